What follows belongs to an exercise in optimizing a design on an open flow for small area; a production flow would make more cautious choices.
Function was checked by simulation only, so behaviour that the tests miss may differ from the original.
Order is by start time. A run may have started before the one above it ended, and the first run may already hold edits.
Some runs may be left out. An edit can pass the tests and still lose a function that they never use.
Power figures rest on the tool's default switching activity, not on a simulated workload.

==> design.v <==
module tv80_alu ( 
  Q, F_Out, 
  Arith16, Z16, ALU_Op, IR, ISet, BusA, BusB, F_In
  );
  parameter		Mode   = 0;
  parameter		Flag_C = 0;
  parameter		Flag_N = 1;
  parameter		Flag_P = 2;
  parameter		Flag_X = 3;
  parameter		Flag_H = 4;
  parameter		Flag_Y = 5;
  parameter		Flag_Z = 6;
  parameter		Flag_S = 7;
  input 		Arith16;
  input 		Z16;
  input [3:0]           ALU_Op ;
  input [5:0]           IR;
  input [1:0]           ISet;
  input [7:0]           BusA;
  input [7:0]           BusB;
  input [7:0]           F_In;
  output [7:0]          Q;
  output [7:0]          F_Out;
  reg [7:0]             Q;
  reg [7:0]             F_Out;
  function [4:0] AddSub4;
    input [3:0] A;
    input [3:0] B;
    input Sub;
    input Carry_In;
    begin
      AddSub4 = { 1'b0, A } + { 1'b0, (Sub)?~B:B } + Carry_In;
    end
  endfunction  
  function [3:0] AddSub3;
    input [2:0] A;
    input [2:0] B;
    input Sub;
    input Carry_In;
    begin
      AddSub3 = { 1'b0, A } + { 1'b0, (Sub)?~B:B } + Carry_In;
    end
  endfunction  
  function [1:0] AddSub1;
    input A;
    input B;
    input Sub;
    input Carry_In;
    begin
      AddSub1 = { 1'b0, A } + { 1'b0, (Sub)?~B:B } + Carry_In;
    end
  endfunction  
  reg UseCarry;
  reg Carry7_v;
  reg OverFlow_v;
  reg HalfCarry_v;
  reg Carry_v;
  reg [7:0] Q_v;
  reg [7:0] BitMask;
  always @( ALU_Op or BusA or BusB or F_In or IR)
    begin
      case (IR[5:3])
        3'b000 : BitMask = 8'b00000001;
        3'b001 : BitMask = 8'b00000010;
        3'b010 : BitMask = 8'b00000100; 
        3'b011 : BitMask = 8'b00001000; 
        3'b100 : BitMask = 8'b00010000; 
        3'b101 : BitMask = 8'b00100000; 
        3'b110 : BitMask = 8'b01000000; 
        default: BitMask = 8'b10000000; 
      endcase  
      UseCarry = ~ ALU_Op[2] && ALU_Op[0];
      { HalfCarry_v, Q_v[3:0] } = AddSub4(BusA[3:0], BusB[3:0], ALU_Op[1], ALU_Op[1] ^ (UseCarry && F_In[Flag_C]) );
      { Carry7_v, Q_v[6:4]  } = AddSub3(BusA[6:4], BusB[6:4], ALU_Op[1], HalfCarry_v);
      { Carry_v, Q_v[7] } = AddSub1(BusA[7], BusB[7], ALU_Op[1], Carry7_v);
      OverFlow_v = Carry_v ^ Carry7_v;
    end  
  reg [7:0] Q_t;
  reg [8:0] DAA_Q;
  always @ ( ALU_Op or Arith16 or BitMask or BusA or BusB
	    or Carry_v or F_In or HalfCarry_v or IR or ISet
	    or OverFlow_v or Q_v or Z16)
    begin
      Q_t = 8'h00;
      DAA_Q = 9'h000;
      F_Out = F_In;
      case (ALU_Op)
	4'b0000, 4'b0001,  4'b0010, 4'b0011, 4'b0100, 4'b0101, 4'b0110, 4'b0111 :
          begin
	    F_Out[Flag_N] = 1'b0;
	    F_Out[Flag_C] = 1'b0;
	    case (ALU_Op[2:0])
	      3'b000, 3'b001 :  
                begin
		  Q_t = Q_v;
		  F_Out[Flag_C] = Carry_v;
		  F_Out[Flag_H] = HalfCarry_v;
		  F_Out[Flag_P] = OverFlow_v;
                end
	      3'b010, 3'b011, 3'b111 :  
                begin
		  Q_t = Q_v;
		  F_Out[Flag_N] = 1'b1;
		  F_Out[Flag_C] = ~ Carry_v;
		  F_Out[Flag_H] = ~ HalfCarry_v;
		  F_Out[Flag_P] = OverFlow_v;
                end
	      3'b100 :  
                begin
		  Q_t[7:0] = BusA & BusB;
		  F_Out[Flag_H] = 1'b1;
                end
	      3'b101 :  
                begin
		  Q_t[7:0] = BusA ^ BusB;
		  F_Out[Flag_H] = 1'b0;
                end
	      default :  
                begin
		  Q_t[7:0] = BusA | BusB;
		  F_Out[Flag_H] = 1'b0;
                end
	    endcase  
	    if (ALU_Op[2:0] == 3'b111 ) 
              begin  
		F_Out[Flag_X] = BusB[3];
		F_Out[Flag_Y] = BusB[5];
	      end 
            else 
              begin
		F_Out[Flag_X] = Q_t[3];
		F_Out[Flag_Y] = Q_t[5];
	      end
	    if (Q_t[7:0] == 8'b00000000 ) 
              begin
		F_Out[Flag_Z] = 1'b1;
		if (Z16 == 1'b1 ) 
                  begin
		    F_Out[Flag_Z] = F_In[Flag_Z];	 
		  end
	      end 
            else 
              begin
		F_Out[Flag_Z] = 1'b0;
	      end  
	    F_Out[Flag_S] = Q_t[7];
	    case (ALU_Op[2:0])
	      3'b000, 3'b001, 3'b010, 3'b011, 3'b111 :  
                ;
	      default :
	        F_Out[Flag_P] = ~(^Q_t);                    
	    endcase  
	    if (Arith16 == 1'b1 ) 
              begin
		F_Out[Flag_S] = F_In[Flag_S];
		F_Out[Flag_Z] = F_In[Flag_Z];
		F_Out[Flag_P] = F_In[Flag_P];
	      end
          end  
	4'b1100 :
          begin
	    F_Out[Flag_H] = F_In[Flag_H];
	    F_Out[Flag_C] = F_In[Flag_C];
	    DAA_Q[7:0] = BusA;
	    DAA_Q[8] = 1'b0;
	    if (F_In[Flag_N] == 1'b0 ) 
              begin
		if (DAA_Q[3:0] > 9 || F_In[Flag_H] == 1'b1 ) 
                  begin
		    if ((DAA_Q[3:0] > 9) ) 
                      begin
			F_Out[Flag_H] = 1'b1;
		      end 
                    else 
                      begin
			F_Out[Flag_H] = 1'b0;
		      end
		    DAA_Q = DAA_Q + 6;
		  end  
		if (DAA_Q[8:4] > 9 || F_In[Flag_C] == 1'b1 ) 
                  begin
		    DAA_Q = DAA_Q + 96;  
		  end
	      end 
            else 
              begin
		if (DAA_Q[3:0] > 9 || F_In[Flag_H] == 1'b1 ) 
                  begin
		    if (DAA_Q[3:0] > 5 ) 
                      begin
			F_Out[Flag_H] = 1'b0;
		      end
		    DAA_Q[7:0] = DAA_Q[7:0] - 6;
		  end
		if (BusA > 153 || F_In[Flag_C] == 1'b1 ) 
                  begin
		    DAA_Q = DAA_Q - 352;  
		  end
	      end  
	    F_Out[Flag_X] = DAA_Q[3];
	    F_Out[Flag_Y] = DAA_Q[5];
	    F_Out[Flag_C] = F_In[Flag_C] || DAA_Q[8];
	    Q_t = DAA_Q[7:0];
	    if (DAA_Q[7:0] == 8'b00000000 ) 
              begin
		F_Out[Flag_Z] = 1'b1;
	      end 
            else 
              begin
		F_Out[Flag_Z] = 1'b0;
	      end
	    F_Out[Flag_S] = DAA_Q[7];
	    F_Out[Flag_P] = ~ (^DAA_Q);
          end  
	4'b1101, 4'b1110 :
          begin
	    Q_t[7:4] = BusA[7:4];
	    if (ALU_Op[0] == 1'b1 ) 
              begin
		Q_t[3:0] = BusB[7:4];
	      end 
            else 
              begin
		Q_t[3:0] = BusB[3:0];
	      end
	    F_Out[Flag_H] = 1'b0;
	    F_Out[Flag_N] = 1'b0;
	    F_Out[Flag_X] = Q_t[3];
	    F_Out[Flag_Y] = Q_t[5];
	    if (Q_t[7:0] == 8'b00000000 ) 
              begin
		F_Out[Flag_Z] = 1'b1;
	      end 
            else 
              begin
		F_Out[Flag_Z] = 1'b0;
	      end
	    F_Out[Flag_S] = Q_t[7];
            F_Out[Flag_P] = ~(^Q_t);
          end  
	4'b1001 :
          begin
	    Q_t[7:0] = BusB & BitMask;
	    F_Out[Flag_S] = Q_t[7];
	    if (Q_t[7:0] == 8'b00000000 ) 
              begin
		F_Out[Flag_Z] = 1'b1;
		F_Out[Flag_P] = 1'b1;
	      end 
            else 
              begin
		F_Out[Flag_Z] = 1'b0;
		F_Out[Flag_P] = 1'b0;
	      end
	    F_Out[Flag_H] = 1'b1;
	    F_Out[Flag_N] = 1'b0;
	    F_Out[Flag_X] = 1'b0;
	    F_Out[Flag_Y] = 1'b0;
	    if (IR[2:0] != 3'b110 ) 
              begin
		F_Out[Flag_X] = BusB[3];
		F_Out[Flag_Y] = BusB[5];
	      end
          end  
	4'b1010 :
	  Q_t[7:0] = BusB | BitMask;
	4'b1011 :
	  Q_t[7:0] = BusB & ~ BitMask;
	4'b1000 :
          begin
	    case (IR[5:3])
	      3'b000 :  
                begin
		  Q_t[7:1] = BusA[6:0];
		  Q_t[0] = BusA[7];
		  F_Out[Flag_C] = BusA[7];
                end
	      3'b010 :  
                begin
		  Q_t[7:1] = BusA[6:0];
		  Q_t[0] = F_In[Flag_C];
		  F_Out[Flag_C] = BusA[7];
                end
	      3'b001 :  
                begin
		  Q_t[6:0] = BusA[7:1];
		  Q_t[7] = BusA[0];
		  F_Out[Flag_C] = BusA[0];
                end
	      3'b011 :  
                begin                        
		  Q_t[6:0] = BusA[7:1];
		  Q_t[7] = F_In[Flag_C];
		  F_Out[Flag_C] = BusA[0];
                end
	      3'b100 :  
                begin
		  Q_t[7:1] = BusA[6:0];
		  Q_t[0] = 1'b0;
		  F_Out[Flag_C] = BusA[7];
                end
	      3'b110 :  
                begin
		  if (Mode == 3 ) 
                    begin
		      Q_t[7:4] = BusA[3:0];
		      Q_t[3:0] = BusA[7:4];
		      F_Out[Flag_C] = 1'b0;                            
		    end 
                  else 
                    begin
		      Q_t[7:1] = BusA[6:0];
		      Q_t[0] = 1'b1;
		      F_Out[Flag_C] = BusA[7];
		    end  
                end  
	      3'b101 :  
                begin
		  Q_t[6:0] = BusA[7:1];
		  Q_t[7] = BusA[7];
		  F_Out[Flag_C] = BusA[0];
                end
	      default :  
                begin
		  Q_t[6:0] = BusA[7:1];
		  Q_t[7] = 1'b0;
		  F_Out[Flag_C] = BusA[0];
                end
	    endcase  
	    F_Out[Flag_H] = 1'b0;
	    F_Out[Flag_N] = 1'b0;
	    F_Out[Flag_X] = Q_t[3];
	    F_Out[Flag_Y] = Q_t[5];
	    F_Out[Flag_S] = Q_t[7];
	    if (Q_t[7:0] == 8'b00000000 ) 
              begin
		F_Out[Flag_Z] = 1'b1;
	      end 
            else 
              begin
		F_Out[Flag_Z] = 1'b0;
	      end
            F_Out[Flag_P] = ~(^Q_t);
	    if (ISet == 2'b00 ) 
              begin
		F_Out[Flag_P] = F_In[Flag_P];
		F_Out[Flag_S] = F_In[Flag_S];
		F_Out[Flag_Z] = F_In[Flag_Z];
	      end
          end  
	default :
	  ;
      endcase  
      Q = Q_t;
    end  
endmodule  
module tv80_mcode 
  ( 
  MCycles, TStates, Prefix, Inc_PC, Inc_WZ, IncDec_16, Read_To_Reg, 
  Read_To_Acc, Set_BusA_To, Set_BusB_To, ALU_Op, Save_ALU, PreserveC, 
  Arith16, Set_Addr_To, IORQ, Jump, JumpE, JumpXY, Call, RstP, LDZ, 
  LDW, LDSPHL, Special_LD, ExchangeDH, ExchangeRp, ExchangeAF, 
  ExchangeRS, I_DJNZ, I_CPL, I_CCF, I_SCF, I_RETN, I_BT, I_BC, I_BTR, 
  I_RLD, I_RRD, I_INRC, SetDI, SetEI, IMode, Halt, NoRead, Write, 
  IR, ISet, MCycle, F, NMICycle, IntCycle
  );
  parameter             Mode   = 0;
  parameter             Flag_C = 0;
  parameter             Flag_N = 1;
  parameter             Flag_P = 2;
  parameter             Flag_X = 3;
  parameter             Flag_H = 4;
  parameter             Flag_Y = 5;
  parameter             Flag_Z = 6;
  parameter             Flag_S = 7;
  input [7:0]           IR;
  input [1:0]           ISet                    ;
  input [6:0]           MCycle                  ;
  input [7:0]           F                       ;
  input                 NMICycle                ;
  input                 IntCycle                ;
  output [2:0]          MCycles                 ;
  output [2:0]          TStates                 ;
  output [1:0]          Prefix                  ;  
  output                Inc_PC                  ;
  output                Inc_WZ                  ;
  output [3:0]          IncDec_16               ;  
  output                Read_To_Reg             ;
  output                Read_To_Acc             ;
  output [3:0]          Set_BusA_To     ;  
  output [3:0]          Set_BusB_To     ;  
  output [3:0]          ALU_Op                  ;
  output                Save_ALU                ;
  output                PreserveC               ;
  output                Arith16                 ;
  output [2:0]          Set_Addr_To             ;  
  output                IORQ                    ;
  output                Jump                    ;
  output                JumpE                   ;
  output                JumpXY                  ;
  output                Call                    ;
  output                RstP                    ;
  output                LDZ                     ;
  output                LDW                     ;
  output                LDSPHL                  ;
  output [2:0]          Special_LD              ;  
  output                ExchangeDH              ;
  output                ExchangeRp              ;
  output                ExchangeAF              ;
  output                ExchangeRS              ;
  output                I_DJNZ                  ;
  output                I_CPL                   ;
  output                I_CCF                   ;
  output                I_SCF                   ;
  output                I_RETN                  ;
  output                I_BT                    ;
  output                I_BC                    ;
  output                I_BTR                   ;
  output                I_RLD                   ;
  output                I_RRD                   ;
  output                I_INRC                  ;
  output                SetDI                   ;
  output                SetEI                   ;
  output [1:0]          IMode                   ;
  output                Halt                    ;
  output                NoRead                  ;
  output                Write   ;                
  reg [2:0]             MCycles                 ;
  reg [2:0]             TStates                 ;
  reg [1:0]             Prefix                  ;  
  reg                   Inc_PC                  ;
  reg                   Inc_WZ                  ;
  reg [3:0]             IncDec_16               ;  
  reg                   Read_To_Reg             ;
  reg                   Read_To_Acc             ;
  reg [3:0]             Set_BusA_To     ;  
  reg [3:0]             Set_BusB_To     ;  
  reg [3:0]             ALU_Op                  ;
  reg                   Save_ALU                ;
  reg                   PreserveC               ;
  reg                   Arith16                 ;
  reg [2:0]             Set_Addr_To             ;  
  reg                   IORQ                    ;
  reg                   Jump                    ;
  reg                   JumpE                   ;
  reg                   JumpXY                  ;
  reg                   Call                    ;
  reg                   RstP                    ;
  reg                   LDZ                     ;
  reg                   LDW                     ;
  reg                   LDSPHL                  ;
  reg [2:0]             Special_LD              ;  
  reg                   ExchangeDH              ;
  reg                   ExchangeRp              ;
  reg                   ExchangeAF              ;
  reg                   ExchangeRS              ;
  reg                   I_DJNZ                  ;
  reg                   I_CPL                   ;
  reg                   I_CCF                   ;
  reg                   I_SCF                   ;
  reg                   I_RETN                  ;
  reg                   I_BT                    ;
  reg                   I_BC                    ;
  reg                   I_BTR                   ;
  reg                   I_RLD                   ;
  reg                   I_RRD                   ;
  reg                   I_INRC                  ;
  reg                   SetDI                   ;
  reg                   SetEI                   ;
  reg [1:0]             IMode                   ;
  reg                   Halt                    ;
  reg                   NoRead                  ;
  reg                   Write   ;                
  parameter             aNone   = 3'b111;
  parameter             aBC     = 3'b000;
  parameter             aDE     = 3'b001;
  parameter             aXY     = 3'b010;
  parameter             aIOA    = 3'b100;
  parameter             aSP     = 3'b101;
  parameter             aZI     = 3'b110;
  function is_cc_true;
    input [7:0] F;
    input [2:0] cc;
    begin
      if (Mode == 3 ) 
        begin
          case (cc)
            3'b000  : is_cc_true = F[7] == 1'b0;  
            3'b001  : is_cc_true = F[7] == 1'b1;  
            3'b010  : is_cc_true = F[4] == 1'b0;  
            3'b011  : is_cc_true = F[4] == 1'b1;  
            3'b100  : is_cc_true = 0;
            3'b101  : is_cc_true = 0;
            3'b110  : is_cc_true = 0;
            3'b111  : is_cc_true = 0;
          endcase
        end 
      else 
        begin
          case (cc)
            3'b000  : is_cc_true = F[6] == 1'b0;  
            3'b001  : is_cc_true = F[6] == 1'b1;  
            3'b010  : is_cc_true = F[0] == 1'b0;  
            3'b011  : is_cc_true = F[0] == 1'b1;  
            3'b100  : is_cc_true = F[2] == 1'b0;  
            3'b101  : is_cc_true = F[2] == 1'b1;  
            3'b110  : is_cc_true = F[7] == 1'b0;  
            3'b111  : is_cc_true = F[7] == 1'b1;  
          endcase
        end
    end
  endfunction  
  reg [2:0] DDD;
  reg [2:0] SSS;
  reg [1:0] DPAIR;
  always @ ( F or IR or ISet or IntCycle or MCycle
            or NMICycle)
    begin
      DDD = IR[5:3];
      SSS = IR[2:0];
      DPAIR = IR[5:4];
      MCycles = 3'b001;
      if (MCycle[0] ) 
        begin
          TStates = 3'b100;
        end 
      else 
        begin
          TStates = 3'b011;
        end
      Prefix = 2'b00;
      Inc_PC = 1'b0;
      Inc_WZ = 1'b0;
      IncDec_16 = 4'b0000;
      Read_To_Acc = 1'b0;
      Read_To_Reg = 1'b0;
      Set_BusB_To = 4'b0000;
      Set_BusA_To = 4'b0000;
      ALU_Op = { 1'b0, IR[5:3] };
      Save_ALU = 1'b0;
      PreserveC = 1'b0;
      Arith16 = 1'b0;
      IORQ = 1'b0;
      Set_Addr_To = aNone;
      Jump = 1'b0;
      JumpE = 1'b0;
      JumpXY = 1'b0;
      Call = 1'b0;
      RstP = 1'b0;
      LDZ = 1'b0;
      LDW = 1'b0;
      LDSPHL = 1'b0;
      Special_LD = 3'b000;
      ExchangeDH = 1'b0;
      ExchangeRp = 1'b0;
      ExchangeAF = 1'b0;
      ExchangeRS = 1'b0;
      I_DJNZ = 1'b0;
      I_CPL = 1'b0;
      I_CCF = 1'b0;
      I_SCF = 1'b0;
      I_RETN = 1'b0;
      I_BT = 1'b0;
      I_BC = 1'b0;
      I_BTR = 1'b0;
      I_RLD = 1'b0;
      I_RRD = 1'b0;
      I_INRC = 1'b0;
      SetDI = 1'b0;
      SetEI = 1'b0;
      IMode = 2'b11;
      Halt = 1'b0;
      NoRead = 1'b0;
      Write = 1'b0;
      case (ISet)
        2'b00  :
          begin
            casex (IR)
              8'b01xxxxxx :
                begin
                  if (IR[5:0] == 6'b110110)
                    Halt = 1'b1;
                  else if (IR[2:0] == 3'b110)
                    begin
                      MCycles = 3'b010;
                      if (MCycle[0])
                        Set_Addr_To = aXY;
                      if (MCycle[1])
                        begin
                          Set_BusA_To[2:0] = DDD;
                          Read_To_Reg = 1'b1;
                        end
                    end  
                  else if (IR[5:3] == 3'b110)
                    begin
                      MCycles = 3'b010;
                      if (MCycle[0])
                        begin
                          Set_Addr_To = aXY;
                          Set_BusB_To[2:0] = SSS;
                          Set_BusB_To[3] = 1'b0;
                        end
                      if (MCycle[1])
                        Write = 1'b1;
                    end  
                  else
                    begin
                      Set_BusB_To[2:0] = SSS;
                      ExchangeRp = 1'b1;
                      Set_BusA_To[2:0] = DDD;
                      Read_To_Reg = 1'b1;
                    end  
                end  
              8'b00xxx110 :
                begin
                  if (IR[5:3] == 3'b110)
                    begin
                      MCycles = 3'b011;
                      if (MCycle[1])
                        begin
                          Inc_PC = 1'b1;
                          Set_Addr_To = aXY;
                          Set_BusB_To[2:0] = SSS;
                          Set_BusB_To[3] = 1'b0;
                        end
                      if (MCycle[2])
                        Write = 1'b1;
                    end  
                  else
                    begin
                      MCycles = 3'b010;
                      if (MCycle[1])
                        begin
                          Inc_PC = 1'b1;
                          Set_BusA_To[2:0] = DDD;
                          Read_To_Reg = 1'b1;
                        end
                    end
                end
              8'b00001010  :
                begin
                  MCycles = 3'b010;
                  if (MCycle[0])
                    Set_Addr_To = aBC;
                  if (MCycle[1])
                    Read_To_Acc = 1'b1;
                end  
              8'b00011010  :
                begin
                  MCycles = 3'b010;
                  if (MCycle[0])
                    Set_Addr_To = aDE;
                  if (MCycle[1])
                    Read_To_Acc = 1'b1;
                end  
              8'b00111010  :
                begin
                  if (Mode == 3 ) 
                    begin
                      MCycles = 3'b010;
                      if (MCycle[0])
                        Set_Addr_To = aXY;
                      if (MCycle[1])
                        begin
                          Read_To_Acc = 1'b1;
                          IncDec_16 = 4'b1110;
                        end
                    end 
                  else 
                    begin
                      MCycles = 3'b100;
                      if (MCycle[1])
                        begin
                          Inc_PC = 1'b1;
                          LDZ = 1'b1;
                        end
                      if (MCycle[2])
                        begin
                          Set_Addr_To = aZI;
                          Inc_PC = 1'b1;
                        end
                      if (MCycle[3])
                        begin
                          Read_To_Acc = 1'b1;
                        end
                    end  
                end  
              8'b00000010  :
                begin
                  MCycles = 3'b010;
                  if (MCycle[0])
                    begin
                      Set_Addr_To = aBC;
                      Set_BusB_To = 4'b0111;
                    end
                  if (MCycle[1])
                    begin
                      Write = 1'b1;
                    end
                end  
              8'b00010010  :
                begin
                  MCycles = 3'b010;
                  case (1'b1)  
                    MCycle[0] :
                      begin
                        Set_Addr_To = aDE;
                        Set_BusB_To = 4'b0111;
                      end
                    MCycle[1] :
                      Write = 1'b1;
                    default :;
                  endcase  
                end  
              8'b00110010  :
                begin
                  if (Mode == 3 ) 
                    begin
                      MCycles = 3'b010;
                      case (1'b1)  
                        MCycle[0] :
                          begin
                            Set_Addr_To = aXY;
                            Set_BusB_To = 4'b0111;
                          end
                        MCycle[1] :
                          begin
                            Write = 1'b1;
                            IncDec_16 = 4'b1110;
                          end
                        default :;
                      endcase  
                    end 
                  else 
                    begin
                      MCycles = 3'b100;
                      case (1'b1)  
                        MCycle[1] :
                          begin
                            Inc_PC = 1'b1;
                            LDZ = 1'b1;
                          end
                        MCycle[2] :
                          begin
                            Set_Addr_To = aZI;
                            Inc_PC = 1'b1;
                            Set_BusB_To = 4'b0111;
                          end
                        MCycle[3] :
                          begin
                            Write = 1'b1;
                          end
                        default :;
                      endcase
                    end  
                end  
              8'b00000001,8'b00010001,8'b00100001,8'b00110001  :
                begin
                  MCycles = 3'b011;
                  case (1'b1)  
                    MCycle[1] :
                      begin
                        Inc_PC = 1'b1;
                        Read_To_Reg = 1'b1;
                        if (DPAIR == 2'b11 ) 
                          begin
                            Set_BusA_To[3:0] = 4'b1000;
                          end 
                        else 
                          begin
                            Set_BusA_To[2:1] = DPAIR;
                            Set_BusA_To[0] = 1'b1;
                          end
                      end  
                    MCycle[2] :
                      begin
                        Inc_PC = 1'b1;
                        Read_To_Reg = 1'b1;
                        if (DPAIR == 2'b11 ) 
                          begin
                            Set_BusA_To[3:0] = 4'b1001;
                          end 
                        else 
                          begin
                            Set_BusA_To[2:1] = DPAIR;
                            Set_BusA_To[0] = 1'b0;
                          end
                      end  
                    default :;
                  endcase  
                end  
              8'b00101010  :
                begin
                  if (Mode == 3 ) 
                    begin
                      MCycles = 3'b010;
                      case (1'b1)  
                        MCycle[0] :
                          Set_Addr_To = aXY;
                        MCycle[1] :
                          begin
                            Read_To_Acc = 1'b1;
                            IncDec_16 = 4'b0110;
                          end
                        default :;
                      endcase
                    end 
                  else 
                    begin
                      MCycles = 3'b101;
                      case (1'b1)  
                        MCycle[1] :
                          begin
                            Inc_PC = 1'b1;
                            LDZ = 1'b1;
                          end
                        MCycle[2] :
                          begin
                            Set_Addr_To = aZI;
                            Inc_PC = 1'b1;
                            LDW = 1'b1;
                          end
                        MCycle[3] :
                          begin
                            Set_BusA_To[2:0] = 3'b101;  
                            Read_To_Reg = 1'b1;
                            Inc_WZ = 1'b1;
                            Set_Addr_To = aZI;
                          end
                        MCycle[4] :
                          begin
                            Set_BusA_To[2:0] = 3'b100;  
                            Read_To_Reg = 1'b1;
                          end
                        default :;
                      endcase
                    end  
                end  
              8'b00100010  :
                begin
                  if (Mode == 3 ) 
                    begin
                      MCycles = 3'b010;
                      case (1'b1)  
                        MCycle[0] :
                          begin
                            Set_Addr_To = aXY;
                            Set_BusB_To = 4'b0111;
                          end
                        MCycle[1] :
                          begin
                            Write = 1'b1;
                            IncDec_16 = 4'b0110;
                          end
                        default :;
                      endcase
                    end 
                  else 
                    begin
                      MCycles = 3'b101;
                      case (1'b1)  
                        MCycle[1] :
                          begin
                            Inc_PC = 1'b1;
                            LDZ = 1'b1;
                          end
                        MCycle[2] :
                          begin
                            Set_Addr_To = aZI;
                            Inc_PC = 1'b1;
                            LDW = 1'b1;
                            Set_BusB_To = 4'b0101;  
                          end
                        MCycle[3] :
                          begin
                            Inc_WZ = 1'b1;
                            Set_Addr_To = aZI;
                            Write = 1'b1;
                            Set_BusB_To = 4'b0100;  
                          end
                        MCycle[4] :                          
                          Write = 1'b1;
                        default :;
                      endcase
                    end  
                end  
              8'b11111001  :
                begin
                  TStates = 3'b110;
                  LDSPHL = 1'b1;
                end
              8'b11xx0101 :
                begin
                  MCycles = 3'b011;
                  case (1'b1)  
                    MCycle[0] :
                      begin
                        TStates = 3'b101;
                        IncDec_16 = 4'b1111;
                        Set_Addr_To = aSP;
                        if (DPAIR == 2'b11 ) 
                          begin
                            Set_BusB_To = 4'b0111;
                          end 
                        else
                          begin
                            Set_BusB_To[2:1] = DPAIR;
                            Set_BusB_To[0] = 1'b0;
                            Set_BusB_To[3] = 1'b0;
                          end
                      end  
                    MCycle[1] :
                      begin
                        IncDec_16 = 4'b1111;
                        Set_Addr_To = aSP;
                        if (DPAIR == 2'b11 ) 
                          begin
                            Set_BusB_To = 4'b1011;
                          end 
                        else 
                          begin
                            Set_BusB_To[2:1] = DPAIR;
                            Set_BusB_To[0] = 1'b1;
                            Set_BusB_To[3] = 1'b0;
                          end
                        Write = 1'b1;
                      end  
                    MCycle[2] :
                      Write = 1'b1;
                    default :;
                  endcase  
                end  
              8'b11xx0001 :
                begin
                  MCycles = 3'b011;
                  case (1'b1)  
                    MCycle[0] :
                      Set_Addr_To = aSP;
                    MCycle[1] :
                      begin
                        IncDec_16 = 4'b0111;
                        Set_Addr_To = aSP;
                        Read_To_Reg = 1'b1;
                        if (DPAIR == 2'b11 ) 
                          begin
                            Set_BusA_To[3:0] = 4'b1011;
                          end 
                        else 
                          begin
                            Set_BusA_To[2:1] = DPAIR;
                            Set_BusA_To[0] = 1'b1;
                          end
                      end  
                    MCycle[2] :
                      begin
                        IncDec_16 = 4'b0111;
                        Read_To_Reg = 1'b1;
                        if (DPAIR == 2'b11 ) 
                          begin
                            Set_BusA_To[3:0] = 4'b0111;
                          end 
                        else 
                          begin
                            Set_BusA_To[2:1] = DPAIR;
                            Set_BusA_To[0] = 1'b0;
                          end
                      end  
                    default :;
                  endcase  
                end  
              8'b11101011  :
                begin
                  if (Mode != 3 ) 
                    begin
                      ExchangeDH = 1'b1;
                    end
                end
              8'b00001000  :
                begin
                  if (Mode == 3 ) 
                    begin
                      MCycles = 3'b101;
                      case (1'b1)  
                        MCycle[1] :
                          begin
                            Inc_PC = 1'b1;
                            LDZ = 1'b1;
                          end
                        MCycle[2] :
                          begin
                            Set_Addr_To = aZI;
                            Inc_PC = 1'b1;
                            LDW = 1'b1;
                            Set_BusB_To = 4'b1000;
                          end
                        MCycle[3] :
                          begin
                            Inc_WZ = 1'b1;
                            Set_Addr_To = aZI;
                            Write = 1'b1;
                            Set_BusB_To = 4'b1001;
                          end
                        MCycle[4] :
                          Write = 1'b1;
                        default :;
                      endcase
                    end 
                  else if (Mode < 2 ) 
                    begin
                      ExchangeAF = 1'b1;
                    end
                end  
              8'b11011001  :
                begin
                  if (Mode == 3 ) 
                    begin
                      MCycles = 3'b011;
                      case (1'b1)  
                        MCycle[0] :
                          Set_Addr_To = aSP;
                        MCycle[1] :
                          begin
                            IncDec_16 = 4'b0111;
                            Set_Addr_To = aSP;
                            LDZ = 1'b1;
                          end
                        MCycle[2] :
                          begin
                            Jump = 1'b1;
                            IncDec_16 = 4'b0111;
                            I_RETN = 1'b1;
                            SetEI = 1'b1;
                          end
                        default :;
                      endcase
                    end 
                  else if (Mode < 2 ) 
                    begin
                      ExchangeRS = 1'b1;
                    end
                end  
              8'b11100011  :
                begin
                  if (Mode != 3 ) 
                    begin
                      MCycles = 3'b101;
                      case (1'b1)  
                        MCycle[0] :
                          Set_Addr_To = aSP;
                        MCycle[1] :
                          begin
                            Read_To_Reg = 1'b1;
                            Set_BusA_To = 4'b0101;
                            Set_BusB_To = 4'b0101;
                            Set_Addr_To = aSP;
                          end
                        MCycle[2] :
                          begin
                            IncDec_16 = 4'b0111;
                            Set_Addr_To = aSP;
                            TStates = 3'b100;
                            Write = 1'b1;
                          end
                        MCycle[3] :
                          begin
                            Read_To_Reg = 1'b1;
                            Set_BusA_To = 4'b0100;
                            Set_BusB_To = 4'b0100;
                            Set_Addr_To = aSP;
                          end
                        MCycle[4] :
                          begin
                            IncDec_16 = 4'b1111;
                            TStates = 3'b101;
                            Write = 1'b1;
                          end
                        default :;
                      endcase
                    end  
                end  
              8'b10xxxxxx :
                begin
                  if (IR[2:0] == 3'b110)
                    begin
                      MCycles = 3'b010;
                      case (1'b1)  
                        MCycle[0] :
                          Set_Addr_To = aXY;
                        MCycle[1] :
                          begin
                            Read_To_Reg = 1'b1;
                            Save_ALU = 1'b1;
                            Set_BusB_To[2:0] = SSS;
                            Set_BusA_To[2:0] = 3'b111;
                          end
                        default :;
                      endcase  
                    end  
                  else
                    begin
                      Set_BusB_To[2:0] = SSS;
                      Set_BusA_To[2:0] = 3'b111;
                      Read_To_Reg = 1'b1;
                      Save_ALU = 1'b1;
                    end  
                end  
              8'b11xxx110 :
                begin
                  MCycles = 3'b010;
                  if (MCycle[1] ) 
                    begin
                      Inc_PC = 1'b1;
                      Read_To_Reg = 1'b1;
                      Save_ALU = 1'b1;
                      Set_BusB_To[2:0] = SSS;
                      Set_BusA_To[2:0] = 3'b111;
                    end
                end
              8'b00xxx100 :
                begin
                  if (IR[5:3] == 3'b110)
                    begin
                      MCycles = 3'b011;
                      case (1'b1)  
                        MCycle[0] :
                          Set_Addr_To = aXY;
                        MCycle[1] :
                          begin
                            TStates = 3'b100;
                            Set_Addr_To = aXY;
                            Read_To_Reg = 1'b1;
                            Save_ALU = 1'b1;
                            PreserveC = 1'b1;
                            ALU_Op = 4'b0000;
                            Set_BusB_To = 4'b1010;
                            Set_BusA_To[2:0] = DDD;
                          end  
                        MCycle[2] :
                          Write = 1'b1;
                        default :;
                      endcase  
                    end  
                  else
                    begin
                      Set_BusB_To = 4'b1010;
                      Set_BusA_To[2:0] = DDD;
                      Read_To_Reg = 1'b1;
                      Save_ALU = 1'b1;
                      PreserveC = 1'b1;
                      ALU_Op = 4'b0000;
                    end
                end
              8'b00xxx101 :
                begin               
                  if (IR[5:3] == 3'b110)
                    begin
                      MCycles = 3'b011;
                      case (1'b1)  
                        MCycle[0] :
                          Set_Addr_To = aXY;
                        MCycle[1] :
                          begin
                            TStates = 3'b100;
                            Set_Addr_To = aXY;
                            ALU_Op = 4'b0010;
                            Read_To_Reg = 1'b1;
                            Save_ALU = 1'b1;
                            PreserveC = 1'b1;
                            Set_BusB_To = 4'b1010;
                            Set_BusA_To[2:0] = DDD;
                          end  
                        MCycle[2] :
                          Write = 1'b1;
                        default :;
                      endcase  
                    end
                  else
                    begin
                      Set_BusB_To = 4'b1010;
                      Set_BusA_To[2:0] = DDD;
                      Read_To_Reg = 1'b1;
                      Save_ALU = 1'b1;
                      PreserveC = 1'b1;
                      ALU_Op = 4'b0010;
                    end
                end
              8'b00100111  :
                begin
                  Set_BusA_To[2:0] = 3'b111;
                  Read_To_Reg = 1'b1;
                  ALU_Op = 4'b1100;
                  Save_ALU = 1'b1;
                end
              8'b00101111  :
                I_CPL = 1'b1;
              8'b00111111  :
                I_CCF = 1'b1;
              8'b00110111  :
                I_SCF = 1'b1;
              8'b00000000  :
                begin
                  if (NMICycle == 1'b1 ) 
                    begin
                      MCycles = 3'b011;
                      case (1'b1)  
                        MCycle[0] :
                          begin
                            TStates = 3'b101;
                            IncDec_16 = 4'b1111;
                            Set_Addr_To = aSP;
                            Set_BusB_To = 4'b1101;
                          end
                        MCycle[1] :
                          begin
                            TStates = 3'b100;
                            Write = 1'b1;
                            IncDec_16 = 4'b1111;
                            Set_Addr_To = aSP;
                            Set_BusB_To = 4'b1100;
                          end
                        MCycle[2] :
                          begin
                            TStates = 3'b100;
                            Write = 1'b1;
                          end
                        default :;
                      endcase  
                    end 
                  else if (IntCycle == 1'b1 ) 
                    begin
                      MCycles = 3'b101;
                      case (1'b1)  
                        MCycle[0] :
                          begin
                            LDZ = 1'b1;
                            TStates = 3'b101;
                            IncDec_16 = 4'b1111;
                            Set_Addr_To = aSP;
                            Set_BusB_To = 4'b1101;
                          end
                        MCycle[1] :
                          begin
                            TStates = 3'b100;
                            Write = 1'b1;
                            IncDec_16 = 4'b1111;
                            Set_Addr_To = aSP;
                            Set_BusB_To = 4'b1100;
                          end
                        MCycle[2] :
                          begin
                            TStates = 3'b100;
                            Write = 1'b1;
                          end
                        MCycle[3] :
                          begin
                            Inc_PC = 1'b1;
                            LDZ = 1'b1;
                          end
                        MCycle[4] :
                          Jump = 1'b1;
                        default :;
                      endcase
                    end
                end  
              8'b11110011  :
                SetDI = 1'b1;
              8'b11111011  :
                SetEI = 1'b1;
              8'b00xx1001  :
                begin
                  MCycles = 3'b011;
                  case (1'b1)  
                    MCycle[1] :
                      begin
                        NoRead = 1'b1;
                        ALU_Op = 4'b0000;
                        Read_To_Reg = 1'b1;
                        Save_ALU = 1'b1;
                        Set_BusA_To[2:0] = 3'b101;
                        case (IR[5:4])
                          0,1,2  :
                            begin
                              Set_BusB_To[2:1] = IR[5:4];
                              Set_BusB_To[0] = 1'b1;
                            end
                          default :
                            Set_BusB_To = 4'b1000;
                        endcase  
                        TStates = 3'b100;
                        Arith16 = 1'b1;
                      end  
                    MCycle[2] :
                      begin
                        NoRead = 1'b1;
                        Read_To_Reg = 1'b1;
                        Save_ALU = 1'b1;
                        ALU_Op = 4'b0001;
                        Set_BusA_To[2:0] = 3'b100;
                        case (IR[5:4])
                          0,1,2  :
                            Set_BusB_To[2:1] = IR[5:4];
                          default :
                            Set_BusB_To = 4'b1001;
                        endcase
                        Arith16 = 1'b1;
                      end  
                    default :;
                  endcase  
                end  
              8'b00xx0011 :
                begin
                  TStates = 3'b110;
                  IncDec_16[3:2] = 2'b01;
                  IncDec_16[1:0] = DPAIR;
                end
              8'b00xx1011 :
                begin
                  TStates = 3'b110;
                  IncDec_16[3:2] = 2'b11;
                  IncDec_16[1:0] = DPAIR;
                end
              8'b00000111,
                  8'b00010111,
                  8'b00001111,
                  8'b00011111 :
                    begin
                      Set_BusA_To[2:0] = 3'b111;
                      ALU_Op = 4'b1000;
                      Read_To_Reg = 1'b1;
                      Save_ALU = 1'b1;
                    end  
              8'b11000011  :
                begin
                  MCycles = 3'b011;
                  if (MCycle[1])
                    begin
                      Inc_PC = 1'b1;
                      LDZ = 1'b1;
                    end
                  if (MCycle[2])
                    begin
                      Inc_PC = 1'b1;
                      Jump = 1'b1;
                    end
                end  
              8'b11xxx010  :
                begin
                  if (IR[5] == 1'b1 && Mode == 3 ) 
                    begin
                      case (IR[4:3])
                        2'b00  :
                          begin
                            MCycles = 3'b010;
                            case (1'b1)  
                              MCycle[0] :
                                begin
                                  Set_Addr_To = aBC;
                                  Set_BusB_To   = 4'b0111;
                                end
                              MCycle[1] :
                                begin
                                  Write = 1'b1;
                                  IORQ = 1'b1;
                                end
                              default :;
                            endcase  
                          end  
                        2'b01  :
                          begin
                            MCycles = 3'b100;
                            case (1'b1)  
                              MCycle[1] :
                                begin
                                  Inc_PC = 1'b1;
                                  LDZ = 1'b1;
                                end
                              MCycle[2] :
                                begin
                                  Set_Addr_To = aZI;
                                  Inc_PC = 1'b1;
                                  Set_BusB_To = 4'b0111;
                                end
                              MCycle[3] :
                                Write = 1'b1;
                              default :;
                            endcase  
                          end  
                        2'b10  :
                          begin
                            MCycles = 3'b010;
                            case (1'b1)  
                              MCycle[0] :
                                Set_Addr_To = aBC;
                              MCycle[1] :
                                begin
                                  Read_To_Acc = 1'b1;
                                  IORQ = 1'b1;
                                end
                              default :;
                            endcase  
                          end  
                        2'b11  :
                          begin
                            MCycles = 3'b100;
                            case (1'b1)  
                              MCycle[1] :
                                begin
                                  Inc_PC = 1'b1;
                                  LDZ = 1'b1;
                                end
                              MCycle[2] :
                                begin
                                  Set_Addr_To = aZI;
                                  Inc_PC = 1'b1;
                                end
                              MCycle[3] :
                                Read_To_Acc = 1'b1;
                              default :;
                            endcase  
                          end
                      endcase
                    end 
                  else 
                    begin
                      MCycles = 3'b011;
                      case (1'b1)  
                        MCycle[1] :
                          begin
                            Inc_PC = 1'b1;
                            LDZ = 1'b1;
                          end
                        MCycle[2] :
                          begin
                            Inc_PC = 1'b1;
                            if (is_cc_true(F, IR[5:3]) ) 
                              begin
                                Jump = 1'b1;
                              end
                          end
                        default :;
                      endcase
                    end  
                end  
              8'b00011000  :
                begin
                  if (Mode != 2 ) 
                    begin
                      MCycles = 3'b011;
                      case (1'b1)  
                        MCycle[1] :
                          Inc_PC = 1'b1;
                        MCycle[2] :
                          begin
                            NoRead = 1'b1;
                            JumpE = 1'b1;
                            TStates = 3'b101;
                          end
                        default :;
                      endcase
                    end  
                end  
              8'b001xx000  :
                begin
                  if (Mode != 2 ) 
                    begin
                      MCycles = 3'd3;
                      case (1'b1)  
                        MCycle[1] :
                          begin
                            Inc_PC = 1'b1;
                            case (IR[4:3])
                              0 : MCycles = (F[Flag_Z]) ? 3'd2 : 3'd3;
                              1 : MCycles = (!F[Flag_Z]) ? 3'd2 : 3'd3;
                              2 : MCycles = (F[Flag_C]) ? 3'd2 : 3'd3;
                              3 : MCycles = (!F[Flag_C]) ? 3'd2 : 3'd3;
                            endcase
                          end
                        MCycle[2] :
                          begin
                            NoRead = 1'b1;
                            JumpE = 1'b1;
                            TStates = 3'd5;
                          end
                        default :;
                      endcase
                    end  
                end  
              8'b11101001  :
                JumpXY = 1'b1;
              8'b00010000  :
                begin
                  if (Mode == 3 ) 
                    begin
                      I_DJNZ = 1'b1;
                    end 
                  else if (Mode < 2 ) 
                    begin
                      MCycles = 3'b011;
                      case (1'b1)  
                        MCycle[0] :
                          begin
                            TStates = 3'b101;
                            I_DJNZ = 1'b1;
                            Set_BusB_To = 4'b1010;
                            Set_BusA_To[2:0] = 3'b000;
                            Read_To_Reg = 1'b1;
                            Save_ALU = 1'b1;
                            ALU_Op = 4'b0010;
                          end
                        MCycle[1] :
                          begin
                            I_DJNZ = 1'b1;
                            Inc_PC = 1'b1;
                          end
                        MCycle[2] :
                          begin
                            NoRead = 1'b1;
                            JumpE = 1'b1;
                            TStates = 3'b101;
                          end
                        default :;
                      endcase
                    end  
                end  
              8'b11001101  :
                begin
                  MCycles = 3'b101;
                  case (1'b1)  
                    MCycle[1] :
                      begin
                        Inc_PC = 1'b1;
                        LDZ = 1'b1;
                      end
                    MCycle[2] :
                      begin
                        IncDec_16 = 4'b1111;
                        Inc_PC = 1'b1;
                        TStates = 3'b100;
                        Set_Addr_To = aSP;
                        LDW = 1'b1;
                        Set_BusB_To = 4'b1101;
                      end
                    MCycle[3] :
                      begin
                        Write = 1'b1;
                        IncDec_16 = 4'b1111;
                        Set_Addr_To = aSP;
                        Set_BusB_To = 4'b1100;
                      end
                    MCycle[4] :
                      begin
                        Write = 1'b1;
                        Call = 1'b1;
                      end
                    default :;
                  endcase  
                end  
              8'b11xxx100  :
                begin
                  if (IR[5] == 1'b0 || Mode != 3 ) 
                    begin
                      MCycles = 3'b101;
                      case (1'b1)  
                        MCycle[1] :
                          begin
                            Inc_PC = 1'b1;
                            LDZ = 1'b1;
                          end
                        MCycle[2] :
                          begin
                            Inc_PC = 1'b1;
                            LDW = 1'b1;
                            if (is_cc_true(F, IR[5:3]) ) 
                              begin
                                IncDec_16 = 4'b1111;
                                Set_Addr_To = aSP;
                                TStates = 3'b100;
                                Set_BusB_To = 4'b1101;
                              end 
                            else 
                              begin
                                MCycles = 3'b011;
                              end  
                          end  
                        MCycle[3] :
                          begin
                            Write = 1'b1;
                            IncDec_16 = 4'b1111;
                            Set_Addr_To = aSP;
                            Set_BusB_To = 4'b1100;
                          end
                        MCycle[4] :
                          begin
                            Write = 1'b1;
                            Call = 1'b1;
                          end
                        default :;
                      endcase
                    end  
                end  
              8'b11001001  :
                begin
                  MCycles = 3'b011;
                  case (1'b1)  
                    MCycle[0] :
                      begin
                        TStates = 3'b101;
                        Set_Addr_To = aSP;
                      end
                    MCycle[1] :
                      begin
                        IncDec_16 = 4'b0111;
                        Set_Addr_To = aSP;
                        LDZ = 1'b1;
                      end
                    MCycle[2] :
                      begin
                        Jump = 1'b1;
                        IncDec_16 = 4'b0111;
                      end
                    default :;
                  endcase  
                end  
              8'b11000000,8'b11001000,8'b11010000,8'b11011000,8'b11100000,8'b11101000,8'b11110000,8'b11111000  :
                begin                  
                  if (IR[5] == 1'b1 && Mode == 3 ) 
                    begin
                      case (IR[4:3])
                        2'b00  :
                          begin
                            MCycles = 3'b011;
                            case (1'b1)  
                              MCycle[1] :
                                begin
                                  Inc_PC = 1'b1;
                                  Set_Addr_To = aIOA;
                                  Set_BusB_To   = 4'b0111;
                                end
                              MCycle[2] :
                                Write = 1'b1;
                              default :;
                            endcase  
                          end  
                        2'b01  :
                          begin
                            MCycles = 3'b011;
                            case (1'b1)  
                              MCycle[1] :
                                begin
                                  ALU_Op = 4'b0000;
                                  Inc_PC = 1'b1;
                                  Read_To_Reg = 1'b1;
                                  Save_ALU = 1'b1;
                                  Set_BusA_To = 4'b1000;
                                  Set_BusB_To = 4'b0110;
                                end
                              MCycle[2] :
                                begin
                                  NoRead = 1'b1;
                                  Read_To_Reg = 1'b1;
                                  Save_ALU = 1'b1;
                                  ALU_Op = 4'b0001;
                                  Set_BusA_To = 4'b1001;
                                  Set_BusB_To = 4'b1110;         
                                end
                              default :;
                            endcase  
                          end  
                        2'b10  :
                          begin
                            MCycles = 3'b011;
                            case (1'b1)  
                              MCycle[1] :
                                begin
                                  Inc_PC = 1'b1;
                                  Set_Addr_To = aIOA;
                                end
                              MCycle[2] :
                                Read_To_Acc = 1'b1;
                              default :;
                            endcase  
                          end  
                        2'b11  :
                          begin
                            MCycles = 3'b101;
                            case (1'b1)  
                              MCycle[1] :
                                begin
                                  Inc_PC = 1'b1;
                                  LDZ = 1'b1;
                                end
                              MCycle[2] :
                                begin
                                  Set_Addr_To = aZI;
                                  Inc_PC = 1'b1;
                                  LDW = 1'b1;
                                end
                              MCycle[3] :
                                begin
                                  Set_BusA_To[2:0] = 3'b101;  
                                  Read_To_Reg = 1'b1;
                                  Inc_WZ = 1'b1;
                                  Set_Addr_To = aZI;
                                end
                              MCycle[4] :
                                begin
                                  Set_BusA_To[2:0] = 3'b100;  
                                  Read_To_Reg = 1'b1;
                                end
                              default :;
                            endcase  
                          end  
                      endcase  
                    end 
                  else 
                    begin
                      MCycles = 3'b011;
                      case (1'b1)  
                        MCycle[0] :
                          begin
                            if (is_cc_true(F, IR[5:3]) )                              
                              begin
                                Set_Addr_To = aSP;
                              end 
                            else 
                              begin
                                MCycles = 3'b001;
                              end
                            TStates = 3'b101;
                          end  
                        MCycle[1] :
                          begin
                            IncDec_16 = 4'b0111;
                            Set_Addr_To = aSP;
                            LDZ = 1'b1;
                          end
                        MCycle[2] :
                          begin
                            Jump = 1'b1;
                            IncDec_16 = 4'b0111;
                          end
                        default :;
                      endcase
                    end  
                end  
              8'b11000111,8'b11001111,8'b11010111,8'b11011111,8'b11100111,8'b11101111,8'b11110111,8'b11111111  :
                begin
                  MCycles = 3'b011;
                  case (1'b1)  
                    MCycle[0] :
                      begin
                        TStates = 3'b101;
                        IncDec_16 = 4'b1111;
                        Set_Addr_To = aSP;
                        Set_BusB_To = 4'b1101;
                      end
                    MCycle[1] :
                      begin
                        Write = 1'b1;
                        IncDec_16 = 4'b1111;
                        Set_Addr_To = aSP;
                        Set_BusB_To = 4'b1100;
                      end
                    MCycle[2] :
                      begin
                        Write = 1'b1;
                        RstP = 1'b1;
                      end
                    default :;
                  endcase  
                end  
              8'b11011011  :
                begin
                  if (Mode != 3 ) 
                    begin
                      MCycles = 3'b011;
                      case (1'b1)  
                        MCycle[1] :
                          begin
                            Inc_PC = 1'b1;
                            Set_Addr_To = aIOA;
                          end
                        MCycle[2] :
                          begin
                            Read_To_Acc = 1'b1;
                            IORQ = 1'b1;
                          end
                        default :;
                      endcase
                    end  
                end  
              8'b11010011  :
                begin
                  if (Mode != 3 ) 
                    begin
                      MCycles = 3'b011;
                      case (1'b1)  
                        MCycle[1] :
                          begin
                            Inc_PC = 1'b1;
                            Set_Addr_To = aIOA;
                            Set_BusB_To = 4'b0111;
                          end
                        MCycle[2] :
                          begin
                            Write = 1'b1;
                            IORQ = 1'b1;
                          end
                        default :;
                      endcase
                    end  
                end  
              8'b11001011  :
                begin
                  if (Mode != 2 ) 
                    begin
                      Prefix = 2'b01;
                    end
                end              
              8'b11101101  :
                begin
                  if (Mode < 2 ) 
                    begin
                      Prefix = 2'b10;
                    end
                end
              8'b11011101,8'b11111101  :
                begin
                  if (Mode < 2 ) 
                    begin
                      Prefix = 2'b11;
                    end
                end
            endcase  
          end  
        2'b01  :
          begin
            Set_BusA_To[2:0] = IR[2:0];
            Set_BusB_To[2:0] = IR[2:0];
            casex (IR)
              8'b00000000,8'b00000001,8'b00000010,8'b00000011,8'b00000100,8'b00000101,8'b00000111,
              8'b00010000,8'b00010001,8'b00010010,8'b00010011,8'b00010100,8'b00010101,8'b00010111,
              8'b00001000,8'b00001001,8'b00001010,8'b00001011,8'b00001100,8'b00001101,8'b00001111,
              8'b00011000,8'b00011001,8'b00011010,8'b00011011,8'b00011100,8'b00011101,8'b00011111,
              8'b00100000,8'b00100001,8'b00100010,8'b00100011,8'b00100100,8'b00100101,8'b00100111,
              8'b00101000,8'b00101001,8'b00101010,8'b00101011,8'b00101100,8'b00101101,8'b00101111,
              8'b00110000,8'b00110001,8'b00110010,8'b00110011,8'b00110100,8'b00110101,8'b00110111,
              8'b00111000,8'b00111001,8'b00111010,8'b00111011,8'b00111100,8'b00111101,8'b00111111 :
                begin
                  if (MCycle[0] ) begin
                    ALU_Op = 4'b1000;
                    Read_To_Reg = 1'b1;
                    Save_ALU = 1'b1;
                  end
                end  
              8'b00xxx110  :
                begin
                  MCycles = 3'b011;
                  case (1'b1)  
                    MCycle[0], MCycle[6] :
                      Set_Addr_To = aXY;
                    MCycle[1] :
                      begin
                        ALU_Op = 4'b1000;
                        Read_To_Reg = 1'b1;
                        Save_ALU = 1'b1;
                        Set_Addr_To = aXY;
                        TStates = 3'b100;
                      end
                    MCycle[2] :
                      Write = 1'b1;
                    default :;
                  endcase  
                end  
              8'b01000000,8'b01000001,8'b01000010,8'b01000011,8'b01000100,8'b01000101,8'b01000111,
                  8'b01001000,8'b01001001,8'b01001010,8'b01001011,8'b01001100,8'b01001101,8'b01001111,
                  8'b01010000,8'b01010001,8'b01010010,8'b01010011,8'b01010100,8'b01010101,8'b01010111,
                  8'b01011000,8'b01011001,8'b01011010,8'b01011011,8'b01011100,8'b01011101,8'b01011111,
                  8'b01100000,8'b01100001,8'b01100010,8'b01100011,8'b01100100,8'b01100101,8'b01100111,
                  8'b01101000,8'b01101001,8'b01101010,8'b01101011,8'b01101100,8'b01101101,8'b01101111,
                  8'b01110000,8'b01110001,8'b01110010,8'b01110011,8'b01110100,8'b01110101,8'b01110111,
                  8'b01111000,8'b01111001,8'b01111010,8'b01111011,8'b01111100,8'b01111101,8'b01111111 :
                    begin
                      if (MCycle[0] )
                        begin
                          Set_BusB_To[2:0] = IR[2:0];
                          ALU_Op = 4'b1001;
                        end
                    end  
              8'b01000110,8'b01001110,8'b01010110,8'b01011110,8'b01100110,8'b01101110,8'b01110110,8'b01111110  :
                begin
                  MCycles = 3'b010;
                  case (1'b1)  
                    MCycle[0], MCycle[6] :
                      Set_Addr_To = aXY;
                    MCycle[1] :
                      begin
                        ALU_Op = 4'b1001;
                        TStates = 3'b100;
                      end
                    default :;
                  endcase  
                end  
              8'b11000000,8'b11000001,8'b11000010,8'b11000011,8'b11000100,8'b11000101,8'b11000111,
                  8'b11001000,8'b11001001,8'b11001010,8'b11001011,8'b11001100,8'b11001101,8'b11001111,
                  8'b11010000,8'b11010001,8'b11010010,8'b11010011,8'b11010100,8'b11010101,8'b11010111,
                  8'b11011000,8'b11011001,8'b11011010,8'b11011011,8'b11011100,8'b11011101,8'b11011111,
                  8'b11100000,8'b11100001,8'b11100010,8'b11100011,8'b11100100,8'b11100101,8'b11100111,
                  8'b11101000,8'b11101001,8'b11101010,8'b11101011,8'b11101100,8'b11101101,8'b11101111,
                  8'b11110000,8'b11110001,8'b11110010,8'b11110011,8'b11110100,8'b11110101,8'b11110111,
                  8'b11111000,8'b11111001,8'b11111010,8'b11111011,8'b11111100,8'b11111101,8'b11111111 :
                    begin
                      if (MCycle[0] ) 
                        begin
                          ALU_Op = 4'b1010;
                          Read_To_Reg = 1'b1;
                          Save_ALU = 1'b1;
                        end
                    end  
              8'b11000110,8'b11001110,8'b11010110,8'b11011110,8'b11100110,8'b11101110,8'b11110110,8'b11111110  :
                begin
                  MCycles = 3'b011;
                  case (1'b1)  
                    MCycle[0], MCycle[6] :
                      Set_Addr_To = aXY;
                    MCycle[1] :
                      begin
                        ALU_Op = 4'b1010;
                        Read_To_Reg = 1'b1;
                        Save_ALU = 1'b1;
                        Set_Addr_To = aXY;
                        TStates = 3'b100;
                      end
                    MCycle[2] :
                      Write = 1'b1;
                    default :;
                  endcase  
                end  
              8'b10000000,8'b10000001,8'b10000010,8'b10000011,8'b10000100,8'b10000101,8'b10000111,
                  8'b10001000,8'b10001001,8'b10001010,8'b10001011,8'b10001100,8'b10001101,8'b10001111,
                  8'b10010000,8'b10010001,8'b10010010,8'b10010011,8'b10010100,8'b10010101,8'b10010111,
                  8'b10011000,8'b10011001,8'b10011010,8'b10011011,8'b10011100,8'b10011101,8'b10011111,
                  8'b10100000,8'b10100001,8'b10100010,8'b10100011,8'b10100100,8'b10100101,8'b10100111,
                  8'b10101000,8'b10101001,8'b10101010,8'b10101011,8'b10101100,8'b10101101,8'b10101111,
                  8'b10110000,8'b10110001,8'b10110010,8'b10110011,8'b10110100,8'b10110101,8'b10110111,
                  8'b10111000,8'b10111001,8'b10111010,8'b10111011,8'b10111100,8'b10111101,8'b10111111 :
                    begin
                      if (MCycle[0] ) 
                        begin
                          ALU_Op = 4'b1011;
                          Read_To_Reg = 1'b1;
                          Save_ALU = 1'b1;
                        end
                    end  
              8'b10000110,8'b10001110,8'b10010110,8'b10011110,8'b10100110,8'b10101110,8'b10110110,8'b10111110  :
                begin
                  MCycles = 3'b011;
                  case (1'b1)  
                    MCycle[0], MCycle[6] :
                      Set_Addr_To = aXY;
                    MCycle[1] :
                      begin
                        ALU_Op = 4'b1011;
                        Read_To_Reg = 1'b1;
                        Save_ALU = 1'b1;
                        Set_Addr_To = aXY;
                        TStates = 3'b100;
                      end
                    MCycle[2] :
                      Write = 1'b1;
                    default :;
                  endcase  
                end  
            endcase  
          end  
        default :
          begin : default_ed_block
            casex (IR)
              8'b01010111  :
                begin
                  Special_LD = 3'b100;
                  TStates = 3'b101;
                end
              8'b01011111  :
                begin
                  Special_LD = 3'b101;
                  TStates = 3'b101;
                end
              8'b01000111  :
                begin
                  Special_LD = 3'b110;
                  TStates = 3'b101;
                end
              8'b01001111  :
                begin
                  Special_LD = 3'b111;
                  TStates = 3'b101;
                end
              8'b01001011,8'b01011011,8'b01101011,8'b01111011  :
                begin
                  MCycles = 3'b101;
                  case (1'b1)  
                    MCycle[1] :
                      begin
                        Inc_PC = 1'b1;
                        LDZ = 1'b1;
                      end
                    MCycle[2] :
                      begin
                        Set_Addr_To = aZI;
                        Inc_PC = 1'b1;
                        LDW = 1'b1;
                      end
                    MCycle[3] :
                      begin
                        Read_To_Reg = 1'b1;
                        if (IR[5:4] == 2'b11 ) 
                          begin
                            Set_BusA_To = 4'b1000;
                          end 
                        else 
                          begin
                            Set_BusA_To[2:1] = IR[5:4];
                            Set_BusA_To[0] = 1'b1;
                          end
                        Inc_WZ = 1'b1;
                        Set_Addr_To = aZI;
                      end  
                    MCycle[4] :
                      begin
                        Read_To_Reg = 1'b1;
                        if (IR[5:4] == 2'b11 ) 
                          begin
                            Set_BusA_To = 4'b1001;
                          end 
                        else 
                          begin
                            Set_BusA_To[2:1] = IR[5:4];
                            Set_BusA_To[0] = 1'b0;
                          end
                      end  
                    default :;
                  endcase  
                end  
              8'b01000011,8'b01010011,8'b01100011,8'b01110011  :
                begin
                  MCycles = 3'b101;
                  case (1'b1)  
                    MCycle[1] :
                      begin
                        Inc_PC = 1'b1;
                        LDZ = 1'b1;
                      end
                    MCycle[2] :
                      begin
                        Set_Addr_To = aZI;
                        Inc_PC = 1'b1;
                        LDW = 1'b1;
                        if (IR[5:4] == 2'b11 ) 
                          begin
                            Set_BusB_To = 4'b1000;
                          end 
                        else 
                          begin
                            Set_BusB_To[2:1] = IR[5:4];
                            Set_BusB_To[0] = 1'b1;
                            Set_BusB_To[3] = 1'b0;
                          end
                      end  
                    MCycle[3] :
                      begin
                        Inc_WZ = 1'b1;
                        Set_Addr_To = aZI;
                        Write = 1'b1;
                        if (IR[5:4] == 2'b11 ) 
                          begin
                            Set_BusB_To = 4'b1001;
                          end 
                        else 
                          begin
                            Set_BusB_To[2:1] = IR[5:4];
                            Set_BusB_To[0] = 1'b0;
                            Set_BusB_To[3] = 1'b0;
                          end
                      end  
                    MCycle[4] :
                      begin
                        Write = 1'b1;
                      end
                    default :;
                  endcase  
                end  
              8'b10100000 , 8'b10101000 , 8'b10110000 , 8'b10111000  :
                begin
                  MCycles = 3'b100;
                  case (1'b1)  
                    MCycle[0] :
                      begin
                        Set_Addr_To = aXY;
                        IncDec_16 = 4'b1100;  
                      end
                    MCycle[1] :
                      begin
                        Set_BusB_To = 4'b0110;
                        Set_BusA_To[2:0] = 3'b111;
                        ALU_Op = 4'b0000;
                        Set_Addr_To = aDE;
                        if (IR[3] == 1'b0 ) 
                          begin
                            IncDec_16 = 4'b0110;  
                          end 
                        else 
                          begin
                            IncDec_16 = 4'b1110;
                          end
                      end  
                    MCycle[2] :
                      begin
                        I_BT = 1'b1;
                        TStates = 3'b101;
                        Write = 1'b1;
                        if (IR[3] == 1'b0 ) 
                          begin
                            IncDec_16 = 4'b0101;  
                          end 
                        else 
                          begin
                            IncDec_16 = 4'b1101;
                          end
                      end  
                    MCycle[3] :
                      begin
                        NoRead = 1'b1;
                        TStates = 3'b101;
                      end
                    default :;
                  endcase  
                end  
              8'b10100001 , 8'b10101001 , 8'b10110001 , 8'b10111001  :
                begin
                  MCycles = 3'b100;
                  case (1'b1)  
                    MCycle[0] :
                      begin
                        Set_Addr_To = aXY;
                        IncDec_16 = 4'b1100;  
                      end
                    MCycle[1] :
                      begin
                        Set_BusB_To = 4'b0110;
                        Set_BusA_To[2:0] = 3'b111;
                        ALU_Op = 4'b0111;
                        Save_ALU = 1'b1;
                        PreserveC = 1'b1;
                        if (IR[3] == 1'b0 ) 
                          begin
                            IncDec_16 = 4'b0110;
                          end 
                        else 
                          begin
                            IncDec_16 = 4'b1110;
                          end
                      end  
                    MCycle[2] :
                      begin
                        NoRead = 1'b1;
                        I_BC = 1'b1;
                        TStates = 3'b101;
                      end
                    MCycle[3] :
                      begin
                        NoRead = 1'b1;
                        TStates = 3'b101;
                      end
                    default :;
                  endcase  
                end  
              8'b01000100,8'b01001100,8'b01010100,8'b01011100,8'b01100100,8'b01101100,8'b01110100,8'b01111100  :
                begin
                  ALU_Op = 4'b0010;
                  Set_BusB_To = 4'b0111;
                  Set_BusA_To = 4'b1010;
                  Read_To_Acc = 1'b1;
                  Save_ALU = 1'b1;
                end
              8'b01000110,8'b01001110,8'b01100110,8'b01101110  :
                begin
                  IMode = 2'b00;
                end
              8'b01010110,8'b01110110  :
                IMode = 2'b01;
              8'b01011110,8'b01110111  :
                IMode = 2'b10;
              8'b01001010,8'b01011010,8'b01101010,8'b01111010  :
                begin
                  MCycles = 3'b011;
                  case (1'b1)  
                    MCycle[1] :
                      begin
                        NoRead = 1'b1;
                        ALU_Op = 4'b0001;
                        Read_To_Reg = 1'b1;
                        Save_ALU = 1'b1;
                        Set_BusA_To[2:0] = 3'b101;
                        case (IR[5:4])
                          0,1,2  :
                            begin
                              Set_BusB_To[2:1] = IR[5:4];
                              Set_BusB_To[0] = 1'b1;
                            end
                          default :
                            Set_BusB_To = 4'b1000;
                        endcase
                        TStates = 3'b100;
                      end  
                    MCycle[2] :
                      begin
                        NoRead = 1'b1;
                        Read_To_Reg = 1'b1;
                        Save_ALU = 1'b1;
                        ALU_Op = 4'b0001;
                        Set_BusA_To[2:0] = 3'b100;
                        case (IR[5:4])
                          0,1,2  :
                            begin
                              Set_BusB_To[2:1] = IR[5:4];
                              Set_BusB_To[0] = 1'b0;
                            end
                          default :
                            Set_BusB_To = 4'b1001;
                        endcase  
                      end  
                    default :;
                  endcase  
                end  
              8'b01000010,8'b01010010,8'b01100010,8'b01110010  :
                begin
                  MCycles = 3'b011;
                  case (1'b1)  
                    MCycle[1] :
                      begin
                        NoRead = 1'b1;
                        ALU_Op = 4'b0011;
                        Read_To_Reg = 1'b1;
                        Save_ALU = 1'b1;
                        Set_BusA_To[2:0] = 3'b101;
                        case (IR[5:4])
                          0,1,2  :
                            begin
                              Set_BusB_To[2:1] = IR[5:4];
                              Set_BusB_To[0] = 1'b1;
                            end
                          default :
                            Set_BusB_To = 4'b1000;
                        endcase
                        TStates = 3'b100;
                      end  
                    MCycle[2] :
                      begin
                        NoRead = 1'b1;
                        ALU_Op = 4'b0011;
                        Read_To_Reg = 1'b1;
                        Save_ALU = 1'b1;
                        Set_BusA_To[2:0] = 3'b100;
                        case (IR[5:4])
                          0,1,2  :
                            Set_BusB_To[2:1] = IR[5:4];
                          default :
                            Set_BusB_To = 4'b1001;
                        endcase
                      end  
                    default :;
                  endcase  
                end  
              8'b01101111  :
                begin
                  MCycles = 3'b100;
                  case (1'b1)  
                    MCycle[1] :
                      begin
                        NoRead = 1'b1;
                        Set_Addr_To = aXY;
                      end
                    MCycle[2] :
                      begin
                        Read_To_Reg = 1'b1;
                        Set_BusB_To[2:0] = 3'b110;
                        Set_BusA_To[2:0] = 3'b111;
                        ALU_Op = 4'b1101;
                        TStates = 3'b100;
                        Set_Addr_To = aXY;
                        Save_ALU = 1'b1;
                      end
                    MCycle[3] :
                      begin
                        I_RLD = 1'b1;
                        Write = 1'b1;
                      end
                    default :;
                  endcase  
                end  
              8'b01100111  :
                begin
                  MCycles = 3'b100;
                  case (1'b1)  
                    MCycle[1] :
                      Set_Addr_To = aXY;
                    MCycle[2] :
                      begin
                        Read_To_Reg = 1'b1;
                        Set_BusB_To[2:0] = 3'b110;
                        Set_BusA_To[2:0] = 3'b111;
                        ALU_Op = 4'b1110;
                        TStates = 3'b100;
                        Set_Addr_To = aXY;
                        Save_ALU = 1'b1;
                      end
                    MCycle[3] :
                      begin
                        I_RRD = 1'b1;
                        Write = 1'b1;
                      end
                    default :;
                  endcase  
                end  
              8'b01000101,8'b01001101,8'b01010101,8'b01011101,8'b01100101,8'b01101101,8'b01110101,8'b01111101  :
                begin
                  MCycles = 3'b011;
                  case (1'b1)  
                    MCycle[0] :
                      Set_Addr_To = aSP;
                    MCycle[1] :
                      begin
                        IncDec_16 = 4'b0111;
                        Set_Addr_To = aSP;
                        LDZ = 1'b1;
                      end
                    MCycle[2] :
                      begin
                        Jump = 1'b1;
                        IncDec_16 = 4'b0111;
                        I_RETN = 1'b1;
                      end
                    default :;
                  endcase  
                end  
              8'b01000000,8'b01001000,8'b01010000,8'b01011000,8'b01100000,8'b01101000,8'b01110000,8'b01111000  :
                begin
                  MCycles = 3'b010;
                  case (1'b1)  
                    MCycle[0] :
                      Set_Addr_To = aBC;
                    MCycle[1] :
                      begin
                        IORQ = 1'b1;
                        if (IR[5:3] != 3'b110 ) 
                          begin
                            Read_To_Reg = 1'b1;
                            Set_BusA_To[2:0] = IR[5:3];
                          end
                        I_INRC = 1'b1;
                      end
                    default :;
                  endcase  
                end  
              8'b01000001,8'b01001001,8'b01010001,8'b01011001,8'b01100001,8'b01101001,8'b01110001,8'b01111001  :
                begin
                  MCycles = 3'b010;
                  case (1'b1)  
                    MCycle[0] :
                      begin
                        Set_Addr_To = aBC;
                        Set_BusB_To[2:0]        = IR[5:3];
                        if (IR[5:3] == 3'b110 ) 
                          begin
                            Set_BusB_To[3] = 1'b1;
                          end
                      end
                    MCycle[1] :
                      begin
                        Write = 1'b1;
                        IORQ = 1'b1;
                      end
                    default :;
                  endcase  
                end  
              8'b10100010 , 8'b10101010 , 8'b10110010 , 8'b10111010  :
                begin
                  MCycles = 3'b100;
                  case (1'b1)  
                    MCycle[0] :
                      begin
                        Set_Addr_To = aBC;
                        Set_BusB_To = 4'b1010;
                        Set_BusA_To = 4'b0000;
                        Read_To_Reg = 1'b1;
                        Save_ALU = 1'b1;
                        ALU_Op = 4'b0010;
                      end
                    MCycle[1] :
                      begin
                        IORQ = 1'b1;
                        Set_BusB_To = 4'b0110;
                        Set_Addr_To = aXY;
                      end
                    MCycle[2] :
                      begin
                        if (IR[3] == 1'b0 ) 
                          begin
			    IncDec_16 = 4'b0110;
                          end 
                        else 
                          begin
			    IncDec_16 = 4'b1110;
                          end
                        TStates = 3'b100;
                        Write = 1'b1;
                        I_BTR = 1'b1;
                      end  
                    MCycle[3] :
                      begin
                        NoRead = 1'b1;
                        TStates = 3'b101;
                      end
                    default :;
                  endcase  
                end  
              8'b10100011 , 8'b10101011 , 8'b10110011 , 8'b10111011  :
                begin
                  MCycles = 3'b100;
                  case (1'b1)  
                    MCycle[0] :
                      begin
                        TStates = 3'b101;
                        Set_Addr_To = aXY;
                        Set_BusB_To = 4'b1010;
                        Set_BusA_To = 4'b0000;
                        Read_To_Reg = 1'b1;
                        Save_ALU = 1'b1;
                        ALU_Op = 4'b0010;
                      end
                    MCycle[1] :
                      begin
                        Set_BusB_To = 4'b0110;
                        Set_Addr_To = aBC;
                        if (IR[3] == 1'b0 ) 
                          begin
                            IncDec_16 = 4'b0110;
                          end 
                        else 
                          begin
                            IncDec_16 = 4'b1110;
                          end
                      end
                    MCycle[2] :
                      begin
                        if (IR[3] == 1'b0 ) 
                          begin
                            IncDec_16 = 4'b0010;
                          end 
                        else 
                          begin
                            IncDec_16 = 4'b1010;
                          end
                        IORQ = 1'b1;
                        Write = 1'b1;
                        I_BTR = 1'b1;
                      end  
                    MCycle[3] :
                      begin
                        NoRead = 1'b1;
                        TStates = 3'b101;
                      end
                    default :;
                  endcase  
                end  
            endcase  
          end  
      endcase  
      if (Mode == 1 ) 
        begin
          if (MCycle[0] ) 
            begin
            end 
          else 
            begin
              TStates = 3'b011;
            end
        end
      if (Mode == 3 ) 
        begin
          if (MCycle[0] ) 
            begin
            end 
          else 
            begin
              TStates = 3'b100;
            end
        end
      if (Mode < 2 ) 
        begin
          if (MCycle[5] ) 
            begin
              Inc_PC = 1'b1;
              if (Mode == 1 ) 
                begin
                  Set_Addr_To = aXY;
                  TStates = 3'b100;
                  Set_BusB_To[2:0] = SSS;
                  Set_BusB_To[3] = 1'b0;
                end
              if (IR == 8'b00110110 || IR == 8'b11001011 ) 
                begin
                  Set_Addr_To = aNone;
                end
            end
          if (MCycle[6] ) 
            begin
              if (Mode == 0 ) 
                begin
                  TStates = 3'b101;
                end
              if (ISet != 2'b01 ) 
                begin
                  Set_Addr_To = aXY;
                end
              Set_BusB_To[2:0] = SSS;
              Set_BusB_To[3] = 1'b0;
              if (IR == 8'b00110110 || ISet == 2'b01 ) 
                begin
                  Inc_PC = 1'b1;
                end 
              else 
                begin
                  NoRead = 1'b1;
                end
            end
        end  
    end  
endmodule  
module tv80_reg ( 
  DOBH, DOAL, DOCL, DOBL, DOCH, DOAH, 
  AddrC, AddrA, AddrB, DIH, DIL, clk, CEN, WEH, WEL
  );
    input  [2:0] AddrC;
    output [7:0] DOBH;
    input  [2:0] AddrA;
    input  [2:0] AddrB;
    input  [7:0] DIH;
    output [7:0] DOAL;
    output [7:0] DOCL;
    input  [7:0] DIL;
    output [7:0] DOBL;
    output [7:0] DOCH;
    output [7:0] DOAH;
    input  clk, CEN, WEH, WEL;
  reg [7:0] RegsH [0:7];
  reg [7:0] RegsL [0:7];
  always @(posedge clk)
    begin
      if (CEN)
        begin
          if (WEH) RegsH[AddrA] <= DIH;
          if (WEL) RegsL[AddrA] <= DIL;
        end
    end
  assign DOAH = RegsH[AddrA];
  assign DOAL = RegsL[AddrA];
  assign DOBH = RegsH[AddrB];
  assign DOBL = RegsL[AddrB];
  assign DOCH = RegsH[AddrC];
  assign DOCL = RegsL[AddrC];
  wire [7:0] H = RegsH[2];
  wire [7:0] L = RegsL[2];
endmodule
module tv80_core ( 
  m1_n, iorq, no_read, write, rfsh_n, halt_n, busak_n, A, dout, mc, ts, 
  intcycle_n, IntE, stop, 
  reset_n, clk, cen, wait_n, int_n, nmi_n, busrq_n, dinst, di
  );
  parameter Mode = 1;    
  parameter IOWait = 1;  
  parameter Flag_C = 0;
  parameter Flag_N = 1;
  parameter Flag_P = 2;
  parameter Flag_X = 3;
  parameter Flag_H = 4;
  parameter Flag_Y = 5;
  parameter Flag_Z = 6;
  parameter Flag_S = 7;
  input     reset_n;            
  input     clk;                
  input     cen;                
  input     wait_n;             
  input     int_n;              
  input     nmi_n;              
  input     busrq_n;            
  output    m1_n;               
  output    iorq;               
  output    no_read;            
  output    write;              
  output    rfsh_n;             
  output    halt_n;             
  output    busak_n;            
  output [15:0] A; 
  input [7:0]   dinst;  
  input [7:0]   di;     
  output [7:0]  dout;     
  output [6:0]  mc;     
  output [6:0]  ts;     
  output        intcycle_n;     
  output        IntE;           
  output        stop;           
  reg    m1_n;          
  reg    iorq;          
  reg    rfsh_n;                
  reg    halt_n;                
  reg    busak_n;               
  reg [15:0] A; 
  reg [7:0]  dout;        
  reg [6:0]  mc;        
  reg [6:0]  ts;        
  reg   intcycle_n;     
  reg   IntE;           
  reg   stop;           
  parameter     aNone    = 3'b111;
  parameter     aBC      = 3'b000;
  parameter     aDE      = 3'b001;
  parameter     aXY      = 3'b010;
  parameter     aIOA     = 3'b100;
  parameter     aSP      = 3'b101;
  parameter     aZI      = 3'b110;
  reg [7:0]     ACC, F;
  reg [7:0]     Ap, Fp;
  reg [7:0]     I;
  reg [7:0]     R;
  reg [15:0]    SP, PC;
  reg [7:0]     RegDIH;
  reg [7:0]     RegDIL;
  wire [15:0]   RegBusA;
  wire [15:0]   RegBusB;
  wire [15:0]   RegBusC;
  reg [2:0]     RegAddrA_r;
  reg [2:0]     RegAddrA;
  reg [2:0]     RegAddrB_r;
  reg [2:0]     RegAddrB;
  reg [2:0]     RegAddrC;
  reg           RegWEH;
  reg           RegWEL;
  reg           Alternate;
  reg [15:0]    TmpAddr;         
  reg [7:0]     IR;              
  reg [1:0]     ISet;            
  reg [15:0]    RegBusA_r;
  reg [15:0]    ID16;
  reg [7:0]     Save_Mux;
  reg [6:0]     tstate;
  reg [6:0]     mcycle;
  reg           last_mcycle, last_tstate;
  reg           IntE_FF1;
  reg           IntE_FF2;
  reg           Halt_FF;
  reg           BusReq_s;
  reg           BusAck;
  reg           ClkEn;
  reg           NMI_s;
  reg           INT_s;
  reg [1:0]     IStatus;
  reg [7:0]     DI_Reg;
  reg           T_Res;
  reg [1:0]     XY_State;
  reg [2:0]     Pre_XY_F_M;
  reg           NextIs_XY_Fetch;
  reg           XY_Ind;
  reg           No_BTR;
  reg           BTR_r;
  reg           Auto_Wait;
  reg           Auto_Wait_t1;
  reg           Auto_Wait_t2;
  reg           IncDecZ;
  reg [7:0]     BusB;
  reg [7:0]     BusA;
  wire [7:0]    ALU_Q;
  wire [7:0]    F_Out;
  reg [4:0]     Read_To_Reg_r;
  reg           Arith16_r;
  reg           Z16_r;
  reg [3:0]     ALU_Op_r;
  reg           Save_ALU_r;
  reg           PreserveC_r;
  reg [2:0]     mcycles;
  wire [2:0]    mcycles_d;
  wire [2:0]    tstates;
  reg           IntCycle;
  reg           NMICycle;
  wire          Inc_PC;
  wire          Inc_WZ;
  wire [3:0]    IncDec_16;
  wire [1:0]    Prefix;
  wire          Read_To_Acc;
  wire          Read_To_Reg;
  wire [3:0]     Set_BusB_To;
  wire [3:0]     Set_BusA_To;
  wire [3:0]     ALU_Op;
  wire           Save_ALU;
  wire           PreserveC;
  wire           Arith16;
  wire [2:0]     Set_Addr_To;
  wire           Jump;
  wire           JumpE;
  wire           JumpXY;
  wire           Call;
  wire           RstP;
  wire           LDZ;
  wire           LDW;
  wire           LDSPHL;
  wire           iorq_i;
  wire [2:0]     Special_LD;
  wire           ExchangeDH;
  wire           ExchangeRp;
  wire           ExchangeAF;
  wire           ExchangeRS;
  wire           I_DJNZ;
  wire           I_CPL;
  wire           I_CCF;
  wire           I_SCF;
  wire           I_RETN;
  wire           I_BT;
  wire           I_BC;
  wire           I_BTR;
  wire           I_RLD;
  wire           I_RRD;
  wire           I_INRC;
  wire           SetDI;
  wire           SetEI;
  wire [1:0]     IMode;
  wire           Halt;
  reg [15:0]     PC16;
  reg [15:0]     PC16_B;
  reg [15:0]     SP16, SP16_A, SP16_B;
  reg [15:0]     ID16_B;
  reg            Oldnmi_n;
  tv80_mcode #(Mode, Flag_C, Flag_N, Flag_P, Flag_X, Flag_H, Flag_Y, Flag_Z, Flag_S) i_mcode
    (
     .IR                   (IR),
     .ISet                 (ISet),
     .MCycle               (mcycle),
     .F                    (F),
     .NMICycle             (NMICycle),
     .IntCycle             (IntCycle),
     .MCycles              (mcycles_d),
     .TStates              (tstates),
     .Prefix               (Prefix),
     .Inc_PC               (Inc_PC),
     .Inc_WZ               (Inc_WZ),
     .IncDec_16            (IncDec_16),
     .Read_To_Acc          (Read_To_Acc),
     .Read_To_Reg          (Read_To_Reg),
     .Set_BusB_To          (Set_BusB_To),
     .Set_BusA_To          (Set_BusA_To),
     .ALU_Op               (ALU_Op),
     .Save_ALU             (Save_ALU),
     .PreserveC            (PreserveC),
     .Arith16              (Arith16),
     .Set_Addr_To          (Set_Addr_To),
     .IORQ                 (iorq_i),
     .Jump                 (Jump),
     .JumpE                (JumpE),
     .JumpXY               (JumpXY),
     .Call                 (Call),
     .RstP                 (RstP),
     .LDZ                  (LDZ),
     .LDW                  (LDW),
     .LDSPHL               (LDSPHL),
     .Special_LD           (Special_LD),
     .ExchangeDH           (ExchangeDH),
     .ExchangeRp           (ExchangeRp),
     .ExchangeAF           (ExchangeAF),
     .ExchangeRS           (ExchangeRS),
     .I_DJNZ               (I_DJNZ),
     .I_CPL                (I_CPL),
     .I_CCF                (I_CCF),
     .I_SCF                (I_SCF),
     .I_RETN               (I_RETN),
     .I_BT                 (I_BT),
     .I_BC                 (I_BC),
     .I_BTR                (I_BTR),
     .I_RLD                (I_RLD),
     .I_RRD                (I_RRD),
     .I_INRC               (I_INRC),
     .SetDI                (SetDI),
     .SetEI                (SetEI),
     .IMode                (IMode),
     .Halt                 (Halt),
     .NoRead               (no_read),
     .Write                (write)
     );
  tv80_alu #(Mode, Flag_C, Flag_N, Flag_P, Flag_X, Flag_H, Flag_Y, Flag_Z, Flag_S) i_alu
    (
     .Arith16              (Arith16_r),
     .Z16                  (Z16_r),
     .ALU_Op               (ALU_Op_r),
     .IR                   (IR[5:0]),
     .ISet                 (ISet),
     .BusA                 (BusA),
     .BusB                 (BusB),
     .F_In                 (F),
     .Q                    (ALU_Q),
     .F_Out                (F_Out)
     );
  function [6:0] number_to_bitvec;
    input [2:0] num;
    begin
      case (num)
        1 : number_to_bitvec = 7'b0000001;
        2 : number_to_bitvec = 7'b0000010;
        3 : number_to_bitvec = 7'b0000100;
        4 : number_to_bitvec = 7'b0001000;
        5 : number_to_bitvec = 7'b0010000;
        6 : number_to_bitvec = 7'b0100000;
        7 : number_to_bitvec = 7'b1000000;
        default : number_to_bitvec = 7'b0000000;
      endcase  
    end
  endfunction  
  always @( mcycle or mcycles or tstate or tstates)
    begin
      case (mcycles)
        1 : last_mcycle = mcycle[0];
        2 : last_mcycle = mcycle[1];
        3 : last_mcycle = mcycle[2];
        4 : last_mcycle = mcycle[3];
        5 : last_mcycle = mcycle[4];
        6 : last_mcycle = mcycle[5];
        7 : last_mcycle = mcycle[6];
        default : last_mcycle = 1'b0;
      endcase  
      case (tstates)
        0 : last_tstate = tstate[0];
        1 : last_tstate = tstate[1];
        2 : last_tstate = tstate[2];
        3 : last_tstate = tstate[3];
        4 : last_tstate = tstate[4];
        5 : last_tstate = tstate[5];
        6 : last_tstate = tstate[6];
        default : last_tstate = 1'b0;
      endcase
    end  
  always @( ALU_Q or BusAck or BusB or DI_Reg
           or ExchangeRp or IR or Save_ALU_r or Set_Addr_To or XY_Ind
           or XY_State or cen or last_tstate or mcycle)
    begin
      ClkEn = cen && ~ BusAck;
      if (last_tstate)
        T_Res = 1'b1;
      else T_Res = 1'b0;
      if (XY_State != 2'b00 && XY_Ind == 1'b0 &&
          ((Set_Addr_To == aXY) ||
           (mcycle[0] && IR == 8'b11001011) ||
           (mcycle[0] && IR == 8'b00110110)))
        NextIs_XY_Fetch = 1'b1;
      else 
        NextIs_XY_Fetch = 1'b0;
      if (ExchangeRp)
        Save_Mux = BusB;
      else if (!Save_ALU_r)
        Save_Mux = DI_Reg;
      else
        Save_Mux = ALU_Q;
    end  
  always @ (posedge clk)
    begin
      if (reset_n == 1'b0 ) 
        begin
          PC <= 0;   
          A <= 0;
          TmpAddr <= 0;
          IR <= 8'b00000000;
          ISet <= 2'b00;
          XY_State <= 2'b00;
          IStatus <= 2'b00;
          mcycles <= 3'b000;
          dout <= 8'b00000000;
          ACC <= 8'hFF;
          F <= 8'hFF;
          Ap <= 8'hFF;
          Fp <= 8'hFF;
          I <= 0;
          R <= 0;
          SP <= 16'hFFFF;
          Alternate <= 1'b0;
          Read_To_Reg_r <= 5'b00000;
          Arith16_r <= 1'b0;
          BTR_r <= 1'b0;
          Z16_r <= 1'b0;
          ALU_Op_r <= 4'b0000;
          Save_ALU_r <= 1'b0;
          PreserveC_r <= 1'b0;
          XY_Ind <= 1'b0;
        end 
      else 
        begin
          if (ClkEn == 1'b1 ) 
            begin
              ALU_Op_r <= 4'b0000;
              Save_ALU_r <= 1'b0;
              Read_To_Reg_r <= 5'b00000;
              mcycles <= mcycles_d;
              if (IMode != 2'b11 ) 
                begin
                  IStatus <= IMode;
                end
              Arith16_r <= Arith16;
              PreserveC_r <= PreserveC;
              if (ISet == 2'b10 && ALU_Op[2] == 1'b0 && ALU_Op[0] == 1'b1 && mcycle[2] ) 
                begin
                  Z16_r <= 1'b1;
                end 
              else 
                begin
                  Z16_r <= 1'b0;
                end
              if (mcycle[0] && (tstate[1] | tstate[2] | tstate[3] )) 
                begin
                  if (tstate[2] && wait_n == 1'b1 ) 
                    begin
                      if (Mode < 2 ) 
                        begin
                          A[7:0] <= R;
                          A[15:8] <= I;
                          R[6:0] <= R[6:0] + 1;
                        end
                      if (Jump == 1'b0 && Call == 1'b0 && NMICycle == 1'b0 && IntCycle == 1'b0 && ~ (Halt_FF == 1'b1 || Halt == 1'b1) ) 
                        begin
                          PC <= PC16;
                        end
                      if (IntCycle == 1'b1 && IStatus == 2'b01 ) 
                        begin
                          IR <= 8'b11111111;
                        end 
                      else if (Halt_FF == 1'b1 || (IntCycle == 1'b1 && IStatus == 2'b10) || NMICycle == 1'b1 ) 
                        begin
                          IR <= 8'b00000000;
                        end 
                      else 
                        begin
                          IR <= dinst;
                        end
                      ISet <= 2'b00;
                      if (Prefix != 2'b00 ) 
                        begin
                          if (Prefix == 2'b11 ) 
                            begin
                              if (IR[5] == 1'b1 ) 
                                begin
                                  XY_State <= 2'b10;
                                end 
                              else 
                                begin
                                  XY_State <= 2'b01;
                                end
                            end 
                          else 
                            begin
                              if (Prefix == 2'b10 ) 
                                begin
                                  XY_State <= 2'b00;
                                  XY_Ind <= 1'b0;
                                end
                              ISet <= Prefix;
                            end
                        end 
                      else 
                        begin
                          XY_State <= 2'b00;
                          XY_Ind <= 1'b0;
                        end
                    end  
                end 
              else 
                begin
                  if (mcycle[5] ) 
                    begin
                      XY_Ind <= 1'b1;
                      if (Prefix == 2'b01 ) 
                        begin
                          ISet <= 2'b01;
                        end
                    end
                  if (T_Res == 1'b1 ) 
                    begin
                      BTR_r <= (I_BT || I_BC || I_BTR) && ~ No_BTR;
                      if (Jump == 1'b1 ) 
                        begin
                          A[15:8] <= DI_Reg;
                          A[7:0] <= TmpAddr[7:0];
                          PC[15:8] <= DI_Reg;
                          PC[7:0] <= TmpAddr[7:0];
                        end 
                      else if (JumpXY == 1'b1 ) 
                        begin
                          A <= RegBusC;
                          PC <= RegBusC;
                        end else if (Call == 1'b1 || RstP == 1'b1 ) 
                          begin
                            A <= TmpAddr;
                            PC <= TmpAddr;
                          end 
                        else if (last_mcycle && NMICycle == 1'b1 ) 
                          begin
                            A <= 16'b0000000001100110;
                            PC <= 16'b0000000001100110;
                          end 
                        else if (mcycle[2] && IntCycle == 1'b1 && IStatus == 2'b10 ) 
                          begin
                            A[15:8] <= I;
                            A[7:0] <= TmpAddr[7:0];
                            PC[15:8] <= I;
                            PC[7:0] <= TmpAddr[7:0];
                          end 
                        else 
                          begin
                            case (Set_Addr_To)
                              aXY :
                                begin
                                  if (XY_State == 2'b00 ) 
                                    begin
                                      A <= RegBusC;
                                    end 
                                  else 
                                    begin
                                      if (NextIs_XY_Fetch == 1'b1 )
                                        begin
                                          A <= PC;
                                        end 
                                      else 
                                        begin
                                          A <= TmpAddr;
                                        end
                                    end  
                                end  
                              aIOA :
                                begin
                                  if (Mode == 3 ) 
                                    begin
                                      A[15:8] <= 8'hFF;
                                    end 
                                  else if (Mode == 2 ) 
                                    begin
                                      A[15:8] <= DI_Reg;
                                    end 
                                  else 
                                    begin
                                      A[15:8] <= ACC;
                                    end
                                  A[7:0] <= DI_Reg;
                                end  
                              aSP :
                                begin
                                  A <= SP;
                                end
                              aBC :
                                begin
                                  if (Mode == 3 && iorq_i == 1'b1 ) 
                                    begin
                                      A[15:8] <= 8'hFF;
                                      A[7:0] <= RegBusC[7:0];
                                    end 
                                  else 
                                    begin
                                      A <= RegBusC;
                                    end
                                end  
                              aDE :
                                begin
                                  A <= RegBusC;
                                end
                              aZI :
                                begin                                  
                                  if (Inc_WZ == 1'b1 ) 
                                    begin
                                      A <= TmpAddr + 1;
                                    end 
                                  else 
                                    begin
                                      A[15:8] <= DI_Reg;
                                      A[7:0] <= TmpAddr[7:0];
                                    end
                                end  
                              default   :
                                begin                                    
                                  A <= PC;
                                end
                            endcase  
                          end  
                      Save_ALU_r <= Save_ALU;
                      ALU_Op_r <= ALU_Op;
                      if (I_CPL == 1'b1 ) 
                        begin
                          ACC <= ~ ACC;
                          F[Flag_Y] <= ~ ACC[5];
                          F[Flag_H] <= 1'b1;
                          F[Flag_X] <= ~ ACC[3];
                          F[Flag_N] <= 1'b1;
                        end
                      if (I_CCF == 1'b1 ) 
                        begin
                          F[Flag_C] <= ~ F[Flag_C];
                          F[Flag_Y] <= ACC[5];
                          F[Flag_H] <= F[Flag_C];
                          F[Flag_X] <= ACC[3];
                          F[Flag_N] <= 1'b0;
                        end
                      if (I_SCF == 1'b1 ) 
                        begin
                          F[Flag_C] <= 1'b1;
                          F[Flag_Y] <= ACC[5];
                          F[Flag_H] <= 1'b0;
                          F[Flag_X] <= ACC[3];
                          F[Flag_N] <= 1'b0;
                        end
                    end  
                  if (tstate[2] && wait_n == 1'b1 ) 
                    begin
                      if (ISet == 2'b01 && mcycle[6] ) 
                        begin
                          IR <= dinst;
                        end
                      if (JumpE == 1'b1 ) 
                        begin
                          PC <= PC16;
                        end 
                      else if (Inc_PC == 1'b1 ) 
                        begin
                          PC <= PC16;
                        end
                      if (BTR_r == 1'b1 ) 
                        begin
                          PC <= PC16;
                        end
                      if (RstP == 1'b1 ) 
                        begin
                          TmpAddr <= { 10'h0, IR[5:3], 3'h0 };
                        end
                    end
                  if (tstate[3] && mcycle[5] ) 
                    begin
                      TmpAddr <= SP16;
                    end
                  if ((tstate[2] && wait_n == 1'b1) || (tstate[4] && mcycle[0]) ) 
                    begin
                      if (IncDec_16[2:0] == 3'b111 ) 
                        begin
                          SP <= SP16;
                        end
                    end
                  if (LDSPHL == 1'b1 ) 
                    begin
                      SP <= RegBusC;
                    end
                  if (ExchangeAF == 1'b1 ) 
                    begin
                      Ap <= ACC;
                      ACC <= Ap;
                      Fp <= F;
                      F <= Fp;
                    end
                  if (ExchangeRS == 1'b1 ) 
                    begin
                      Alternate <= ~ Alternate;
                    end
                end  
              if (tstate[3] ) 
                begin
                  if (LDZ == 1'b1 ) 
                    begin
                      TmpAddr[7:0] <= DI_Reg;
                    end
                  if (LDW == 1'b1 ) 
                    begin
                      TmpAddr[15:8] <= DI_Reg;
                    end
                  if (Special_LD[2] == 1'b1 ) 
                    begin
                      case (Special_LD[1:0])
                        2'b00 :
                          begin
                            ACC <= I;
                            F[Flag_P] <= IntE_FF2;
                          end
                        2'b01 :
                          begin
                            ACC <= R;
                            F[Flag_P] <= IntE_FF2;
                          end
                        2'b10 :
                          I <= ACC;
                        default :
                          R <= ACC;
                      endcase
                    end
                end  
              if ((I_DJNZ == 1'b0 && Save_ALU_r == 1'b1) || ALU_Op_r == 4'b1001 ) 
                begin
                  if (Mode == 3 ) 
                    begin
                      F[6] <= F_Out[6];
                      F[5] <= F_Out[5];
                      F[7] <= F_Out[7];
                      if (PreserveC_r == 1'b0 ) 
                        begin
                          F[4] <= F_Out[4];
                        end
                    end 
                  else 
                    begin
                      F[7:1] <= F_Out[7:1];
                      if (PreserveC_r == 1'b0 ) 
                        begin
                          F[Flag_C] <= F_Out[0];
                        end
                    end
                end  
              if (T_Res == 1'b1 && I_INRC == 1'b1 ) 
                begin
                  F[Flag_H] <= 1'b0;
                  F[Flag_N] <= 1'b0;
                  if (DI_Reg[7:0] == 8'b00000000 ) 
                    begin
                      F[Flag_Z] <= 1'b1;
                    end 
                  else 
                    begin
                      F[Flag_Z] <= 1'b0;
                    end
                  F[Flag_S] <= DI_Reg[7];
                  F[Flag_P] <= ~ (^DI_Reg[7:0]);
                end  
              if (tstate[1] && Auto_Wait_t1 == 1'b0 ) 
                begin
                  dout <= BusB;
                  if (I_RLD == 1'b1 ) 
                    begin
                      dout[3:0] <= BusA[3:0];
                      dout[7:4] <= BusB[3:0];
                    end
                  if (I_RRD == 1'b1 ) 
                    begin
                      dout[3:0] <= BusB[7:4];
                      dout[7:4] <= BusA[3:0];
                    end
                end
              if (T_Res == 1'b1 ) 
                begin
                  Read_To_Reg_r[3:0] <= Set_BusA_To;
                  Read_To_Reg_r[4] <= Read_To_Reg;
                  if (Read_To_Acc == 1'b1 ) 
                    begin
                      Read_To_Reg_r[3:0] <= 4'b0111;
                      Read_To_Reg_r[4] <= 1'b1;
                    end
                end
              if (tstate[1] && I_BT == 1'b1 ) 
                begin
                  F[Flag_X] <= ALU_Q[3];
                  F[Flag_Y] <= ALU_Q[1];
                  F[Flag_H] <= 1'b0;
                  F[Flag_N] <= 1'b0;
                end
              if (I_BC == 1'b1 || I_BT == 1'b1 ) 
                begin
                  F[Flag_P] <= IncDecZ;
                end
              if ((tstate[1] && Save_ALU_r == 1'b0 && Auto_Wait_t1 == 1'b0) ||
                  (Save_ALU_r == 1'b1 && ALU_Op_r != 4'b0111) ) 
                begin
                  case (Read_To_Reg_r)
                    5'b10111 :
                      ACC <= Save_Mux;
                    5'b10110 :
                      dout <= Save_Mux;
                    5'b11000 :
                      SP[7:0] <= Save_Mux;
                    5'b11001 :
                      SP[15:8] <= Save_Mux;
                    5'b11011 :
                      F <= Save_Mux;
                  endcase
                end  
            end  
        end  
    end
  always @ (posedge clk)
    begin
      if (ClkEn == 1'b1 ) 
        begin
          RegAddrA_r <=  { Alternate, Set_BusA_To[2:1] };
          if (XY_Ind == 1'b0 && XY_State != 2'b00 && Set_BusA_To[2:1] == 2'b10 ) 
            begin
              RegAddrA_r <= { XY_State[1],  2'b11 };
            end
          RegAddrB_r <= { Alternate, Set_BusB_To[2:1] };
          if (XY_Ind == 1'b0 && XY_State != 2'b00 && Set_BusB_To[2:1] == 2'b10 ) 
            begin
              RegAddrB_r <= { XY_State[1],  2'b11 };
            end
          RegAddrC <= { Alternate,  Set_Addr_To[1:0] };
          if ((JumpXY == 1'b1 || LDSPHL == 1'b1) ) 
            begin
              RegAddrC <= { Alternate, 2'b10 };
            end
          if (((JumpXY == 1'b1 || LDSPHL == 1'b1) && XY_State != 2'b00) || (mcycle[5]) ) 
            begin
              RegAddrC <= { XY_State[1],  2'b11 };
            end
          if (I_DJNZ == 1'b1 && Save_ALU_r == 1'b1 && Mode < 2 ) 
            begin
              IncDecZ <= F_Out[Flag_Z];
            end
          if ((tstate[2] || (tstate[3] && mcycle[0])) && IncDec_16[2:0] == 3'b100 ) 
            begin
              if (ID16 == 0 ) 
                begin
                  IncDecZ <= 1'b0;
                end 
              else 
                begin
                  IncDecZ <= 1'b1;
                end
            end
          RegBusA_r <= RegBusA;
        end
    end  
  always @( Alternate or ExchangeDH or IncDec_16
           or RegAddrA_r or RegAddrB_r or XY_State or mcycle or tstate)
    begin
      if ((tstate[2] || (tstate[3] && mcycle[0] && IncDec_16[2] == 1'b1)) && XY_State == 2'b00)
        RegAddrA = { Alternate, IncDec_16[1:0] };
      else if ((tstate[2] || (tstate[3] && mcycle[0] && IncDec_16[2] == 1'b1)) && IncDec_16[1:0] == 2'b10)
        RegAddrA = { XY_State[1], 2'b11 };
      else if (ExchangeDH == 1'b1 && tstate[3])
        RegAddrA = { Alternate, 2'b10 };
      else if (ExchangeDH == 1'b1 && tstate[4])
        RegAddrA = { Alternate, 2'b01 };
      else
        RegAddrA = RegAddrA_r;
      if (ExchangeDH == 1'b1 && tstate[3])
        RegAddrB = { Alternate, 2'b01 };
      else
        RegAddrB = RegAddrB_r;
    end  
  always @( ALU_Op_r or Auto_Wait_t1 or ExchangeDH
           or IncDec_16 or Read_To_Reg_r or Save_ALU_r or mcycle
           or tstate or wait_n)
    begin
      RegWEH = 1'b0;
      RegWEL = 1'b0;
      if ((tstate[1] && Save_ALU_r == 1'b0 && Auto_Wait_t1 == 1'b0) ||
          (Save_ALU_r == 1'b1 && ALU_Op_r != 4'b0111) ) 
        begin
          case (Read_To_Reg_r)
            5'b10000 , 5'b10001 , 5'b10010 , 5'b10011 , 5'b10100 , 5'b10101 :
              begin
                RegWEH = ~ Read_To_Reg_r[0];
                RegWEL = Read_To_Reg_r[0];
              end
          endcase  
        end  
      if (ExchangeDH == 1'b1 && (tstate[3] || tstate[4]) ) 
        begin
          RegWEH = 1'b1;
          RegWEL = 1'b1;
        end
      if (IncDec_16[2] == 1'b1 && ((tstate[2] && wait_n == 1'b1 && mcycle != 3'b001) || (tstate[3] && mcycle[0])) ) 
        begin
          case (IncDec_16[1:0])
            2'b00 , 2'b01 , 2'b10 :
              begin
                RegWEH = 1'b1;
                RegWEL = 1'b1;
              end
          endcase
        end
    end  
  always @( ExchangeDH or ID16 or IncDec_16 or RegBusA_r
           or RegBusB or Save_Mux or mcycle or tstate)
    begin
      RegDIH = Save_Mux;
      RegDIL = Save_Mux;
      if (ExchangeDH == 1'b1 && tstate[3] ) 
        begin
          RegDIH = RegBusB[15:8];
          RegDIL = RegBusB[7:0];
        end
      else if (ExchangeDH == 1'b1 && tstate[4] ) 
        begin
          RegDIH = RegBusA_r[15:8];
          RegDIL = RegBusA_r[7:0];
        end
      else if (IncDec_16[2] == 1'b1 && ((tstate[2] && mcycle != 3'b001) || (tstate[3] && mcycle[0])) ) 
        begin
          RegDIH = ID16[15:8];
          RegDIL = ID16[7:0];
        end
    end
  tv80_reg i_reg
    (
     .clk                  (clk),
     .CEN                  (ClkEn),
     .WEH                  (RegWEH),
     .WEL                  (RegWEL),
     .AddrA                (RegAddrA),
     .AddrB                (RegAddrB),
     .AddrC                (RegAddrC),
     .DIH                  (RegDIH),
     .DIL                  (RegDIL),
     .DOAH                 (RegBusA[15:8]),
     .DOAL                 (RegBusA[7:0]),
     .DOBH                 (RegBusB[15:8]),
     .DOBL                 (RegBusB[7:0]),
     .DOCH                 (RegBusC[15:8]),
     .DOCL                 (RegBusC[7:0])
     );
  always @ (posedge clk)
    begin
      if (ClkEn == 1'b1 ) 
        begin
          case (Set_BusB_To)
            4'b0111 :
              BusB <= ACC;
            4'b0000 , 4'b0001 , 4'b0010 , 4'b0011 , 4'b0100 , 4'b0101 :
              begin
                if (Set_BusB_To[0] == 1'b1 ) 
                  begin
                    BusB <= RegBusB[7:0];
                  end 
                else 
                  begin
                    BusB <= RegBusB[15:8];
                  end
              end
            4'b0110 :
              BusB <= DI_Reg;
            4'b1000 :
              BusB <= SP[7:0];
            4'b1001 :
              BusB <= SP[15:8];
            4'b1010 :
              BusB <= 8'b00000001;
            4'b1011 :
              BusB <= F;
            4'b1100 :
              BusB <= PC[7:0];
            4'b1101 :
              BusB <= PC[15:8];
            4'b1110 :
              BusB <= 8'b00000000;
            default :
              BusB <= 8'h00;
          endcase
          case (Set_BusA_To)
            4'b0111 :
              BusA <= ACC;
            4'b0000 , 4'b0001 , 4'b0010 , 4'b0011 , 4'b0100 , 4'b0101 :
              begin
                if (Set_BusA_To[0] == 1'b1 )
                  begin
                    BusA <= RegBusA[7:0];
                  end 
                else 
                  begin
                    BusA <= RegBusA[15:8];
                  end
              end
            4'b0110 :
              BusA <= DI_Reg;
            4'b1000 :
              BusA <= SP[7:0];
            4'b1001 :
              BusA <= SP[15:8];
            4'b1010 :
              BusA <= 8'b00000000;
            default :
              ;
          endcase
        end
    end
  always @ (posedge clk)
    begin
      if (reset_n == 1'b0 ) 
        begin
          rfsh_n <= 1'b1;
        end 
      else
        begin
          if (cen == 1'b1 ) 
            begin
              if (mcycle[0] && ((tstate[2]  && wait_n == 1'b1) || tstate[3]) ) 
                begin
                  rfsh_n <= 1'b0;
                end 
              else 
                begin
                  rfsh_n <= 1'b1;
                end
            end
        end
    end
  always @( BusAck or Halt_FF or I_DJNZ or IntCycle
           or IntE_FF1 or di or iorq_i or mcycle or tstate)
    begin
      mc = mcycle;
      ts = tstate;
      DI_Reg = di;
      halt_n = ~ Halt_FF;
      busak_n = ~ BusAck;
      intcycle_n = ~ IntCycle;
      IntE = IntE_FF1;
      iorq = iorq_i;
      stop = I_DJNZ;
    end
  always @ (posedge clk)
    begin : sync_inputs
      if (reset_n == 1'b0 ) 
        begin
          BusReq_s <= 1'b0;
          INT_s <= 1'b0;
          NMI_s <= 1'b0;
          Oldnmi_n <= 1'b0;
        end 
      else
        begin
          if (cen == 1'b1 ) 
            begin
              BusReq_s <= ~ busrq_n;
              INT_s <= ~ int_n;
              if (NMICycle == 1'b1 ) 
                begin
                  NMI_s <= 1'b0;
                end 
              else if (nmi_n == 1'b0 && Oldnmi_n == 1'b1 ) 
                begin
                  NMI_s <= 1'b1;
                end
              Oldnmi_n <= nmi_n;
            end
        end
    end
  always @ (posedge clk)
    begin
      if (reset_n == 1'b0 ) 
        begin
          mcycle <= 7'b0000001;
          tstate <= 7'b0000001;
          Pre_XY_F_M <= 3'b000;
          Halt_FF <= 1'b0;
          BusAck <= 1'b0;
          NMICycle <= 1'b0;
          IntCycle <= 1'b0;
          IntE_FF1 <= 1'b0;
          IntE_FF2 <= 1'b0;
          No_BTR <= 1'b0;
          Auto_Wait_t1 <= 1'b0;
          Auto_Wait_t2 <= 1'b0;
          m1_n <= 1'b1;
        end 
      else
        begin
          if (cen == 1'b1 ) 
            begin
              if (T_Res == 1'b1 ) 
                begin
                  Auto_Wait_t1 <= 1'b0;
                end 
              else 
                begin
                  Auto_Wait_t1 <= Auto_Wait || iorq_i;
                end
              Auto_Wait_t2 <= Auto_Wait_t1;
              No_BTR <= (I_BT && (~ IR[4] || ~ F[Flag_P])) ||
                        (I_BC && (~ IR[4] || F[Flag_Z] || ~ F[Flag_P])) ||
                        (I_BTR && (~ IR[4] || F[Flag_Z]));
              if (tstate[2] ) 
                begin
                  if (SetEI == 1'b1 ) 
                    begin
                      IntE_FF1 <= 1'b1;
                      IntE_FF2 <= 1'b1;
                    end
                  if (I_RETN == 1'b1 ) 
                    begin
                      IntE_FF1 <= IntE_FF2;
                    end
                end
              if (tstate[3] ) 
                begin
                  if (SetDI == 1'b1 ) 
                    begin
                      IntE_FF1 <= 1'b0;
                      IntE_FF2 <= 1'b0;
                    end
                end
              if (IntCycle == 1'b1 || NMICycle == 1'b1 ) 
                begin
                  Halt_FF <= 1'b0;
                end
              if (mcycle[0] && tstate[2] && wait_n == 1'b1 ) 
                begin
                  m1_n <= 1'b1;
                end
              if (BusReq_s == 1'b1 && BusAck == 1'b1 ) 
                begin
                end 
              else 
                begin
                  BusAck <= 1'b0;
                  if (tstate[2] && wait_n == 1'b0 ) 
                    begin
                    end 
                  else if (T_Res == 1'b1 ) 
                    begin
                      if (Halt == 1'b1 ) 
                        begin
                          Halt_FF <= 1'b1;
                        end
                      if (BusReq_s == 1'b1 ) 
                        begin
                          BusAck <= 1'b1;
                        end 
                      else 
                        begin
                          tstate <= 7'b0000010;
                          if (NextIs_XY_Fetch == 1'b1 ) 
                            begin
                              mcycle <= 7'b0100000;
                              Pre_XY_F_M <= mcycle;
                              if (IR == 8'b00110110 && Mode == 0 ) 
                                begin
                                  Pre_XY_F_M <= 3'b010;
                                end
                            end 
                          else if ((mcycle[6]) || (mcycle[5] && Mode == 1 && ISet != 2'b01) ) 
                            begin
                              mcycle <= number_to_bitvec(Pre_XY_F_M + 1);
                            end 
                          else if ((last_mcycle) ||
                                   No_BTR == 1'b1 ||
                                   (mcycle[1] && I_DJNZ == 1'b1 && IncDecZ == 1'b1) ) 
                            begin
                              m1_n <= 1'b0;
                              mcycle <= 7'b0000001;
                              IntCycle <= 1'b0;
                              NMICycle <= 1'b0;
                              if (NMI_s == 1'b1 && Prefix == 2'b00 ) 
                                begin
                                  NMICycle <= 1'b1;
                                  IntE_FF1 <= 1'b0;
                                end 
                              else if ((IntE_FF1 == 1'b1 && INT_s == 1'b1) && Prefix == 2'b00 && SetEI == 1'b0 ) 
                                begin
                                  IntCycle <= 1'b1;
                                  IntE_FF1 <= 1'b0;
                                  IntE_FF2 <= 1'b0;
                                end
                            end 
                          else 
                            begin
                              mcycle <= { mcycle[5:0], mcycle[6] };
                            end
                        end
                    end 
                  else 
                    begin    
                      if ( ~(Auto_Wait == 1'b1 && Auto_Wait_t2 == 1'b0) &&
                           ~(IOWait == 1 && iorq_i == 1'b1 && Auto_Wait_t1 == 1'b0) ) 
                        begin
                          tstate <= { tstate[5:0], tstate[6] };
                        end
                    end
                end
              if (tstate[0]) 
                begin
                  m1_n <= 1'b0;
                end
            end
        end
    end
  always @( BTR_r or DI_Reg or IncDec_16 or JumpE or PC
           or RegBusA or RegBusC or SP or tstate)
    begin
      if (JumpE == 1'b1 ) 
        begin
          PC16_B = { {8{DI_Reg[7]}}, DI_Reg };
        end 
      else if (BTR_r == 1'b1 ) 
        begin
          PC16_B = -2;
        end
      else
        begin
          PC16_B = 1;
        end
      if (tstate[3])
        begin
          SP16_A = RegBusC;
          SP16_B = { {8{DI_Reg[7]}}, DI_Reg };
        end
      else
        begin
          SP16_A = SP;
          if (IncDec_16[3] == 1'b1)
            SP16_B = -1;
          else
            SP16_B = 1;
        end
      if (IncDec_16[3])  
        ID16_B = -1;
      else
        ID16_B = 1;
      ID16 = RegBusA + ID16_B;
      PC16 = PC + PC16_B;
      SP16 = SP16_A + SP16_B;
    end  
  always @( IntCycle or NMICycle or mcycle)
    begin
      Auto_Wait = 1'b0;
      if (IntCycle == 1'b1 || NMICycle == 1'b1 ) 
        begin
          if (mcycle[0] ) 
            begin
              Auto_Wait = 1'b1;
            end
        end
    end  
endmodule  
module tv80s ( 
  m1_n, mreq_n, iorq_n, rd_n, wr_n, rfsh_n, halt_n, busak_n, A, dout, 
  reset_n, clk, wait_n, int_n, nmi_n, busrq_n, di
  );
  parameter Mode = 0;     
  parameter T2Write = 1;  
  parameter IOWait  = 1;  
  input         reset_n; 
  input         clk; 
  input         wait_n; 
  input         int_n; 
  input         nmi_n; 
  input         busrq_n; 
  output        m1_n; 
  output        mreq_n; 
  output        iorq_n; 
  output        rd_n; 
  output        wr_n; 
  output        rfsh_n; 
  output        halt_n; 
  output        busak_n; 
  output [15:0] A;
  input [7:0]   di;
  output [7:0]  dout;
  reg           mreq_n; 
  reg           iorq_n; 
  reg           rd_n; 
  reg           wr_n; 
  wire          cen;
  wire          intcycle_n;
  wire          no_read;
  wire          write;
  wire          iorq;
  reg [7:0]     di_reg;
  wire [6:0]    mcycle;
  wire [6:0]    tstate;
  assign    cen = 1;
  tv80_core #(Mode, IOWait) i_tv80_core
    (
     .cen (cen),
     .m1_n (m1_n),
     .iorq (iorq),
     .no_read (no_read),
     .write (write),
     .rfsh_n (rfsh_n),
     .halt_n (halt_n),
     .wait_n (wait_n),
     .int_n (int_n),
     .nmi_n (nmi_n),
     .reset_n (reset_n),
     .busrq_n (busrq_n),
     .busak_n (busak_n),
     .clk (clk),
     .IntE (),
     .stop (),
     .A (A),
     .dinst (di),
     .di (di_reg),
     .dout (dout),
     .mc (mcycle),
     .ts (tstate),
     .intcycle_n (intcycle_n)
     );  
  always @(posedge clk)
    begin
      if (!reset_n)
        begin
          rd_n   <= 1'b1;
          wr_n   <= 1'b1;
          iorq_n <= 1'b1;
          mreq_n <= 1'b1;
          di_reg <= 0;
        end
      else
        begin
          rd_n <= 1'b1;
          wr_n <= 1'b1;
          iorq_n <= 1'b1;
          mreq_n <= 1'b1;
          if (mcycle[0])
            begin
              if (tstate[1] || (tstate[2] && wait_n == 1'b0))
                begin
                  rd_n <= ~ intcycle_n;
                  mreq_n <= ~ intcycle_n;
                  iorq_n <= intcycle_n;
                end
              if (tstate[3])
            mreq_n <= 1'b0;
            end  
          else
            begin
              if ((tstate[1] || (tstate[2] && wait_n == 1'b0)) && no_read == 1'b0 && write == 1'b0)
                begin
                  rd_n <= 1'b0;
                  iorq_n <= ~ iorq;
                  mreq_n <= iorq;
                end
              if (T2Write == 0)
                begin                          
                  if (tstate[2] && write == 1'b1)
                    begin
                      wr_n <= 1'b0;
                      iorq_n <= ~ iorq;
                      mreq_n <= iorq;
                    end
                end
              else
                begin
                  if ((tstate[1] || (tstate[2] && wait_n == 1'b0)) && write == 1'b1)
                    begin
                      wr_n <= 1'b0;
                      iorq_n <= ~ iorq;
                      mreq_n <= iorq;
                  end
                end  
            end  
          if (tstate[2] && wait_n == 1'b1)
            di_reg <= di;
        end  
    end  
endmodule  
==> run.sh <==
#!/bin/bash
# synth_recipe.tcl (not shown) runs the flow's synth.tcl, then flattens the netlist and writes it again
# the make line also repeats each setting of config.mk as NAME=value (left out here)
make -C /OpenROAD-flow-scripts/flow DESIGN_CONFIG=/design/flow/config.mk WORK_HOME=/design/flow/orfs CLKGATE_MAP_FILE= SYNTH_SCRIPT=/design/flow/synth_recipe.tcl finish
==> config.mk <==
export PLATFORM = sky130hd
export DESIGN_NAME = tv80s
export DESIGN_NICKNAME = tv80s
export VERILOG_FILES = /design/flow/design.v
export SDC_FILE = /design/flow/constraint.sdc
export NUM_CORES = 4
export LEC_CHECK = 0
export CAP_MARGIN = 20
export CORE_MARGIN = 2
export CORE_UTILIZATION = 40
export SLEW_MARGIN = 20
==> constraint.sdc <==
create_clock -name core_clock -period 14.0 [get_ports {clk}]
set_input_delay 2.8000 -clock core_clock [delete_from_list [all_inputs] [get_ports {clk}]]
set_output_delay 2.8000 -clock core_clock [all_outputs]
set_load 0.01 [all_outputs]
==> summary.txt, run 1 <==
Worst setup path
  • Reg2Reg Launch Point: i_tv80_core.IR[3]
  • Critical path required time: 14.48 ns
  • R2R setup slack: 5.07 ns
  • Kind of end point of the critical path: flip-flop
  • Critical path peak fanout: 51
  • Critical R2R Capture: i_tv80_core.SP[14]
  • CP startpoint kind: flip-flop
  • Path depth of the worst reg2reg path: 31
  • Crit-path slowest cell: dfxtp_4
  • Slowest stage delay, CP: 0.77 ns
  • Crit path kind: flip-flop to flip-flop
  • CP arrival: 9.40 ns
  • Worst path most repeated cell: o21ai_0

Synthesis
  • Largest cells by area after synthesis: edfxtp_1 15%, dfxtp_1 12%, nand2_1 6.5%
  • Post-synth EDFFs: 170
  • Avg Synthesized Cell Area: 7.48 sq um
  • Ys Warns: 5
  • Post-synthesis cell area: 34,200 sq um
  • Sequential area share after synthesis: 26.5%
  • Biggest area consumer among synthesized cells: edfxtp_1
  • Synth async-reset ratio: 0%
  • Cell variety after synth: 115
  • Syn Inst Count: 4,566
  • Ys flop type: dfxtp_1
  • Yosys reg bits: 367
  • Post-synth top area share: 14.9%
  • Syn Nets: 4,691

STA
  • Fin crit share: 63.8%
  • Final hold vios: 0
  • Fmax: 112 MHz
  • Fin crit period: 8.93 ns
  • Final setup fails: 0
  • Max-slew violations: 0
  • Clock skew: 0.0270 ns
  • Max-Slew Margin vs Limit: 16.7%
  • Worst slew pin tran: 1.21 ns
  • Setup_tns: 0 ns
  • RSZ-0062 raised after global routing: no

CTS
  • Reg clk slew, reported paths: 0.06 ns
  • Worst-Skew Late Latency: 0.62 ns
  • Cts hold-fix bufs: 0
  • Root Buffer Master: clkbuf_16
  • H-Tree Depth: 2
  • Max Buffers Root-to-Sink: 3
  • Num Clock Sinks: 367
  • CTS tree: yes
  • Setup repair bufs after CTS: 0
  • PostCTS Resize Cnt: 0
  • CTS buffer count: 45

Route
  • Highest Signal Layer: met5
  • Pre-antenna DRT Iters: 9
  • Met1 Wirelength: 75.9 mm
  • Drt via density: 7.12
  • Drt total wl: 201 mm
  • Via count: 40,200
  • Routed len/inst: 35.6 um
  • Met3 wire len: 26.8 mm
  • Length of routed met2 wiring: 83.3 mm
  • Initial drt markers: 6,547
  • DRC errors left: 0
  • Number of routed nets with antenna violations: 0

Place
  • Post-DP HPWL: 150 mm
  • I/O Buffers: 45
  • GPL Wtd Cong: 1.09
  • Placed insts: 5,551

Global routing
  • Largest net degree at the start of global routing: 63
  • All-layer global routing usage: 44.5%
  • Vias in the first global route: 36,400
  • First-pass GRT wire length: 281 mm
  • Grt ovf: 0
  • Initial antenna violation count: 19

Pwr
  • Pwr/cell area: 244 nW/um^2
  • Pleak: 13.6 nW
  • Peak VDD IR: 0.227 mV

Flow run
  • Maximum Capacitance Violations: 0

Min path
  • Hold path start: i_tv80_core.Pre_XY_F_M[2]
  • Hold path cells: 2
  • Hold Path End: i_tv80_core.Pre_XY_F_M[2]
  • Tightest Hold Check Type: flip-flop to flip-flop

Cells and area
  • Area Growth Syn to Fin: 9.74%
  • Number of fill cells: 8,937
  • Final #Nets: 4,579
  • Share of layout cells above drive strength 1: 9.04%
  • Finished Layout Cells: 5,640
  • Top flop regs: i_tv80_core.i_reg.RegsH x64, i_tv80_core.i_reg.RegsL x64

Die
  • Starting Density: 40.2%
  • FP Rows: 107
  • Die width: 296 um
  • Top-level I/O count: 46
  • Core area: 84,900 sq um
  • Die H: 296 um
  • Full die area: 87,700 sq um

Outcome
  • Status: complete, no violations
==> cells by family (layout without fill, tap and decap cells) <==
family	after synthesis	count (layout)	synth area share, %
buffers and inverters	515	440	5.98
other	0	5	0
and+or+nand+nor	1738	1738	23.9
muxes	188	188	6.91
AOI/OAI and AO/OA	1543	1543	29.8
adders and majority gates	111	111	4.24
DFF	367	367	26.5
xor gates and xnor gates	104	104	2.67
==> synth_stat cells (43+ instances only) <==
master      n
a211oi_1   72
a21oi_1   429
a221oi_1   57
a22oi_1    43
a31oi_1    61
and3_1     46
clkbuf_1  315
dfxtp_1   197
edfxtp_1  170
ha_1      103
inv_1     123
mux2i_1   130
nand2_1   592
nand2b_1   43
nand3_1   144
nor2_1    485
nor2b_1    45
nor3_1    128
o211ai_1   83
o21ai_0   299
o22ai_1    94
xnor2_1    76
==> cell usage in the layout (no fill, tap or decap), types with 37 or more instances in the layout <==
| cell type | count |
|---|---|
| a211oi_1 | 71 |
| a21oi_1 | 423 |
| a221oi_1 | 57 |
| a22oi_1 | 43 |
| a31oi_1 | 61 |
| and3_1 | 46 |
| buf_4 | 180 |
| clkbuf_16 | 45 |
| clkdlybuf4s50_1 | 44 |
| dfxtp_1 | 187 |
| edfxtp_1 | 170 |
| ha_1 | 103 |
| inv_1 | 121 |
| mux2i_1 | 129 |
| nand2_1 | 592 |
| nand2b_1 | 42 |
| nand3_1 | 144 |
| nor2_1 | 481 |
| nor2b_1 | 45 |
| nor3_1 | 124 |
| o211ai_1 | 83 |
| o21ai_0 | 298 |
| o221ai_1 | 37 |
| o22ai_1 | 94 |
| xnor2_1 | 76 |
==> layer usage <==
layer | up-vias | GRT usage (%)
met5 | - | 0
met4 | 20 | 26.5
met3 | 741 | 14.4
met2 | 3146 | 65.2
met1 | 19400 | 57.0
li1 | 16900 | -
==> worst max path at each step <==
stage	slack, ns	endpoint	cells after the start	from
3_3_place_gp	5.37	i_tv80_core.i_reg.RegsH[2][7]	26	i_tv80_core.IR[3]
5_1_grt	4.61	i_tv80_core.i_reg.RegsH[3][7]	25	i_tv80_core.IR[1]
2_1_floorplan	6.88	i_tv80_core.i_reg.RegsH[0][7]	30	i_tv80_core.IR[7]
3_5_place_dp	5.34	i_tv80_core.i_reg.RegsH[2][7]	26	i_tv80_core.IR[3]
6_report	5.07	i_tv80_core.SP[14]	31	i_tv80_core.IR[3]
4_1_cts	5.30	i_tv80_core.i_reg.RegsH[3][7]	26	i_tv80_core.IR[3]
==> critical path: cells and delay by family, from the launching register on <==
family / cells / cell delay [ns]
AO/OA/AOI/OAI: 17 / 3.48
AND/OR/NAND/NOR: 9 / 2.63
buffers and inverters: 3 / 1.33
flip-flops: 1 / 0.77
adder cells (fa/ha/maj): 1 / 0.37
XOR/XNOR: 1 / 0.12
==> through the flow <==
stage / total power, mW / area [sq um] / hold slack (ns) / util, % / setup slack, ns
finish: 9.13 / 37500 / 0.455 / 44.2 / 5.07
CTS: 8.83 / 37400 / 0.459 / 44.1 / 5.30
detailed placement: 7.60 / 36000 / 0.449 / 42.4 / 5.34
floorplan: 5.37 / 34200 / 0.432 / - / 6.88
global placement: 7.61 / 36000 / 0.440 / 42.4 / 5.37
global route: 9.47 / 37500 / 0.476 / 44.1 / 4.61
==> area by class of cell <==
type / count / area (sq um) / area share (%)
Antenna cell: 5 / 12.5 / 0.0334
Multi-Input combinational cell: 3684 / 23200 / 61.9
Clock inverter: 27 / 300 / 0.801
Inverter: 132 / 499 / 1.33
Tap cell: 1144 / 1430 / 3.82
Timing Repair Buffer: 224 / 1790 / 4.78
Clock buffer: 57 / 1180 / 3.15
Sequential cell: 367 / 9070 / 24.2
==> where the power goes <==
group	leakage (nW)	internal (mW)	total, mW	switching, mW
Combinational	9.70	2.04	6.10	4.06
Sequential	3.23	1.43	1.81	0.379
Clock	0.702	0.680	1.22	0.541
Total	13.6	4.15	9.13	4.98
==> run 2, diff against run 1 <==
--- a/design.v
+++ b/design.v
@@ -2566,8 +2566,20 @@
     end
-  assign DOAH = RegsH[AddrA];
-  assign DOAL = RegsL[AddrA];
-  assign DOBH = RegsH[AddrB];
-  assign DOBL = RegsL[AddrB];
-  assign DOCH = RegsH[AddrC];
-  assign DOCL = RegsL[AddrC];
+  function [7:0] rd8;
+    input [2:0] a;
+    input [63:0] r;
+    integer k;
+    begin
+      rd8 = 8'h00;
+      for (k = 0; k < 8; k = k + 1)
+        rd8 = rd8 | (r[k*8 +: 8] & {8{a == k}});
+    end
+  endfunction
+  wire [63:0] allH = {RegsH[7], RegsH[6], RegsH[5], RegsH[4], RegsH[3], RegsH[2], RegsH[1], RegsH[0]};
+  wire [63:0] allL = {RegsL[7], RegsL[6], RegsL[5], RegsL[4], RegsL[3], RegsL[2], RegsL[1], RegsL[0]};
+  assign DOAH = rd8(AddrA, allH);
+  assign DOAL = rd8(AddrA, allL);
+  assign DOBH = rd8(AddrB, allH);
+  assign DOBL = rd8(AddrB, allL);
+  assign DOCH = rd8(AddrC, allH);
+  assign DOCL = rd8(AddrC, allL);
   wire [7:0] H = RegsH[2];
@@ -2656,4 +2668,6 @@
   reg [7:0]     Save_Mux;
-  reg [6:0]     tstate;
-  reg [6:0]     mcycle;
+  reg [2:0]     tstate_b;
+  reg [2:0]     mcycle_b;
+  wire [6:0]    tstate = 7'b0000001 << tstate_b;
+  wire [6:0]    mcycle = 7'b0000001 << mcycle_b;
   reg           last_mcycle, last_tstate;
@@ -2827,22 +2841,4 @@
     begin
-      case (mcycles)
-        1 : last_mcycle = mcycle[0];
-        2 : last_mcycle = mcycle[1];
-        3 : last_mcycle = mcycle[2];
-        4 : last_mcycle = mcycle[3];
-        5 : last_mcycle = mcycle[4];
-        6 : last_mcycle = mcycle[5];
-        7 : last_mcycle = mcycle[6];
-        default : last_mcycle = 1'b0;
-      endcase  
-      case (tstates)
-        0 : last_tstate = tstate[0];
-        1 : last_tstate = tstate[1];
-        2 : last_tstate = tstate[2];
-        3 : last_tstate = tstate[3];
-        4 : last_tstate = tstate[4];
-        5 : last_tstate = tstate[5];
-        6 : last_tstate = tstate[6];
-        default : last_tstate = 1'b0;
-      endcase
+      last_mcycle = (mcycle_b + 3'd1 == mcycles);
+      last_tstate = (tstate_b == tstates);
     end  
@@ -2872,31 +2868,2 @@
     begin
-      if (reset_n == 1'b0 ) 
-        begin
-          PC <= 0;   
-          A <= 0;
-          TmpAddr <= 0;
-          IR <= 8'b00000000;
-          ISet <= 2'b00;
-          XY_State <= 2'b00;
-          IStatus <= 2'b00;
-          mcycles <= 3'b000;
-          dout <= 8'b00000000;
-          ACC <= 8'hFF;
-          F <= 8'hFF;
-          Ap <= 8'hFF;
-          Fp <= 8'hFF;
-          I <= 0;
-          R <= 0;
-          SP <= 16'hFFFF;
-          Alternate <= 1'b0;
-          Read_To_Reg_r <= 5'b00000;
-          Arith16_r <= 1'b0;
-          BTR_r <= 1'b0;
-          Z16_r <= 1'b0;
-          ALU_Op_r <= 4'b0000;
-          Save_ALU_r <= 1'b0;
-          PreserveC_r <= 1'b0;
-          XY_Ind <= 1'b0;
-        end 
-      else 
         begin
@@ -3291,2 +3258,24 @@
         end  
+      if (reset_n == 1'b0 )
+        begin
+          PC <= 0;   
+          A <= 0;
+          TmpAddr <= 0;
+          IR <= 8'b00000000;
+          ISet <= 2'b00;
+          XY_State <= 2'b00;
+          IStatus <= 2'b00;
+          mcycles <= 3'b000;
+          I <= 0;
+          R <= 0;
+          Alternate <= 1'b0;
+          Read_To_Reg_r <= 5'b00000;
+          Arith16_r <= 1'b0;
+          BTR_r <= 1'b0;
+          Z16_r <= 1'b0;
+          ALU_Op_r <= 4'b0000;
+          Save_ALU_r <= 1'b0;
+          PreserveC_r <= 1'b0;
+          XY_Ind <= 1'b0;
+        end 
     end
@@ -3330,5 +3319,6 @@
             end
-          RegBusA_r <= RegBusA;
         end
     end  
+  always @ (posedge clk)
+    RegBusA_r <= RegBusA;
   always @( Alternate or ExchangeDH or IncDec_16
@@ -3552,4 +3542,4 @@
         begin
-          mcycle <= 7'b0000001;
-          tstate <= 7'b0000001;
+          mcycle_b <= 3'd0;
+          tstate_b <= 3'd0;
           Pre_XY_F_M <= 3'b000;
@@ -3631,6 +3621,6 @@
                         begin
-                          tstate <= 7'b0000010;
+                          tstate_b <= 3'd1;
                           if (NextIs_XY_Fetch == 1'b1 ) 
                             begin
-                              mcycle <= 7'b0100000;
+                              mcycle_b <= 3'd5;
                               Pre_XY_F_M <= mcycle;
@@ -3643,3 +3633,3 @@
                             begin
-                              mcycle <= number_to_bitvec(Pre_XY_F_M + 1);
+                              mcycle_b <= Pre_XY_F_M;
                             end 
@@ -3650,3 +3640,3 @@
                               m1_n <= 1'b0;
-                              mcycle <= 7'b0000001;
+                              mcycle_b <= 3'd0;
                               IntCycle <= 1'b0;
@@ -3667,3 +3657,3 @@
                             begin
-                              mcycle <= { mcycle[5:0], mcycle[6] };
+                              mcycle_b <= (mcycle_b == 3'd6) ? 3'd0 : mcycle_b + 3'd1;
                             end
@@ -3676,3 +3666,3 @@
                         begin
-                          tstate <= { tstate[5:0], tstate[6] };
+                          tstate_b <= (tstate_b == 3'd6) ? 3'd0 : tstate_b + 3'd1;
                         end
@@ -3800,11 +3790,2 @@
     begin
-      if (!reset_n)
-        begin
-          rd_n   <= 1'b1;
-          wr_n   <= 1'b1;
-          iorq_n <= 1'b1;
-          mreq_n <= 1'b1;
-          di_reg <= 0;
-        end
-      else
         begin
@@ -3854,3 +3835,10 @@
             di_reg <= di;
-        end  
+        end
+      if (!reset_n)
+        begin
+          rd_n   <= 1'b1;
+          wr_n   <= 1'b1;
+          iorq_n <= 1'b1;
+          mreq_n <= 1'b1;
+        end
     end  
==> flow/run.sh (new file) <==
#!/bin/bash
# Layout flow: the standard ORFS flow (standard.sh) with an area-oriented synthesis:
#  - ABC maps the combinational logic with flow/abc_area.script instead of ORFS's
#    delay-oriented script (no buffering or upsizing at synthesis),
#  - adders use a ripple-carry $lcu (flow/lcu_ripple.v) instead of Kogge-Stone,
#    and are left to ABC rather than mapped to full/half-adder cells.
# Flip-flop mapping, register names and every step after synthesis are the standard flow's own.
set -euo pipefail
W=$PWD
ABC_SCRIPT=$W/flow/abc_area.script

# ORFS synth.tcl with only the abc call's script replaced
sed 's#log_cmd abc {\*}$abc_args#log_cmd abc -script '"$ABC_SCRIPT"' {*}[lrange $abc_args 2 end]#' \
  "$FLOW_HOME/scripts/synth.tcl" > "$W/synth_area.tcl"
grep -q "abc -script $ABC_SCRIPT" "$W/synth_area.tcl"

# synth_recipe.tcl, sourcing the patched synth.tcl
sed 's#^source \$::env(SCRIPTS_DIR)/synth.tcl$#source '"$W"'/synth_area.tcl#' \
  "$W/synth_recipe.tcl" > "$W/synth_recipe_area.tcl"
grep -q "synth_area.tcl" "$W/synth_recipe_area.tcl"

# standard.sh, using the patched synthesis script and no adder-cell mapping
sed -e 's#SYNTH_SCRIPT=[^ ]*#SYNTH_SCRIPT='"$W"'/synth_recipe_area.tcl#' \
    -e 's#CLKGATE_MAP_FILE= #CLKGATE_MAP_FILE= ADDER_MAP_FILE= #' \
  "$W/standard.sh" > "$W/standard_area.sh"
grep -q "synth_recipe_area.tcl" "$W/standard_area.sh"
grep -q "ADDER_MAP_FILE= " "$W/standard_area.sh"

export SYNTH_OPERATIONS_ARGS="-extra-map $W/flow/lcu_ripple.v"
if [[ -f $W/flow/cts_args ]]; then
  export CTS_ARGS="$(cat $W/flow/cts_args)"
fi

bash "$W/standard_area.sh" ${ORFS_TARGETS:-finish} > "$W/flow_make.log" 2>&1
==> flow/abc_area.script (new file) <==
&get -n
&st
&deepsyn -T 60 -I 4
&dch -f
&nf -a -F 8 -A 4 -R 1000
&put
==> flow/cts_args (new file) <==
-sink_clustering_enable -repair_clock_nets -buf_list "sky130_fd_sc_hd__clkbuf_8" -sink_clustering_size 12 -sink_clustering_max_diameter 80 -dont_use_dummy_load
==> flow/lcu_ripple.v (new file) <==
(* techmap_celltype = "$lcu" *)
module _80_lcu_ripple (P, G, CI, CO);
	parameter WIDTH = 2;

	(* force_downto *)
	input [WIDTH-1:0] P, G;
	input CI;

	(* force_downto *)
	output [WIDTH-1:0] CO;

	integer i;
	(* force_downto *)
	reg [WIDTH-1:0] g;

	wire [1023:0] _TECHMAP_DO_ = "proc; opt -fast";

	always @* begin
		g = G;
		g[0] = g[0] | (P[0] & CI);
		for (i = 1; i < WIDTH; i = i + 1)
			g[i] = g[i] | P[i] & g[i - 1];
	end

	assign CO = g;
endmodule
==> standard.sh (new file) <==
#!/bin/bash
# synth_recipe.tcl (not shown) runs the flow's synth.tcl, then flattens the netlist and writes it again
# the make line also repeats each setting of config.mk as NAME=value (left out here)
make -C /OpenROAD-flow-scripts/flow DESIGN_CONFIG=/design/flow/config.mk WORK_HOME=/design/flow/orfs CLKGATE_MAP_FILE= SYNTH_SCRIPT=/design/flow/synth_recipe.tcl "${@:-finish}"
--- a/config.mk
+++ b/config.mk
@@ -10,2 +10,3 @@
 export CORE_UTILIZATION = 40
-export SLEW_MARGIN = 20
+export GPL_TIMING_DRIVEN = 0
+export SLEW_MARGIN = 10
removed: run.sh
==> run 2 against run 1 <==
Against the previous run:
- global-route usage shrank 2.4 points
- worst setup slack worse by 3.9 ns
- still clean
- utilization increased by 1.7 points
==> summary.txt, run 2 <==
Synthesis
  • Ys flop type: edfxtp_1
  • Syn Nets: 2,951 (-37%)
  • Post-synth top area share: 27.0% (+12 points)
  • Top-count cell post-synth: nand2_1
  • Avg Synthesized Cell Area: 8.26 sq um (+10%)
  • Post-synth top cells: 376 x nand2_1, 346 x nor2_1, 260 x a21oi_1
  • Post-synth EDFFs: 218 (+28%)
  • Syn Inst Count: 2,937 (-36%)
  • Biggest area consumer among synthesized cells: edfxtp_1
  • Ys Warns: 5 (unchanged)
  • Sequential area share after synthesis: 38.6% (+12 points)
  • Post-synthesis cell area: 24,300 sq um (-29%)
  • Cell variety after synth: 68 (-41%)
  • Synth async-reset ratio: 0% (unchanged)
  • Yosys reg bits: 359 (-2.2%)
  • Largest cells by area after synthesis: edfxtp_1 27%, dfxtp_1 12%, nand2_1 5.8%

CTS
  • Num Clock Sinks: 359 (-2.2%)
  • Max Buffers Root-to-Sink: 3 (unchanged)
  • Worst-Skew Late Latency: 0.70 ns (+0.08 ns)
  • CTS tree: yes
  • Setup repair bufs after CTS: 0 (unchanged)
  • Cts hold-fix bufs: 0 (unchanged)
  • Root Buffer Master: clkbuf_8
  • H-Tree Depth: 2 (unchanged)
  • Reg clk slew, reported paths: 0.08 ns (+0.02 ns)
  • CTS buffer count: 41 (-8.9%)
  • PostCTS Resize Cnt: 0 (unchanged)

Place
  • GPL Wtd Cong: 1.03 (-5.6%)
  • Post-DP HPWL: 102 mm (-32%)
  • I/O Buffers: 45 (unchanged)

Die
  • Die width: 250 um (-16%)
  • Full die area: 62,600 sq um (-29%)
  • Top-level I/O count: 46 (unchanged)
  • Starting Density: 40.3% (+0.093 points)
  • Die H: 250 um (-16%)
  • Core area: 60,100 sq um (-29%)
  • FP Rows: 90 (-16%)

STA
  • Final setup fails: 0 (unchanged)
  • Max-slew violations: 0 (unchanged)
  • Worst slew pin tran: 1.29 ns (+0.0790 ns)
  • Final hold vios: 0 (unchanged)
  • RSZ-0062 raised after global routing: no
  • Fmax: 78.1 MHz (-30%)
  • Clock skew: 0.0994 ns (+0.0724 ns)
  • Setup_tns: 0 ns (unchanged)
  • Max-Slew Margin vs Limit: 13.8% (-2.9 points)
  • Fin crit share: 91.4% (+28 points)
  • Fin crit period: 12.80 ns (+3.87 ns)

Worst setup path
  • Crit-path leading delay family: simple AND/OR/NAND/NOR gates
  • Crit path kind: flip-flop to flip-flop
  • Critical path peak fanout: 23 (-55%)
  • Worst path most repeated cell: nor2_1
  • Crit-path slowest cell: nor2_1
  • CP startpoint kind: flip-flop
  • Slowest stage delay, CP: 0.90 ns (+0.13 ns)
  • Kind of end point of the critical path: flip-flop
  • Critical path required time: 14.36 ns (-0.12 ns)
  • Crit path buf inv count: 2 (-1)
  • CP arrival: 13.16 ns (+3.76 ns)
  • R2R setup slack: 1.20 ns (-3.87 ns)

Cells and area
  • Most common cell after layout, fill and taps aside: nand2_1
  • Register area: 9380 sq um (+3.4%)
  • Share of layout cells above drive strength 1: 6.40% (-2.6 points)
  • Finished Core Util: 45.8% (+1.7 points)
  • Top flop regs: i_tv80_core.i_reg.RegsH x64, i_tv80_core.i_reg.RegsL x64
  • Final #Nets: 3,125 (-32%)
  • Number of fill cells: 5,949 (-33%)
  • Area Growth Syn to Fin: 13.7%
  • Area occupied by multi-input gates: 14,900 sq um (-36%)
  • Most frequent cells in the layout: 376 x nand2_1, 329 x nor2_1, 256 x a21oi_1

Route
  • Via count: 29,000 (-28%)
  • Pre-antenna DRT Iters: 13 (+4)
  • Routed len/inst: 35.1 um (-1.4%)
  • Drt via density: 7.44 (+4.4%)
  • Initial drt markers: 5,433 (-17%)
  • DRC errors left: 0 (unchanged)
  • Number of routed nets with antenna violations: 0 (unchanged)
  • Drt total wl: 137 mm (-32%)

Global routing
  • Vias in the first global route: 26,500 (-27%)
  • Largest net degree at the start of global routing: 70 (+11%)
  • First-pass GRT wire length: 194 mm (-31%)
  • All-layer global routing usage: 42.1% (-2.4 points)
  • Grt ovf: 0 (unchanged)
  • Initial antenna violation count: 4 (-15)

Flow run
  • Maximum Capacitance Violations: 0 (unchanged)

Pwr
  • Peak VDD IR: 0.0813 mV (-64%)
  • Pleak: 9.15 nW (-33%)
  • Pwr/cell area: 143 nW/um^2 (-41%)

Outcome
  • Status: complete, no violations

Min path
  • Tightest Hold Check Type: flip-flop to flip-flop
==> run 2: cell count changes after synthesis, moves of 69 or more <==
cell / change
clkbuf_1: -315
a222oi_1: +69
nand2_1: -216
ha_1: -103
mux2i_1: -118
a21oi_1: -169
inv_1: -123
clkinv_1: +71
nor2_1: -139
==> run 2: worst paths after layout <==
check                             from                             to  cells past startpoint
max                  i_tv80_core.IR[5]  i_tv80_core.i_reg.RegsH[4][7]                     45
min          i_tv80_core.Pre_XY_F_M[0]      i_tv80_core.Pre_XY_F_M[0]                      2
max reg2reg          i_tv80_core.IR[5]  i_tv80_core.i_reg.RegsH[4][7]                     45
min reg2reg  i_tv80_core.Pre_XY_F_M[0]      i_tv80_core.Pre_XY_F_M[0]                      2
==> run 2: area by class of cell <==
cell class	count	area share, %
Multi-Input combinational cell	2504	54.1
Sequential cell	359	34.0
Timing Repair Buffer	131	5.24
Tap cell	782	3.55
Clock buffer	41	2.05
Inverter	74	1.03
Antenna cell	6	0.0545
==> run 2: logic make-up after synthesis <==
family,count (synthesis),share of synthesized area [%]
flops,359,38.6
mux,13,0.542
simple gates,1214,23.0
buf+inv,74,1.15
xor+xnor,117,4.23
compound gates,1153,32.2
fa+ha+maj,7,0.289
==> run 2: per-layer routing <==
layer,global-route usage [%],up-vias,wire [um]
met2,62.3,2533,57000
met3,12.0,469,19200
met1,56.4,13900,52600
li1,-,12000,-
met4,20.6,6,7950
met5,0,-,42
==> run 2: worst register-to-register path, delay by kind of cell (launching register included) <==
| kind | cells | cell delay, ns |
|---|---|---|
| and+or+nand+nor | 23 | 5.25 |
| muxes | 1 | 0.17 |
| buffers and inverters | 2 | 0.89 |
| adders and majority gates | 1 | 0.40 |
| AOI/OAI and AO/OA | 16 | 3.92 |
| DFF | 1 | 0.87 |
| xor gates and xnor gates | 2 | 1.02 |
==> run 2: per-stage QoR <==
| step | hold slack, ns | instance area (sq um) | power (mW) | instances | worst slack, ns |
|---|---|---|---|---|---|
| after CTS | 0.463 | 27400 | 3.84 | 3876 | 1.97 |
| after floorplan | 0.421 | 24300 | 2.48 | 2937 | 4.98 |
| final | 0.465 | 27600 | 3.95 | 3897 | 1.20 |
| after detailed placement | 0.447 | 26800 | 3.20 | 3835 | 1.93 |
| after global placement | 0.444 | 25700 | 3.12 | 3764 | 0.483 |
| after global routing | 0.482 | 27600 | 4.06 | 3892 | 0.734 |
==> run 2: where the power goes <==
| part | total [mW] | internal [mW] | switching, mW | leakage [nW] |
|---|---|---|---|---|
| clock | 0.659 | 0.260 | 0.400 | 0.295 |
| sequential | 1.60 | 1.27 | 0.332 | 3.25 |
| combinational | 1.69 | 0.617 | 1.07 | 5.60 |
| total | 3.95 | 2.14 | 1.81 | 9.15 |
==> run 3, diff against run 2 <==
--- a/design.v
+++ b/design.v
@@ -2895,4 +2895,4 @@
                         begin
-                          A[7:0] <= R;
-                          A[15:8] <= I;
+                          ;  
+                          ;  
                           R[6:0] <= R[6:0] + 1;
@@ -2901,3 +2901,3 @@
                         begin
-                          PC <= PC16;
+                          ;  
                         end
@@ -2961,6 +2961,6 @@
                         begin
-                          A[15:8] <= DI_Reg;
-                          A[7:0] <= TmpAddr[7:0];
-                          PC[15:8] <= DI_Reg;
-                          PC[7:0] <= TmpAddr[7:0];
+                          ;  
+                          ;  
+                          ;  
+                          ;  
                         end 
@@ -2968,8 +2968,8 @@
                         begin
-                          A <= RegBusC;
-                          PC <= RegBusC;
+                          ;  
+                          ;  
                         end else if (Call == 1'b1 || RstP == 1'b1 ) 
                           begin
-                            A <= TmpAddr;
-                            PC <= TmpAddr;
+                            ;  
+                            ;  
                           end 
@@ -2977,4 +2977,4 @@
                           begin
-                            A <= 16'b0000000001100110;
-                            PC <= 16'b0000000001100110;
+                            ;  
+                            ;  
                           end 
@@ -2982,6 +2982,6 @@
                           begin
-                            A[15:8] <= I;
-                            A[7:0] <= TmpAddr[7:0];
-                            PC[15:8] <= I;
-                            PC[7:0] <= TmpAddr[7:0];
+                            ;  
+                            ;  
+                            ;  
+                            ;  
                           end 
@@ -2994,3 +2994,3 @@
                                     begin
-                                      A <= RegBusC;
+                                      ;  
                                     end 
@@ -3000,3 +3000,3 @@
                                         begin
-                                          A <= PC;
+                                          ;  
                                         end 
@@ -3004,3 +3004,3 @@
                                         begin
-                                          A <= TmpAddr;
+                                          ;  
                                         end
@@ -3012,3 +3012,3 @@
                                     begin
-                                      A[15:8] <= 8'hFF;
+                                      ;  
                                     end 
@@ -3016,3 +3016,3 @@
                                     begin
-                                      A[15:8] <= DI_Reg;
+                                      ;  
                                     end 
@@ -3020,5 +3020,5 @@
                                     begin
-                                      A[15:8] <= ACC;
+                                      ;  
                                     end
-                                  A[7:0] <= DI_Reg;
+                                  ;  
                                 end  
@@ -3026,3 +3026,3 @@
                                 begin
-                                  A <= SP;
+                                  ;  
                                 end
@@ -3032,4 +3032,4 @@
                                     begin
-                                      A[15:8] <= 8'hFF;
-                                      A[7:0] <= RegBusC[7:0];
+                                      ;  
+                                      ;  
                                     end 
@@ -3037,3 +3037,3 @@
                                     begin
-                                      A <= RegBusC;
+                                      ;  
                                     end
@@ -3042,3 +3042,3 @@
                                 begin
-                                  A <= RegBusC;
+                                  ;  
                                 end
@@ -3048,3 +3048,3 @@
                                     begin
-                                      A <= TmpAddr + 1;
+                                      ;  
                                     end 
@@ -3052,4 +3052,4 @@
                                     begin
-                                      A[15:8] <= DI_Reg;
-                                      A[7:0] <= TmpAddr[7:0];
+                                      ;  
+                                      ;  
                                     end
@@ -3058,3 +3058,3 @@
                                 begin                                    
-                                  A <= PC;
+                                  ;  
                                 end
@@ -3097,3 +3097,3 @@
                         begin
-                          PC <= PC16;
+                          ;  
                         end 
@@ -3101,3 +3101,3 @@
                         begin
-                          PC <= PC16;
+                          ;  
                         end
@@ -3105,3 +3105,3 @@
                         begin
-                          PC <= PC16;
+                          ;  
                         end
@@ -3260,4 +3260,4 @@
         begin
-          PC <= 0;   
-          A <= 0;
+          ;  
+          ;  
           TmpAddr <= 0;
@@ -3281,2 +3281,75 @@
     end
+  reg [15:0] JumpTarget;
+  reg        JumpTarget_v;
+  reg [15:0] AddrSel;
+  always @*
+    begin
+      JumpTarget_v = 1'b1;
+      if (Jump == 1'b1)
+        JumpTarget = { DI_Reg, TmpAddr[7:0] };
+      else if (JumpXY == 1'b1)
+        JumpTarget = RegBusC;
+      else if (Call == 1'b1 || RstP == 1'b1)
+        JumpTarget = TmpAddr;
+      else if (last_mcycle && NMICycle == 1'b1)
+        JumpTarget = 16'b0000000001100110;
+      else
+        begin
+          JumpTarget = { I, TmpAddr[7:0] };
+          JumpTarget_v = mcycle[2] && IntCycle == 1'b1 && IStatus == 2'b10;
+        end
+      case (Set_Addr_To)
+        aXY :
+          if (XY_State == 2'b00)
+            AddrSel = RegBusC;
+          else if (NextIs_XY_Fetch == 1'b1)
+            AddrSel = PC;
+          else
+            AddrSel = TmpAddr;
+        aIOA :
+          AddrSel = { ACC, DI_Reg };
+        aSP :
+          AddrSel = SP;
+        aBC, aDE :
+          AddrSel = RegBusC;
+        aZI :
+          if (Inc_WZ == 1'b1)
+            AddrSel = TmpAddr + 1;
+          else
+            AddrSel = { DI_Reg, TmpAddr[7:0] };
+        default :
+          AddrSel = PC;
+      endcase
+    end
+  always @ (posedge clk)
+    begin
+      if (ClkEn == 1'b1)
+        begin
+          if (mcycle[0] && (tstate[1] | tstate[2] | tstate[3]))
+            begin
+              if (tstate[2] && wait_n == 1'b1)
+                begin
+                  A <= { I, R };
+                  if (Jump == 1'b0 && Call == 1'b0 && NMICycle == 1'b0 && IntCycle == 1'b0 && ~ (Halt_FF == 1'b1 || Halt == 1'b1) )
+                    PC <= PC16;
+                end
+            end
+          else
+            begin
+              if (T_Res == 1'b1)
+                begin
+                  A <= JumpTarget_v ? JumpTarget : AddrSel;
+                  if (JumpTarget_v)
+                    PC <= JumpTarget;
+                end
+              if (tstate[2] && wait_n == 1'b1 && (JumpE == 1'b1 || Inc_PC == 1'b1 || BTR_r == 1'b1))
+                PC <= PC16;
+            end
+        end
+      if (reset_n == 1'b0)
+        begin
+          PC <= 0;
+          A <= 0;
+        end
+    end
   always @ (posedge clk)
--- a/flow/run.sh
+++ b/flow/run.sh
@@ -6,3 +6,5 @@
 #    and are left to ABC rather than mapped to full/half-adder cells.
-# Flip-flop mapping, register names and every step after synthesis are the standard flow's own.
+# After synthesis: the standard flow's own steps, except port buffers of the smallest buffer cell,
+# and clock-tree options from flow/cts_args (smaller clock buffers, no dummy loads).
+# Flip-flop mapping and register names are the standard flow's own.
 set -euo pipefail
@@ -29,2 +31,4 @@
 export SYNTH_OPERATIONS_ARGS="-extra-map $W/flow/lcu_ripple.v"
+# input and output port buffers: the smallest buffer cell
+export BUFFER_PORTS_ARGS="-buffer_cell sky130_fd_sc_hd__buf_1"
 if [[ -f $W/flow/cts_args ]]; then
==> run 3 against run 2 <==
Against the previous run:
- highest routed layer unchanged
- largest cell class unchanged
- cell count fell by 2.7%
- design area fell by 2.3%
- routed wire length fell by 4.6%
- via count fell by 3.0%
- first-iteration DRC count fell by 6.1%
- register-to-register slack got worse by 0.14 ns
- still clean
- sequential share of layout area rose by 0.83 points
- largest power group unchanged
==> summary.txt, run 3 <==
Synthesis
  • Syn Inst Count: 2,847 (-3.1%)
  • Post-synthesis cell area: 24,000 sq um (-1.1%)
  • Sequential area share after synthesis: 39.1% (+0.44 points)
  • Ys Warns: 5 (unchanged)
  • Synth async-reset ratio: 0% (unchanged)
  • Post-synth top area share: 27.3% (+0.31 points)
  • Ys flop type: edfxtp_1
  • Biggest area consumer among synthesized cells: edfxtp_1
  • Post-synth EDFFs: 218 (unchanged)
  • Yosys reg bits: 359 (unchanged)
  • Top-count cell post-synth: nand2_1
  • Largest cells by area after synthesis: edfxtp_1 27%, dfxtp_1 12%, nand2_1 5.9%
  • Post-synth top cells: 379 x nand2_1, 307 x nor2_1, 244 x o21ai_0
  • Syn Nets: 2,861 (-3.0%)
  • Avg Synthesized Cell Area: 8.42 sq um (+2.0%)
  • Cell variety after synth: 66 (-2.9%)

Pwr
  • Pwr/cell area: 214 nW/um^2 (+50%)
  • Pleak: 8.69 nW (-5.1%)
  • Total chip power: 5.77 mW (+46%)
  • Peak VDD IR: 0.0927 mV (+14%)

Global routing
  • Initial antenna violation count: 4 (unchanged)
  • First-pass GRT wire length: 186 mm (-3.9%)
  • Largest net degree at the start of global routing: 58 (-17%)
  • Vias in the first global route: 26,000 (-2.0%)
  • Grt ovf: 0 (unchanged)
  • All-layer global routing usage: 40.6% (-1.6 points)

Route
  • Number of routed nets with antenna violations: 0 (unchanged)
  • Met1 Wirelength: 49.6 mm (-5.7%)
  • Routed len/inst: 34.4 um (-2.0%)
  • Highest Signal Layer: met5
  • Drt via density: 7.42 (-0.30%)
  • Pre-antenna DRT Iters: 14 (+1)
  • Initial drt markers: 5,099 (-6.1%)
  • Length of routed met2 wiring: 53.4 mm (-6.3%)
  • Drt total wl: 131 mm (-4.6%)
  • Via count: 28,100 (-3.0%)
  • Met3 wire len: 18.6 mm (-3.0%)
  • DRC errors left: 0 (unchanged)

Die
  • Die width: 249 um (-0.56%)
  • Core area: 59,100 sq um (-1.7%)
  • Die H: 249 um (-0.56%)
  • FP Rows: 89 (-1.1%)
  • Starting Density: 40.5% (+0.22 points)
  • Top-level I/O count: 46 (unchanged)
  • Full die area: 61,900 sq um (-1.1%)

STA
  • Max-Slew Margin vs Limit: 10.9% (-2.9 points)
  • Max-slew violations: 0 (unchanged)
  • Fin crit share: 92.4% (+0.99 points)
  • Setup_tns: 0 ns (unchanged)
  • Fmax: 77.3 MHz (-1.1%)
  • Final hold vios: 0 (unchanged)
  • Clock skew: 0.122 ns (+0.0226 ns)
  • Worst slew pin tran: 1.34 ns (+0.0438 ns)
  • Final setup fails: 0 (unchanged)
  • PnR worst setup slack: 1.06 ns (-0.139 ns)
  • Fin Hold WS: 0.446 ns (-0.0194 ns)
  • RSZ-0062 raised after global routing: no
  • Fin crit period: 12.94 ns (+0.139 ns)

Cells and area
  • Finished Cell Area: 26,900 sq um (-2.3%)
  • Area Growth Syn to Fin: 12.3%
  • Finished Core Util: 45.5% (-0.31 points)
  • Finished Layout Cells: 3,793 (-2.7%)
  • Top flop regs: i_tv80_core.i_reg.RegsH x64, i_tv80_core.i_reg.RegsL x64
  • Number of fill cells: 5,818 (-2.2%)
  • Most frequent cells in the layout: 379 x nand2_1, 290 x nor2_1, 240 x o21ai_0
  • Final #Nets: 3,035 (-2.9%)
  • Most common cell after layout, fill and taps aside: nand2_1
  • Share of layout cells above drive strength 1: 6.66% (+0.26 points)

Worst setup path
  • Path depth of the worst reg2reg path: 51 (+13%)
  • Crit-path slowest cell: nor2b_1
  • Reg2Reg Launch Point: i_tv80_core.IR[5]
  • Crit path kind: flip-flop to flip-flop
  • Worst path most repeated cell: o21ai_0
  • Critical R2R Capture: i_tv80_core.SP[15]
  • Critical path peak fanout: 25 (+8.7%)
  • Kind of end point of the critical path: flip-flop
  • CP arrival: 13.30 ns (+0.14 ns)
  • CP startpoint kind: flip-flop
  • Critical path required time: 14.36 ns (about the same)
  • Slowest stage delay, CP: 0.91 ns (about the same)
  • R2R setup slack: 1.06 ns (-0.14 ns)

CTS
  • Root Buffer Master: clkbuf_8
  • H-Tree Depth: 2 (unchanged)
  • Num Clock Sinks: 359 (unchanged)
  • Setup repair bufs after CTS: 0 (unchanged)
  • Cts hold-fix bufs: 0 (unchanged)
  • Reg clk slew, reported paths: 0.09 ns (about the same)
  • PostCTS Resize Cnt: 0 (unchanged)
  • CTS tree: yes
  • CTS buffer count: 37 (-9.8%)
  • Worst-Skew Late Latency: 0.68 ns (-0.02 ns)
  • Max Buffers Root-to-Sink: 3 (unchanged)

Place
  • I/O Buffers: 45 (unchanged)
  • DP Area: 26,300 sq um (-2.0%)
  • GPL Wtd Cong: 1.04 (+0.82%)
  • Pre-CTS setup slack: 0.965 ns (-0.968 ns)
  • Post-DP HPWL: 96.8 mm (-5.5%)
  • Placed insts: 3,736 (-2.6%)

Min path
  • Hold Path End: i_tv80_core.A[3]
  • Tightest Hold Check Type: flip-flop to flip-flop
  • Hold path start: i_tv80_core.A[3]
  • Hold path cells: 2 (unchanged)

Flow run
  • Maximum Capacitance Violations: 0 (unchanged)

Outcome
  • Status: complete, no violations
## run 3: cell type report
class,instances,area [sq um],area share [%]
Multi-Input combinational cell,2411,14600,54.4
Sequential cell,359,9380,34.8
Timing Repair Buffer,135,1130,4.21
Tap cell,773,967,3.59
Clock buffer,37,509,1.89
Inverter,77,294,1.09
Antenna cell,1,2.50,0.00929
## run 3: where the power goes
| part | switching [mW] | internal (mW) |
|---|---|---|
| clock network | 0.383 | 0.236 |
| registers | 0.431 | 1.35 |
| logic | 2.23 | 1.13 |
| total | 3.05 | 2.72 |
## run 3: critical path, delay by kind of cell (launching register included)
kind,cells,cell delay [ns]
compound gates,22,5.01
xor+xnor,6,1.18
fa+ha+maj,2,0.71
buf+inv,3,0.77
flops,1,0.86
mux,3,0.65
simple gates,15,3.39
## run 3: how the worst max path moves through the flow
stage | start | endpoint | slack, ns | cells after the start
after floorplan | i_tv80_core.IR[3] | i_tv80_core.i_reg.RegsH[0][7] | 3.44 | 45
after global placement | i_tv80_core.IR[3] | i_tv80_core.i_reg.RegsH[1][7] | -2.44 | 46
after detailed placement | i_tv80_core.IR[5] | i_tv80_core.SP[14] | 0.96 | 50
after CTS | i_tv80_core.IR[5] | i_tv80_core.SP[14] | 0.94 | 50
after global routing | i_tv80_core.IR[5] | i_tv80_core.TmpAddr[15] | 0.38 | 50
final | i_tv80_core.IR[5] | i_tv80_core.SP[15] | 1.06 | 51
## run 3: kinds of logic after synthesis
group | after synthesis | synth area share [%]
buffers and inverters | 77 | 1.21
AND/OR/NAND/NOR | 1184 | 22.9
AO/OA/AOI/OAI | 1068 | 30.9
multiplexers | 21 | 0.908
flip-flops | 359 | 39.1
adder cells (fa/ha/maj) | 6 | 0.250
XOR/XNOR | 132 | 4.82
## run 3: routing by layer
layer	vias to the layer above	global-route usage, %
met5	-	0
li1	11700	-
met1	13500	53.3
met2	2419	59.0
met3	554	13.0
met4	6	22.1
==> run 4, diff against run 3 <==
--- a/design.v
+++ b/design.v
@@ -79,5 +79,5 @@
   reg [8:0] DAA_Q;
-  always @ ( ALU_Op or Arith16 or BitMask or BusA or BusB
-	    or Carry_v or F_In or HalfCarry_v or IR or ISet
-	    or OverFlow_v or Q_v or Z16)
+  reg       DAA_H;
+  always @ ( ALU_Op or BitMask or BusA or BusB
+	    or F_In or IR or Q_v)
     begin
@@ -85,2 +85,80 @@
       DAA_Q = 9'h000;
+      DAA_H = F_In[Flag_H];
+      case (ALU_Op)
+	4'b0000, 4'b0001,  4'b0010, 4'b0011, 4'b0100, 4'b0101, 4'b0110, 4'b0111 :
+	  case (ALU_Op[2:0])
+	    3'b100 : Q_t = BusA & BusB;    
+	    3'b101 : Q_t = BusA ^ BusB;    
+	    3'b110 : Q_t = BusA | BusB;    
+	    default : Q_t = Q_v;           
+	  endcase
+	4'b1100 :
+          begin
+	    DAA_Q[7:0] = BusA;
+	    DAA_Q[8] = 1'b0;
+	    if (F_In[Flag_N] == 1'b0 )
+              begin
+		if (DAA_Q[3:0] > 9 || F_In[Flag_H] == 1'b1 )
+                  begin
+		    DAA_H = (DAA_Q[3:0] > 9);
+		    DAA_Q = DAA_Q + 6;
+		  end
+		if (DAA_Q[8:4] > 9 || F_In[Flag_C] == 1'b1 )
+                  begin
+		    DAA_Q = DAA_Q + 96;  
+		  end
+	      end
+            else
+              begin
+		if (DAA_Q[3:0] > 9 || F_In[Flag_H] == 1'b1 )
+                  begin
+		    if (DAA_Q[3:0] > 5 )
+                      begin
+			DAA_H = 1'b0;
+		      end
+		    DAA_Q[7:0] = DAA_Q[7:0] - 6;
+		  end
+		if (BusA > 153 || F_In[Flag_C] == 1'b1 )
+                  begin
+		    DAA_Q = DAA_Q - 352;  
+		  end
+	      end
+	    Q_t = DAA_Q[7:0];
+          end
+	4'b1101, 4'b1110 :
+          begin
+	    Q_t[7:4] = BusA[7:4];
+	    if (ALU_Op[0] == 1'b1 )
+	      Q_t[3:0] = BusB[7:4];
+	    else
+	      Q_t[3:0] = BusB[3:0];
+          end
+	4'b1001 :
+	  Q_t[7:0] = BusB & BitMask;
+	4'b1010 :
+	  Q_t[7:0] = BusB | BitMask;
+	4'b1011 :
+	  Q_t[7:0] = BusB & ~ BitMask;
+	4'b1000 :
+	  case (IR[5:3])
+	    3'b000 : Q_t = { BusA[6:0], BusA[7] };       
+	    3'b010 : Q_t = { BusA[6:0], F_In[Flag_C] };  
+	    3'b001 : Q_t = { BusA[0], BusA[7:1] };       
+	    3'b011 : Q_t = { F_In[Flag_C], BusA[7:1] };  
+	    3'b100 : Q_t = { BusA[6:0], 1'b0 };          
+	    3'b110 : Q_t = { BusA[6:0], 1'b1 };          
+	    3'b101 : Q_t = { BusA[7], BusA[7:1] };       
+	    default : Q_t = { 1'b0, BusA[7:1] };         
+	  endcase
+	default :
+	  ;
+      endcase
+      Q = Q_t;
+    end
+  wire Q_zero = (Q == 8'b00000000);
+  wire Q_par  = ~(^Q);
+  always @ ( ALU_Op or Arith16 or BusA or BusB or Carry_v
+	    or DAA_H or DAA_Q or F_In or HalfCarry_v or IR or ISet
+	    or OverFlow_v or Q or Q_par or Q_zero or Z16)
+    begin
       F_Out = F_In;
@@ -94,3 +172,2 @@
                 begin
-		  Q_t = Q_v;
 		  F_Out[Flag_C] = Carry_v;
@@ -101,3 +178,2 @@
                 begin
-		  Q_t = Q_v;
 		  F_Out[Flag_N] = 1'b1;
@@ -109,9 +185,4 @@
                 begin
-		  Q_t[7:0] = BusA & BusB;
 		  F_Out[Flag_H] = 1'b1;
-                end
-	      3'b101 :  
-                begin
-		  Q_t[7:0] = BusA ^ BusB;
-		  F_Out[Flag_H] = 1'b0;
+		  F_Out[Flag_P] = Q_par;
                 end
@@ -119,7 +190,7 @@
                 begin
-		  Q_t[7:0] = BusA | BusB;
 		  F_Out[Flag_H] = 1'b0;
+		  F_Out[Flag_P] = Q_par;
                 end
-	    endcase  
-	    if (ALU_Op[2:0] == 3'b111 ) 
+	    endcase
+	    if (ALU_Op[2:0] == 3'b111 )
               begin  
@@ -127,28 +198,18 @@
 		F_Out[Flag_Y] = BusB[5];
-	      end 
-            else 
+	      end
+            else
               begin
-		F_Out[Flag_X] = Q_t[3];
-		F_Out[Flag_Y] = Q_t[5];
+		F_Out[Flag_X] = Q[3];
+		F_Out[Flag_Y] = Q[5];
 	      end
-	    if (Q_t[7:0] == 8'b00000000 ) 
+	    if (Q_zero)
               begin
 		F_Out[Flag_Z] = 1'b1;
-		if (Z16 == 1'b1 ) 
-                  begin
-		    F_Out[Flag_Z] = F_In[Flag_Z];	 
-		  end
-	      end 
-            else 
-              begin
-		F_Out[Flag_Z] = 1'b0;
-	      end  
-	    F_Out[Flag_S] = Q_t[7];
-	    case (ALU_Op[2:0])
-	      3'b000, 3'b001, 3'b010, 3'b011, 3'b111 :  
-                ;
-	      default :
-	        F_Out[Flag_P] = ~(^Q_t);                    
-	    endcase  
-	    if (Arith16 == 1'b1 ) 
+		if (Z16 == 1'b1 )
+		  F_Out[Flag_Z] = F_In[Flag_Z];	 
+	      end
+            else
+	      F_Out[Flag_Z] = 1'b0;
+	    F_Out[Flag_S] = Q[7];
+	    if (Arith16 == 1'b1 )
               begin
@@ -158,98 +219,28 @@
 	      end
-          end  
+          end
 	4'b1100 :
           begin
-	    F_Out[Flag_H] = F_In[Flag_H];
-	    F_Out[Flag_C] = F_In[Flag_C];
-	    DAA_Q[7:0] = BusA;
-	    DAA_Q[8] = 1'b0;
-	    if (F_In[Flag_N] == 1'b0 ) 
-              begin
-		if (DAA_Q[3:0] > 9 || F_In[Flag_H] == 1'b1 ) 
-                  begin
-		    if ((DAA_Q[3:0] > 9) ) 
-                      begin
-			F_Out[Flag_H] = 1'b1;
-		      end 
-                    else 
-                      begin
-			F_Out[Flag_H] = 1'b0;
-		      end
-		    DAA_Q = DAA_Q + 6;
-		  end  
-		if (DAA_Q[8:4] > 9 || F_In[Flag_C] == 1'b1 ) 
-                  begin
-		    DAA_Q = DAA_Q + 96;  
-		  end
-	      end 
-            else 
-              begin
-		if (DAA_Q[3:0] > 9 || F_In[Flag_H] == 1'b1 ) 
-                  begin
-		    if (DAA_Q[3:0] > 5 ) 
-                      begin
-			F_Out[Flag_H] = 1'b0;
-		      end
-		    DAA_Q[7:0] = DAA_Q[7:0] - 6;
-		  end
-		if (BusA > 153 || F_In[Flag_C] == 1'b1 ) 
-                  begin
-		    DAA_Q = DAA_Q - 352;  
-		  end
-	      end  
-	    F_Out[Flag_X] = DAA_Q[3];
-	    F_Out[Flag_Y] = DAA_Q[5];
+	    F_Out[Flag_H] = DAA_H;
+	    F_Out[Flag_X] = Q[3];
+	    F_Out[Flag_Y] = Q[5];
 	    F_Out[Flag_C] = F_In[Flag_C] || DAA_Q[8];
-	    Q_t = DAA_Q[7:0];
-	    if (DAA_Q[7:0] == 8'b00000000 ) 
-              begin
-		F_Out[Flag_Z] = 1'b1;
-	      end 
-            else 
-              begin
-		F_Out[Flag_Z] = 1'b0;
-	      end
-	    F_Out[Flag_S] = DAA_Q[7];
-	    F_Out[Flag_P] = ~ (^DAA_Q);
-          end  
+	    F_Out[Flag_Z] = Q_zero;
+	    F_Out[Flag_S] = Q[7];
+	    F_Out[Flag_P] = Q_par ^ DAA_Q[8];    
+          end
 	4'b1101, 4'b1110 :
           begin
-	    Q_t[7:4] = BusA[7:4];
-	    if (ALU_Op[0] == 1'b1 ) 
-              begin
-		Q_t[3:0] = BusB[7:4];
-	      end 
-            else 
-              begin
-		Q_t[3:0] = BusB[3:0];
-	      end
 	    F_Out[Flag_H] = 1'b0;
 	    F_Out[Flag_N] = 1'b0;
-	    F_Out[Flag_X] = Q_t[3];
-	    F_Out[Flag_Y] = Q_t[5];
-	    if (Q_t[7:0] == 8'b00000000 ) 
-              begin
-		F_Out[Flag_Z] = 1'b1;
-	      end 
-            else 
-              begin
-		F_Out[Flag_Z] = 1'b0;
-	      end
-	    F_Out[Flag_S] = Q_t[7];
-            F_Out[Flag_P] = ~(^Q_t);
-          end  
+	    F_Out[Flag_X] = Q[3];
+	    F_Out[Flag_Y] = Q[5];
+	    F_Out[Flag_Z] = Q_zero;
+	    F_Out[Flag_S] = Q[7];
+            F_Out[Flag_P] = Q_par;
+          end
 	4'b1001 :
           begin
-	    Q_t[7:0] = BusB & BitMask;
-	    F_Out[Flag_S] = Q_t[7];
-	    if (Q_t[7:0] == 8'b00000000 ) 
-              begin
-		F_Out[Flag_Z] = 1'b1;
-		F_Out[Flag_P] = 1'b1;
-	      end 
-            else 
-              begin
-		F_Out[Flag_Z] = 1'b0;
-		F_Out[Flag_P] = 1'b0;
-	      end
+	    F_Out[Flag_S] = Q[7];
+	    F_Out[Flag_Z] = Q_zero;
+	    F_Out[Flag_P] = Q_zero;
 	    F_Out[Flag_H] = 1'b1;
@@ -258,3 +249,3 @@
 	    F_Out[Flag_Y] = 1'b0;
-	    if (IR[2:0] != 3'b110 ) 
+	    if (IR[2:0] != 3'b110 )
               begin
@@ -263,7 +254,3 @@
 	      end
-          end  
-	4'b1010 :
-	  Q_t[7:0] = BusB | BitMask;
-	4'b1011 :
-	  Q_t[7:0] = BusB & ~ BitMask;
+          end
 	4'b1000 :
@@ -271,75 +258,15 @@
 	    case (IR[5:3])
-	      3'b000 :  
-                begin
-		  Q_t[7:1] = BusA[6:0];
-		  Q_t[0] = BusA[7];
-		  F_Out[Flag_C] = BusA[7];
-                end
-	      3'b010 :  
-                begin
-		  Q_t[7:1] = BusA[6:0];
-		  Q_t[0] = F_In[Flag_C];
-		  F_Out[Flag_C] = BusA[7];
-                end
-	      3'b001 :  
-                begin
-		  Q_t[6:0] = BusA[7:1];
-		  Q_t[7] = BusA[0];
-		  F_Out[Flag_C] = BusA[0];
-                end
-	      3'b011 :  
-                begin                        
-		  Q_t[6:0] = BusA[7:1];
-		  Q_t[7] = F_In[Flag_C];
-		  F_Out[Flag_C] = BusA[0];
-                end
-	      3'b100 :  
-                begin
-		  Q_t[7:1] = BusA[6:0];
-		  Q_t[0] = 1'b0;
-		  F_Out[Flag_C] = BusA[7];
-                end
-	      3'b110 :  
-                begin
-		  if (Mode == 3 ) 
-                    begin
-		      Q_t[7:4] = BusA[3:0];
-		      Q_t[3:0] = BusA[7:4];
-		      F_Out[Flag_C] = 1'b0;                            
-		    end 
-                  else 
-                    begin
-		      Q_t[7:1] = BusA[6:0];
-		      Q_t[0] = 1'b1;
-		      F_Out[Flag_C] = BusA[7];
-		    end  
-                end  
-	      3'b101 :  
-                begin
-		  Q_t[6:0] = BusA[7:1];
-		  Q_t[7] = BusA[7];
-		  F_Out[Flag_C] = BusA[0];
-                end
-	      default :  
-                begin
-		  Q_t[6:0] = BusA[7:1];
-		  Q_t[7] = 1'b0;
-		  F_Out[Flag_C] = BusA[0];
-                end
-	    endcase  
+	      3'b000, 3'b010, 3'b100, 3'b110 :  
+		F_Out[Flag_C] = BusA[7];
+	      default :                         
+		F_Out[Flag_C] = BusA[0];
+	    endcase
 	    F_Out[Flag_H] = 1'b0;
 	    F_Out[Flag_N] = 1'b0;
-	    F_Out[Flag_X] = Q_t[3];
-	    F_Out[Flag_Y] = Q_t[5];
-	    F_Out[Flag_S] = Q_t[7];
-	    if (Q_t[7:0] == 8'b00000000 ) 
-              begin
-		F_Out[Flag_Z] = 1'b1;
-	      end 
-            else 
-              begin
-		F_Out[Flag_Z] = 1'b0;
-	      end
-            F_Out[Flag_P] = ~(^Q_t);
-	    if (ISet == 2'b00 ) 
+	    F_Out[Flag_X] = Q[3];
+	    F_Out[Flag_Y] = Q[5];
+	    F_Out[Flag_S] = Q[7];
+	    F_Out[Flag_Z] = Q_zero;
+            F_Out[Flag_P] = Q_par;
+	    if (ISet == 2'b00 )
               begin
@@ -349,8 +276,7 @@
 	      end
-          end  
+          end
 	default :
 	  ;
-      endcase  
-      Q = Q_t;
-    end  
+      endcase
+    end
 endmodule  
@@ -3066,7 +2992,7 @@
                         begin
-                          ACC <= ~ ACC;
-                          F[Flag_Y] <= ~ ACC[5];
-                          F[Flag_H] <= 1'b1;
-                          F[Flag_X] <= ~ ACC[3];
-                          F[Flag_N] <= 1'b1;
+                          ;  
+                          ;  
+                          ;  
+                          ;  
+                          ;  
                         end
@@ -3074,7 +3000,7 @@
                         begin
-                          F[Flag_C] <= ~ F[Flag_C];
-                          F[Flag_Y] <= ACC[5];
-                          F[Flag_H] <= F[Flag_C];
-                          F[Flag_X] <= ACC[3];
-                          F[Flag_N] <= 1'b0;
+                          ;  
+                          ;  
+                          ;  
+                          ;  
+                          ;  
                         end
@@ -3082,7 +3008,7 @@
                         begin
-                          F[Flag_C] <= 1'b1;
-                          F[Flag_Y] <= ACC[5];
-                          F[Flag_H] <= 1'b0;
-                          F[Flag_X] <= ACC[3];
-                          F[Flag_N] <= 1'b0;
+                          ;  
+                          ;  
+                          ;  
+                          ;  
+                          ;  
                         end
@@ -3109,3 +3035,3 @@
                         begin
-                          TmpAddr <= { 10'h0, IR[5:3], 3'h0 };
+                          ;  
                         end
@@ -3114,3 +3040,3 @@
                     begin
-                      TmpAddr <= SP16;
+                      ;  
                     end
@@ -3120,3 +3046,3 @@
                         begin
-                          SP <= SP16;
+                          ;  
                         end
@@ -3125,3 +3051,3 @@
                     begin
-                      SP <= RegBusC;
+                      ;  
                     end
@@ -3130,5 +3056,5 @@
                       Ap <= ACC;
-                      ACC <= Ap;
+                      ;  
                       Fp <= F;
-                      F <= Fp;
+                      ;  
                     end
@@ -3143,3 +3069,3 @@
                     begin
-                      TmpAddr[7:0] <= DI_Reg;
+                      ;  
                     end
@@ -3147,3 +3073,3 @@
                     begin
-                      TmpAddr[15:8] <= DI_Reg;
+                      ;  
                     end
@@ -3154,4 +3080,4 @@
                           begin
-                            ACC <= I;
-                            F[Flag_P] <= IntE_FF2;
+                            ;  
+                            ;  
                           end
@@ -3159,4 +3085,4 @@
                           begin
-                            ACC <= R;
-                            F[Flag_P] <= IntE_FF2;
+                            ;  
+                            ;  
                           end
@@ -3173,8 +3099,8 @@
                     begin
-                      F[6] <= F_Out[6];
-                      F[5] <= F_Out[5];
-                      F[7] <= F_Out[7];
+                      ;  
+                      ;  
+                      ;  
                       if (PreserveC_r == 1'b0 ) 
                         begin
-                          F[4] <= F_Out[4];
+                          ;  
                         end
@@ -3183,6 +3109,6 @@
                     begin
-                      F[7:1] <= F_Out[7:1];
+                      ;  
                       if (PreserveC_r == 1'b0 ) 
                         begin
-                          F[Flag_C] <= F_Out[0];
+                          ;  
                         end
@@ -3192,7 +3118,7 @@
                 begin
-                  F[Flag_H] <= 1'b0;
-                  F[Flag_N] <= 1'b0;
+                  ;  
+                  ;  
                   if (DI_Reg[7:0] == 8'b00000000 ) 
                     begin
-                      F[Flag_Z] <= 1'b1;
+                      ;  
                     end 
@@ -3200,6 +3126,6 @@
                     begin
-                      F[Flag_Z] <= 1'b0;
+                      ;  
                     end
-                  F[Flag_S] <= DI_Reg[7];
-                  F[Flag_P] <= ~ (^DI_Reg[7:0]);
+                  ;  
+                  ;  
                 end  
@@ -3207,7 +3133,7 @@
                 begin
-                  dout <= BusB;
+                  ;  
                   if (I_RLD == 1'b1 ) 
                     begin
-                      dout[3:0] <= BusA[3:0];
-                      dout[7:4] <= BusB[3:0];
+                      ;  
+                      ;  
                     end
@@ -3215,4 +3141,4 @@
                     begin
-                      dout[3:0] <= BusB[7:4];
-                      dout[7:4] <= BusA[3:0];
+                      ;  
+                      ;  
                     end
@@ -3231,6 +3157,6 @@
                 begin
-                  F[Flag_X] <= ALU_Q[3];
-                  F[Flag_Y] <= ALU_Q[1];
-                  F[Flag_H] <= 1'b0;
-                  F[Flag_N] <= 1'b0;
+                  ;  
+                  ;  
+                  ;  
+                  ;  
                 end
@@ -3238,3 +3164,3 @@
                 begin
-                  F[Flag_P] <= IncDecZ;
+                  ;  
                 end
@@ -3245,11 +3171,11 @@
                     5'b10111 :
-                      ACC <= Save_Mux;
+                      ;  
                     5'b10110 :
-                      dout <= Save_Mux;
+                      ;  
                     5'b11000 :
-                      SP[7:0] <= Save_Mux;
+                      ;  
                     5'b11001 :
-                      SP[15:8] <= Save_Mux;
+                      ;  
                     5'b11011 :
-                      F <= Save_Mux;
+                      ;  
                   endcase
@@ -3262,3 +3188,3 @@
           ;  
-          TmpAddr <= 0;
+          ;  
           IR <= 8'b00000000;
@@ -3281,44 +3207,92 @@
     end
-  reg [15:0] JumpTarget;
-  reg        JumpTarget_v;
-  reg [15:0] AddrSel;
-  always @*
+  wire       M1_Early = mcycle[0] && (tstate[1] | tstate[2] | tstate[3]);
+  wire       T2_Go    = tstate[2] && wait_n == 1'b1;
+  wire       A_Rfsh   = ClkEn && M1_Early && T2_Go;              
+  wire       A_TRes   = ClkEn && !M1_Early && T_Res == 1'b1;     
+  wire       J_Jump = Jump == 1'b1;
+  wire       J_XY   = !J_Jump && JumpXY == 1'b1;
+  wire       J_Call = !J_Jump && !JumpXY && (Call == 1'b1 || RstP == 1'b1);
+  wire       J_NMI  = !J_Jump && !JumpXY && !(Call || RstP) && last_mcycle && NMICycle == 1'b1;
+  wire       J_IM2  = !J_Jump && !JumpXY && !(Call || RstP) && !(last_mcycle && NMICycle) &&
+                      mcycle[2] && IntCycle == 1'b1 && IStatus == 2'b10;
+  wire       J_Any  = J_Jump | J_XY | J_Call | J_NMI | J_IM2;
+  wire       S_Def  = !J_Any;
+  wire       S_RBC  = S_Def && (Set_Addr_To == aBC || Set_Addr_To == aDE ||
+                                (Set_Addr_To == aXY && XY_State == 2'b00));
+  wire       S_PC   = S_Def && (Set_Addr_To == 3'b011 || Set_Addr_To == aNone ||
+                                (Set_Addr_To == aXY && XY_State != 2'b00 && NextIs_XY_Fetch == 1'b1));
+  wire       S_Tmp  = S_Def && Set_Addr_To == aXY && XY_State != 2'b00 && NextIs_XY_Fetch == 1'b0;
+  wire       S_IOA  = S_Def && Set_Addr_To == aIOA;
+  wire       S_SP   = S_Def && Set_Addr_To == aSP;
+  wire       S_ZI1  = S_Def && Set_Addr_To == aZI && Inc_WZ == 1'b1;
+  wire       S_ZI0  = S_Def && Set_Addr_To == aZI && Inc_WZ == 1'b0;
+  wire [15:0] TmpAddr_1 = TmpAddr + 1;
+  wire [7:0] JT_H = ({8{J_Jump}} & DI_Reg) | ({8{J_XY}} & RegBusC[15:8]) |
+                    ({8{J_Call}} & TmpAddr[15:8]) | ({8{J_IM2}} & I);
+  wire [7:0] JT_L = ({8{J_Jump | J_Call | J_IM2}} & TmpAddr[7:0]) | ({8{J_XY}} & RegBusC[7:0]) |
+                    ({8{J_NMI}} & 8'b01100110);
+  wire [7:0] AT_H = JT_H | ({8{S_RBC}} & RegBusC[15:8]) | ({8{S_PC}} & PC[15:8]) |
+                    ({8{S_Tmp}} & TmpAddr[15:8]) | ({8{S_IOA}} & ACC) | ({8{S_SP}} & SP[15:8]) |
+                    ({8{S_ZI1}} & TmpAddr_1[15:8]) | ({8{S_ZI0}} & DI_Reg);
+  wire [7:0] AT_L = JT_L | ({8{S_RBC}} & RegBusC[7:0]) | ({8{S_PC}} & PC[7:0]) |
+                    ({8{S_Tmp | S_ZI0}} & TmpAddr[7:0]) | ({8{S_IOA}} & DI_Reg) | ({8{S_SP}} & SP[7:0]) |
+                    ({8{S_ZI1}} & TmpAddr_1[7:0]);
+  wire       PC_Inc = ClkEn && ((M1_Early && T2_Go && Jump == 1'b0 && Call == 1'b0 && NMICycle == 1'b0 &&
+                                 IntCycle == 1'b0 && ~(Halt_FF == 1'b1 || Halt == 1'b1)) ||
+                                (!M1_Early && T2_Go && (JumpE == 1'b1 || Inc_PC == 1'b1 || BTR_r == 1'b1)));
+  wire       PC_Jmp = A_TRes && J_Any;
+  always @ (posedge clk)
     begin
-      JumpTarget_v = 1'b1;
-      if (Jump == 1'b1)
-        JumpTarget = { DI_Reg, TmpAddr[7:0] };
-      else if (JumpXY == 1'b1)
-        JumpTarget = RegBusC;
-      else if (Call == 1'b1 || RstP == 1'b1)
-        JumpTarget = TmpAddr;
-      else if (last_mcycle && NMICycle == 1'b1)
-        JumpTarget = 16'b0000000001100110;
-      else
+      if (A_Rfsh)
+        A <= { I, R };
+      else if (A_TRes)
+        A <= { AT_H, AT_L };
+      if (PC_Inc)
+        PC <= PC16;
+      else if (PC_Jmp)
+        PC <= { JT_H, JT_L };
+      if (reset_n == 1'b0)
         begin
-          JumpTarget = { I, TmpAddr[7:0] };
-          JumpTarget_v = mcycle[2] && IntCycle == 1'b1 && IStatus == 2'b10;
+          PC <= 0;
+          A <= 0;
         end
-      case (Set_Addr_To)
-        aXY :
-          if (XY_State == 2'b00)
-            AddrSel = RegBusC;
-          else if (NextIs_XY_Fetch == 1'b1)
-            AddrSel = PC;
-          else
-            AddrSel = TmpAddr;
-        aIOA :
-          AddrSel = { ACC, DI_Reg };
-        aSP :
-          AddrSel = SP;
-        aBC, aDE :
-          AddrSel = RegBusC;
-        aZI :
-          if (Inc_WZ == 1'b1)
-            AddrSel = TmpAddr + 1;
-          else
-            AddrSel = { DI_Reg, TmpAddr[7:0] };
-        default :
-          AddrSel = PC;
-      endcase
     end
+  wire       Reg_Wr_Cond = (tstate[1] && Save_ALU_r == 1'b0 && Auto_Wait_t1 == 1'b0) ||
+                           (Save_ALU_r == 1'b1 && ALU_Op_r != 4'b0111);
+  wire       SP_Byte_L = Reg_Wr_Cond && Read_To_Reg_r == 5'b11000;
+  wire       SP_Byte_H = Reg_Wr_Cond && Read_To_Reg_r == 5'b11001;
+  wire       SP_HL     = !M1_Early && LDSPHL == 1'b1;
+  wire       SP_IncDec = !M1_Early && !(LDSPHL == 1'b1) &&
+                         (T2_Go || (tstate[4] && mcycle[0])) && IncDec_16[2:0] == 3'b111;
+  wire [7:0] SP_n_L = ({8{SP_Byte_L}} & Save_Mux) | ({8{!SP_Byte_L && SP_HL}} & RegBusC[7:0]) |
+                      ({8{!SP_Byte_L && SP_IncDec}} & SP16[7:0]);
+  wire [7:0] SP_n_H = ({8{SP_Byte_H}} & Save_Mux) | ({8{!SP_Byte_H && SP_HL}} & RegBusC[15:8]) |
+                      ({8{!SP_Byte_H && SP_IncDec}} & SP16[15:8]);
+  wire       Tmp_Z   = tstate[3] && LDZ == 1'b1;
+  wire       Tmp_W   = tstate[3] && LDW == 1'b1;
+  wire       Tmp_SP  = !M1_Early && tstate[3] && mcycle[5];
+  wire       Tmp_Rst = !M1_Early && T2_Go && RstP == 1'b1;
+  wire [7:0] Tmp_n_L = ({8{Tmp_Z}} & DI_Reg) | ({8{!Tmp_Z && Tmp_SP}} & SP16[7:0]) |
+                       ({8{!Tmp_Z && Tmp_Rst}} & { 2'b00, IR[5:3], 3'b000 });
+  wire [7:0] Tmp_n_H = ({8{Tmp_W}} & DI_Reg) | ({8{!Tmp_W && Tmp_SP}} & SP16[15:8]);
+  wire       Dout_Save = Reg_Wr_Cond && Read_To_Reg_r == 5'b10110;
+  wire       Dout_Bus  = tstate[1] && Auto_Wait_t1 == 1'b0;
+  wire       Dout_RRD  = !Dout_Save && I_RRD == 1'b1;
+  wire       Dout_RLD  = !Dout_Save && I_RRD == 1'b0 && I_RLD == 1'b1;
+  wire       Dout_B    = !Dout_Save && I_RRD == 1'b0 && I_RLD == 1'b0;
+  wire [7:0] Dout_n    = ({8{Dout_Save}} & Save_Mux) |
+                         ({8{Dout_RRD}} & { BusA[3:0], BusB[7:4] }) |
+                         ({8{Dout_RLD}} & { BusB[3:0], BusA[3:0] }) |
+                         ({8{Dout_B}} & BusB);
+  wire [15:0] BB = 16'b1 << Set_BusB_To;
+  wire [15:0] BA = 16'b1 << Set_BusA_To;
+  wire [7:0] BusB_n = ({8{BB[7]}} & ACC) | ({8{BB[0] | BB[2] | BB[4]}} & RegBusB[15:8]) |
+                      ({8{BB[1] | BB[3] | BB[5]}} & RegBusB[7:0]) | ({8{BB[6]}} & DI_Reg) |
+                      ({8{BB[8]}} & SP[7:0]) | ({8{BB[9]}} & SP[15:8]) | { 7'b0000000, BB[10] } |
+                      ({8{BB[11]}} & F) | ({8{BB[12]}} & PC[7:0]) | ({8{BB[13]}} & PC[15:8]);
+  wire       BusA_Ld = Set_BusA_To[3] == 1'b0 || Set_BusA_To[2:0] == 3'b000 ||
+                       Set_BusA_To[2:0] == 3'b001 || Set_BusA_To[2:0] == 3'b010;
+  wire [7:0] BusA_n = ({8{BA[7]}} & ACC) | ({8{BA[0] | BA[2] | BA[4]}} & RegBusA[15:8]) |
+                      ({8{BA[1] | BA[3] | BA[5]}} & RegBusA[7:0]) | ({8{BA[6]}} & DI_Reg) |
+                      ({8{BA[8]}} & SP[7:0]) | ({8{BA[9]}} & SP[15:8]);
   always @ (posedge clk)
@@ -3327,29 +3301,111 @@
         begin
-          if (mcycle[0] && (tstate[1] | tstate[2] | tstate[3]))
-            begin
-              if (tstate[2] && wait_n == 1'b1)
-                begin
-                  A <= { I, R };
-                  if (Jump == 1'b0 && Call == 1'b0 && NMICycle == 1'b0 && IntCycle == 1'b0 && ~ (Halt_FF == 1'b1 || Halt == 1'b1) )
-                    PC <= PC16;
-                end
-            end
-          else
-            begin
-              if (T_Res == 1'b1)
-                begin
-                  A <= JumpTarget_v ? JumpTarget : AddrSel;
-                  if (JumpTarget_v)
-                    PC <= JumpTarget;
-                end
-              if (tstate[2] && wait_n == 1'b1 && (JumpE == 1'b1 || Inc_PC == 1'b1 || BTR_r == 1'b1))
-                PC <= PC16;
-            end
+          if (SP_Byte_L || SP_HL || SP_IncDec)
+            SP[7:0] <= SP_n_L;
+          if (SP_Byte_H || SP_HL || SP_IncDec)
+            SP[15:8] <= SP_n_H;
+          if (Tmp_Z || Tmp_SP || Tmp_Rst)
+            TmpAddr[7:0] <= Tmp_n_L;
+          if (Tmp_W || Tmp_SP || Tmp_Rst)
+            TmpAddr[15:8] <= Tmp_n_H;
+          if (Dout_Save || Dout_Bus)
+            dout <= Dout_n;
+          BusB <= BusB_n;
+          if (BusA_Ld)
+            BusA <= BusA_n;
         end
       if (reset_n == 1'b0)
-        begin
-          PC <= 0;
-          A <= 0;
-        end
+        TmpAddr <= 0;
     end
+  wire       F_CPL  = !M1_Early && T_Res == 1'b1 && I_CPL == 1'b1;
+  wire       F_CCF  = !M1_Early && T_Res == 1'b1 && I_CCF == 1'b1;
+  wire       F_SCF  = !M1_Early && T_Res == 1'b1 && I_SCF == 1'b1;
+  wire       F_XAF  = !M1_Early && ExchangeAF == 1'b1;
+  wire       F_LDIR = tstate[3] && Special_LD[2] == 1'b1 && Special_LD[1] == 1'b0;
+  wire       F_ALU  = (I_DJNZ == 1'b0 && Save_ALU_r == 1'b1) || ALU_Op_r == 4'b1001;
+  wire       F_ALUC = F_ALU && PreserveC_r == 1'b0;
+  wire       F_INRC = T_Res == 1'b1 && I_INRC == 1'b1;
+  wire       F_BT   = tstate[1] && I_BT == 1'b1;
+  wire       F_BC   = I_BC == 1'b1 || I_BT == 1'b1;
+  wire       F_Save = Reg_Wr_Cond && Read_To_Reg_r == 5'b11011;
+  wire       DI_Zero = DI_Reg == 8'b00000000;
+  wire       DI_Par  = ~(^DI_Reg);
+  wire       F_En_0 = F_Save || F_ALUC || F_XAF || F_SCF || F_CCF;
+  wire       F_n_0  = (F_Save && Save_Mux[0]) ||
+                      (F_ALUC && !F_Save && F_Out[0]) ||
+                      (F_XAF && !F_Save && !F_ALUC && Fp[0]) ||
+                      (F_SCF && !F_Save && !F_ALUC && !F_XAF && 1'b1) ||
+                      (F_CCF && !F_Save && !F_ALUC && !F_XAF && !F_SCF && ~F[0]);
+  wire       F_En_1 = F_Save || F_BT || F_INRC || F_ALU || F_XAF || F_SCF || F_CCF || F_CPL;
+  wire       F_n_1  = (F_Save && Save_Mux[1]) ||
+                      (F_BT && !F_Save && 1'b0) ||
+                      (F_INRC && !F_Save && !F_BT && 1'b0) ||
+                      (F_ALU && !F_Save && !F_BT && !F_INRC && F_Out[1]) ||
+                      (F_XAF && !F_Save && !F_BT && !F_INRC && !F_ALU && Fp[1]) ||
+                      (F_SCF && !F_Save && !F_BT && !F_INRC && !F_ALU && !F_XAF && 1'b0) ||
+                      (F_CCF && !F_Save && !F_BT && !F_INRC && !F_ALU && !F_XAF && !F_SCF && 1'b0) ||
+                      (F_CPL && !F_Save && !F_BT && !F_INRC && !F_ALU && !F_XAF && !F_SCF && !F_CCF && 1'b1);
+  wire       F_En_2 = F_Save || F_BC || F_INRC || F_ALU || F_LDIR || F_XAF;
+  wire       F_n_2  = (F_Save && Save_Mux[2]) ||
+                      (F_BC && !F_Save && IncDecZ) ||
+                      (F_INRC && !F_Save && !F_BC && DI_Par) ||
+                      (F_ALU && !F_Save && !F_BC && !F_INRC && F_Out[2]) ||
+                      (F_LDIR && !F_Save && !F_BC && !F_INRC && !F_ALU && IntE_FF2) ||
+                      (F_XAF && !F_Save && !F_BC && !F_INRC && !F_ALU && !F_LDIR && Fp[2]);
+  wire       F_En_3 = F_Save || F_BT || F_ALU || F_XAF || F_SCF || F_CCF || F_CPL;
+  wire       F_n_3  = (F_Save && Save_Mux[3]) ||
+                      (F_BT && !F_Save && ALU_Q[3]) ||
+                      (F_ALU && !F_Save && !F_BT && F_Out[3]) ||
+                      (F_XAF && !F_Save && !F_BT && !F_ALU && Fp[3]) ||
+                      (F_SCF && !F_Save && !F_BT && !F_ALU && !F_XAF && ACC[3]) ||
+                      (F_CCF && !F_Save && !F_BT && !F_ALU && !F_XAF && !F_SCF && ACC[3]) ||
+                      (F_CPL && !F_Save && !F_BT && !F_ALU && !F_XAF && !F_SCF && !F_CCF && ~ACC[3]);
+  wire       F_En_4 = F_Save || F_BT || F_INRC || F_ALU || F_XAF || F_SCF || F_CCF || F_CPL;
+  wire       F_n_4  = (F_Save && Save_Mux[4]) ||
+                      (F_BT && !F_Save && 1'b0) ||
+                      (F_INRC && !F_Save && !F_BT && 1'b0) ||
+                      (F_ALU && !F_Save && !F_BT && !F_INRC && F_Out[4]) ||
+                      (F_XAF && !F_Save && !F_BT && !F_INRC && !F_ALU && Fp[4]) ||
+                      (F_SCF && !F_Save && !F_BT && !F_INRC && !F_ALU && !F_XAF && 1'b0) ||
+                      (F_CCF && !F_Save && !F_BT && !F_INRC && !F_ALU && !F_XAF && !F_SCF && F[0]) ||
+                      (F_CPL && !F_Save && !F_BT && !F_INRC && !F_ALU && !F_XAF && !F_SCF && !F_CCF && 1'b1);
+  wire       F_En_5 = F_Save || F_BT || F_ALU || F_XAF || F_SCF || F_CCF || F_CPL;
+  wire       F_n_5  = (F_Save && Save_Mux[5]) ||
+                      (F_BT && !F_Save && ALU_Q[1]) ||
+                      (F_ALU && !F_Save && !F_BT && F_Out[5]) ||
+                      (F_XAF && !F_Save && !F_BT && !F_ALU && Fp[5]) ||
+                      (F_SCF && !F_Save && !F_BT && !F_ALU && !F_XAF && ACC[5]) ||
+                      (F_CCF && !F_Save && !F_BT && !F_ALU && !F_XAF && !F_SCF && ACC[5]) ||
+                      (F_CPL && !F_Save && !F_BT && !F_ALU && !F_XAF && !F_SCF && !F_CCF && ~ACC[5]);
+  wire       F_En_6 = F_Save || F_INRC || F_ALU || F_XAF;
+  wire       F_n_6  = (F_Save && Save_Mux[6]) ||
+                      (F_INRC && !F_Save && DI_Zero) ||
+                      (F_ALU && !F_Save && !F_INRC && F_Out[6]) ||
+                      (F_XAF && !F_Save && !F_INRC && !F_ALU && Fp[6]);
+  wire       F_En_7 = F_Save || F_INRC || F_ALU || F_XAF;
+  wire       F_n_7  = (F_Save && Save_Mux[7]) ||
+                      (F_INRC && !F_Save && DI_Reg[7]) ||
+                      (F_ALU && !F_Save && !F_INRC && F_Out[7]) ||
+                      (F_XAF && !F_Save && !F_INRC && !F_ALU && Fp[7]);
+  wire       ACC_Save = Reg_Wr_Cond && Read_To_Reg_r == 5'b10111;
+  wire       ACC_I    = tstate[3] && Special_LD == 3'b100;
+  wire       ACC_R    = tstate[3] && Special_LD == 3'b101;
+  wire [7:0] ACC_n = ({8{ACC_Save}} & Save_Mux) |
+                     ({8{!ACC_Save && ACC_I}} & I) |
+                     ({8{!ACC_Save && ACC_R}} & R) |
+                     ({8{!ACC_Save && !ACC_I && !ACC_R && F_XAF}} & Ap) |
+                     ({8{!ACC_Save && !ACC_I && !ACC_R && !F_XAF && F_CPL}} & ~ACC);
+  always @ (posedge clk)
+    if (ClkEn == 1'b1)
+      begin
+        if (F_En_0) F[0] <= F_n_0;
+        if (F_En_1) F[1] <= F_n_1;
+        if (F_En_2) F[2] <= F_n_2;
+        if (F_En_3) F[3] <= F_n_3;
+        if (F_En_4) F[4] <= F_n_4;
+        if (F_En_5) F[5] <= F_n_5;
+        if (F_En_6) F[6] <= F_n_6;
+        if (F_En_7) F[7] <= F_n_7;
+        if (ACC_Save || ACC_I || ACC_R || F_XAF || F_CPL)
+          ACC <= ACC_n;
+      end
   always @ (posedge clk)
@@ -3492,3 +3548,3 @@
             4'b0111 :
-              BusB <= ACC;
+              ;  
             4'b0000 , 4'b0001 , 4'b0010 , 4'b0011 , 4'b0100 , 4'b0101 :
@@ -3497,3 +3553,3 @@
                   begin
-                    BusB <= RegBusB[7:0];
+                    ;  
                   end 
@@ -3501,3 +3557,3 @@
                   begin
-                    BusB <= RegBusB[15:8];
+                    ;  
                   end
@@ -3505,19 +3561,19 @@
             4'b0110 :
-              BusB <= DI_Reg;
+              ;  
             4'b1000 :
-              BusB <= SP[7:0];
+              ;  
             4'b1001 :
-              BusB <= SP[15:8];
+              ;  
             4'b1010 :
-              BusB <= 8'b00000001;
+              ;  
             4'b1011 :
-              BusB <= F;
+              ;  
             4'b1100 :
-              BusB <= PC[7:0];
+              ;  
             4'b1101 :
-              BusB <= PC[15:8];
+              ;  
             4'b1110 :
-              BusB <= 8'b00000000;
+              ;  
             default :
-              BusB <= 8'h00;
+              ;  
           endcase
@@ -3525,3 +3581,3 @@
             4'b0111 :
-              BusA <= ACC;
+              ;  
             4'b0000 , 4'b0001 , 4'b0010 , 4'b0011 , 4'b0100 , 4'b0101 :
@@ -3530,3 +3586,3 @@
                   begin
-                    BusA <= RegBusA[7:0];
+                    ;  
                   end 
@@ -3534,3 +3590,3 @@
                   begin
-                    BusA <= RegBusA[15:8];
+                    ;  
                   end
@@ -3538,9 +3594,9 @@
             4'b0110 :
-              BusA <= DI_Reg;
+              ;  
             4'b1000 :
-              BusA <= SP[7:0];
+              ;  
             4'b1001 :
-              BusA <= SP[15:8];
+              ;  
             4'b1010 :
-              BusA <= 8'b00000000;
+              ;  
             default :
==> run 4 against run 3 <==
Against the previous run:
- still clean
- cell count is 5.2% lower
- register-to-register slack worse by 0.20 ns
- non-clock buffer count is 11 lower
- combinational power is 29% lower
- critical path type unchanged
- largest power group unchanged
==> summary.txt, run 4 <==
STA
  • Max-Slew Margin vs Limit: 0.935% (-9.9 points)
  • Clock skew: 0.130 ns (+0.00823 ns)
  • Fin crit share: 93.9% (+1.4 points)
  • Final hold vios: 0 (unchanged)
  • Final setup fails: 0 (unchanged)
  • RSZ-0062 raised after global routing: no
  • Worst slew pin tran: 1.48 ns (+0.146 ns)
  • Fin crit period: 13.14 ns (+0.203 ns)
  • Fin Hold WS: 0.445 ns (-0.000540 ns)
  • PnR worst setup slack: 0.860 ns (-0.203 ns)
  • Setup_tns: 0 ns (unchanged)
  • Max-slew violations: 0 (unchanged)
  • Fmax: 76.1 MHz (-1.5%)

Synthesis
  • Post-synthesis cell area: 23,100 sq um (-3.9%)
  • Post-synth EDFFs: 218 (unchanged)
  • Ys Warns: 5 (unchanged)
  • Top-count cell post-synth: nand2_1
  • Yosys reg bits: 359 (unchanged)
  • Sequential area share after synthesis: 40.6% (+1.6 points)
  • Post-synth top area share: 28.4% (+1.1 points)
  • Cell variety after synth: 65 (-1.5%)
  • Biggest area consumer among synthesized cells: edfxtp_1
  • Avg Synthesized Cell Area: 8.61 sq um (+2.3%)
  • Largest cells by area after synthesis: edfxtp_1 28%, dfxtp_1 12%, nand2_1 6.0%
  • Synth async-reset ratio: 0% (unchanged)
  • Post-synth top cells: 370 x nand2_1, 299 x nor2_1, 218 x edfxtp_1
  • Syn Nets: 2,690 (-6.0%)
  • Syn Inst Count: 2,676 (-6.0%)
  • Ys flop type: edfxtp_1

Die
  • Die width: 244 um (-1.9%)
  • Starting Density: 40.6% (+0.10 points)
  • Top-level I/O count: 46 (unchanged)
  • FP Rows: 87 (-2.2%)
  • Die H: 244 um (-1.9%)
  • Full die area: 59,600 sq um (-3.8%)
  • Core area: 56,700 sq um (-4.1%)

CTS
  • CTS buffer count: 38 (+2.7%)
  • Num Clock Sinks: 359 (unchanged)
  • Setup repair bufs after CTS: 0 (unchanged)
  • H-Tree Depth: 2 (unchanged)
  • Root Buffer Master: clkbuf_8
  • Reg clk slew, reported paths: 0.08 ns (about the same)
  • Worst-Skew Late Latency: 0.69 ns (about the same)
  • CTS tree: yes
  • PostCTS Resize Cnt: 0 (unchanged)
  • Cts hold-fix bufs: 0 (unchanged)
  • Max Buffers Root-to-Sink: 3 (unchanged)

Route
  • Met3 wire len: 18.2 mm (-2.4%)
  • Drt total wl: 126 mm (-3.4%)
  • Highest Signal Layer: met5
  • Via count: 26,700 (-5.0%)
  • Drt via density: 7.43 (+0.25%)
  • Pre-antenna DRT Iters: 10 (-4)
  • DRC errors left: 0 (unchanged)
  • Met1 Wirelength: 48.3 mm (-2.6%)
  • Length of routed met2 wiring: 52.2 mm (-2.3%)
  • Number of routed nets with antenna violations: 0 (unchanged)
  • Initial drt markers: 5,012 (-1.7%)
  • Routed len/inst: 35.1 um (+1.9%)

Global routing
  • Vias in the first global route: 24,700 (-4.9%)
  • First-pass GRT wire length: 178 mm (-4.0%)
  • Initial antenna violation count: 5 (+1)
  • Largest net degree at the start of global routing: 56 (-3.4%)
  • Grt ovf: 0 (unchanged)
  • All-layer global routing usage: 41.0% (+0.47 points)

Cells and area
  • Most frequent cells in the layout: 370 x nand2_1, 283 x nor2_1, 218 x edfxtp_1
  • Number of fill cells: 5,576 (-4.2%)
  • Most common cell after layout, fill and taps aside: nand2_1
  • Finished Cell Area: 25,800 sq um (-4.2%)
  • Area Growth Syn to Fin: 11.9%
  • Top flop regs: i_tv80_core.i_reg.RegsH x64, i_tv80_core.i_reg.RegsL x64
  • Share of layout cells above drive strength 1: 6.38% (-0.28 points)
  • Final #Nets: 2,854 (-6.0%)

Worst setup path
  • CP startpoint kind: flip-flop
  • CP arrival: 13.50 ns (+0.20 ns)
  • Critical path required time: 14.36 ns (about the same)
  • Kind of end point of the critical path: flip-flop
  • Crit path kind: flip-flop to flip-flop
  • Crit-path slowest cell: nor3b_1
  • Worst path most repeated cell: nand2_1
  • Slowest stage delay, CP: 1.29 ns (+0.38 ns)
  • Critical path peak fanout: 18 (-28%)

Pwr
  • Pwr/cell area: 175 nW/um^2 (-18%)
  • Total chip power: 4.52 mW (-22%)
  • Switching Power: 2.25 mW (-26%)
  • Pint: 2.27 mW (-17%)
  • Peak VDD IR: 0.106 mV (+15%)
  • Pleak: 8.44 nW (-2.8%)
  • Comb pwr share: 52.7% (-5.6 points)
  • Reg power frac: 33.5% (+2.5 points)
  • Switching Share: 49.7% (-3.1 points)
  • Clock power frac: 13.8% (+3.1 points)

Flow run
  • Maximum Capacitance Violations: 0 (unchanged)

Place
  • Pre-CTS setup slack: 1.74 ns (+0.773 ns)
  • I/O Buffers: 45 (unchanged)
  • GPL Wtd Cong: 1.05 (+0.70%)
  • DP Area: 25,200 sq um (-4.0%)
  • Post-DP HPWL: 93.7 mm (-3.2%)

Min path
  • Tightest Hold Check Type: flip-flop to flip-flop

Outcome
  • Status: complete, no violations
-- run 4: worst max-delay path, delay by kind of cell, from the launching register on --
kind	cells	cell delay [ns]
and+or+nand+nor	25	7.84
AOI/OAI and AO/OA	16	2.39
DFF	1	0.97
adders and majority gates	2	0.81
xor gates and xnor gates	3	0.49
buffers and inverters	2	0.33
-- run 4: layout make-up --
type	instances	area, sq um	share of cell area [%]
well taps	756	946	3.67
clock buffers	38	523	2.03
flip-flops and latches	359	9380	36.4
repair buffers	124	1000	3.89
diodes	1	2.50	0.00970
inverters	45	171	0.665
multi-input cells	2272	13800	53.4
-- run 4: per-layer routing --
| metal | up-vias | GRT usage, % |
|---|---|---|
| li1 | 11100 | - |
| met1 | 12900 | 54.1 |
| met2 | 2256 | 60.4 |
| met3 | 496 | 13.9 |
| met4 | 4 | 19.1 |
| met5 | - | 0 |
-- run 4: power by group through the flow --
| stage | clock [mW] | combinational [mW] | sequential (mW) |
|---|---|---|---|
| after global routing | 0.662 | 2.47 | 1.51 |
| after CTS | 0.621 | 2.26 | 1.50 |
| after floorplan | 0 | 1.35 | 1.42 |
| final | 0.625 | 2.38 | 1.51 |
| after detailed placement | 0 | 2.25 | 1.52 |
| after global placement | 0 | 2.11 | 1.53 |
-- run 4: per-stage QoR --
stage | cells | util [%]
floorplan | 2676 | -
global placement | 3477 | 42.6
detailed placement | 3548 | 44.5
CTS | 3586 | 45.4
global route | 3595 | 45.5
finish | 3595 | 45.5
-- run 4: logic make-up (layout without fill, tap and decap cells) --
logic type | after synthesis | count (layout) | share of synthesized area (%)
DFF | 359 | 359 | 40.6
AOI/OAI and AO/OA | 980 | 980 | 30.2
muxes | 11 | 11 | 0.494
buffers and inverters | 45 | 207 | 0.733
and+or+nand+nor | 1174 | 1174 | 23.9
adders and majority gates | 9 | 9 | 0.391
other | 0 | 1 | 0
xor gates and xnor gates | 98 | 98 | 3.72
-- run 4: worst paths after layout --
kind	endpoint	startpoint	slack [ns]	cells after the start
hold reg to reg	i_tv80_core.A[1]	i_tv80_core.A[1]	0.45	2
setup / recovery	i_tv80_core.IncDecZ	i_tv80_core.IR[0]	0.86	48
setup reg to reg	i_tv80_core.IncDecZ	i_tv80_core.IR[0]	0.86	48
hold / removal	i_tv80_core.A[1]	i_tv80_core.A[1]	0.45	2
==> run 5, diff against run 4 <==
--- a/config.mk
+++ b/config.mk
@@ -11,2 +11,2 @@
 export GPL_TIMING_DRIVEN = 0
-export SLEW_MARGIN = 10
+export SLEW_MARGIN = 0
==> run 5 against run 4 <==
Against the previous run:
- largest cell class unchanged
- cell count shrank 0.31%
- area after synthesis is the same
- design area shrank 0.42%
- die area is the same
- combinational power is essentially flat
- clock power shrank 2%
- critical path depth is the same
- sequential share of layout area grew 0.14 points
- global-route usage shrank 0.10 points
- hold slack gained 0.00064 ns
- register-to-register slack gained 0.24 ns
- still clean on timing, DRC and antenna
- flip-flop and latch count is the same
==> summary.txt, run 5 <==
Outcome
  • Status: complete, no violations

Worst setup path
  • CP arrival: 13.24 ns (-0.26 ns)
  • Crit-path slowest cell: nor3b_1
  • Kind of end point of the critical path: flip-flop
  • Crit path kind: flip-flop to flip-flop
  • Crit-path leading delay family: simple AND/OR/NAND/NOR gates
  • Critical path required time: 14.34 ns (-0.02 ns)
  • Slowest stage delay, CP: 1.19 ns (-0.10 ns)
  • CP startpoint kind: flip-flop
  • Critical path peak fanout: 18 (unchanged)
  • Worst path most repeated cell: nand2_1
  • Crit path buf inv count: 2 (unchanged)

Synthesis
  • Synth async-reset ratio: 0% (unchanged)
  • Ys Warns: 5 (unchanged)
  • Ys flop type: edfxtp_1
  • Yosys reg bits: 359 (unchanged)
  • Post-synth top area share: 28.4% (unchanged)
  • Post-synth EDFFs: 218 (unchanged)
  • Syn Inst Count: 2,676 (unchanged)
  • Top-count cell post-synth: nand2_1
  • Post-synthesis cell area: 23,100 sq um (unchanged)
  • Largest cells by area after synthesis: edfxtp_1 28%, dfxtp_1 12%, nand2_1 6.0%
  • Cell variety after synth: 65 (unchanged)
  • Syn Nets: 2,690 (unchanged)
  • Post-synth top cells: 370 x nand2_1, 299 x nor2_1, 218 x edfxtp_1
  • Biggest area consumer among synthesized cells: edfxtp_1
  • Avg Synthesized Cell Area: 8.61 sq um (unchanged)
  • Sequential area share after synthesis: 40.6% (unchanged)

Route
  • Initial drt markers: 4,950 (-1.2%)
  • Routed len/inst: 35.0 um (-0.11%)
  • Drt total wl: 126 mm (-0.42%)
  • Pre-antenna DRT Iters: 13 (+3)
  • Drt via density: 7.44 (+0.14%)
  • DRC errors left: 0 (unchanged)
  • Number of routed nets with antenna violations: 0 (unchanged)
  • Via count: 26,700 (-0.16%)

Place
  • I/O Buffers: 45 (unchanged)
  • GPL Wtd Cong: 1.05 (unchanged)
  • Post-DP HPWL: 93.3 mm (-0.44%)
  • DP Area: 25,100 sq um (-0.37%)

CTS
  • Max Buffers Root-to-Sink: 3 (unchanged)
  • Num Clock Sinks: 359 (unchanged)
  • Root Buffer Master: clkbuf_8
  • CTS buffer count: 38 (unchanged)
  • Cts hold-fix bufs: 0 (unchanged)
  • Reg clk slew, reported paths: 0.07 ns (about the same)
  • Setup repair bufs after CTS: 0 (unchanged)
  • H-Tree Depth: 2 (unchanged)
  • CTS tree: yes
  • Worst-Skew Late Latency: 0.68 ns (about the same)
  • PostCTS Resize Cnt: 0 (unchanged)

Cells and area
  • Most frequent cells in the layout: 370 x nand2_1, 284 x nor2_1, 218 x edfxtp_1
  • Top flop regs: i_tv80_core.i_reg.RegsH x64, i_tv80_core.i_reg.RegsL x64
  • Share of layout cells above drive strength 1: 5.80% (-0.58 points)
  • Most common cell after layout, fill and taps aside: nand2_1
  • Area Growth Syn to Fin: 11.4%
  • Final #Nets: 2,843 (-0.39%)
  • Finished Cell Area: 25,700 sq um (-0.42%)

STA
  • Fmax: 77.5 MHz (+1.9%)
  • RSZ-0062 raised after global routing: no
  • Final setup fails: 0 (unchanged)
  • Max-slew violations: 0 (unchanged)
  • Fin crit period: 12.90 ns (-0.244 ns)
  • Final hold vios: 0 (unchanged)
  • Fin crit share: 92.1% (-1.7 points)
  • Max-Slew Margin vs Limit: 10.0% (+9.1 points)
  • Worst slew pin tran: 1.35 ns (-0.136 ns)
  • Setup_tns: 0 ns (unchanged)
  • Clock skew: 0.111 ns (-0.0192 ns)

Flow run
  • Maximum Capacitance Violations: 0 (unchanged)

Die
  • Core area: 56,700 sq um (unchanged)
  • FP Rows: 87 (unchanged)
  • Die H: 244 um (unchanged)
  • Top-level I/O count: 46 (unchanged)
  • Starting Density: 40.6% (unchanged)
  • Full die area: 59,600 sq um (unchanged)
  • Die width: 244 um (unchanged)

Global routing
  • Grt ovf: 0 (unchanged)
  • First-pass GRT wire length: 178 mm (about the same)
  • Initial antenna violation count: 4 (-1)
  • All-layer global routing usage: 40.9% (-0.10 points)
  • Largest net degree at the start of global routing: 41 (-27%)
  • Vias in the first global route: 24,800 (+0.50%)

Pwr
  • Pleak: 8.38 nW (-0.76%)
  • Peak VDD IR: 0.118 mV (+10%)
  • Pwr/cell area: 175 nW/um^2 (+0.13%)

Min path
  • Tightest Hold Check Type: flip-flop to flip-flop
run 5: path summary, 6_finish.rpt:
| check | start | end | slack, ns | cells past startpoint |
|---|---|---|---|---|
| max reg2reg | i_tv80_core.IR[0] | i_tv80_core.IncDecZ | 1.10 | 48 |
| min | i_tv80_core.A[1] | i_tv80_core.A[1] | 0.45 | 2 |
| max | i_tv80_core.IR[0] | i_tv80_core.IncDecZ | 1.10 | 48 |
| min reg2reg | i_tv80_core.A[1] | i_tv80_core.A[1] | 0.45 | 2 |
run 5: cell type report:
class | count | area [sq um]
clock buffer | 38 | 523
antenna | 1 | 2.50
tap | 756 | 946
multi-input combinational | 2272 | 13700
timing repair buffer | 113 | 930
sequential | 359 | 9380
inverter | 45 | 171
fill | 5691 | 31000
run 5: worst register-to-register path, delay by kind of cell (launching register included):
family / cells / cell delay, ns
flip-flops: 1 / 0.91
AND/OR/NAND/NOR: 25 / 7.69
buffers and inverters: 2 / 0.33
XOR/XNOR: 3 / 0.49
AO/OA/AOI/OAI: 16 / 2.40
adder cells (fa/ha/maj): 2 / 0.81
run 5: power by group:
part	switching, mW	internal, mW
Combinational	1.62	0.756
Sequential	0.245	1.27
Clock	0.372	0.242
Total	2.23	2.27
run 5: metal layers:
layer | GRT usage, % | share of wire (%) | vias to the layer above
li1 | - | - | 11100
met1 | 55.0 | 39 | 13000
met2 | 60.7 | 42 | 2191
met3 | 12.7 | 14 | 442
met4 | 17.3 | 5.3 | 4
met5 | 0 | 0.022 | -
run 5: through the flow:
| stage | utilization [%] | hold WS [ns] | setup slack, ns | std cells | power (mW) |
|---|---|---|---|---|---|
| after floorplan | - | 0.444 | 4.91 | 2676 | 2.77 |
| after global placement | 42.6 | 0.432 | 0.279 | 3477 | 3.63 |
| after detailed placement | 44.3 | 0.439 | 1.76 | 3539 | 3.77 |
| after CTS | 45.2 | 0.451 | 1.71 | 3577 | 4.37 |
| after global routing | 45.3 | 0.475 | 0.758 | 3584 | 4.65 |
| final | 45.3 | 0.446 | 1.10 | 3584 | 4.51 |
run 5: cell families (layout without fill, tap and decap cells):
logic type      Yosys count  after routing  share of synthesized area, %
compound gates          980            980                          30.2
xor+xnor                 98             98                          3.72
fa+ha+maj                 9              9                         0.391
buf+inv                  45            196                         0.733
flops                   359            359                          40.6
mux                      11             11                         0.494
other cells               0              1                             0
simple gates           1174           1174                          23.9
==> run 6, diff against run 5 <==
==> flow/cts_args (replaced) <==
-sink_clustering_enable -repair_clock_nets -buf_list "sky130_fd_sc_hd__clkbuf_4" -sink_clustering_size 8 -sink_clustering_max_diameter 60 -dont_use_dummy_load
--- a/config.mk
+++ b/config.mk
@@ -11,2 +11,2 @@
 export GPL_TIMING_DRIVEN = 0
-export SLEW_MARGIN = 0
+export SLEW_MARGIN = 10
==> run 6 against run 5 <==
Against the previous run:
- highest routed layer unchanged
- first-iteration DRC count rose by 3.9%
- clock skew rose by 0.044 ns
- utilization barely moved
- die area did not move
- largest power group unchanged
- still clean on timing, DRC and antenna
==> summary.txt, run 6 <==
Outcome
  • Status: complete, no violations

Synthesis
  • Post-synthesis cell area: 23,100 sq um (unchanged)
  • Biggest area consumer among synthesized cells: edfxtp_1
  • Mux cell area share after synthesis: 0.494% (unchanged)
  • Post-synth top cells: 370 x nand2_1, 299 x nor2_1, 218 x edfxtp_1
  • Avg Synthesized Cell Area: 8.61 sq um (unchanged)
  • Synth async-reset ratio: 0% (unchanged)
  • Post-synth EDFFs: 218 (unchanged)
  • Largest cells by area after synthesis: edfxtp_1 28%, dfxtp_1 12%, nand2_1 6.0%
  • Syn Inst Count: 2,676 (unchanged)
  • Syn Nets: 2,690 (unchanged)
  • Post-synthesis compound-gate area fraction: 30.2% (unchanged)
  • Synth Area in Adders: 0.391% (unchanged)
  • Xor and xnor area share after synthesis: 3.72% (unchanged)
  • Largest family of logic cells by synthesized area: compound AO/OA/AOI/OAI gates
  • Ys Warns: 5 (unchanged)
  • Top-count cell post-synth: nand2_1
  • Cell variety after synth: 65 (unchanged)
  • Ys flop type: edfxtp_1
  • Yosys reg bits: 359 (unchanged)
  • Post-synth top area share: 28.4% (unchanged)
  • Simple-gate share of the synthesized area: 23.9% (unchanged)
  • Sequential area share after synthesis: 40.6% (unchanged)

CTS
  • Cts hold-fix bufs: 0 (unchanged)
  • Max Buffers Root-to-Sink: 3 (unchanged)
  • Setup repair bufs after CTS: 0 (unchanged)
  • Root Buffer Master: clkbuf_4
  • Worst-Skew Late Latency: 0.89 ns (+0.21 ns)
  • CTS buffer count: 53 (+39%)
  • CTS tree: yes
  • Reg clk slew, reported paths: 0.09 ns (+0.02 ns)
  • H-Tree Depth: 2 (unchanged)
  • PostCTS Resize Cnt: 0 (unchanged)
  • Num Clock Sinks: 359 (unchanged)

Route
  • Drt total wl: 126 mm (+0.61%)
  • Initial drt markers: 5,145 (+3.9%)
  • Number of routed nets with antenna violations: 0 (unchanged)
  • Via count: 26,900 (+0.93%)
  • Drt via density: 7.46 (+0.20%)
  • Pre-antenna DRT Iters: 12 (-1)
  • DRC errors left: 0 (unchanged)
  • Routed len/inst: 35.0 um (-0.12%)

Die
  • Top-level I/O count: 46 (unchanged)
  • Starting Density: 40.6% (unchanged)
  • Full die area: 59,600 sq um (unchanged)
  • Die width: 244 um (unchanged)
  • Core area: 56,700 sq um (unchanged)
  • Die H: 244 um (unchanged)
  • FP Rows: 87 (unchanged)

Worst setup path
  • Kind of end point of the critical path: flip-flop
  • CP startpoint kind: flip-flop
  • Crit-path slowest cell: nor3b_1
  • Path depth of the worst reg2reg path: 48 (unchanged)
  • Crit path kind: flip-flop to flip-flop
  • Worst path most repeated cell: nand2_1
  • Critical path required time: 14.54 ns (+0.20 ns)
  • Slowest stage delay, CP: 1.24 ns (+0.05 ns)
  • Critical path peak fanout: 18 (unchanged)
  • CP arrival: 13.67 ns (+0.43 ns)

Min path
  • Hold path cells: 2 (unchanged)
  • Tightest Hold Check Type: flip-flop to flip-flop

STA
  • Setup_tns: 0 ns (unchanged)
  • RSZ-0062 raised after global routing: no
  • Fmax: 76.1 MHz (-1.8%)
  • Max-Slew Margin vs Limit: 6.46% (-3.6 points)
  • Final hold vios: 0 (unchanged)
  • Clock skew: 0.155 ns (+0.0444 ns)
  • Fin crit period: 13.13 ns (+0.236 ns)
  • Max-slew violations: 0 (unchanged)
  • Worst slew pin tran: 1.40 ns (+0.0532 ns)
  • Final setup fails: 0 (unchanged)
  • Fin crit share: 93.8% (+1.7 points)

Global routing
  • Initial antenna violation count: 5 (+1)
  • All-layer global routing usage: 41.1% (+0.20 points)
  • First-pass GRT wire length: 179 mm (+0.30%)
  • Largest net degree at the start of global routing: 56 (+37%)
  • Grt ovf: 0 (unchanged)
  • Vias in the first global route: 24,900 (+0.24%)

Cells and area
  • Area Growth Syn to Fin: 11.3% (about the same)
  • Share of layout cells above drive strength 1: 6.87% (+1.1 points)
  • Number of fill cells: 5,613 (-1.4%)
  • Final #Nets: 2,869 (+0.91%)
  • Top flop regs: i_tv80_core.i_reg.RegsH x64, i_tv80_core.i_reg.RegsL x64
  • Finished Cell Area: 25,700 sq um (about the same)
  • Most frequent cells in the layout: 370 x nand2_1, 283 x nor2_1, 218 x edfxtp_1
  • Most common cell after layout, fill and taps aside: nand2_1

Pwr
  • Pwr/cell area: 173 nW/um^2 (-1.2%)
  • Peak VDD IR: 0.108 mV (-8.5%)
  • Pleak: 8.41 nW (+0.41%)

Place
  • DP Area: 25,200 sq um (+0.37%)
  • GPL Wtd Cong: 1.05 (unchanged)
  • Post-DP HPWL: 93.7 mm (+0.44%)
  • I/O Buffers: 45 (unchanged)

Flow run
  • Maximum Capacitance Violations: 0 (unchanged)
run 6: power by group:
group	switching (mW)	internal [mW]
logic	1.63	0.755
registers	0.239	1.27
clock network	0.378	0.172
total	2.25	2.20
run 6: worst paths after layout:
| check | from | end | slack [ns] |
|---|---|---|---|
| worst max register to register | i_tv80_core.IR[0] | i_tv80_core.IncDecZ | 0.87 |
| worst min register to register | i_tv80_core.A[1] | i_tv80_core.A[1] | 0.45 |
| worst max-delay path | i_tv80_core.IR[0] | i_tv80_core.IncDecZ | 0.87 |
| worst min-delay path | i_tv80_core.A[1] | i_tv80_core.A[1] | 0.45 |
run 6: metal layers:
metal  GRT usage [%]  vias to the layer above  share of wire (%)
met4            19.9                        4                6.0
met2            60.3                     2321                 41
li1                -                    11100                  -
met3            14.1                      508                 14
met5               0                        -              0.022
met1            54.1                    13000                 38
run 6: cell type report:
| type | instances | area (sq um) | area share, % |
|---|---|---|---|
| Multi-Input combinational cell | 2272 | 13800 | 53.6 |
| Sequential cell | 359 | 9380 | 36.5 |
| Timing Repair Buffer | 124 | 1000 | 3.90 |
| Tap cell | 756 | 946 | 3.69 |
| Clock buffer | 53 | 398 | 1.55 |
| Inverter | 45 | 171 | 0.668 |
| Antenna cell | 1 | 2.50 | 0.00975 |
run 6: logic make-up (layout without fill, tap and decap cells):
| kind of cell | after synthesis | count (layout) |
|---|---|---|
| flip-flops | 359 | 359 |
| buffers and inverters | 45 | 222 |
| XOR/XNOR | 98 | 98 |
| adder cells (fa/ha/maj) | 9 | 9 |
| AO/OA/AOI/OAI | 980 | 980 |
| other | 0 | 1 |
| multiplexers | 11 | 11 |
| AND/OR/NAND/NOR | 1174 | 1174 |
run 6: per-stage QoR:
step	hold WS [ns]	total power [mW]	instances	util, %	setup slack (ns)
2_1_floorplan	0.444	2.77	2676	-	4.91
3_3_place_gp	0.432	3.63	3477	42.6	0.279
3_5_place_dp	0.437	3.77	3548	44.5	1.74
4_1_cts	0.451	4.31	3601	45.2	1.70
5_1_grt	0.475	4.59	3610	45.2	0.620
6_report	0.448	4.45	3610	45.2	0.868
run 6: critical path: cells and delay by family, from the launching register on:
kind            cells  cell delay (ns)
simple gates       25             7.80
compound gates     16             2.41
flops               1             0.97
fa+ha+maj           2             0.81
xor+xnor            3             0.49
buf+inv             2             0.33
==> run 7, diff against run 6 <==
--- a/config.mk
+++ b/config.mk
@@ -11,2 +11,2 @@
 export GPL_TIMING_DRIVEN = 0
-export SLEW_MARGIN = 10
+export SLEW_MARGIN = 0
==> run 7 against run 6 <==
Against the previous run:
- still clean
- routed wire length shrank 0.13%
- clock power shrank 1%
- total power down 0.22%
- global-route usage decreased by 0.086 points
- critical path type unchanged
- largest cell class unchanged
==> summary.txt, run 7 <==
Global routing
  • Vias in the first global route: 24,900 (+0.068%)
  • Largest net degree at the start of global routing: 41 (-27%)
  • Grt ovf: 0 (unchanged)
  • All-layer global routing usage: 41.0% (-0.086 points)
  • Initial antenna violation count: 4 (-1)
  • First-pass GRT wire length: 179 mm (about the same)

Cells and area
  • Most frequent cells in the layout: 370 x nand2_1, 284 x nor2_1, 218 x edfxtp_1
  • Final #Nets: 2,859 (-0.35%)
  • Area Growth Syn to Fin: 10.9%
  • Finished Core Util: 45.1% (-0.15 points)
  • Finished Layout Cells: 3,603 (-0.19%)
  • Most common cell after layout, fill and taps aside: nand2_1
  • Share of layout cells above drive strength 1: 6.33% (-0.54 points)
  • Top flop regs: i_tv80_core.i_reg.RegsH x64, i_tv80_core.i_reg.RegsL x64

Die
  • Top-level I/O count: 46 (unchanged)
  • Full die area: 59,600 sq um (unchanged)
  • Die width: 244 um (unchanged)
  • Core area: 56,700 sq um (unchanged)
  • FP Rows: 87 (unchanged)
  • Die H: 244 um (unchanged)
  • Starting Density: 40.6% (unchanged)

Place
  • I/O Buffers: 45 (unchanged)
  • Placed insts: 3,539 (-0.25%)
  • GPL Wtd Cong: 1.05 (unchanged)
  • Post-DP HPWL: 93.3 mm (-0.44%)
  • Pre-CTS setup slack: 1.76 ns (+0.0256 ns)

Worst setup path
  • CP arrival: 13.43 ns (-0.24 ns)
  • Crit-path slowest cell: nor3b_1
  • Critical path required time: 14.53 ns (about the same)
  • Crit path kind: flip-flop to flip-flop
  • Worst path most repeated cell: nand2_1
  • Slowest stage delay, CP: 1.17 ns (-0.07 ns)
  • R2R setup slack: 1.10 ns (+0.23 ns)
  • CP startpoint kind: flip-flop
  • Kind of end point of the critical path: flip-flop
  • Critical path peak fanout: 18 (unchanged)

CTS
  • Worst-Skew Late Latency: 0.86 ns (-0.03 ns)
  • Reg clk slew, reported paths: 0.10 ns (about the same)
  • Num Clock Sinks: 359 (unchanged)
  • PostCTS Resize Cnt: 0 (unchanged)
  • H-Tree Depth: 2 (unchanged)
  • Setup repair bufs after CTS: 0 (unchanged)
  • Cts hold-fix bufs: 0 (unchanged)
  • CTS tree: yes
  • Root Buffer Master: clkbuf_4
  • Max Buffers Root-to-Sink: 3 (unchanged)
  • CTS buffer count: 53 (unchanged)

STA
  • Clock skew: 0.166 ns (+0.0101 ns)
  • Fin Hold WS: 0.450 ns (+0.00292 ns)
  • Max-slew violations: 0 (unchanged)
  • Setup_tns: 0 ns (unchanged)
  • PnR worst setup slack: 1.10 ns (+0.231 ns)
  • Final setup fails: 0 (unchanged)
  • Fin crit period: 12.90 ns (-0.231 ns)
  • Final hold vios: 0 (unchanged)
  • Fmax: 77.5 MHz (+1.8%)
  • Max-Slew Margin vs Limit: 12.6% (+6.2 points)
  • Worst slew pin tran: 1.31 ns (-0.0925 ns)
  • Fin crit share: 92.2% (-1.6 points)
  • RSZ-0062 raised after global routing: no

Pwr
  • Pleak: 8.36 nW (-0.68%)
  • Pwr/cell area: 174 nW/um^2 (+0.11%)
  • Switching Power: 2.24 mW (-0.51%)
  • Pint: 2.20 mW (about the same)
  • Comb pwr share: 53.5% (about the same)
  • Peak VDD IR: 0.117 mV (+9.0%)
  • Reg power frac: 34.3% (+0.3 points)
  • Clock power frac: 12.2% (-0.2 points)
  • Switching Share: 50.4% (-0.15 points)

Synthesis
  • Avg Synthesized Cell Area: 8.61 sq um (unchanged)
  • Ys Warns: 5 (unchanged)
  • Largest cells by area after synthesis: edfxtp_1 28%, dfxtp_1 12%, nand2_1 6.0%
  • Sequential area share after synthesis: 40.6% (unchanged)
  • Post-synth EDFFs: 218 (unchanged)
  • Yosys reg bits: 359 (unchanged)
  • Cell variety after synth: 65 (unchanged)
  • Syn Nets: 2,690 (unchanged)
  • Synth async-reset ratio: 0% (unchanged)
  • Biggest area consumer among synthesized cells: edfxtp_1
  • Syn Inst Count: 2,676 (unchanged)
  • Post-synth top area share: 28.4% (unchanged)
  • Top-count cell post-synth: nand2_1
  • Ys flop type: edfxtp_1
  • Post-synthesis cell area: 23,100 sq um (unchanged)
  • Post-synth top cells: 370 x nand2_1, 299 x nor2_1, 218 x edfxtp_1

Route
  • Number of routed nets with antenna violations: 0 (unchanged)
  • Drt via density: 7.42 (-0.54%)
  • Met1 Wirelength: 49.0 mm (+1.6%)
  • Length of routed met2 wiring: 52.0 mm (-0.47%)
  • Routed len/inst: 35.0 um (about the same)
  • Drt total wl: 126 mm (-0.13%)
  • Initial drt markers: 4,879 (-5.2%)
  • Met3 wire len: 17.8 mm (-2.5%)
  • Via count: 26,700 (-0.74%)
  • Highest Signal Layer: met4
  • Pre-antenna DRT Iters: 11 (-1)
  • DRC errors left: 0 (unchanged)

Min path
  • Tightest Hold Check Type: flip-flop to flip-flop

Outcome
  • Status: complete, no violations

Flow run
  • Maximum Capacitance Violations: 0 (unchanged)
==> run 7: cell count changes in the layout (fill, tap and decap cells not counted), sizes merged <==
cell	delta
buf	-14
clkbuf	+3
clkdlybuf4s18	+1
diode	+3
==> run 7: area by class of cell <==
type / instances / area, sq um
clock buffer: 53 / 398
multi-input combinational: 2272 / 13700
inverter: 45 / 171
fill: 5743 / 31100
tap: 756 / 946
sequential: 359 / 9380
antenna: 4 / 10.0
timing repair buffer: 114 / 941
==> run 7: routing by layer <==
metal  vias to the layer above  global-route usage (%)
li1                      11100                       -
met1                     12900                    54.7
met2                      2190                    60.9
met3                       502                    13.3
met4                         0                    17.8
met5                         -                       0
==> run 7: power groups by stage <==
stage | sequential, mW | combinational [mW] | clock, mW
2_1_floorplan | 1.42 | 1.35 | 0
3_3_place_gp | 1.53 | 2.11 | 0
3_5_place_dp | 1.53 | 2.24 | 0
4_1_cts | 1.50 | 2.25 | 0.549
5_1_grt | 1.52 | 2.47 | 0.588
6_report | 1.52 | 2.38 | 0.543
==> run 7: path summary, 6_finish.rpt <==
check | endpoint | depth (start not counted) | from
setup / recovery | i_tv80_core.IncDecZ | 48 | i_tv80_core.IR[0]
hold / removal | i_tv80_core.A[1] | 2 | i_tv80_core.A[1]
setup reg to reg | i_tv80_core.IncDecZ | 48 | i_tv80_core.IR[0]
hold reg to reg | i_tv80_core.A[1] | 2 | i_tv80_core.A[1]
==> run 7: kinds of logic after synthesis <==
logic type	after synthesis	share of synthesized area [%]
XOR/XNOR	98	3.72
multiplexers	11	0.494
AND/OR/NAND/NOR	1174	23.9
AO/OA/AOI/OAI	980	30.2
buffers and inverters	45	0.733
adder cells (fa/ha/maj)	9	0.391
flip-flops	359	40.6
==> run 7: critical path: cells and delay by family (launching register included) <==
family	cells	cell delay (ns)
AND/OR/NAND/NOR	25	7.58
AO/OA/AOI/OAI	16	2.36
flip-flops	1	0.98
adder cells (fa/ha/maj)	2	0.81
XOR/XNOR	3	0.50
buffers and inverters	2	0.33
==> run 7: metrics by stage <==
stage,power (mW),cell area (sq um)
2_1_floorplan,2.77,23100
3_3_place_gp,3.63,24200
3_5_place_dp,3.77,25100
4_1_cts,4.30,25500
5_1_grt,4.58,25600
6_report,4.44,25600
==> run 8, diff against run 7 <==
--- a/config.mk
+++ b/config.mk
@@ -7,3 +7,3 @@
 export LEC_CHECK = 0
-export CAP_MARGIN = 20
+export CAP_MARGIN = 10
 export CORE_MARGIN = 2
==> run 8 against run 7 <==
Against the previous run:
- non-clock buffer count decreased by 15
- critical endpoint unchanged
- clock skew decreased by 0.012 ns
- count of clock-buffer cells in the layout increased by 1
- critical path depth unchanged
- largest power group unchanged
==> summary.txt, run 8 <==
Global routing
  • Largest net degree at the start of global routing: 41 (unchanged)
  • Grt ovf: 0 (unchanged)
  • Vias in the first global route: 24,700 (-1.0%)
  • All-layer global routing usage: 41.0% (-0.070 points)
  • First-pass GRT wire length: 179 mm (-0.18%)
  • Initial antenna violation count: 5 (+1)

Cells and area
  • Top flop regs: i_tv80_core.i_reg.RegsH x64, i_tv80_core.i_reg.RegsL x64
  • Final #Nets: 2,845 (-0.49%)
  • Most common cell after layout, fill and taps aside: nand2_1
  • Share of layout cells above drive strength 1: 5.90% (-0.43 points)
  • Finished Core Util: 44.8% (-0.29 points)
  • Most frequent cells in the layout: 370 x nand2_1, 284 x nor2_1, 218 x edfxtp_1
  • Area Growth Syn to Fin: 10.2%

Route
  • Met1 Wirelength: 48.8 mm (-0.40%)
  • Pre-antenna DRT Iters: 14 (+3)
  • DRC errors left: 0 (unchanged)
  • Number of routed nets with antenna violations: 0 (unchanged)
  • Met3 wire len: 18.3 mm (+2.3%)
  • Routed len/inst: 35.1 um (+0.36%)
  • Drt total wl: 126 mm (about the same)
  • Highest Signal Layer: met4
  • Length of routed met2 wiring: 52.2 mm (+0.31%)
  • Drt via density: 7.47 (+0.66%)
  • Via count: 26,800 (+0.27%)
  • Initial drt markers: 5,066 (+3.8%)

Synthesis
  • Avg Synthesized Cell Area: 8.61 sq um (unchanged)
  • Post-synthesis cell area: 23,100 sq um (unchanged)
  • Synth async-reset ratio: 0% (unchanged)
  • Sequential area share after synthesis: 40.6% (unchanged)
  • Yosys reg bits: 359 (unchanged)
  • Syn Nets: 2,690 (unchanged)
  • Cell variety after synth: 65 (unchanged)
  • Post-synth EDFFs: 218 (unchanged)
  • Biggest area consumer among synthesized cells: edfxtp_1
  • Top-count cell post-synth: nand2_1
  • Post-synth top cells: 370 x nand2_1, 299 x nor2_1, 218 x edfxtp_1
  • Ys flop type: edfxtp_1
  • Largest cells by area after synthesis: edfxtp_1 28%, dfxtp_1 12%, nand2_1 6.0%
  • Syn Inst Count: 2,676 (unchanged)
  • Post-synth top area share: 28.4% (unchanged)
  • Ys Warns: 5 (unchanged)

Worst setup path
  • CP arrival: 13.62 ns (+0.19 ns)
  • CP startpoint kind: flip-flop
  • Crit path kind: flip-flop to flip-flop
  • Critical path required time: 14.57 ns (+0.04 ns)
  • Slowest stage delay, CP: 1.24 ns (+0.07 ns)
  • Critical path peak fanout: 18 (unchanged)
  • Worst path most repeated cell: nand2_1
  • Crit-path slowest cell: nor3b_1
  • Kind of end point of the critical path: flip-flop

CTS
  • Root Buffer Master: clkbuf_4
  • Worst-Skew Late Latency: 0.91 ns (+0.05 ns)
  • Setup repair bufs after CTS: 0 (unchanged)
  • Max Buffers Root-to-Sink: 3 (unchanged)
  • CTS tree: yes
  • CTS buffer count: 54 (+1.9%)
  • Cts hold-fix bufs: 0 (unchanged)
  • Reg clk slew, reported paths: 0.10 ns (about the same)
  • PostCTS Resize Cnt: 0 (unchanged)
  • H-Tree Depth: 2 (unchanged)
  • Num Clock Sinks: 359 (unchanged)

Flow run
  • Maximum Capacitance Violations: 0 (unchanged)

Place
  • I/O Buffers: 45 (unchanged)
  • Pre-CTS setup slack: 1.70 ns (-0.0637 ns)
  • Post-DP HPWL: 92.8 mm (-0.61%)
  • GPL Wtd Cong: 1.05 (unchanged)

STA
  • Clock skew: 0.154 ns (-0.0116 ns)
  • Max-slew violations: 0 (unchanged)
  • Setup_tns: 0 ns (unchanged)
  • Max-Slew Margin vs Limit: 6.29% (-6.3 points)
  • Fmax: 76.6 MHz (-1.1%)
  • Final setup fails: 0 (unchanged)
  • Worst slew pin tran: 1.40 ns (+0.0950 ns)
  • Fin crit share: 93.2% (+1.1 points)
  • Final hold vios: 0 (unchanged)
  • RSZ-0062 raised after global routing: no
  • PnR worst setup slack: 0.951 ns (-0.148 ns)
  • Fin crit period: 13.05 ns (+0.148 ns)

Min path
  • Tightest Hold Check Type: flip-flop to flip-flop

Die
  • FP Rows: 87 (unchanged)
  • Die H: 244 um (unchanged)
  • Core area: 56,700 sq um (unchanged)
  • Top-level I/O count: 46 (unchanged)
  • Full die area: 59,600 sq um (unchanged)
  • Starting Density: 40.6% (unchanged)
  • Die width: 244 um (unchanged)

Pwr
  • Pwr/cell area: 174 nW/um^2 (+0.52%)
  • Peak VDD IR: 0.118 mV (+0.96%)
  • Total chip power: 4.43 mW (-0.12%)
  • Pleak: 8.28 nW (-0.95%)

Outcome
  • Status: complete, no violations
==> run 8: cell types whose count changed in the layout (fill, tap and decap cells not counted), sizes merged <==
cell / before / now
buf: 110 / 97
clkbuf: 56 / 55
==> run 8: cell type report <==
class	count	area (sq um)
diodes	4	10.0
clock buffers	54	405
fillers	5711	31300
inverters	45	171
multi-input cells	2272	13700
flip-flops and latches	359	9380
well taps	756	946
repair buffers	99	771
==> run 8: metal layers <==
| metal | vias to the layer above | GRT usage [%] |
|---|---|---|
| li1 | 11100 | - |
| met1 | 13000 | 54.8 |
| met2 | 2310 | 60.8 |
| met3 | 461 | 13.1 |
| met4 | 0 | 17.4 |
| met5 | - | 0 |
==> run 8: final timing paths <==
path	from	endpoint	slack [ns]	cells past startpoint
worst max-delay path	i_tv80_core.IR[0]	i_tv80_core.IncDecZ	0.95	48
worst min-delay path	i_tv80_core.A[1]	i_tv80_core.A[1]	0.45	2
worst max register to register	i_tv80_core.IR[0]	i_tv80_core.IncDecZ	0.95	48
worst min register to register	i_tv80_core.A[1]	i_tv80_core.A[1]	0.45	2
==> run 8: worst max-delay path: cells and delay by family, from the launching register on <==
kind | cells | cell delay [ns]
AND/OR/NAND/NOR | 25 | 7.81
adder cells (fa/ha/maj) | 2 | 0.81
buffers and inverters | 2 | 0.32
AO/OA/AOI/OAI | 16 | 2.38
flip-flops | 1 | 0.95
XOR/XNOR | 3 | 0.49
==> run 8: stage by stage <==
step | instances | hold WS, ns | cell area, sq um
after floorplan | 2676 | 0.444 | 23100
after global placement | 3477 | 0.432 | 24200
after detailed placement | 3527 | 0.437 | 25000
after CTS | 3581 | 0.450 | 25400
after global routing | 3586 | 0.475 | 25400
final | 3589 | 0.446 | 25400
==> run 8: logic make-up after synthesis <==
family	after synthesis	share of synthesized area, %
simple gates	1174	23.9
compound gates	980	30.2
flops	359	40.6
xor+xnor	98	3.72
buf+inv	45	0.733
mux	11	0.494
fa+ha+maj	9	0.391
==> run 8: power breakdown <==
group	switching (mW)	internal, mW	total [mW]
registers	0.247	1.27	1.52
clock network	0.379	0.175	0.554
logic	1.62	0.742	2.36
total	2.24	2.19	4.43
==> run 9, diff against run 8 <==
--- a/config.mk
+++ b/config.mk
@@ -7,3 +7,3 @@
 export LEC_CHECK = 0
-export CAP_MARGIN = 10
+export CAP_MARGIN = 0
 export CORE_MARGIN = 2
==> run 9 against run 8 <==
Against the previous run:
- the layout now fails its checks (capacitance limit, slew limit)
- via count decreased by 0.45%
- register-to-register slack got worse by 0.06 ns
- utilization fell by 0.12 points
- hold slack improved by 0.0024 ns
- die area is the same
- critical path depth stayed put
- clock power down 2%
- design area is 0.27% lower
- sequential share of layout area up 0.10 points
- cell count decreased by 0.25%
- maximum frequency is 0.45% lower
- critical path type unchanged
==> summary.txt, run 9 <==
Outcome
  • Status: failed layout checks
  • SO Faults: capacitance limit, slew limit

Route
  • Routed len/inst: 35.3 um (+0.33%)
  • Drt via density: 7.45 (-0.20%)
  • Pre-antenna DRT Iters: 10 (-4)
  • DRC errors left: 0 (unchanged)
  • Drt total wl: 126 mm (about the same)
  • Initial drt markers: 4,959 (-2.1%)
  • Number of routed nets with antenna violations: 0 (unchanged)
  • Via count: 26,700 (-0.45%)

Synthesis
  • Post-synth top area share: 28.4% (unchanged)
  • Avg Synthesized Cell Area: 8.61 sq um (unchanged)
  • Post-synth EDFFs: 218 (unchanged)
  • Largest family of logic cells by synthesized area: compound AO/OA/AOI/OAI gates
  • Synth async-reset ratio: 0% (unchanged)
  • Post-synthesis cell area: 23,100 sq um (unchanged)
  • Ys flop type: edfxtp_1
  • Cell variety after synth: 65 (unchanged)
  • Yosys reg bits: 359 (unchanged)
  • Xor and xnor area share after synthesis: 3.72% (unchanged)
  • Syn Nets: 2,690 (unchanged)
  • Top-count cell post-synth: nand2_1
  • Sequential area share after synthesis: 40.6% (unchanged)
  • Ys Warns: 5 (unchanged)
  • Syn Inst Count: 2,676 (unchanged)
  • Mux cell area share after synthesis: 0.494% (unchanged)
  • Post-synthesis compound-gate area fraction: 30.2% (unchanged)
  • Biggest area consumer among synthesized cells: edfxtp_1
  • Simple-gate share of the synthesized area: 23.9% (unchanged)
  • Largest cells by area after synthesis: edfxtp_1 28%, dfxtp_1 12%, nand2_1 6.0%
  • Synth Area in Adders: 0.391% (unchanged)
  • Post-synth top cells: 370 x nand2_1, 299 x nor2_1, 218 x edfxtp_1

Min path
  • Tightest Hold Check Type: flip-flop to flip-flop

Worst setup path
  • CP arrival: 13.66 ns (+0.04 ns)
  • Reg2Reg Launch Point: i_tv80_core.IR[0]
  • Crit-path slowest cell: nor3b_1
  • Critical R2R Capture: i_tv80_core.IncDecZ
  • Path depth of the worst reg2reg path: 48 (unchanged)
  • CP endpoint: i_tv80_core.IncDecZ
  • Crit path kind: flip-flop to flip-flop
  • Critical path peak fanout: 18 (unchanged)
  • Kind of end point of the critical path: flip-flop
  • Slowest stage delay, CP: 1.29 ns (+0.05 ns)
  • CP startpoint kind: flip-flop
  • Critical path origin: i_tv80_core.IR[0]
  • Critical path required time: 14.55 ns (-0.02 ns)
  • Worst path most repeated cell: nand2_1
  • R2R setup slack: 0.89 ns (-0.06 ns)

Pwr
  • Switching Power: 2.23 mW (-0.35%)
  • Peak VDD IR: 0.117 mV (-1.0%)
  • Clock power frac: 12.3% (-0.2 points)
  • Comb pwr share: 53.2% (about the same)
  • Pwr/cell area: 174 nW/um^2 (-0.22%)
  • Switching Share: 50.6% (+0.073 points)
  • Pint: 2.18 mW (-0.64%)
  • Reg power frac: 34.5% (+0.2 points)
  • Pleak: 8.23 nW (-0.62%)
  • Total chip power: 4.41 mW (-0.49%)

STA
  • Max-slew violations: 1 (+1)
  • Fin Hold WS: 0.449 ns (+0.00243 ns)
  • Fmax: 76.3 MHz (-0.45%)
  • Setup_tns: 0 ns (unchanged)
  • Fin crit share: 93.6% (+0.42 points)
  • Worst slew pin tran: 1.50 ns (+0.0959 ns)
  • Clock skew: 0.144 ns (-0.0104 ns)
  • Final hold vios: 0 (unchanged)
  • RSZ-0062 raised after global routing: no
  • Max-Slew Margin vs Limit: -0.265% (-6.6 points)
  • Final setup fails: 0 (unchanged)
  • Fin crit period: 13.11 ns (+0.0590 ns)

CTS
  • H-Tree Depth: 2 (unchanged)
  • PostCTS Resize Cnt: 0 (unchanged)
  • Root Buffer Master: clkbuf_4
  • Setup repair bufs after CTS: 0 (unchanged)
  • Num Clock Sinks: 359 (unchanged)
  • CTS buffer count: 52 (-3.7%)
  • Max Buffers Root-to-Sink: 3 (unchanged)
  • Worst-Skew Late Latency: 0.87 ns (-0.04 ns)
  • CTS tree: yes
  • Cts hold-fix bufs: 0 (unchanged)
  • Reg clk slew, reported paths: 0.09 ns (about the same)

Place
  • Post-DP HPWL: 92.7 mm (about the same)
  • GPL Wtd Cong: 1.05 (unchanged)
  • I/O Buffers: 45 (unchanged)
  • Placed insts: 3,523 (-0.11%)

Global routing
  • Grt ovf: 0 (unchanged)
  • Initial antenna violation count: 7 (+2)
  • First-pass GRT wire length: 179 mm (+0.14%)
  • Vias in the first global route: 25,000 (+1.3%)
  • All-layer global routing usage: 41.0% (about the same)
  • Largest net degree at the start of global routing: 41 (unchanged)

Cells and area
  • Final #Nets: 2,835 (-0.35%)
  • Area Growth Syn to Fin: 9.93%
  • Top flop regs: i_tv80_core.i_reg.RegsH x64, i_tv80_core.i_reg.RegsL x64
  • Number of fill cells: 5,681 (-0.53%)
  • Most frequent cells in the layout: 370 x nand2_1, 284 x nor2_1, 218 x edfxtp_1
  • Finished Layout Cells: 3,580 (-0.25%)
  • Most common cell after layout, fill and taps aside: nand2_1
  • Share of layout cells above drive strength 1: 5.60% (-0.30 points)

Die
  • Die H: 244 um (unchanged)
  • FP Rows: 87 (unchanged)
  • Top-level I/O count: 46 (unchanged)
  • Starting Density: 40.6% (unchanged)
  • Die width: 244 um (unchanged)
  • Core area: 56,700 sq um (unchanged)
  • Full die area: 59,600 sq um (unchanged)

Flow run
  • Maximum Capacitance Violations: 2 (+2)
## run 9: cell counts after synthesis
No cell type changed its count.
## run 9: logic make-up (layout without fill, tap and decap cells)
| group | Yosys count | after routing |
|---|---|---|
| AO/OA/AOI/OAI | 980 | 980 |
| XOR/XNOR | 98 | 98 |
| adder cells (fa/ha/maj) | 9 | 9 |
| buffers and inverters | 45 | 188 |
| flip-flops | 359 | 359 |
| multiplexers | 11 | 11 |
| other | 0 | 5 |
| AND/OR/NAND/NOR | 1174 | 1174 |
## run 9: critical path: cells and delay by family (launching register included)
| kind | cells | cell delay [ns] |
|---|---|---|
| AO/OA/AOI/OAI | 16 | 2.36 |
| adder cells (fa/ha/maj) | 2 | 0.81 |
| buffers and inverters | 2 | 0.33 |
| XOR/XNOR | 3 | 0.48 |
| flip-flops | 1 | 0.93 |
| AND/OR/NAND/NOR | 25 | 7.92 |
## run 9: worst min path at each step
stage                                         end  slack (ns)  cells after the start                     from
after global placement           i_tv80_core.A[8]        0.43                      2         i_tv80_core.A[8]
after global routing             i_tv80_core.A[1]        0.48                      2         i_tv80_core.A[1]
final                            i_tv80_core.A[1]        0.45                      2         i_tv80_core.A[1]
after detailed placement         i_tv80_core.A[1]        0.44                      2         i_tv80_core.A[1]
after CTS                        i_tv80_core.A[1]        0.45                      2         i_tv80_core.A[1]
after floorplan           i_tv80_core.TmpAddr[14]        0.44                      2  i_tv80_core.TmpAddr[14]
## run 9: final cells by class
cell class,instances,area [sq um],share of cell area (%)
Multi-Input combinational cell,2272,13700,54.2
Sequential cell,359,9380,37.0
Tap cell,756,946,3.73
Timing Repair Buffer,91,708,2.79
Clock buffer,52,390,1.54
Inverter,45,171,0.676
Antenna cell,5,12.5,0.0494
## run 9: power by group through the flow
stage / Clock, mW / Combinational, mW / Sequential [mW]
2_1_floorplan: 0 / 1.35 / 1.42
5_1_grt: 0.591 / 2.44 / 1.52
3_5_place_dp: 0 / 2.22 / 1.53
6_report: 0.541 / 2.35 / 1.52
3_3_place_gp: 0 / 2.11 / 1.53
4_1_cts: 0.549 / 2.22 / 1.51
## run 9: metrics by stage
step / worst slack [ns] / utilization [%] / area, sq um
final: 0.892 / 44.7 / 25300
after global routing: 0.557 / 44.7 / 25300
after CTS: 1.71 / 44.7 / 25300
after detailed placement: 1.72 / 44.0 / 24900
after global placement: 0.279 / 42.6 / 24200
after floorplan: 4.91 / - / 23100
## run 9: metal layers
metal / up-vias / wire length [um] / global-route usage [%]
li1: 11100 / - / -
met1: 12900 / 48400 / 54.4
met2: 2265 / 51900 / 60.2
met3: 479 / 18600 / 13.7
met4: 2 / 7320 / 18.7
met5: - / 13 / 0

-- static timing again, ports no longer ideal --
The flow's constraints put no driver on any port. The routed layouts listed below were extracted and timed again, unchanged, in two steps. Step 1: set_driving_cell puts a clkbuf_16 on clk and a buf_2 on each other input, an assumption about the parent block. Step 2 adds t to the input delays and takes it off the output delays; t is the mean of the earliest and latest rising clock arrival at the registers after step 1. Input paths then give back, and output paths get back, about the clock's delay inside the block. Slacks: ideal / step 1 / step 2; pairs: ideal / step 1.
run	t (ns)	setup WS [ns]	worst register clock-pin slew, ns	worst slew at a driven data input, ns	pins driven straight from the clock port
run 1	0.680	5.074 / 5.074 / 5.074	0.08 / 0.08	0.04	1
run 2	0.708	1.202 / 1.202 / 1.202	0.10 / 0.10	0.04	1
run 3	0.669	1.063 / 1.063 / 1.063	0.10 / 0.10	0.05	1
run 4	0.688	0.860 / 0.860 / 0.860	0.11 / 0.11	0.07	1
run 5	0.689	1.104 / 1.104 / 1.104	0.10 / 0.10	0.07	1
run 6	0.871	0.868 / 0.868 / 0.868	0.12 / 0.12	0.07	1
run 7	0.841	1.098 / 1.098 / 1.098	0.12 / 0.12	0.07	1
run 8	0.879	0.951 / 0.951 / 0.951	0.12 / 0.12	0.06	1
run 9	0.859	0.892 / 0.892 / 0.892	0.11 / 0.11	0.07	1
